This is an optimization exercise on Yosys and OpenROAD, whose aim is small area and a short achievable clock period, not a production implementation. Where RTL was checked, it was by simulation tests only, not by an equivalence proof against the original. Order is by start time. A run may have started before the one above it ended, and the first run may already hold edits. Some runs may be left out. An edit can pass the tests and still lose a function that they never use. The RTL of runs 5 to 7, 11 and 14 to 16 was laid out without a check of its function. Power and IR drop assume default switching activity.

==> design.v <==
`timescale 1ns / 1ps
module Fetch(
    input wire clk,
    input wire reset,
    input wire freeze,
    input wire update_pc,
    input wire [15:0] instruction,
    input wire [31:0] pc_new,
    output reg [15:0] data,
    output reg [31:0] pc
    );
always @(*)
begin
    data = instruction;
end
always @(posedge clk)
begin
    if (reset == 1) begin
        pc <= 0;
    end
    else begin
        if (freeze == 1) begin
            pc <= pc;
        end
        else begin
            if (update_pc == 1) begin
                pc <= pc_new;
            end
            else begin
                pc <= pc + 1;
            end
        end
    end
end
endmodule
`timescale 1ns / 1ps
module PipelineReg#(parameter bits_in = 0, parameter dep_out = 0)(
    input wire clk,
    input wire reset,
    input wire freeze,
    input wire update_pc,
    input wire [bits_in:0] data_in,
    input wire [63:0] operands_in,
    input wire [33:0] MuxData,
    output reg [63:0] operands_out,
    output reg [bits_in:0] data_out,
    output reg [dep_out:0] dependency_out,
    output reg [31:0] new_operand
    );
always @(posedge clk)
begin
    operands_out <= 0;
    if (reset == 1) begin
        case (bits_in)
            15 :
                begin
                    data_out <= {2'b00, 5'b00001, 9'b0};
                    dependency_out <= {2'b00, 5'b00001, 9'b0};
                end
            18 :
                begin
                    data_out <= {5'b00001, 14'b0};
                    dependency_out <= {5'b00001, 3'b0};
                end
            41 :
                begin
                    data_out <= 0;
                    dependency_out <= 0;
                    new_operand <= 0;
                end
        endcase
    end
    else
    case (bits_in)
        15 : 
            begin
                if (update_pc == 1) begin
                    data_out <= {2'b00, 5'b00001, 9'b0};
                    dependency_out <= {2'b00, 5'b00001, 9'b0};
                end
                else begin
                    if (freeze == 1) begin
                        dependency_out <= dependency_out;
                        data_out <= data_out;
                    end
                    else begin
                        dependency_out <= data_in;
                        data_out <= data_in;
                    end
                end
            end
        18 : 
            begin
                if (update_pc == 1) begin
                    data_out <= {5'b00001, 14'b0};
                    dependency_out <= {5'b00001, 3'b0};
                end
                else begin
                    if (freeze == 1) begin
                        data_out <= {5'b00001, 14'b0};
                        dependency_out <= {5'b00001, 3'b0};
                    end
                    else begin
                        if (MuxData[33:32] == 2'b01) begin
                            operands_out[63:32] <= MuxData[31:0];
                            operands_out[31:0] <= operands_in[31:0];
                        end
                        else if (MuxData[33:32] == 2'b10) begin
                            operands_out[31:0] <= MuxData[31:0];
                            operands_out[63:32] <= operands_in[63:32];
                        end
                        else begin
                            operands_out <= operands_in; 
                        end
                        data_out <= data_in;
                        dependency_out <= data_in[18:11];
                    end
                end
            end 
        41 :
            begin
                data_out <= data_in;
                dependency_out <= data_in[41:34];
                new_operand <= data_in[33:2];
            end
    endcase
end
endmodule
`timescale 1ns / 1ps
module Read(
    input wire [15:0] instruction,
    output reg [7:0] src,
    output reg [18:0] data
    );
reg [1:0] prefix;
reg [4:0] opcode;
reg [2:0] addr;
reg [7:0] val;
reg [2:0] cond;
always @(*)
begin
    prefix = 0;
    opcode = 0;
    addr = 0;
    cond = 0;
    val = 0;
    src = 0;
    prefix = instruction[15:14];
    case (prefix)
        2'b01:
            begin
                opcode = instruction[13:9];
                addr = instruction[8:6];
                case (opcode)
                    5'b01101, 5'b01110, 5'b01111 :
                        begin
                            src[7:6] = 2'b01;
                            src[5:3] = instruction[8:6];
                            val = {2'b0, instruction[5:0]};
                        end
                    default:
                        begin
                            src[7:6] = 2'b10;
                            src[5:3] = instruction[5:3];
                            src[2:0] = instruction[2:0];
                        end
                endcase
            end
        2'b10:
            begin
                addr = instruction[10:8];
                case (instruction[13:11])
                    3'b000:
                        begin
                            opcode = 5'b10000;
                        end
                    3'b001:
                        begin
                            src[7:6] = 2'b01;
                            src[5:3] = instruction[10:8];
                            opcode = 5'b10001;
                            val = instruction[7:0];
                        end
                    3'b010:
                        begin
                            src[7:6] = 2'b10;
                            src[5:3] = instruction[10:8];
                            src[2:0] = instruction[2:0];
                            opcode = 5'b10010;
                        end
                endcase
            end
        2'b11:
            begin
                case (instruction[13:12])
                    2'b00:
                        begin
                            src[7:6] = 2'b01;
                            src[5:3] = instruction[2:0];
                            opcode = 5'b10011;
                            val = {2'b0, instruction[5:0]};
                        end
                    2'b01 : opcode = 5'b10100;
                    2'b10:
                        begin
                            src[7:6] = 2'b10;
                            src[5:3] = instruction[8:6];
                            src[2:0] = instruction[2:0];
                            opcode = 5'b10101;
                            cond = instruction[11:9];
                        end
                    2'b11:
                        begin
                            src[7:6] = 2'b01;
                            src[5:3] = instruction[8:6];
                            opcode = 5'b10110;
                            cond = instruction[11:9];
                            val = {2'b0, instruction[5:0]};
                        end
                endcase
            end
        2'b00: 
            begin
                case(instruction[13:9])
                    5'b00001 : opcode = 5'b00001;
                    5'b00010 : opcode = 5'b00010;
                endcase
            end
    endcase
    data = {opcode, addr, cond, val};
end
endmodule
`timescale 1ns / 1ps
module Regs(
    input wire clk,
    input wire reset,
    input wire we,
    input wire [7:0] src,
    input wire [2:0] dest,
    input wire [31:0] result,
    output reg [63:0] operands
    );
reg [31:0] R[7:0];    
integer i;
always @(*)begin
    operands = 0;
    case (src[7:6])
        2'b01:
            begin
                operands[63:32] = R[src[5:3]];
                operands[31:0] = 0;
            end
        2'b10:
            begin
                operands[63:32] = R[src[5:3]];
                operands[31:0] = R[src[2:0]];
            end
    endcase
end
always @(posedge clk)
begin
    if (reset == 1) begin
        for (i = 0; i <= 7; i = i + 1) begin
            R[i] <= 0;
        end
    end
    else begin
        if (we == 1) begin
            R[dest] <= result;
        end    
    end
end
endmodule
`timescale 1ns / 1ps
module Execute(
    input wire [18:0] instruction,
    input wire [63:0] operands_in,
    output reg [9:0] addr,
    output reg update_pc,
    output reg [31:0] pc_new,
    output reg [31:0] data_out,
    output reg [41:0] exec_out,
    output reg [31:0] exec_operand_fast
    );
reg [31:0] result;
reg [7:0] val;
reg [2:0] cond;
reg [2:0] dest;
reg read_memory;
reg write_enable;
reg [4:0] opcode;
reg [31:0] operand1;
reg [31:0] operand2;
always @(*)
begin
    read_memory = 0;
    addr = 0;
    data_out = 0;
    write_enable = 0;
    update_pc = 0;
    val = instruction[7:0];
    cond = 0;
    opcode = instruction[18:14];
    result = 0;
    dest = 0;
    operand1 = operands_in[63:32];
    operand2 = operands_in[31:0];
    pc_new = 0;
    case(opcode)
        5'b00011 : 
            begin 
                result = operand1 + operand2;
                dest = instruction[13:11];
                write_enable = 1;
            end
        5'b00100 : 
            begin 
                result = operand1 + operand2;
                dest = instruction[13:11];
                write_enable = 1;
            end
        5'b00101 : 
            begin
                result = operand1 - operand2;
                dest = instruction[13:11];
                write_enable = 1;
            end
        5'b00110 : 
            begin
                result = operand1 - operand2;
                dest = instruction[13:11];
                write_enable = 1;
            end
        5'b00111 : 
            begin
                result = operand1 & operand2;
                dest = instruction[13:11];
                write_enable = 1;
            end
        5'b01000 : 
            begin
                result = operand1 | operand2;
                dest = instruction[13:11];
                write_enable = 1;
            end
        5'b01001 : 
            begin
                result = operand1 ^ operand2;
                dest = instruction[13:11];
                write_enable = 1;
            end
        5'b01010 : 
            begin
                result = ~(operand1 & operand2);
                dest = instruction[13:11];
                write_enable = 1;
            end
        5'b01011 : 
            begin
                result = ~(operand1 | operand2);
                dest = instruction[13:11];
                write_enable = 1;
            end
        5'b01100 : 
            begin
                result = ~(operand1 ^ operand2);
                dest = instruction[13:11];
                write_enable = 1;
            end
        5'b01101 : 
            begin
                result = operand1 >> val;
                dest = instruction[13:11];
                write_enable = 1;
            end
        5'b01110 : 
            begin
                result = $signed(operand1) >>> val;
                dest = instruction[13:11];
                write_enable = 1;
            end
        5'b01111 : 
            begin
                result = operand1 << val;
                dest = instruction[13:11];
                write_enable = 1;
            end
        5'b10000 : 
            begin
                dest = instruction[13:11];
                read_memory = 1;
                write_enable = 1;
            end
        5'b10001 : 
            begin
                result = {operand1[31:8],val};
                dest = instruction[13:11];
                write_enable = 1;
            end
        5'b10010 : 
            begin
                addr = operand1;
                data_out = operand2;
            end
        5'b10011 : 
            begin
                update_pc = 1;
                pc_new = operand1;
            end
        5'b10100 :
            begin
                update_pc = 1;
                pc_new = operand1 + val;
            end
        5'b10101 : 
            begin
                cond = instruction[10:8];
                case (cond)
                    3'b000 : if ($signed(operand1) < 0) begin
                                update_pc = 1;
                                pc_new = operand2;   
                             end
                    3'b001 : if ($signed(operand1) >= 0) begin
                                update_pc = 1;
                                pc_new = operand2;   
                             end
                    3'b010 : if (operand1 == 0) begin
                                update_pc = 1;
                                pc_new = operand2;   
                             end
                    3'b011 : if (operand1 != 0) begin
                                update_pc = 1;
                                pc_new = operand2;   
                             end
                endcase
            end
        5'b10110 :
            begin
                cond = instruction[10:8];
                val = instruction[5:0];
                case (cond)
                    3'b000 : if ($signed(operand1) < 0) begin
                                update_pc = 1;
                                pc_new = pc_new + val;   
                             end
                    3'b001 : if ($signed(operand1) >= 0) begin
                                update_pc = 1;
                                pc_new = pc_new + val;   
                             end
                    3'b010 : if (operand1 == 0) begin
                                update_pc = 1;
                                pc_new = pc_new + val;   
                             end
                    3'b011 : if (operand1 != 0) begin
                                update_pc = 1;
                                pc_new = pc_new + val;   
                             end
                endcase
            end
        5'b00001 : ;
        5'b00010 : ; 
    endcase
    exec_out = {opcode, dest, result, read_memory, write_enable};
    exec_operand_fast = result;
end    
endmodule
`timescale 1ns / 1ps
module WriteBack(
    input wire [31:0] data_in,
    input wire [41:0] exec_out,
    output reg we,
    output reg [2:0] dest,
    output reg [31:0] result
    );
reg read_memory;
always @(*)
begin
    read_memory = exec_out[1:1]; 
    we = exec_out[0:0];
    dest = exec_out[36:34]; 
    if (read_memory == 1) begin
        result = data_in;
    end
    else begin
        result = exec_out[34:2];
    end
end    
endmodule
`timescale 1ns / 1ps
module MUX_DataDependency(
    input wire [3:0] MuxCtrl,
    input wire [31:0] exec_operand,
    input wire [31:0] load_data,
    input wire [31:0] exec_operand_fast,
    output reg [33:0] MuxData
    );
always @(*)
begin
    case (MuxCtrl)
        4'b0101, 4'b0111 : MuxData = {2'b01,load_data};
        4'b0110, 4'b1000 : MuxData = {2'b10,load_data};
        4'b0011 : MuxData = {2'b01,exec_operand};
        4'b0100 : MuxData = {2'b10,exec_operand};
        4'b0001 : MuxData = {2'b01,exec_operand_fast};
        4'b0010 : MuxData = {2'b10,exec_operand_fast};
        default : MuxData = 0;
    endcase
end    
endmodule
`timescale 1ns / 1ps
module DataDependencyDetection(
    input wire [15:0] dataR1,
    input wire [7:0] dataR2,
    input wire [7:0] dataR3,
    input wire update_pc,
    output reg freeze,
    output reg [3:0] MuxCtrl
    );
reg marker;    
always @(*)
begin
    marker = 0;
    freeze = 0;
    MuxCtrl = 0;
    if (((dataR2[7:3] == 5'b10011) | (dataR2[7:3] == 5'b10100) | (dataR2[7:3] == 5'b10101) | (dataR2[7:3] == 5'b10110)) & (update_pc == 1)) begin
    end
    else begin
        case (dataR1[15:14])
            2'b01 :
                begin
                    case (dataR1[13:9])
                        5'b01101, 5'b01110, 5'b01111 :
                            begin 
                                if (dataR1[8:6] == dataR2[2:0]) begin
                                    if (dataR2[7:3] == 5'b10000) begin
                                        freeze = 1;
                                        MuxCtrl = 4'b0101;  
                                    end
                                    else if (dataR2[7:3] != 5'b00001) begin
                                        MuxCtrl = 4'b0001;  
                                    end
                                end
                                else if (dataR1[8:6] == dataR3[2:0]) begin
                                    if (dataR3[7:3] == 5'b10000) begin
                                        MuxCtrl = 4'b0111;  
                                    end
                                    else if (dataR2[7:3] != 5'b00001) begin
                                        MuxCtrl = 4'b0011;  
                                    end
                                end
                            end
                        default :
                            begin
                                if (dataR1[5:3] == dataR2[2:0]) begin
                                    if (dataR2[7:3] == 5'b10000) begin
                                        freeze = 1;
                                        MuxCtrl = 4'b0101;  
                                    end
                                    else if (dataR2[7:3] != 5'b00001) begin
                                        MuxCtrl = 4'b0001;  
                                    end
                                end
                                else if (dataR1[2:0] == dataR2[2:0]) begin
                                    if (dataR2[7:3] == 5'b10000) begin
                                        freeze = 1;
                                        MuxCtrl = 4'b0110;  
                                    end
                                    else if (dataR2[7:3] != 5'b00001) begin
                                        MuxCtrl = 4'b0010;  
                                    end
                                end
                                else if (dataR1[5:3] == dataR3[2:0]) begin
                                    if (dataR3[7:3] == 5'b10000) begin
                                        MuxCtrl = 4'b0111;  
                                    end
                                    else if (dataR3[7:3] != 5'b00001) begin
                                        MuxCtrl = 4'b0011;  
                                    end
                                end
                                else if (dataR1[2:0] == dataR3[2:0]) begin
                                    if (dataR3[7:3] == 5'b10000) begin
                                        MuxCtrl = 4'b1000;  
                                    end
                                    else if (dataR2[7:3] != 5'b00001) begin
                                        MuxCtrl = 4'b0100;  
                                    end
                                end
                            end
                    endcase
                end
            2'b10 :
                begin
                    case (dataR1[13:11])
                        3'b001 : 
                            begin
                                if (dataR1[10:8] == dataR2[2:0]) begin
                                    if (dataR2[7:3] == 5'b10000) begin
                                        freeze = 1;
                                        MuxCtrl = 4'b0101;  
                                    end
                                    else begin
                                        MuxCtrl = 4'b0001;  
                                    end
                                end
                                else if (dataR1[10:8] == dataR3[2:0]) begin
                                    if (dataR3[7:3] == 5'b10000) begin
                                        MuxCtrl = 4'b0111;  
                                    end
                                    else begin
                                        MuxCtrl = 4'b0011;  
                                    end
                                end
                            end
                        3'b010 : 
                            begin
                                if (dataR1[10:8] == dataR2[2:0]) begin
                                    if (dataR2[7:3] == 5'b10000) begin
                                        freeze = 1;
                                        MuxCtrl = 4'b0101;  
                                    end
                                    else begin
                                        MuxCtrl = 4'b0001;  
                                    end
                                end
                                else if (dataR1[10:8] == dataR3[2:0]) begin
                                    if (dataR3[7:3] == 5'b10000) begin
                                        MuxCtrl = 4'b0111;  
                                    end
                                    else begin
                                        MuxCtrl = 4'b0011;  
                                    end
                                end
                                else if (dataR1[2:0] == dataR2[2:0]) begin
                                    if (dataR2[7:3] == 5'b10000) begin
                                        freeze = 1;
                                        MuxCtrl = 4'b0110;  
                                    end
                                    else begin
                                        MuxCtrl = 4'b0010;  
                                    end
                                end
                                else if (dataR1[2:0] == dataR3[2:0]) begin
                                    if (dataR3[7:3] == 5'b10000) begin
                                        MuxCtrl = 4'b1000;  
                                    end
                                    else begin
                                        MuxCtrl = 4'b0100;  
                                    end
                                end
                            end
                    endcase
                end
            2'b11 :
                begin
                    case (dataR1[13:12])
                        2'b00 :
                            begin
                                if (dataR1[2:0] == dataR2[2:0]) begin
                                    if (dataR2[7:3] == 5'b10000) begin
                                        freeze = 1;
                                        MuxCtrl = 4'b0101;  
                                    end
                                    else begin
                                        MuxCtrl = 4'b0001;  
                                    end
                                end
                                else if (dataR1[2:0] == dataR3[2:0]) begin
                                    if (dataR3[7:3] == 5'b10000) begin
                                        MuxCtrl = 4'b0111;  
                                    end
                                    else begin
                                        MuxCtrl = 4'b0011;  
                                    end
                                end
                            end
                        2'b10 : 
                            begin
                                if (dataR1[8:6] == dataR2[2:0]) begin
                                    if (dataR2[7:3] == 5'b10000) begin
                                        freeze = 1;
                                        MuxCtrl = 4'b0101;  
                                    end
                                    else begin
                                        MuxCtrl = 4'b0001;  
                                    end
                                end
                                else if (dataR1[8:6] == dataR3[2:0]) begin
                                    if (dataR3[7:3] == 5'b10000) begin
                                        MuxCtrl = 4'b0111;  
                                    end
                                    else begin
                                        MuxCtrl = 4'b0011;  
                                    end
                                end
                                else if (dataR1[2:0] == dataR2[2:0]) begin
                                    if (dataR2[7:3] == 5'b10000) begin
                                        freeze = 1;
                                        MuxCtrl = 4'b0110;  
                                    end
                                    else begin
                                        MuxCtrl = 4'b0010;  
                                    end
                                end
                                else if (dataR1[2:0] == dataR3[2:0]) begin
                                    if (dataR3[7:3] == 5'b10000) begin
                                        MuxCtrl = 4'b1000;  
                                    end
                                    else begin
                                        MuxCtrl = 4'b0100;  
                                    end
                                end
                            end
                        2'b11 :
                            begin
                                if (dataR1[8:6] == dataR2[2:0]) begin
                                    if (dataR2[7:3] == 5'b10000) begin
                                        MuxCtrl = 4'b0101;  
                                        freeze = 1;
                                    end
                                    else begin
                                        MuxCtrl = 4'b0001;  
                                    end
                                end
                                else if (dataR1[8:6] == dataR3[2:0]) begin
                                    if (dataR3[7:3] == 5'b10000) begin
                                        MuxCtrl = 4'b0111;  
                                    end
                                    else begin
                                        MuxCtrl = 4'b0011;  
                                    end
                                end
                            end
                    endcase
                end
        endcase
    end
end
endmodule
`timescale 1ns / 1ps
module Processor(
    input wire clk,
    input wire reset,
    input wire [15:0] instruction,
    input wire [31:0] data_in,
    output wire [31:0] pc,
    output wire [9:0] addr,
    output wire [31:0] data_out
    );
wire freeze;
wire update_pc;
wire [31:0] pc_new;
wire [15:0] data;    
Fetch F(
    .clk(clk),
    .reset(reset),
    .freeze(freeze),
    .update_pc(update_pc),
    .instruction(instruction),
    .pc_new(pc_new),
    .data(data),
    .pc(pc)
);
wire [15:0] R1_out;
wire [15:0] R1_dep;
PipelineReg #(.bits_in(15), .dep_out(15)) R1(
    .clk(clk),
    .reset(reset),
    .freeze(freeze),
    .update_pc(update_pc),
    .data_in(data),
    .data_out(R1_out),
    .dependency_out(R1_dep)
);
wire [7:0] src;
wire [18:0] Read_out;
Read R(
    .instruction(R1_out),
    .src(src),
    .data(Read_out)
);
wire [18:0] R2_out;
wire [7:0] R2_dep;
wire [63:0] operands_in;
wire [63:0] operands_out;
wire [63:0] operands;
wire [33:0] MuxData;
wire [63:0] new_operand;
PipelineReg #(.bits_in(18), .dep_out(7)) R2(
    .clk(clk),
    .reset(reset),
    .freeze(freeze),
    .update_pc(update_pc),
    .data_in(Read_out),
    .operands_in(operands),
    .MuxData(MuxData),
    .operands_out(operands_out),
    .data_out(R2_out),
    .dependency_out(R2_dep)
);
wire [31:0] memory_data;
wire [41:0] Exec_out;
wire [31:0] exec_operand_fast;
assign data_out = memory_data;
Execute E(
    .instruction(R2_out),
    .operands_in(operands_out),
    .addr(addr),
    .update_pc(update_pc),
    .pc_new(pc_new),
    .data_out(memory_data),
    .exec_out(Exec_out),
    .exec_operand_fast(exec_operand_fast)
);
wire [7:0] R3_dep;
wire [41:0] R3_out;
PipelineReg #(.bits_in(41), .dep_out(7)) R3(
    .clk(clk),
    .reset(reset),
    .data_in(Exec_out),
    .data_out(R3_out),
    .dependency_out(R3_dep),
    .new_operand(new_operand)
);
wire we;
wire [2:0] dest;
wire [31:0] result;
WriteBack WB(
    .data_in(data_in),
    .exec_out(R3_out),
    .we(we),
    .dest(dest),
    .result(result)
);
Regs Regs(
    .clk(clk),
    .reset(reset),
    .we(we),
    .src(src),
    .dest(dest),
    .result(result),
    .operands(operands)
);
wire [3:0] MuxCtrl;
DataDependencyDetection DDD(
    .dataR1(R1_dep),
    .dataR2(R2_dep),
    .dataR3(R3_dep),
    .update_pc(update_pc),
    .freeze(freeze),
    .MuxCtrl(MuxCtrl)
);
MUX_DataDependency MUX(
    .MuxCtrl(MuxCtrl),
    .exec_operand(new_operand),
    .load_data(data_in),
    .exec_operand_fast(exec_operand_fast),
    .MuxData(MuxData)
);
endmodule
==> run.sh <==
#!/bin/bash
# synth_recipe.tcl (not shown) runs the flow's synth.tcl, then flattens the netlist and writes it again
# the make line also repeats each setting of config.mk as NAME=value (left out here)
make -C /OpenROAD-flow-scripts/flow DESIGN_CONFIG=/design/flow/config.mk WORK_HOME=/design/flow/orfs CLKGATE_MAP_FILE= SYNTH_SCRIPT=/design/flow/synth_recipe.tcl finish
==> config.mk <==
export PLATFORM = sky130hd
export DESIGN_NAME = Processor
export DESIGN_NICKNAME = Processor
export VERILOG_FILES = /design/flow/design.v
export SDC_FILE = /design/flow/constraint.sdc
export NUM_CORES = 4
export LEC_CHECK = 0
export CAP_MARGIN = 20
export CORE_MARGIN = 2
export CORE_UTILIZATION = 40
export PLACE_DENSITY = 0.6
export SLEW_MARGIN = 20
==> constraint.sdc <==
create_clock -name core_clock -period 6.5 [get_ports {clk}]
set_input_delay 1.3000 -clock core_clock [delete_from_list [all_inputs] [get_ports {clk}]]
set_output_delay 1.3000 -clock core_clock [all_outputs]
set_load 0.01 [all_outputs]
==> results of run 1 <==
[layout make-up]
cell class              instances  area (um2)
repair buffers                242        2150
clock inverters                27         305
multi-input cells            3097       19800
diodes                          2        5.00
inverters                     118         443
clock buffers                  66        1390
well taps                    1060        1330
flip-flops and latches        429       11200
fillers                      8011       44100
[report_power, final]
| part | leakage [uW] | internal (uW) | switching (uW) |
|---|---|---|---|
| Sequential | 0.00405 | 2970 | 111 |
| Clock | 0.000827 | 1750 | 1240 |
| Combinational | 0.00783 | 616 | 1190 |
[layer usage]
| metal | vias to the layer above | wire length [um] | part of all wire |
|---|---|---|---|
| met5 | - | 37 | 0.00024 |
| li1 | 14600 | - | - |
| met4 | 6 | 9710 | 0.063 |
| met3 | 445 | 16700 | 0.11 |
| met1 | 16200 | 61200 | 0.40 |
| met2 | 2306 | 66700 | 0.43 |
[worst paths after layout]
kind	endpoint	from	slack [ns]	cells after the start
min	R2.operands_out[34]$_SDFF_PP0_	R3.new_operand[2]$_SDFF_PP0_	0.51	1
max reg2reg	R2.operands_out[27]$_SDFF_PP0_	R2.operands_out[8]$_SDFF_PP0_	1.11	18
max	R2.operands_out[27]$_SDFF_PP0_	R2.operands_out[8]$_SDFF_PP0_	1.11	18
min reg2reg	R2.operands_out[34]$_SDFF_PP0_	R3.new_operand[2]$_SDFF_PP0_	0.51	1
[sequential cells by signal, summed over array words and instances (netlist names)]
signal and count:
F.pc 32, R1.data_out 16, R2.data_out 12, R2.dependency_out 7
R2.operands_out 64, R3.data_out 3, R3.dependency_out 8, R3.new_operand 31
Regs.R 256
[critical path, stage by stage (launching register included)]
cell      delay [ns]
dfxtp_1         0.36
or4_1           0.60
nor3_2          0.27
nand2b_1        0.15
or2_1           0.29
or4_1           0.55
o21ai_0         0.25
xnor2_1         0.16
ha_1            0.38
a21o_1          0.24
a21o_1          0.17
a21oi_1         0.22
nor3_1          0.10
nor4_1          0.19
o311ai_0        0.17
a221o_1         0.36
a211oi_1        0.40
o221a_2         0.28
o22ai_1         0.07
[kinds of logic after synthesis]
kind of cell | synth area share
xor+xnor | 0.0278
simple gates | 0.226
flops | 0.341
buf+inv | 0.0576
fa+ha+maj | 0.0437
compound gates | 0.220
mux | 0.0836
[cell usage after synthesis (65+ instances only)]
master | n | share of area
ha_1 | 111 | 0.042
nand3_1 | 108 | 0.017
nand2_1 | 548 | 0.063
inv_1 | 115 | 0.013
a21oi_1 | 287 | 0.044
edfxtp_1 | 256 | 0.24
o21ai_0 | 210 | 0.032
nor2_1 | 520 | 0.060
mux2i_1 | 82 | 0.025
mux4_2 | 67 | 0.046
and3_1 | 82 | 0.016
clkbuf_1 | 237 | 0.027
nor3_1 | 65 | 0.0099
dfxtp_1 | 173 | 0.11
xnor2_1 | 74 | 0.020
[placed cells by master (no fill, tap or decap), types with 55 or more instances in the layout]
master / instances
nand2_1: 546
nor2_1: 519
a21oi_1: 287
edfxtp_1: 256
o21ai_0: 210
dfxtp_1: 166
clkdlybuf4s50_1: 122
inv_1: 115
buf_4: 114
ha_1: 111
nand3_1: 106
and3_1: 82
mux2i_1: 81
xnor2_1: 74
mux4_2: 67
nor3_1: 59
a311oi_1: 59
o22ai_1: 57
and2_1: 56
a221oi_1: 55
[per-stage QoR]
stage | setup WS (ns) | hold WS [ns] | instance area (um2) | util
floorplan | 1.97 | 0.477 | 32700 | -
global placement | 1.35 | 0.497 | 34900 | 0.432
detailed placement | 1.26 | 0.497 | 34900 | 0.432
CTS | 1.22 | 0.512 | 36600 | 0.453
global route | 0.787 | 0.545 | 36600 | 0.453
finish | 1.11 | 0.512 | 36600 | 0.454
==> impl_metrics.yaml, run 1 <==
status:
  status: "no timing/DRC/antenna violations"
clock_network:
  clock_sinks: 429
  cts_setup_buffers: 0
  clk_pin_slew_ns: 0.06
  cts_made_buffers: 50
  cts_max_level: 2
  clockRootBuffer: "clkbuf_16"
  clk_latency_ns: 0.64
  ctsLongestPathBuffers: 3
  cts.repair.resized: 0
  cts_tree: "built"
  ctsHoldBuffers: 0
route:
  routed_wl_um: 154000
  drtAntennaViolNets: 0
  first_pass_iters: 9
  viasPerCell: 6.65
  drt_iter0_drc: 5332
  avgRoutedWirePerCell_um: 30.6
  vias: 33500
  route.detailed.drc: 0
sta:
  max_freq_mhz: 186
  setup_violations: 0
  finalClockSkew_ns: 0.0548
  relSlewSlack: 0.121
  period_minus_slack_ns: 5.39
  finalSetupTns_ns: 0
  rsz0062_at_grt: "false"
  maxSlewViolCount: 0
  fin_crit_sh: 0.829
  finalHoldViolations: 0
  worst_slew_pin_slew_ns: 1.32
power_and_ir_drop:
  finalPower_uw: 7870
  leakage_uw: 0.0127
  cellPowerDensity_nw_per_um2: 215
  vdd_drop_max_uv: 218
job:
  maxCapViolCount: 0
worst_setup_path:
  cp-end-kind: "register"
  required_ns: 6.94
  crit_arrival_ns: 5.82
  startpoint_type: "register"
  critical_path_class: "register to register"
  cp_max_fo: 8
floorplan:
  rows: 104
  die_h_um: 290
  die_w_um: 290
  start_util: 0.405
  io_pins: 124
  core-area_um2: 80700
  die_area_um2: 84100
grt:
  use_met1: 0.473
  gr-usage-met3: 0.0651
  use_met2: 0.534
  overflow: 0
  grt-busiest-layer: "met2"
  grt_max_degree: 127
  grt_pass1_vias: 30700
  track_usage: 0.352
  antenna_found_initial: 4
  grt_pass1_wl_um: 220000
yosys:
  ys_types: 110
  synth_flop_cell: "edfxtp_1"
  ys_ff_latch: 429
  ys_warn_count: 12
  syn_area_per_cell_um2: 8.23
  synth-edff-count: 256
  synthArstFlopShare: 0
  seq_area_frac_synth: 0.341
  synth_nets: 4137
  netlist_area_um2: 32700
  syn_inst: 3974
placement:
  dp_hpwl_um: 106000
  place_congestion: 1.10
  port_buffers: 123
  dp_cells: 4944
worst_hold_path:
  hold_path.class: "register to register"
finish:
  drive_gt1_frac: 0.0955
  area_growth_pct: 11.9
  stdcell_count: 5041
  final_nets: 4101
==> run 2: changes to the inputs <==
==> design.v (replaced) <==
`timescale 1ns / 1ps
module Processor(
    input wire clk,
    input wire reset,
    input wire [15:0] instruction,
    input wire [31:0] data_in,
    output reg [31:0] pc,
    output wire [9:0] addr,
    output wire [31:0] data_out
    );
function [31:0] rev32(input [31:0] x);
    integer n;
    begin
        for (n = 0; n < 32; n = n + 1) rev32[n] = x[31-n];
    end
endfunction
reg [15:0] i1;
reg [4:0]  op2;
reg [2:0]  a2;
reg [1:0]  c2;
reg [7:0]  v2;
reg        sub2;
reg [31:0] opA, opB;
reg [31:0] res3;
reg [2:0]  d3;
reg        we3, l3, n3;
reg [31:0] R [0:7];
wire isN   = (op2 == 5'd1);
wire isL   = (op2 == 5'd16);
wire isADD = (op2 == 5'd3);
wire isAND = (op2 == 5'd7);
wire isOR  = (op2 == 5'd8);
wire isXOR = (op2 == 5'd9);
wire isNAND= (op2 == 5'd10);
wire isNOR = (op2 == 5'd11);
wire isXNOR= (op2 == 5'd12);
wire isSHR = (op2 == 5'd13);
wire isSRA = (op2 == 5'd14);
wire isSHL = (op2 == 5'd15);
wire isLDC = (op2 == 5'd17);
wire isST  = (op2 == 5'd18);
wire isJA  = (op2 == 5'd19);
wire isJ0  = (op2 == 5'd20);
wire isJC1 = (op2 == 5'd21);
wire isJC2 = (op2 == 5'd22);
wire we    = (op2 >= 5'd3) && (op2 <= 5'd17);
wire [32:0] sum33 = {opA, 1'b1} + {opB ^ {32{sub2}}, sub2};
wire [31:0] sum = sum33[32:1];
wire [31:0] lg = opA & opB;
wire [31:0] lo = opA | opB;
wire [31:0] lx = opA ^ opB;
wire fill = isSRA & opA[31];
wire [31:0] s0 = v2[0] ? {fill, opA[31:1]} : opA;
wire [31:0] s1 = v2[1] ? {{2{fill}}, s0[31:2]} : s0;
wire [31:0] s2 = v2[2] ? {{4{fill}}, s1[31:4]} : s1;
wire [31:0] s3 = v2[3] ? {{8{fill}}, s2[31:8]} : s2;
wire [31:0] s4 = v2[4] ? {{16{fill}}, s3[31:16]} : s3;
wire [31:0] sh = v2[5] ? {32{fill}} : s4;
wire nr = ~reset;
wire [31:0] ex_res =
      ({32{(isADD | sub2) & nr}} & sum)
    | ({32{isAND & nr}}  & lg)
    | ({32{isOR & nr}}   & lo)
    | ({32{isXOR & nr}}  & lx)
    | ({32{isNAND & nr}} & ~lg)
    | ({32{isNOR & nr}}  & ~lo)
    | ({32{isXNOR & nr}} & ~lx)
    | ({32{(isSHR | isSRA) & nr}} & sh)
    | ({32{isSHL & nr}}  & rev32(sh))
    | ({32{isLDC & nr}}  & {opA[31:8], v2});
reg cond_ok;
always @(*) begin
    case (c2)
        2'd0: cond_ok = opA[31];
        2'd1: cond_ok = ~opA[31];
        2'd2: cond_ok = (opA == 32'd0);
        default: cond_ok = (opA != 32'd0);
    endcase
end
wire update_pc = isJA | isJ0 | ((isJC1 | isJC2) & cond_ok);
wire [31:0] pc_new = ({32{isJA}} & opA) | ({32{isJC1}} & opB)
                   | ({32{isJC2}} & {26'd0, v2[5:0]});
assign addr     = {10{isST}} & opA[9:0];
assign data_out = {32{isST}} & opB;
wire [31:0] wb_val = l3 ? data_in : res3;
wire [1:0] cls = i1[15:14];
wire [4:0] f   = i1[13:9];
wire c_alu = (cls == 2'b01);
wire c_ls  = (cls == 2'b10);
wire c_j   = (cls == 2'b11);
wire c_np  = (cls == 2'b00);
wire shft  = (f == 5'd13) | (f == 5'd14) | (f == 5'd15);
wire [2:0] lk = i1[13:11];
wire [1:0] jk = i1[13:12];
wire T_sh   = c_alu & shft;
wire T_alu2 = c_alu & ~shft;
wire r_ldc  = c_ls & (lk == 3'd1);
wire r_st   = c_ls & (lk == 3'd2);
wire r_j0   = c_j & (jk == 2'd0);
wire r_jc1  = c_j & (jk == 2'd2);
wire r_jc2  = c_j & (jk == 2'd3);
wire T_1    = r_ldc | r_j0 | r_jc2;
wire T_2    = r_st | r_jc1;
reg [4:0] rop;
always @(*) begin
    rop = 5'd0;
    case (cls)
        2'b01:
            case (f)
                5'd3, 5'd4: rop = 5'd3;
                5'd5, 5'd6: rop = 5'd5;
                5'd1, 5'd7, 5'd8, 5'd9, 5'd10, 5'd11, 5'd12, 5'd13, 5'd14,
                5'd15, 5'd16, 5'd17, 5'd18, 5'd19, 5'd21, 5'd22: rop = f;
                5'd20: rop = 5'd19;
                default: rop = 5'd0;
            endcase
        2'b10:
            case (lk)
                3'd0: rop = 5'd16;
                3'd1: rop = 5'd17;
                3'd2: rop = 5'd18;
                default: rop = 5'd0;
            endcase
        2'b11:
            case (jk)
                2'd0: rop = 5'd19;
                2'd1: rop = 5'd20;
                2'd2: rop = i1[11] ? 5'd0 : 5'd21;
                default: rop = i1[11] ? 5'd0 : 5'd22;
            endcase
        default: rop = (f == 5'd1) ? 5'd1 : 5'd0;
    endcase
end
wire [2:0] raddr = c_alu ? i1[8:6] : c_ls ? i1[10:8] : 3'd0;
wire [1:0] rcond = c_j ? i1[10:9] : 2'd0;
wire [7:0] rval  = {c_ls ? i1[7:6] : 2'b00, T_alu2 ? 6'd0 : i1[5:0]};
wire [2:0] sA = T_alu2 ? i1[5:3] : (c_ls ? i1[10:8] : (r_j0 ? i1[2:0] : i1[8:6]));
wire [2:0] sB = i1[2:0];
wire mAe = (sA == a2);
wire mAw = (sA == d3);
wire mBe = (sB == a2);
wire mBw = (sB == d3);
wire freeze = isL & (((T_sh | T_1) & mAe) | (T_alu2 & (mAe | mBe))
                   | (T_2 & (mAe | (~mAw & mBe))));
wire fAe = ((T_sh | T_alu2) & mAe & ~isN) | ((T_1 | T_2) & mAe);
wire fBe = (T_alu2 & ~mAe & mBe & ~isN) | (T_2 & ~mAe & ~mAw & mBe);
wire fAw = (T_sh & ~mAe & mAw & (l3 | ~isN))
         | (T_alu2 & ~mAe & ~mBe & mAw & (l3 | ~n3))
         | ((T_1 | T_2) & ~mAe & mAw);
wire fBw = (T_alu2 & ~mAe & ~mBe & ~mAw & mBw & (l3 | ~isN))
         | (T_2 & ~mAe & ~mAw & ~mBe & mBw);
wire [31:0] a_src = fAe ? ex_res : (fAw ? wb_val : R[sA]);
wire [31:0] b_src = fBe ? ex_res : (fBw ? wb_val : R[sB]);
wire rshl = (rop == 5'd15);
wire kill = reset | update_pc;
always @(posedge clk) begin
    if (reset)
        pc <= 32'd0;
    else if (update_pc)
        pc <= pc_new;
    else if (!freeze)
        pc <= pc + 32'd1;
    if (kill)
        i1[15:9] <= 7'b0000001;
    else if (!freeze)
        i1[15:9] <= instruction[15:9];
    if (!freeze)
        i1[8:0] <= instruction[8:0];
    if (kill | freeze) begin
        op2  <= 5'd1;
        a2   <= 3'd0;
        sub2 <= 1'b0;
    end else begin
        op2  <= rop;
        a2   <= raddr;
        sub2 <= (rop == 5'd5);
    end
    c2  <= rcond;
    v2  <= rval;
    opA <= rshl ? rev32(a_src) : a_src;
    opB <= b_src;
    res3 <= ex_res;
    d3   <= (we & nr) ? a2 : 3'd0;
    we3  <= we & nr;
    l3   <= isL & nr;
    n3   <= isN & nr;
end
integer k;
always @(posedge clk) begin
    if (reset) begin
        for (k = 0; k < 8; k = k + 1) R[k] <= 32'd0;
    end else if (we3) begin
        R[d3] <= wb_val;
    end
end
endmodule
==> impl_metrics.yaml, run 2 <==
worst_setup_path:
  r2r_end: "opB[22]$_DFF_P_"
  critical_path_class: "register to register"
  cp_slowest_cell: "dfxtp_1"
  r2r_cells: 10
  reg2reg_slack_ns: 1.90
  cp-end-kind: "register"
  max_stage_delay_ns: 0.79
  cp_max_fo: 35
  required_ns: 7.02
  startpoint_type: "register"
  cp_cell_sequence: "nor2b_1 -> o211ai_2 -> o31ai_4 -> buf_4 -> xnor2_1 -> and2_1 -> a221oi_2 -> nand2_2 -> mux2_1 -> mux2i_1"
  rr_startpoint: "i1[14]$_SDFFE_PP0N_"
  crit_arrival_ns: 5.12
sta:
  setup_violations: 0
  max_freq_mhz: 218
  worst_slew_pin_slew_ns: 1.11
  finalClockSkew_ns: 0.0385
  fin_crit_sh: 0.707
  relSlewSlack: 0.240
  period_minus_slack_ns: 4.60
  finalHoldViolations: 0
  maxSlewViolCount: 0
  finalSetupTns_ns: 0
  rsz0062_at_grt: "false"
clock_network:
  ctsLongestPathBuffers: 3
  cts_max_level: 2
  clk_latency_ns: 0.61
  clockRootBuffer: "clkbuf_16"
  clock_sinks: 428
  clk_pin_slew_ns: 0.07
  ctsHoldBuffers: 0
  cts_setup_buffers: 0
  cts_made_buffers: 47
  cts_tree: "built"
  cts.repair.resized: 0
yosys:
  synthTopCellsByArea: "edfxtp_1 27%, dfxtp_1 11%, mux4_2 9.1%"
  ys_ff_latch: 428
  synth_flop_cell: "edfxtp_1"
  ys_types: 93
  syn_inst: 3043
  seq_area_frac_synth: 0.386
  netlist.top_cell.by_area: "edfxtp_1"
  synth-edff-count: 265
  netlist_area_um2: 29100
  synthMostInstantiatedCell: "nor2_1"
  synthArstFlopShare: 0
  synth_top_area_share: 0.274
  synth_nets: 3194
  ys_top_cells_by_count: "439 x nor2_1, 298 x nand2_1, 265 x edfxtp_1"
  ys_warn_count: 1
  syn_area_per_cell_um2: 9.55
finish:
  largest_register_ffs: 256
  fillerInstances: 6755
  area_growth_pct: 12.7
  final_common_cell: "nor2_1"
  diodes: 0
  post-route-util: 0.457
  final_nets: 3203
  final-seq-area_um2: 11200
  multi_input_area_um2: 16600
  drive_gt1_frac: 0.125
  stdcell_count: 4040
  layout_common_cells: "435 x nor2_1, 295 x nand2_1, 265 x edfxtp_1, 194 x mux2i_1, 156 x dfxtp_1"
  regMostFlops: "R"
worst_hold_path:
  hold_path.class: "register to register"
  whs_endpoint: "d3[0]$_SDFF_PN0_"
  hold_depth: 1
  holdCritStartpoint: "a2[0]$_SDFF_PP0_"
placement:
  dp_hpwl_um: 81700
  place_congestion: 1.06
  port_buffers: 123
  dp_cells: 3951
floorplan:
  start_util: 0.405
  rows: 98
  die_w_um: 274
  io_pins: 124
  core-area_um2: 71700
  die_h_um: 274
  die_area_um2: 74800
route:
  drtAntennaViolNets: 0
  avgRoutedWirePerCell_um: 28.7
  routed_wl_um: 116000
  route.detailed.drc: 0
  drt_iter0_drc: 3120
  viasPerCell: 6.38
  first_pass_iters: 6
  vias: 25800
power_and_ir_drop:
  vdd_drop_max_uv: 183
  cellPowerDensity_nw_per_um2: 270
  leakage_uw: 0.0125
grt:
  grt_pass1_vias: 25000
  overflow: 0
  grt_pass1_wl_um: 168000
  grt_max_degree: 65
  track_usage: 0.302
  antenna_found_initial: 1
status:
  status: "no timing/DRC/antenna violations"
job:
  maxCapViolCount: 0
-- run 2: changes by cell type in the layout (fill, tap and decap cells not counted), moves of 47 or more --
cell / previous run / this run
a21oi_1: 287 / 155
a311oi_1: 59 / 8
and3_1: 82 / 18
buf_4: 114 / 67
mux2i_1: 81 / 194
mux4_2: 67 / 117
nand2_1: 546 / 295
nor2_1: 519 / 435
o21ai_0: 210 / 117
xnor2_1: 74 / 22
-- run 2: logic make-up after synthesis --
family | count (synthesis) | synth area share
adder cells (fa/ha/maj) | 102 | 0.0438
AO/OA/AOI/OAI | 621 | 0.146
multiplexers | 373 | 0.184
buffers and inverters | 339 | 0.0482
AND/OR/NAND/NOR | 1115 | 0.172
XOR/XNOR | 65 | 0.0198
flip-flops | 428 | 0.386
-- run 2: final cells by class --
class                           count  area share
Clock buffer                       56      0.0385
Clock inverter                     31      0.0106
Inverter                          106      0.0121
Multi-Input combinational cell   2276       0.505
Sequential cell                   428       0.343
Tap cell                          950      0.0363
Timing Repair Buffer              193      0.0542
-- run 2: stage by stage --
| step | hold slack, ns | power [uW] | worst slack [ns] | instance area, um2 |
|---|---|---|---|---|
| floorplan | 0.450 | 5000 | 2.85 | 29100 |
| global placement | 0.519 | 5980 | 1.73 | 31100 |
| detailed placement | 0.523 | 5990 | 1.99 | 31100 |
| CTS | 0.541 | 8770 | 1.97 | 32700 |
| global route | 0.559 | 9150 | 1.60 | 32800 |
| finish | 0.536 | 8830 | 1.90 | 32800 |
-- run 2: layer usage --
| layer | GRT usage | vias up | wire (um) |
|---|---|---|---|
| met5 | 0 | - | 0 |
| met4 | 0.138 | 0 | 5990 |
| met3 | 0.0531 | 302 | 10400 |
| met2 | 0.485 | 1412 | 53300 |
| met1 | 0.396 | 12700 | 46200 |
| li1 | - | 11300 | - |
-- run 2: worst max-delay path by stage --
| stage | from | cells past startpoint | slack, ns | to |
|---|---|---|---|---|
| floorplan | reset | 7 | 2.85 | R[7][0]$_SDFFCE_PN0P_ |
| global placement | i1[14]$_SDFFE_PP0N_ | 10 | 1.73 | opA[31]$_DFF_P_ |
| detailed placement | i1[14]$_SDFFE_PP0N_ | 10 | 1.99 | opB[22]$_DFF_P_ |
| CTS | i1[14]$_SDFFE_PP0N_ | 10 | 1.97 | opB[22]$_DFF_P_ |
| global route | i1[14]$_SDFFE_PP0N_ | 10 | 1.60 | opB[22]$_DFF_P_ |
| finish | i1[14]$_SDFFE_PP0N_ | 10 | 1.90 | opB[22]$_DFF_P_ |
-- run 2: worst max-delay path: cells and delay by family, from the launching register on --
kind | cells | cell delay [ns]
multiplexers | 2 | 0.79
buffers and inverters | 1 | 0.42
flip-flops | 1 | 0.79
AND/OR/NAND/NOR | 3 | 1.53
AO/OA/AOI/OAI | 3 | 0.79
XOR/XNOR | 1 | 0.17
-- run 2: power breakdown --
group          switching (uW)  internal [uW]
Combinational            1630            919
Sequential                416           3090
Clock                    1180           1600
Total                    3220           5610
==> run 3: changes to the inputs <==
--- a/config.mk
+++ b/config.mk
@@ -9,4 +9,5 @@
 export CORE_MARGIN = 2
 export CORE_UTILIZATION = 40
 export PLACE_DENSITY = 0.6
+export SETUP_SLACK_MARGIN = 2.5
 export SLEW_MARGIN = 20
==> impl_metrics.yaml, run 3 <==
floorplan:
  core-area_um2: 71700
  die_w_um: 274
  die_h_um: 274
  die_area_um2: 74800
  start_util: 0.405
  rows: 98
  io_pins: 124
worst_setup_path:
  required_ns: 6.99
  cp_max_fo: 10
  crit_arrival_ns: 4.51
  startpoint_type: "register"
  critical_path_class: "register to register"
  cp-end-kind: "register"
yosys:
  syn_inst: 3043
  ys_types: 93
  synth-edff-count: 265
  netlist.top_cell.by_area: "edfxtp_1"
  ys_ff_latch: 428
  synth_xor_area_frac: 0.0198
  ys_top_cells_by_count: "439 x nor2_1, 298 x nand2_1, 265 x edfxtp_1"
  synthTopCellsByArea: "edfxtp_1 27%, dfxtp_1 11%, mux4_2 9.1%"
  synth_top_family_by_area: "multiplexers"
  synthArstFlopShare: 0
  syn_area_per_cell_um2: 9.55
  synth_flop_cell: "edfxtp_1"
  synthMuxAreaShare: 0.184
  seq_area_frac_synth: 0.386
  synthMostInstantiatedCell: "nor2_1"
  synthAdderAreaFrac: 0.0438
  ys_warn_count: 1
  synth_nets: 3194
  yosys.area_share.simple: 0.172
  synth_compound_area_frac: 0.146
  netlist_area_um2: 29100
  synth_top_area_share: 0.274
grt:
  overflow: 0
  grt_max_degree: 65
  grt_pass1_wl_um: 169000
  antenna_found_initial: 1
  grt_pass1_vias: 25000
  track_usage: 0.303
route:
  drt_iter0_drc: 3313
  wl_met3_um: 10200
  routed_wl_um: 117000
  route.detailed.drc: 0
  vias: 25900
  wl_met1_um: 46800
  avgRoutedWirePerCell_um: 28.9
  wl_met2_um: 53800
  viasPerCell: 6.40
  highest-signal-layer: "met4"
  drtAntennaViolNets: 0
  first_pass_iters: 7
finish:
  regMostFlops: "R"
  drive_gt1_frac: 0.133
  fillerInstances: 6744
  multi_input_area_um2: 16700
  final_nets: 3206
  layout_common_cells: "434 x nor2_1, 292 x nand2_1, 265 x edfxtp_1, 194 x mux2i_1, 153 x a21oi_1"
  diodes: 0
  final_common_cell: "nor2_1"
  area_growth_pct: 13.2
  final-seq-area_um2: 11200
  largest_register_ffs: 256
worst_hold_path:
  hold_path.class: "register to register"
power_and_ir_drop:
  seq_power_share: 0.396
  swShare: 0.366
  power_frac_comb: 0.290
  p_int_uw: 5620
  vdd_drop_max_uv: 184
  cellPowerDensity_nw_per_um2: 269
  leakage_uw: 0.0126
  p_clk_frac: 0.314
  switchingPower_uw: 3240
sta:
  rsz0062_at_grt: "true"
  max_freq_mhz: 249
  maxSlewViolCount: 0
  finalSetupTns_ns: 0
  finalClockSkew_ns: 0.0428
  timing.hold.ws_ns: 0.539
  setup_violations: 0
  fin_crit_sh: 0.618
  worst_slew_pin_slew_ns: 1.14
  finalHoldViolations: 0
  period_minus_slack_ns: 4.02
  relSlewSlack: 0.218
placement:
  dp_hpwl_um: 81700
  port_buffers: 123
  place_congestion: 1.06
clock_network:
  clk_pin_slew_ns: 0.07
  cts_tree: "built"
  cts_made_buffers: 47
  clock_sinks: 428
  cts_max_level: 2
  clk_latency_ns: 0.61
  ctsLongestPathBuffers: 3
  clockRootBuffer: "clkbuf_16"
job:
  maxCapViolCount: 0
status:
  status: "no timing/DRC/antenna violations"
## run 3: layout make-up
class,count,area share
clock inverter,31,0.0105
multi-input combinational,2278,0.507
timing repair buffer,194,0.0543
clock buffer,56,0.0384
inverter,106,0.0121
sequential,428,0.342
tap,950,0.0361
## run 3: cells by family after synthesis
logic type / after synthesis
fa+ha+maj: 102
simple gates: 1115
buf+inv: 339
flops: 428
compound gates: 621
xor+xnor: 65
mux: 373
## run 3: path summary, 6_finish.rpt
| check | slack (ns) | from | depth (start not counted) | endpoint |
|---|---|---|---|---|
| hold reg to reg | 0.54 | pc[6]$_SDFFE_PP0P_ | 2 | pc[6]$_SDFFE_PP0P_ |
| setup reg to reg | 2.48 | opA[31]$_DFF_P_ | 9 | pc[14]$_SDFFE_PP0P_ |
| hold / removal | 0.54 | pc[6]$_SDFFE_PP0P_ | 2 | pc[6]$_SDFFE_PP0P_ |
| setup / recovery | 2.48 | opA[31]$_DFF_P_ | 9 | pc[14]$_SDFFE_PP0P_ |
## run 3: metal layers
metal  vias up  GRT usage
met4         0      0.143
li1      11300          -
met2      1422      0.486
met3       299     0.0527
met1     12800      0.398
met5         -          0
## run 3: timing repair
action	in CTS	in global routing
hold buffers	0	0
resized for setup	17	24
gates cloned	1	1
buffers inserted	0	0
pin swaps	0	1
hold endpoints to repair	0	0
endpoints found under the setup margin	163	133
## run 3: stage by stage
stage / utilization / cell area [um2] / instances / setup WS, ns / power, uW
floorplan: - / 29100 / 3043 / 2.85 / 5000
global placement: 0.434 / 31100 / 3951 / 1.73 / 5980
detailed placement: 0.434 / 31100 / 3951 / 1.99 / 5990
CTS: 0.457 / 32800 / 4039 / 2.46 / 8780
global route: 0.459 / 32900 / 4043 / 2.45 / 9170
finish: 0.459 / 32900 / 4043 / 2.48 / 8860
## run 3: power groups by stage
stage | registers (uW) | clock network, uW | logic (uW)
after floorplan | 3290 | 0 | 1720
after global placement | 3530 | 0 | 2450
after detailed placement | 3530 | 0 | 2460
after CTS | 3470 | 2820 | 2480
after global routing | 3500 | 2930 | 2740
final | 3510 | 2790 | 2570
## run 3: critical path, stage by stage, from the launching register on
cell and delay, ns:
dfxtp_1 0.73, inv_1 0.24, or3_1 0.42, maj3_1 0.35, o21ai_1 0.14, a31oi_1 0.08, or3b_2 0.64, a221oi_1 0.88
a41oi_1 0.10, o221a_2 0.32
==> run 4: changes to the inputs <==
--- a/config.mk
+++ b/config.mk
@@ -5,9 +5,9 @@
 export SDC_FILE = /design/flow/constraint.sdc
 export NUM_CORES = 4
 export LEC_CHECK = 0
+export ABC_CLOCK_PERIOD_IN_PS = 3000
 export CAP_MARGIN = 20
 export CORE_MARGIN = 2
 export CORE_UTILIZATION = 40
 export PLACE_DENSITY = 0.6
-export SETUP_SLACK_MARGIN = 2.5
 export SLEW_MARGIN = 20
==> impl_metrics.yaml, run 4 <==
sta:
  maxSlewViolCount: 0
  fin_crit_sh: 0.707
  period_minus_slack_ns: 4.60
  timing.hold.ws_ns: 0.536
  finalHoldViolations: 0
  finalSetupTns_ns: 0
  setup_violations: 0
  worst_slew_pin_slew_ns: 1.11
  relSlewSlack: 0.240
  finalClockSkew_ns: 0.0385
  max_freq_mhz: 218
  rsz0062_at_grt: "false"
  setup_slack_ns: 1.90
power_and_ir_drop:
  leakage_uw: 0.0125
  cellPowerDensity_nw_per_um2: 270
  switchingPower_uw: 3220
  swShare: 0.365
  p_int_uw: 5610
  seq_power_share: 0.397
  vdd_drop_max_uv: 183
  finalPower_uw: 8830
  p_clk_frac: 0.315
  power_frac_comb: 0.288
yosys:
  synth_flop_cell: "edfxtp_1"
  synth_top_area_share: 0.274
  synth-edff-count: 265
  ys_types: 93
  seq_area_frac_synth: 0.386
  ys_top_cells_by_count: "439 x nor2_1, 298 x nand2_1, 265 x edfxtp_1"
  synth_nets: 3194
  syn_inst: 3043
  synthMostInstantiatedCell: "nor2_1"
  synthTopCellsByArea: "edfxtp_1 27%, dfxtp_1 11%, mux4_2 9.1%"
  ys_ff_latch: 428
  syn_area_per_cell_um2: 9.55
  synthArstFlopShare: 0
  ys_warn_count: 1
  netlist_area_um2: 29100
  netlist.top_cell.by_area: "edfxtp_1"
clock_network:
  clockRootBuffer: "clkbuf_16"
  cts_made_buffers: 47
  cts_max_level: 2
  clk_pin_slew_ns: 0.07
  cts_tree: "built"
  ctsLongestPathBuffers: 3
  ctsHoldBuffers: 0
  clk_latency_ns: 0.61
  cts.repair.resized: 0
  clock_sinks: 428
  cts_setup_buffers: 0
floorplan:
  start_util: 0.405
  rows: 98
  io_pins: 124
  die_h_um: 274
  die_area_um2: 74800
  die_w_um: 274
  core-area_um2: 71700
worst_setup_path:
  cp-end-kind: "register"
  required_ns: 7.02
  crit_arrival_ns: 5.12
  critical_path_class: "register to register"
  cp_max_fo: 35
  startpoint_type: "register"
status:
  status: "no timing/DRC/antenna violations"
grt:
  grt_pass1_wl_um: 168000
  grt-busiest-layer: "met2"
  grt_pass1_vias: 25000
  track_usage: 0.302
  use_met1: 0.396
  use_met2: 0.485
  antenna_found_initial: 1
  overflow: 0
  grt_max_degree: 65
  gr-usage-met3: 0.0531
finish:
  regMostFlops: "R"
  largest_register_ffs: 256
  drive_gt1_frac: 0.125
  final_nets: 3203
  area_growth_pct: 12.7
  final_common_cell: "nor2_1"
  fin_area_um2: 32800
  diodes: 0
  layout_common_cells: "435 x nor2_1, 295 x nand2_1, 265 x edfxtp_1, 194 x mux2i_1, 156 x dfxtp_1"
route:
  route.detailed.drc: 0
  vias: 25800
  drtAntennaViolNets: 0
  routed_wl_um: 116000
  first_pass_iters: 6
  avgRoutedWirePerCell_um: 28.7
  viasPerCell: 6.38
  drt_iter0_drc: 3120
worst_hold_path:
  hold_path.class: "register to register"
placement:
  place_area_um2: 31100
  dp_hpwl_um: 81700
  pre_cts_slack_ns: 1.99
  port_buffers: 123
  place_congestion: 1.06
job:
  maxCapViolCount: 0
==> run 4: cell types whose count changed in the layout (fill, tap and decap cells not counted), moves of 3 or more <==
| cell | before | now |
|---|---|---|
| dfxtp_1 | 148 | 156 |
| dfxtp_2 | 11 | 6 |
| dfxtp_4 | 4 | 1 |
| nand2_1 | 292 | 295 |
| or3b_4 | 3 | 0 |
==> run 4: cells by family after synthesis <==
group                    share of synthesized area
AO/OA/AOI/OAI                                0.146
XOR/XNOR                                    0.0198
adder cells (fa/ha/maj)                     0.0438
buffers and inverters                       0.0482
flip-flops                                   0.386
multiplexers                                 0.184
AND/OR/NAND/NOR                              0.172
==> run 4: worst max-delay path: stages, from the launching register on <==
cell      delay [ns]
dfxtp_1         0.79
nor2b_1         0.69
o211ai_2        0.35
o31ai_4         0.12
buf_4           0.42
xnor2_1         0.17
and2_1          0.22
a221oi_2        0.32
nand2_2         0.62
mux2_1          0.63
mux2i_1         0.16
==> run 4: final timing paths <==
check | from | to | slack [ns] | cells past startpoint
hold / removal | a2[0]$_SDFF_PP0_ | d3[0]$_SDFF_PN0_ | 0.54 | 1
setup reg to reg | i1[14]$_SDFFE_PP0N_ | opB[22]$_DFF_P_ | 1.90 | 10
hold reg to reg | a2[0]$_SDFF_PP0_ | d3[0]$_SDFF_PN0_ | 0.54 | 1
setup / recovery | i1[14]$_SDFFE_PP0N_ | opB[22]$_DFF_P_ | 1.90 | 10
==> run 4: through the flow <==
step / cells / util
6_report: 4040 / 0.457
2_1_floorplan: 3043 / -
3_5_place_dp: 3951 / 0.434
3_3_place_gp: 3951 / 0.434
5_1_grt: 4040 / 0.457
4_1_cts: 4038 / 0.456
==> run 4: power by group through the flow <==
stage	Sequential (uW)	Clock, uW	Combinational, uW
floorplan	3290	0	1720
global route	3500	2930	2720
global placement	3530	0	2450
detailed placement	3530	0	2460
finish	3500	2780	2550
CTS	3470	2820	2480
==> run 4: final cells by class <==
| type | instances | area (um2) |
|---|---|---|
| clock buffer | 56 | 1260 |
| sequential | 428 | 11200 |
| timing repair buffer | 193 | 1770 |
| tap | 950 | 1190 |
| inverter | 106 | 398 |
| clock inverter | 31 | 347 |
| fill | 6755 | 39000 |
| multi-input combinational | 2276 | 16600 |
==> run 4: layer usage <==
metal | vias to the layer above | part of all wire
met5 | - | 0
met4 | 0 | 0.052
met1 | 12700 | 0.40
met3 | 302 | 0.090
met2 | 1412 | 0.46
li1 | 11300 | -
==> run 5: changes to the inputs <==
--- a/design.v
+++ b/design.v
@@ -19,7 +19,7 @@
 reg [2:0]  a2;
 reg [1:0]  c2;
 reg [7:0]  v2;
-reg        sub2;
+reg        sub2, st2;
 reg [31:0] opA, opB;
 reg [31:0] res3;
 reg [2:0]  d3;
@@ -80,27 +80,18 @@
 wire update_pc = isJA | isJ0 | ((isJC1 | isJC2) & cond_ok);
 wire [31:0] pc_new = ({32{isJA}} & opA) | ({32{isJC1}} & opB)
                    | ({32{isJC2}} & {26'd0, v2[5:0]});
-assign addr     = {10{isST}} & opA[9:0];
-assign data_out = {32{isST}} & opB;
+assign addr     = {10{st2}} & opA[9:0];
+assign data_out = {32{st2}} & opB;
 wire [31:0] wb_val = l3 ? data_in : res3;
 wire [1:0] cls = i1[15:14];
 wire [4:0] f   = i1[13:9];
 wire c_alu = (cls == 2'b01);
 wire c_ls  = (cls == 2'b10);
 wire c_j   = (cls == 2'b11);
-wire c_np  = (cls == 2'b00);
 wire shft  = (f == 5'd13) | (f == 5'd14) | (f == 5'd15);
 wire [2:0] lk = i1[13:11];
 wire [1:0] jk = i1[13:12];
-wire T_sh   = c_alu & shft;
 wire T_alu2 = c_alu & ~shft;
-wire r_ldc  = c_ls & (lk == 3'd1);
-wire r_st   = c_ls & (lk == 3'd2);
-wire r_j0   = c_j & (jk == 2'd0);
-wire r_jc1  = c_j & (jk == 2'd2);
-wire r_jc2  = c_j & (jk == 2'd3);
-wire T_1    = r_ldc | r_j0 | r_jc2;
-wire T_2    = r_st | r_jc1;
 reg [4:0] rop;
 always @(*) begin
     rop = 5'd0;
@@ -134,23 +125,72 @@
 wire [2:0] raddr = c_alu ? i1[8:6] : c_ls ? i1[10:8] : 3'd0;
 wire [1:0] rcond = c_j ? i1[10:9] : 2'd0;
 wire [7:0] rval  = {c_ls ? i1[7:6] : 2'b00, T_alu2 ? 6'd0 : i1[5:0]};
-wire [2:0] sA = T_alu2 ? i1[5:3] : (c_ls ? i1[10:8] : (r_j0 ? i1[2:0] : i1[8:6]));
-wire [2:0] sB = i1[2:0];
-wire mAe = (sA == a2);
-wire mAw = (sA == d3);
-wire mBe = (sB == a2);
-wire mBw = (sB == d3);
-wire freeze = isL & (((T_sh | T_1) & mAe) | (T_alu2 & (mAe | mBe))
-                   | (T_2 & (mAe | (~mAw & mBe))));
-wire fAe = ((T_sh | T_alu2) & mAe & ~isN) | ((T_1 | T_2) & mAe);
-wire fBe = (T_alu2 & ~mAe & mBe & ~isN) | (T_2 & ~mAe & ~mAw & mBe);
-wire fAw = (T_sh & ~mAe & mAw & (l3 | ~isN))
-         | (T_alu2 & ~mAe & ~mBe & mAw & (l3 | ~n3))
-         | ((T_1 | T_2) & ~mAe & mAw);
-wire fBw = (T_alu2 & ~mAe & ~mBe & ~mAw & mBw & (l3 | ~isN))
-         | (T_2 & ~mAe & ~mAw & ~mBe & mBw);
-wire [31:0] a_src = fAe ? ex_res : (fAw ? wb_val : R[sA]);
-wire [31:0] b_src = fBe ? ex_res : (fBw ? wb_val : R[sB]);
+function [2:0] srcA(input [15:0] w);
+    begin
+        if (w[15:14] == 2'b01)
+            srcA = ((w[13:9] == 5'd13) | (w[13:9] == 5'd14) | (w[13:9] == 5'd15))
+                   ? w[8:6] : w[5:3];
+        else if (w[15:14] == 2'b10)
+            srcA = w[10:8];
+        else if (w[13:12] == 2'd0)
+            srcA = w[2:0];
+        else
+            srcA = w[8:6];
+    end
+endfunction
+function [4:0] hazard(input [15:0] w, input [2:0] a, input n2, input l2,
+                      input [2:0] d, input n3, input l3);
+    reg alu, sh, t_sh, t_alu2, t_1, t_2, ls, jp;
+    reg ae86, ae53, ae108, ae20, aw86, aw53, aw108, aw20;
+    reg mAe, mAw, mBe, mBw;
+    begin
+        alu = (w[15:14] == 2'b01);
+        ls  = (w[15:14] == 2'b10);
+        jp  = (w[15:14] == 2'b11);
+        sh  = (w[13:9] == 5'd13) | (w[13:9] == 5'd14) | (w[13:9] == 5'd15);
+        t_sh   = alu & sh;
+        t_alu2 = alu & ~sh;
+        t_1 = (ls & (w[13:11] == 3'd1)) | (jp & (w[13:12] == 2'd0))
+            | (jp & (w[13:12] == 2'd3));
+        t_2 = (ls & (w[13:11] == 3'd2)) | (jp & (w[13:12] == 2'd2));
+        ae86 = (w[8:6] == a);  aw86 = (w[8:6] == d);
+        ae53 = (w[5:3] == a);  aw53 = (w[5:3] == d);
+        ae108 = (w[10:8] == a); aw108 = (w[10:8] == d);
+        ae20 = (w[2:0] == a);  aw20 = (w[2:0] == d);
+        if (alu) begin
+            mAe = sh ? ae86 : ae53;
+            mAw = sh ? aw86 : aw53;
+        end else if (ls) begin
+            mAe = ae108;
+            mAw = aw108;
+        end else if (w[13:12] == 2'd0) begin
+            mAe = ae20;
+            mAw = aw20;
+        end else begin
+            mAe = ae86;
+            mAw = aw86;
+        end
+        mBe = ae20;
+        mBw = aw20;
+        hazard[4] = l2 & (((t_sh | t_1) & mAe) | (t_alu2 & (mAe | mBe))
+                        | (t_2 & (mAe | (~mAw & mBe))));
+        hazard[3] = ((t_sh | t_alu2) & mAe & ~n2) | ((t_1 | t_2) & mAe);
+        hazard[2] = (t_alu2 & ~mAe & mBe & ~n2) | (t_2 & ~mAe & ~mAw & mBe);
+        hazard[1] = (t_sh & ~mAe & mAw & (l3 | ~n2))
+                  | (t_alu2 & ~mAe & ~mBe & mAw & (l3 | ~n3))
+                  | ((t_1 | t_2) & ~mAe & mAw);
+        hazard[0] = (t_alu2 & ~mAe & ~mBe & ~mAw & mBw & (l3 | ~n2))
+                  | (t_2 & ~mAe & ~mAw & ~mBe & mBw);
+    end
+endfunction
+reg [2:0] sA1;
+reg freeze, fAe, fBe, fAw, fBw;
+wire [2:0] d3n = we ? a2 : 3'd0;
+wire [4:0] hz_load = hazard(instruction, raddr, rop == 5'd1, rop == 5'd16,
+                            d3n, isN, isL);
+wire [4:0] hz_hold = hazard(i1, 3'd0, 1'b1, 1'b0, a2, 1'b0, 1'b1);
+wire [31:0] a_src = fAe ? ex_res : (fAw ? wb_val : R[sA1]);
+wire [31:0] b_src = fBe ? ex_res : (fBw ? wb_val : R[i1[2:0]]);
 wire rshl = (rop == 5'd15);
 wire kill = reset | update_pc;
 always @(posedge clk) begin
@@ -164,16 +204,26 @@
         i1[15:9] <= 7'b0000001;
     else if (!freeze)
         i1[15:9] <= instruction[15:9];
-    if (!freeze)
+    if (!freeze) begin
         i1[8:0] <= instruction[8:0];
+        sA1 <= srcA(instruction);
+    end
+    if (kill)
+        {freeze, fAe, fBe, fAw, fBw} <= 5'd0;
+    else if (freeze)
+        {freeze, fAe, fBe, fAw, fBw} <= hz_hold;
+    else
+        {freeze, fAe, fBe, fAw, fBw} <= hz_load;
     if (kill | freeze) begin
         op2  <= 5'd1;
         a2   <= 3'd0;
         sub2 <= 1'b0;
+        st2  <= 1'b0;
     end else begin
         op2  <= rop;
         a2   <= raddr;
         sub2 <= (rop == 5'd5);
+        st2  <= (rop == 5'd18);
     end
     c2  <= rcond;
     v2  <= rval;
--- a/config.mk
+++ b/config.mk
@@ -5,9 +5,9 @@
 export SDC_FILE = /design/flow/constraint.sdc
 export NUM_CORES = 4
 export LEC_CHECK = 0
-export ABC_CLOCK_PERIOD_IN_PS = 3000
 export CAP_MARGIN = 20
 export CORE_MARGIN = 2
 export CORE_UTILIZATION = 40
 export PLACE_DENSITY = 0.6
+export SETUP_SLACK_MARGIN = 3.0
 export SLEW_MARGIN = 20
==> impl_metrics.yaml, run 5 <==
finish:
  largest_register_ffs: 256
  fillerInstances: 6819
  layout_common_cells: "433 x nor2_1, 268 x edfxtp_1, 204 x nand2_1, 157 x mux4_2, 141 x dfxtp_1"
  drive_gt1_frac: 0.167
  final_common_cell: "nor2_1"
  fin_area_um2: 34000
  area_growth_pct: 14.7
  stdcell_count: 4011
  regMostFlops: "R"
  final_nets: 3163
  post-route-util: 0.465
  diodes: 0
worst_setup_path:
  required_ns: 7.02
  r2r_cells: 12
  cp_max_fo: 5
  critical_path_class: "register to register"
  reg2reg_slack_ns: 3.06
  r2r_end: "opA[10]$_DFF_P_"
  crit_arrival_ns: 3.96
  startpoint_type: "register"
  rr_startpoint: "sub2$_SDFF_PP0_"
  cp-end-kind: "register"
route:
  drt_iter0_drc: 2991
  viasPerCell: 6.42
  first_pass_iters: 6
  route.detailed.drc: 0
  vias: 25700
  routed_wl_um: 114000
  drtAntennaViolNets: 0
  avgRoutedWirePerCell_um: 28.5
job:
  maxCapViolCount: 0
placement:
  port_buffers: 123
  dp_cells: 3899
  dp_hpwl_um: 79800
  place_congestion: 0.988
  place_area_um2: 31800
yosys:
  synth_flop_cell: "edfxtp_1"
  synth-edff-count: 268
  netlist.top_cell.by_area: "edfxtp_1"
  synth_nets: 3123
  ys_types: 91
  seq_area_frac_synth: 0.387
  synthMostInstantiatedCell: "nor2_1"
  synth_top_area_share: 0.271
  synthTopCellsByArea: "edfxtp_1 27%, mux4_2 12%, dfxtp_1 12%"
  syn_area_per_cell_um2: 9.98
  ys_warn_count: 1
  ys_top_cells_by_count: "437 x nor2_1, 268 x edfxtp_1, 211 x nand2_1"
  ys_ff_latch: 439
  syn_inst: 2972
  synthArstFlopShare: 0
  netlist_area_um2: 29700
worst_hold_path:
  holdCritStartpoint: "sA1[2]$_DFFE_PN_"
  hold_path.class: "register to register"
  hold_depth: 1
grt:
  track_usage: 0.291
  grt_max_degree: 65
  grt_pass1_wl_um: 168000
  grt_pass1_vias: 24900
  antenna_found_initial: 2
  overflow: 0
clock_network:
  cts_made_buffers: 48
  clk_pin_slew_ns: 0.06
  ctsLongestPathBuffers: 3
  cts_tree: "built"
  cts_max_level: 2
  clockRootBuffer: "clkbuf_16"
  clk_latency_ns: 0.60
  ctsHoldBuffers: 0
  clock_sinks: 439
floorplan:
  die_area_um2: 76400
  io_pins: 124
  die_w_um: 276
  start_util: 0.405
  rows: 99
  die_h_um: 276
  core-area_um2: 73200
sta:
  finalClockSkew_ns: 0.0393
  setup_violations: 0
  max_freq_mhz: 291
  worst_slew_pin_slew_ns: 1.13
  period_minus_slack_ns: 3.44
  rsz0062_at_grt: "true"
  finalHoldViolations: 0
  finalSetupTns_ns: 0
  relSlewSlack: 0.241
  fin_crit_sh: 0.529
  maxSlewViolCount: 0
power_and_ir_drop:
  cellPowerDensity_nw_per_um2: 247
  vdd_drop_max_uv: 209
  leakage_uw: 0.0122
status:
  status: "no timing/DRC/antenna violations"
-- run 5: changes by cell type in the layout (fill, tap and decap cells not counted), moves of 31 or more --
cell,change
a211oi_1,+78
a21oi_1,-43
and2_1,+38
mux2i_1,-106
mux4_2,+40
nand2_1,-91
nor2b_1,+47
nor3_1,-64
xor2_1,+31
-- run 5: worst max-delay path by stage --
stage	startpoint	to	depth (start not counted)
finish	sub2$_SDFF_PP0_	opA[10]$_DFF_P_	12
global placement	reset	opB[27]$_DFF_P_	8
detailed placement	reset	opB[27]$_DFF_P_	9
floorplan	reset	opA[6]$_DFF_P_	13
CTS	opA[31]$_DFF_P_	pc[17]$_SDFFE_PP0P_	8
global route	opA[25]$_DFF_P_	st2$_SDFF_PP0_	9
-- run 5: area by class of cell --
class	instances	area (um2)	area share
tap	959	1200	0.0353
multi-input combinational	2206	17400	0.510
clock buffer	70	1390	0.0407
sequential	439	11500	0.338
inverter	101	383	0.0112
timing repair buffer	216	2000	0.0588
clock inverter	20	194	0.00570
-- run 5: cell families after synthesis --
family	after synthesis	share of synthesized area
adder cells (fa/ha/maj)	102	0.0429
multiplexers	297	0.169
AND/OR/NAND/NOR	1010	0.159
buffers and inverters	327	0.0443
XOR/XNOR	113	0.0334
flip-flops	439	0.387
AO/OA/AOI/OAI	684	0.164
-- run 5: through the flow --
| stage | hold slack (ns) | total power (uW) | setup slack, ns |
|---|---|---|---|
| after floorplan | 0.449 | 4730 | 3.03 |
| after global placement | 0.460 | 5510 | 1.74 |
| after detailed placement | 0.469 | 5540 | 1.79 |
| after CTS | 0.477 | 8310 | 2.92 |
| after global routing | 0.490 | 8690 | 2.90 |
| final | 0.470 | 8400 | 3.06 |
-- run 5: layer usage --
layer	up-vias	GRT usage	wire [um]
li1	11300	-	-
met1	12900	0.392	46300
met2	1362	0.460	51500
met3	251	0.0442	10300
met4	4	0.144	6320
met5	-	0	18
-- run 5: worst max-delay path, cell delays in order, from the launching register on --
cell	delay, ns
dfxtp_4	0.41
buf_6	0.16
xor2_1	0.14
ha_1	0.40
nand4_1	0.20
o211ai_1	0.33
o2111ai_2	0.22
o41ai_4	0.40
buf_4	0.19
nor2_2	0.06
xnor2_1	0.17
o211ai_1	0.39
o221a_2	0.27
-- run 5: repair_timing --
action	CTS	global route
endpoints found under the setup margin	270	71
buffers inserted	10	11
resized for setup	62	66
pin swaps	3	15
gates cloned	0	1
-- run 5: where the power goes --
| part | internal [uW] | total (uW) | switching [uW] |
|---|---|---|---|
| clock | 1570 | 2740 | 1170 |
| combinational | 889 | 2180 | 1290 |
| sequential | 3110 | 3480 | 374 |
| total | 5570 | 8400 | 2840 |
==> run 6: changes to the inputs <==
--- a/config.mk
+++ b/config.mk
@@ -9,5 +9,5 @@
 export CORE_MARGIN = 2
 export CORE_UTILIZATION = 40
 export PLACE_DENSITY = 0.6
-export SETUP_SLACK_MARGIN = 3.0
+export SETUP_SLACK_MARGIN = 4.0
 export SLEW_MARGIN = 20
==> impl_metrics.yaml, run 6 <==
status:
  status: "no timing/DRC/antenna violations"
worst_setup_path:
  crit_path_start: "sub2$_SDFF_PP0_"
  cp-end-kind: "register"
  r2r_cells: 12
  required_ns: 7.00
  cp_max_fo: 6
  r2r_end: "opA[0]$_DFF_P_"
  critical_path_class: "register to register"
  startpoint_type: "register"
  rr_startpoint: "sub2$_SDFF_PP0_"
  crit_arrival_ns: 3.79
  reg2reg_slack_ns: 3.21
yosys:
  synth-edff-count: 268
  syn_area_per_cell_um2: 9.98
  synthTopCellsByArea: "edfxtp_1 27%, mux4_2 12%, dfxtp_1 12%"
  ys_warn_count: 1
  ys_types: 91
  netlist.top_cell.by_area: "edfxtp_1"
  seq_area_frac_synth: 0.387
  synth_nets: 3123
  synth_top_area_share: 0.271
  ys_top_cells_by_count: "437 x nor2_1, 268 x edfxtp_1, 211 x nand2_1"
  netlist_area_um2: 29700
  synthArstFlopShare: 0
  synth_flop_cell: "edfxtp_1"
  syn_inst: 2972
  synthMostInstantiatedCell: "nor2_1"
  ys_ff_latch: 439
power_and_ir_drop:
  vdd_drop_max_uv: 185
  cellPowerDensity_nw_per_um2: 231
  finalPower_uw: 9000
  leakage_uw: 0.0144
sta:
  finalSetupTns_ns: 0
  period_minus_slack_ns: 3.29
  setup_violations: 0
  fin_crit_sh: 0.507
  worst_slew_pin_slew_ns: 1.07
  finalClockSkew_ns: 0.0358
  rsz0062_at_grt: "true"
  timing.hold.ws_ns: 0.477
  setup_slack_ns: 3.21
  relSlewSlack: 0.269
  finalHoldViolations: 0
  max_freq_mhz: 304
  maxSlewViolCount: 0
clock_network:
  ctsHoldBuffers: 0
  cts_max_level: 2
  clk_pin_slew_ns: 0.07
  cts_made_buffers: 49
  clockRootBuffer: "clkbuf_16"
  clk_latency_ns: 0.62
  clock_sinks: 439
  cts_tree: "built"
  ctsLongestPathBuffers: 3
finish:
  regMostFlops: "R"
  layout_common_cells: "405 x nor2_1, 268 x edfxtp_1, 187 x nand2_1, 176 x buf_4, 157 x mux4_2"
  final_nets: 3375
  stdcell_count: 4224
  largest_register_ffs: 256
  final_common_cell: "nor2_1"
  area_growth_pct: 31.5
  drive_gt1_frac: 0.358
floorplan:
  io_pins: 124
  die_area_um2: 76400
  die_w_um: 276
  start_util: 0.405
  core-area_um2: 73200
  rows: 99
  die_h_um: 276
job:
  maxCapViolCount: 0
grt:
  grt_pass1_wl_um: 184000
  grt_pass1_vias: 26400
  grt_max_degree: 65
  track_usage: 0.323
  overflow: 0
  antenna_found_initial: 3
placement:
  port_buffers: 123
  place_congestion: 1.00
  dp_cells: 3892
  dp_hpwl_um: 80500
  pre_cts_slack_ns: 1.84
route:
  viasPerCell: 6.52
  drtAntennaViolNets: 0
  routed_wl_um: 129000
  first_pass_iters: 8
  vias: 27600
  drt_iter0_drc: 3233
  route.detailed.drc: 0
  avgRoutedWirePerCell_um: 30.4
worst_hold_path:
  holdCritStartpoint: "sA1[1]$_DFFE_PN_"
  hold_path.class: "register to register"
  hold_depth: 1
[run 6: layout make-up]
| type | count | area [um2] |
|---|---|---|
| clock inverter | 30 | 240 |
| multi-input combinational | 2209 | 19600 |
| antenna | 2 | 5.00 |
| tap | 959 | 1200 |
| timing repair buffer | 424 | 4610 |
| inverter | 101 | 385 |
| fill | 6295 | 34200 |
| clock buffer | 60 | 1290 |
| sequential | 439 | 11700 |
[run 6: how the worst max path moves through the flow]
stage | endpoint | slack [ns] | cells past startpoint
6_report | opA[0]$_DFF_P_ | 3.21 | 12
5_1_grt | opA[0]$_DFF_P_ | 3.12 | 12
4_1_cts | opA[22]$_DFF_P_ | 3.29 | 12
3_5_place_dp | opA[24]$_DFF_P_ | 1.84 | 11
3_3_place_gp | opA[5]$_DFF_P_ | 1.77 | 10
2_1_floorplan | opA[10]$_DFF_P_ | 3.16 | 11
[run 6: critical path, stage by stage, from the launching register on]
cell,delay [ns]
dfxtp_4,0.39
buf_6,0.15
xor2_1,0.14
ha_1,0.39
nand4_1,0.27
o211ai_1,0.36
o2111ai_4,0.20
o41ai_4,0.27
buf_6,0.18
nor2_4,0.06
a41oi_2,0.24
nand3_2,0.15
a221o_1,0.37
[run 6: metrics by stage]
| stage | util | cell area, um2 |
|---|---|---|
| floorplan | - | 30100 |
| global placement | 0.437 | 32000 |
| detailed placement | 0.437 | 32000 |
| CTS | 0.512 | 37500 |
| global route | 0.533 | 39000 |
| finish | 0.533 | 39000 |
[run 6: kinds of logic after synthesis]
group / count (synthesis) / share of synthesized area
AND/OR/NAND/NOR: 1010 / 0.159
multiplexers: 297 / 0.169
buffers and inverters: 327 / 0.0443
XOR/XNOR: 113 / 0.0334
adder cells (fa/ha/maj): 102 / 0.0429
flip-flops: 439 / 0.387
AO/OA/AOI/OAI: 684 / 0.164
[run 6: timing repair]
| item | 4_1_cts | 5_1_grt |
|---|---|---|
| endpoints found under the setup margin | 564 | 309 |
| cloned | 22 | 2 |
| resized for setup | 861 | 268 |
| pin swaps | 131 | 89 |
| setup buffers | 161 | 55 |
[run 6: power by group]
group          total, uW  internal (uW)  switching, uW
Sequential          3500           3120            382
Combinational       2800           1220           1580
Clock               2690           1470           1220
[run 6: routing by layer]
layer,up-vias,track usage,part of all wire
met3,397,0.0616,0.099
li1,11700,-,-
met5,-,0,0.00019
met4,4,0.176,0.066
met1,13800,0.425,0.39
met2,1657,0.504,0.45
==> run 7: changes to the inputs <==
--- a/design.v
+++ b/design.v
@@ -38,7 +38,6 @@
 wire isSRA = (op2 == 5'd14);
 wire isSHL = (op2 == 5'd15);
 wire isLDC = (op2 == 5'd17);
-wire isST  = (op2 == 5'd18);
 wire isJA  = (op2 == 5'd19);
 wire isJ0  = (op2 == 5'd20);
 wire isJC1 = (op2 == 5'd21);
@@ -183,14 +182,23 @@
                   | (t_2 & ~mAe & ~mAw & ~mBe & mBw);
     end
 endfunction
-reg [2:0] sA1;
+reg [7:0] selA, selB;   
 reg freeze, fAe, fBe, fAw, fBw;
 wire [2:0] d3n = we ? a2 : 3'd0;
 wire [4:0] hz_load = hazard(instruction, raddr, rop == 5'd1, rop == 5'd16,
                             d3n, isN, isL);
 wire [4:0] hz_hold = hazard(i1, 3'd0, 1'b1, 1'b0, a2, 1'b0, 1'b1);
-wire [31:0] a_src = fAe ? ex_res : (fAw ? wb_val : R[sA1]);
-wire [31:0] b_src = fBe ? ex_res : (fBw ? wb_val : R[i1[2:0]]);
+reg [31:0] rfA, rfB;
+integer q;
+always @(*) begin
+    rfA = 32'd0; rfB = 32'd0;
+    for (q = 0; q < 8; q = q + 1) begin
+        rfA = rfA | ({32{selA[q]}} & R[q]);
+        rfB = rfB | ({32{selB[q]}} & R[q]);
+    end
+end
+wire [31:0] a_src = fAe ? ex_res : (fAw ? wb_val : rfA);
+wire [31:0] b_src = fBe ? ex_res : (fBw ? wb_val : rfB);
 wire rshl = (rop == 5'd15);
 wire kill = reset | update_pc;
 always @(posedge clk) begin
@@ -206,7 +214,8 @@
         i1[15:9] <= instruction[15:9];
     if (!freeze) begin
         i1[8:0] <= instruction[8:0];
-        sA1 <= srcA(instruction);
+        selA <= 8'd1 << srcA(instruction);
+        selB <= 8'd1 << instruction[2:0];
     end
     if (kill)
         {freeze, fAe, fBe, fAw, fBw} <= 5'd0;
--- a/config.mk
+++ b/config.mk
@@ -8,6 +8,7 @@
 export CAP_MARGIN = 20
 export CORE_MARGIN = 2
 export CORE_UTILIZATION = 40
+export CTS_BUF_LIST = sky130_fd_sc_hd__clkbuf_8
 export PLACE_DENSITY = 0.6
-export SETUP_SLACK_MARGIN = 4.0
+export SETUP_SLACK_MARGIN = 3.0
 export SLEW_MARGIN = 20
==> impl_metrics.yaml, run 7 <==
status:
  status: "no timing/DRC/antenna violations"
yosys:
  syn_inst: 3186
  yosys.area_share.simple: 0.181
  synthTopCellsByArea: "edfxtp_1 29%, dfxtp_1 11%, nor2_1 6.4%"
  synth_top_area_share: 0.289
  syn_area_per_cell_um2: 9.18
  synth_nets: 3337
  netlist_area_um2: 29200
  synthArstFlopShare: 0
  synthMuxAreaShare: 0.0565
  synth_flop_cell: "edfxtp_1"
  seq_area_frac_synth: 0.402
  synthMostInstantiatedCell: "nor2_1"
  synth_xor_area_frac: 0.0318
  synth_compound_area_frac: 0.232
  ys_ff_latch: 446
  ys_types: 115
  synthAdderAreaFrac: 0.0436
  netlist.top_cell.by_area: "edfxtp_1"
  synth_top_family_by_area: "compound AO/OA/AOI/OAI gates"
  ys_warn_count: 1
  synth-edff-count: 281
  ys_top_cells_by_count: "497 x nor2_1, 281 x edfxtp_1, 203 x a21oi_1, 203 x a22oi_1, 172 x clkbuf_1"
job:
  maxCapViolCount: 0
clock_network:
  clockRootBuffer: "clkbuf_8"
  cts_max_level: 3
  cts_tree: "built"
  clk_latency_ns: 0.68
  clk_pin_slew_ns: 0.06
  ctsHoldBuffers: 0
  clock_sinks: 446
  ctsLongestPathBuffers: 3
  cts_made_buffers: 74
worst_setup_path:
  rr_startpoint: "op2[4]$_SDFF_PP0_"
  required_ns: 7.04
  crit_path_start: "op2[4]$_SDFF_PP0_"
  cp_max_fo: 17
  cp-end-kind: "register"
  critical_path_class: "register to register"
  endpoint: "opA[5]$_DFF_P_"
  reg2reg_slack_ns: 2.99
  cp_cell_sequence: "nand2b_1 -> nor2_2 -> buf_4 -> o22ai_1 -> mux2i_2 -> a221o_1 -> a211oi_2 -> a21oi_1 -> a21o_1"
  cp_slowest_cell: "dfxtp_2"
  r2r_end: "opA[5]$_DFF_P_"
  crit_arrival_ns: 4.05
  max_stage_delay_ns: 0.69
  startpoint_type: "register"
  r2r_cells: 9
sta:
  finalSetupTns_ns: 0
  finalHoldViolations: 0
  maxSlewViolCount: 0
  worst_slew_pin_slew_ns: 1.12
  setup_violations: 0
  period_minus_slack_ns: 3.51
  fin_crit_sh: 0.541
  setup_slack_ns: 2.99
  relSlewSlack: 0.235
  rsz0062_at_grt: "true"
  finalClockSkew_ns: 0.0694
  max_freq_mhz: 285
finish:
  layout_common_cells: "490 x nor2_1, 281 x edfxtp_1, 203 x a22oi_1, 198 x a21oi_1, 163 x nand2_1"
  area_growth_pct: 14.2
  final_nets: 3386
  final_common_cell: "nor2_1"
  largest_register_ffs: 256
  regMostFlops: "R"
  drive_gt1_frac: 0.126
  fin_area_um2: 33400
floorplan:
  die_h_um: 274
  io_pins: 124
  start_util: 0.402
  die_w_um: 274
  die_area_um2: 75300
  core-area_um2: 72700
  rows: 99
grt:
  overflow: 0
  grt_pass1_wl_um: 188000
  grt_max_degree: 65
  grt_pass1_vias: 27600
  track_usage: 0.341
  antenna_found_initial: 4
placement:
  place_congestion: 1.03
  place_area_um2: 31200
  dp_hpwl_um: 88000
  port_buffers: 123
  pre_cts_slack_ns: 1.91
route:
  drt_iter0_drc: 3960
  first_pass_iters: 8
  vias: 28500
  avgRoutedWirePerCell_um: 31.0
  routed_wl_um: 132000
  drtAntennaViolNets: 0
  viasPerCell: 6.70
  route.detailed.drc: 0
power_and_ir_drop:
  cellPowerDensity_nw_per_um2: 256
  vdd_drop_max_uv: 129
  leakage_uw: 0.0121
worst_hold_path:
  hold_path.class: "register to register"
run 7: changes by cell type after synthesis, sizes merged, moves of 38 or more:
cell,delta
nand4,+53
nor2,+62
nand2,-42
a222oi,+38
nor2b,-38
a22oi,+188
a21oi,+87
mux4,-127
run 7: critical path: cells and delay by family, from the launching register on:
kind	cells	cell delay, ns
flip-flops	1	0.69
AO/OA/AOI/OAI	5	1.73
AND/OR/NAND/NOR	2	0.46
multiplexers	1	0.24
buffers and inverters	1	0.24
run 7: cell type report:
cell class / count / area (um2)
well taps: 959 / 1200
repair inverters: 1 / 5.00
fillers: 6995 / 39300
inverters: 118 / 448
flip-flops and latches: 446 / 11800
clock inverters: 49 / 364
repair buffers: 217 / 2020
diodes: 2 / 5.00
clock buffers: 81 / 1110
multi-input cells: 2377 / 16400
run 7: how the worst min path moves through the flow:
stage                   startpoint                   to  slack (ns)  depth (start not counted)
2_1_floorplan      i1[5]$_DFFE_PN_     v2[5]$_SDFF_PP0_        0.50                          1
3_3_place_gp   pc[30]$_SDFFE_PP0P_  pc[30]$_SDFFE_PP0P_        0.54                          2
3_5_place_dp       i1[3]$_DFFE_PN_     v2[3]$_SDFF_PP0_        0.55                          1
4_1_cts            i1[4]$_DFFE_PN_     v2[4]$_SDFF_PP0_        0.55                          1
5_1_grt            i1[3]$_DFFE_PN_     v2[3]$_SDFF_PP0_        0.58                          1
6_report           i1[3]$_DFFE_PN_     v2[3]$_SDFF_PP0_        0.56                          1
run 7: timing repair:
| item | 4_1_cts | 5_1_grt |
|---|---|---|
| cloned | 0 | 2 |
| gates resized for setup | 75 | 67 |
| setup endpoints to repair | 132 | 76 |
| pin swaps | 4 | 14 |
| buffers inserted | 6 | 10 |
| endpoints found under the hold margin | 0 | 0 |
run 7: metrics by stage:
stage,instances,hold slack [ns],utilization,total power (uW)
after floorplan,3186,0.495,-,4820
after global placement,4099,0.542,0.429,5790
after detailed placement,4099,0.546,0.429,5810
after CTS,4235,0.554,0.454,8370
after global routing,4249,0.584,0.459,8820
final,4250,0.556,0.459,8560
run 7: cell families after synthesis:
logic type / count (synthesis)
AO/OA/AOI/OAI: 936
XOR/XNOR: 106
adder cells (fa/ha/maj): 102
buffers and inverters: 364
flip-flops: 446
multiplexers: 121
AND/OR/NAND/NOR: 1111
run 7: power by group:
part	switching (uW)	internal (uW)	total, uW
sequential	445	3180	3630
combinational	1540	855	2390
clock	1210	1330	2530
total	3190	5360	8560
run 7: per-layer routing:
layer / GRT usage / vias to the layer above / share of wire
li1: - / 12200 / -
met1: 0.437 / 13800 / 0.38
met2: 0.533 / 1988 / 0.45
met3: 0.0666 / 527 / 0.10
met4: 0.209 / 4 / 0.068
met5: 0 / - / 0.00020
==> run 8: changes to the inputs <==
--- a/design.v
+++ b/design.v
@@ -43,8 +43,29 @@
 wire isJC1 = (op2 == 5'd21);
 wire isJC2 = (op2 == 5'd22);
 wire we    = (op2 >= 5'd3) && (op2 <= 5'd17);
-wire [32:0] sum33 = {opA, 1'b1} + {opB ^ {32{sub2}}, sub2};
-wire [31:0] sum = sum33[32:1];
+wire [31:0] bb = opB ^ {32{sub2}};
+wire [31:0] ap = opA ^ bb;
+wire [31:0] ag = opA & bb;
+reg [31:0] G [0:5];
+reg [31:0] P [0:5];
+integer l, i, j;
+always @(*) begin
+    G[0] = ag;
+    P[0] = ap;
+    G[0][0] = ag[0] | (ap[0] & sub2);
+    for (l = 0; l < 5; l = l + 1) begin
+        G[l+1] = G[l];
+        P[l+1] = P[l];
+        for (i = 0; i < 32; i = i + 1) begin
+            if (i[l]) begin
+                j = ((i >> l) << l) - 1;
+                G[l+1][i] = G[l][i] | (P[l][i] & G[l][j]);
+                P[l+1][i] = P[l][i] & P[l][j];
+            end
+        end
+    end
+end
+wire [31:0] sum = ap ^ {G[5][30:0], sub2};
 wire [31:0] lg = opA & opB;
 wire [31:0] lo = opA | opB;
 wire [31:0] lx = opA ^ opB;
--- a/config.mk
+++ b/config.mk
@@ -8,7 +8,6 @@
 export CAP_MARGIN = 20
 export CORE_MARGIN = 2
 export CORE_UTILIZATION = 40
-export CTS_BUF_LIST = sky130_fd_sc_hd__clkbuf_8
 export PLACE_DENSITY = 0.6
 export SETUP_SLACK_MARGIN = 3.0
 export SLEW_MARGIN = 20
==> impl_metrics.yaml, run 8 <==
finish:
  final_nets: 3276
  post-route-util: 0.467
  layout_common_cells: "487 x nor2_1, 281 x edfxtp_1, 241 x a22oi_1, 190 x nand2_1, 161 x a21oi_1"
  drive_gt1_frac: 0.107
  largest_register_ffs: 256
  regMostFlops: "R"
  final_common_cell: "nor2_1"
  area_growth_pct: 15.7
clock_network:
  ctsLongestPathBuffers: 3
  cts_max_level: 2
  ctsHoldBuffers: 0
  clk_latency_ns: 0.65
  clockRootBuffer: "clkbuf_16"
  cts_made_buffers: 50
  cts_tree: "built"
  clk_pin_slew_ns: 0.06
  clock_sinks: 446
yosys:
  synth_nets: 3227
  netlist_area_um2: 28200
  synthArstFlopShare: 0
  syn_inst: 3078
  synth_top_area_share: 0.299
  ys_ff_latch: 446
  synth-edff-count: 281
  synthTopCellsByArea: "edfxtp_1 30%, dfxtp_1 12%, nor2_1 6.6%"
  ys_top_cells_by_count: "495 x nor2_1, 281 x edfxtp_1, 241 x a22oi_1"
  ys_types: 95
  netlist.top_cell.by_area: "edfxtp_1"
  ys_warn_count: 3
  synthMostInstantiatedCell: "nor2_1"
  syn_area_per_cell_um2: 9.17
  synth_flop_cell: "edfxtp_1"
  seq_area_frac_synth: 0.416
grt:
  overflow: 0
  grt_max_degree: 67
  grt_pass1_wl_um: 173000
  antenna_found_initial: 6
  grt_pass1_vias: 25900
  track_usage: 0.315
placement:
  dp_hpwl_um: 78800
  port_buffers: 123
  place_congestion: 0.995
power_and_ir_drop:
  leakage_uw: 0.0116
  cellPowerDensity_nw_per_um2: 266
  vdd_drop_max_uv: 207
worst_setup_path:
  path_buf_inv: 2
  cp-end-kind: "register"
  critical_path_class: "register to register"
  crit_arrival_ns: 4.08
  rr_startpoint: "opA[4]$_DFF_P_"
  startpoint_type: "register"
  critPathTopFamily: "simple AND/OR/NAND/NOR gates"
  r2r_cells: 10
  cpMostUsedCell: "nor4_1"
  cp_slowest_cell: "or4_4"
  r2r_end: "freeze$_SDFF_PP0_"
  cp_cell_sequence: "buf_4 -> nor4_1 -> nand4_1 -> nor3_2 -> a2111oi_0 -> o31a_2 -> buf_6 -> or2_4 -> or4_4 -> nor4_1"
  max_stage_delay_ns: 0.58
  required_ns: 7.03
  cp_max_fo: 66
  reg2reg_slack_ns: 2.95
sta:
  max_freq_mhz: 282
  finalHoldViolations: 0
  maxSlewViolCount: 0
  relSlewSlack: 0.233
  finalClockSkew_ns: 0.0631
  fin_crit_sh: 0.546
  period_minus_slack_ns: 3.55
  setup_violations: 0
  timing.hold.ws_ns: 0.550
  rsz0062_at_grt: "true"
  finalSetupTns_ns: 0
  worst_slew_pin_slew_ns: 1.12
worst_hold_path:
  hold_path.class: "register to register"
  whs_endpoint: "v2[5]$_SDFF_PP0_"
  hold_depth: 1
  holdCritStartpoint: "i1[5]$_DFFE_PN_"
route:
  drt_iter0_drc: 3792
  first_pass_iters: 6
  drtAntennaViolNets: 0
  vias: 27000
  viasPerCell: 6.58
  avgRoutedWirePerCell_um: 29.2
  routed_wl_um: 120000
  route.detailed.drc: 0
status:
  status: "no timing/DRC/antenna violations"
floorplan:
  die_h_um: 270
  die_w_um: 270
  io_pins: 124
  die_area_um2: 72700
  start_util: 0.404
  core-area_um2: 69900
  rows: 97
job:
  maxCapViolCount: 0
run 8: worst max path at each step:
| stage | startpoint | endpoint | slack, ns | depth (start not counted) |
|---|---|---|---|---|
| floorplan | sub2$_SDFF_PP0_ | opA[9]$_DFF_P_ | 3.00 | 14 |
| global placement | reset | opA[9]$_DFF_P_ | 2.08 | 10 |
| detailed placement | reset | opA[9]$_DFF_P_ | 2.07 | 10 |
| CTS | opB[1]$_DFF_P_ | opA[27]$_DFF_P_ | 2.98 | 11 |
| global route | opA[4]$_DFF_P_ | freeze$_SDFF_PP0_ | 2.93 | 10 |
| finish | opA[4]$_DFF_P_ | freeze$_SDFF_PP0_ | 2.95 | 10 |
run 8: final cells by class:
cell class                      instances  area, um2
Fill cell                            6682      37300
Multi-Input combinational cell       2297      15500
Sequential cell                       446      11800
Timing Repair Buffer                  226       2050
Clock buffer                           62       1340
Tap cell                              940       1180
Inverter                              105        398
Clock inverter                         28        367
Timing Repair inverter                  1       5.00
Antenna cell                            2       5.00
run 8: kinds of logic (layout without fill, tap and decap cells):
| family | count (synthesis) | in the layout | synth area share |
|---|---|---|---|
| AO/OA/AOI/OAI | 883 | 883 | 0.220 |
| XOR/XNOR | 111 | 111 | 0.0344 |
| adder cells (fa/ha/maj) | 100 | 100 | 0.0456 |
| buffers and inverters | 335 | 422 | 0.0463 |
| flip-flops | 446 | 446 | 0.416 |
| multiplexers | 119 | 119 | 0.0573 |
| other | 0 | 2 | 0 |
| AND/OR/NAND/NOR | 1084 | 1084 | 0.180 |
run 8: metrics by stage:
step           setup WS [ns]  cells  total power (uW)  instance area [um2]
2_1_floorplan           3.00   3078              4730                28200
6_report                2.95   4107              8700                32700
3_3_place_gp            2.08   3993              5580                30400
3_5_place_dp            2.07   3993              5630                30400
5_1_grt                 2.93   4106              8960                32700
4_1_cts                 2.98   4091              8570                32400
run 8: power by group:
group	internal, uW	switching, uW	leakage, uW
Combinational	791	1370	0.00651
Clock	1710	1240	0.000820
Sequential	3190	409	0.00430
run 8: what timing repair did:
action,in CTS,in global routing
resized for setup,56,53
hold endpoints to repair,0,0
setup buffers,8,13
setup endpoints to repair,125,80
gates cloned,0,1
pin swaps,5,25
run 8: layer usage:
metal	share of wire	GRT usage
met2	0.45	0.502
met5	0.00031	0
met4	0.060	0.172
met1	0.38	0.404
met3	0.10	0.0580
==> run 9: changes to the inputs <==
--- a/config.mk
+++ b/config.mk
@@ -7,7 +7,7 @@
 export LEC_CHECK = 0
 export CAP_MARGIN = 20
 export CORE_MARGIN = 2
-export CORE_UTILIZATION = 40
-export PLACE_DENSITY = 0.6
+export CORE_UTILIZATION = 55
+export PLACE_DENSITY = 0.75
 export SETUP_SLACK_MARGIN = 3.0
 export SLEW_MARGIN = 20
==> impl_metrics.yaml, run 9 <==
yosys:
  synthMuxAreaShare: 0.0573
  synth_top_area_share: 0.299
  yosys.area_share.simple: 0.180
  netlist.top_cell.by_area: "edfxtp_1"
  synth_compound_area_frac: 0.220
  synth_flop_cell: "edfxtp_1"
  ys_ff_latch: 446
  syn_inst: 3078
  seq_area_frac_synth: 0.416
  ys_types: 95
  netlist_area_um2: 28200
  synthAdderAreaFrac: 0.0456
  ys_top_cells_by_count: "495 x nor2_1, 281 x edfxtp_1, 241 x a22oi_1"
  synth_top_family_by_area: "compound AO/OA/AOI/OAI gates"
  ys_warn_count: 3
  synth_nets: 3227
  synth-edff-count: 281
  synthMostInstantiatedCell: "nor2_1"
  synthArstFlopShare: 0
  synth_xor_area_frac: 0.0344
  syn_area_per_cell_um2: 9.17
  synthTopCellsByArea: "edfxtp_1 30%, dfxtp_1 12%, nor2_1 6.6%"
sta:
  relSlewSlack: 0.207
  finalHoldViolations: 0
  finalSetupTns_ns: 0
  worst_slew_pin_slew_ns: 1.16
  maxSlewViolCount: 0
  setup_violations: 0
  rsz0062_at_grt: "true"
  finalClockSkew_ns: 0.0439
  fin_crit_sh: 0.543
  timing.hold.ws_ns: 0.555
  max_freq_mhz: 283
  period_minus_slack_ns: 3.53
status:
  status: "no timing/DRC/antenna violations"
route:
  vias: 27200
  route.detailed.drc: 0
  viasPerCell: 7.11
  routed_wl_um: 113000
  avgRoutedWirePerCell_um: 29.5
  drt_iter0_drc: 4281
  drtAntennaViolNets: 0
  first_pass_iters: 10
power_and_ir_drop:
  vdd_drop_max_uv: 285
  leakage_uw: 0.0115
  cellPowerDensity_nw_per_um2: 263
clock_network:
  clk_latency_ns: 0.60
  clockRootBuffer: "clkbuf_16"
  cts_made_buffers: 47
  cts_tree: "built"
  ctsLongestPathBuffers: 3
  clock_sinks: 446
  clk_pin_slew_ns: 0.06
  cts_max_level: 2
floorplan:
  die_w_um: 231
  io_pins: 124
  core-area_um2: 51000
  start_util: 0.553
  die_h_um: 231
  rows: 83
  die_area_um2: 53100
worst_setup_path:
  required_ns: 6.92
  path_buf_inv: 3
  startpoint_type: "register"
  critical_path_class: "register to register"
  max_stage_delay_ns: 0.38
  crit_arrival_ns: 3.95
  cp_cell_sequence: "buf_12 -> buf_4 -> xor2_1 -> ha_1 -> nand2_1 -> a211oi_2 -> a21oi_2 -> nor2_1 -> nor2_1 -> fa_2 -> xnor2_2 -> a2111oi_2 -> o21ai_1 -> a21oi_2 -> buf_6 -> o221ai_1"
  cp-end-kind: "register"
  cp_slowest_cell: "dfxtp_4"
  critPathTopFamily: "compound AO/OA/AOI/OAI gates"
  cp_max_fo: 8
finish:
  final_nets: 3266
  post-route-util: 0.630
  largest_register_ffs: 256
  area_growth_pct: 13.9
  stdcell_count: 3833
  fillerInstances: 4235
  layout_common_cells: "491 x nor2_1, 281 x edfxtp_1, 241 x a22oi_1, 191 x nand2_1, 161 x a21oi_1"
  diodes: 0
  final_common_cell: "nor2_1"
  drive_gt1_frac: 0.0993
  regMostFlops: "R"
placement:
  place_congestion: 1.06
  port_buffers: 123
  dp_cells: 3722
  dp_hpwl_um: 74000
job:
  maxCapViolCount: 0
grt:
  track_usage: 0.414
  grt-busiest-layer: "met2"
  use_met2: 0.636
  grt_pass1_vias: 26000
  gr-usage-met3: 0.0925
  grt_pass1_wl_um: 166000
  antenna_found_initial: 2
  use_met1: 0.529
  overflow: 0
  grt_max_degree: 66
worst_hold_path:
  hold_path.class: "register to register"
run 9: cell counts after synthesis:
Identical to the previous run, type by type.
run 9: through the flow:
stage                     cell area [um2]  power, uW  worst slack, ns
after global placement              30000       5500             2.00
after floorplan                     28200       4730             3.00
final                               32100       8470             2.97
after detailed placement            30000       5550             2.02
after global routing                32100       8680             2.83
after CTS                           31800       8270             2.95
run 9: final timing paths:
path | from | to | slack, ns | depth (start not counted)
hold / removal | i1[5]$_DFFE_PN_ | v2[5]$_SDFF_PP0_ | 0.56 | 1
hold reg to reg | i1[5]$_DFFE_PN_ | v2[5]$_SDFF_PP0_ | 0.56 | 1
setup / recovery | sub2$_SDFF_PP0_ | opA[17]$_DFF_P_ | 2.97 | 16
setup reg to reg | sub2$_SDFF_PP0_ | opA[17]$_DFF_P_ | 2.97 | 16
run 9: worst reg2reg max path, stage by stage, from the launching register on:
cell	delay [ns]
dfxtp_4	0.38
buf_12	0.16
buf_4	0.15
xor2_1	0.14
ha_1	0.37
nand2_1	0.11
a211oi_2	0.31
a21oi_2	0.13
nor2_1	0.12
nor2_1	0.07
fa_2	0.37
xnor2_2	0.16
a2111oi_2	0.38
o21ai_1	0.13
a21oi_2	0.13
buf_6	0.14
o221ai_1	0.12
run 9: cell type report:
cell class / instances / area, um2 / share of cell area
clock inverters: 20 / 260 / 0.00810
multi-input cells: 2297 / 15500 / 0.483
clock buffers: 65 / 1290 / 0.0403
flip-flops and latches: 446 / 11800 / 0.367
inverters: 105 / 395 / 0.0123
repair buffers: 220 / 2040 / 0.0634
well taps: 680 / 851 / 0.0265
run 9: per-layer routing:
layer	up-vias	part of all wire
met5	-	0.00012
met4	2	0.074
met3	556	0.13
met2	2205	0.44
met1	12800	0.36
li1	11700	-
run 9: cells by family after synthesis:
family	after synthesis
AO/OA/AOI/OAI	883
XOR/XNOR	111
adder cells (fa/ha/maj)	100
buffers and inverters	335
flip-flops	446
multiplexers	119
AND/OR/NAND/NOR	1084
run 9: what timing repair did:
item | 4_1_cts | 5_1_grt
cloned | 1 | 1
hold buffers | 0 | 0
pin swaps | 6 | 13
buffers inserted | 9 | 15
setup endpoints to repair | 82 | 57
resized for setup | 52 | 45
run 9: report_power, final:
group	internal (uW)	leakage, uW	switching (uW)
logic	792	0.00649	1300
registers	3190	0.00430	429
clock network	1600	0.000752	1160
total	5570	0.0115	2890
==> run 10: changes to the inputs <==
--- a/design.v
+++ b/design.v
@@ -66,9 +66,10 @@
     end
 end
 wire [31:0] sum = ap ^ {G[5][30:0], sub2};
-wire [31:0] lg = opA & opB;
-wire [31:0] lo = opA | opB;
-wire [31:0] lx = opA ^ opB;
+wire lu_g   = isAND | isOR | isNAND | isNOR;
+wire lu_p   = isOR | isXOR | isNOR | isXNOR;
+wire lu_inv = isNAND | isNOR | isXNOR;
+wire [31:0] lu = (({32{lu_g}} & ag) | ({32{lu_p}} & ap)) ^ {32{lu_inv & nr}};
 wire fill = isSRA & opA[31];
 wire [31:0] s0 = v2[0] ? {fill, opA[31:1]} : opA;
 wire [31:0] s1 = v2[1] ? {{2{fill}}, s0[31:2]} : s0;
@@ -79,12 +80,7 @@
 wire nr = ~reset;
 wire [31:0] ex_res =
       ({32{(isADD | sub2) & nr}} & sum)
-    | ({32{isAND & nr}}  & lg)
-    | ({32{isOR & nr}}   & lo)
-    | ({32{isXOR & nr}}  & lx)
-    | ({32{isNAND & nr}} & ~lg)
-    | ({32{isNOR & nr}}  & ~lo)
-    | ({32{isXNOR & nr}} & ~lx)
+    | ({32{nr}} & lu)
     | ({32{(isSHR | isSRA) & nr}} & sh)
     | ({32{isSHL & nr}}  & rev32(sh))
     | ({32{isLDC & nr}}  & {opA[31:8], v2});
--- a/config.mk
+++ b/config.mk
@@ -7,7 +7,7 @@
 export LEC_CHECK = 0
 export CAP_MARGIN = 20
 export CORE_MARGIN = 2
-export CORE_UTILIZATION = 55
-export PLACE_DENSITY = 0.75
+export CORE_UTILIZATION = 40
+export PLACE_DENSITY = 0.6
 export SETUP_SLACK_MARGIN = 3.0
 export SLEW_MARGIN = 20
==> impl_metrics.yaml, run 10 <==
sta:
  maxSlewViolCount: 0
  worst_slew_pin_slew_ns: 1.12
  fin_crit_sh: 0.555
  period_minus_slack_ns: 3.61
  relSlewSlack: 0.235
  max_freq_mhz: 277
  finalClockSkew_ns: 0.0258
  setup_slack_ns: 2.89
  setup_violations: 0
  finalSetupTns_ns: 0
  rsz0062_at_grt: "true"
  finalHoldViolations: 0
finish:
  stdcell_count: 3768
  layout_common_cells: "406 x nor2_1, 281 x edfxtp_1, 226 x a22oi_1, 169 x nand2_1, 148 x dfxtp_1"
  final_nets: 2953
  final_common_cell: "nor2_1"
  regMostFlops: "R"
  largest_register_ffs: 256
  area_growth_pct: 17.1
  drive_gt1_frac: 0.125
  final-seq-area_um2: 11800
  fillerInstances: 6230
  multi_input_area_um2: 14400
clock_network:
  cts_tree: "built"
  clk_latency_ns: 0.59
  clockRootBuffer: "clkbuf_16"
  cts_max_level: 2
  ctsLongestPathBuffers: 3
  clk_pin_slew_ns: 0.07
  cts_made_buffers: 47
  clock_sinks: 446
  ctsHoldBuffers: 0
floorplan:
  die_h_um: 262
  rows: 94
  die_w_um: 262
  die_area_um2: 68800
  io_pins: 124
  core-area_um2: 65900
  start_util: 0.405
placement:
  dp_cells: 3635
  dp_hpwl_um: 74200
  pre_cts_slack_ns: 1.86
  place_congestion: 1.03
  port_buffers: 123
yosys:
  netlist.top_cell.by_area: "edfxtp_1"
  ys_ff_latch: 446
  synth_top_area_share: 0.316
  netlist_area_um2: 26700
  synthTopCellsByArea: "edfxtp_1 32%, dfxtp_1 12%, a22oi_1 6.4%"
  synthArstFlopShare: 0
  ys_types: 91
  synthMostInstantiatedCell: "nor2_1"
  syn_area_per_cell_um2: 9.53
  ys_warn_count: 3
  synth_nets: 2888
  ys_top_cells_by_count: "411 x nor2_1, 281 x edfxtp_1, 226 x a22oi_1"
  syn_inst: 2800
  synth-edff-count: 281
  seq_area_frac_synth: 0.440
  synth_flop_cell: "edfxtp_1"
power_and_ir_drop:
  vdd_drop_max_uv: 206
  cellPowerDensity_nw_per_um2: 266
  leakage_uw: 0.0110
  finalPower_uw: 8310
route:
  routed_wl_um: 114000
  route.detailed.drc: 0
  viasPerCell: 6.71
  wl_met3_um: 12600
  vias: 25300
  first_pass_iters: 9
  avgRoutedWirePerCell_um: 30.4
  wl_met1_um: 44700
  drt_iter0_drc: 3863
  highest-signal-layer: "met5"
  drtAntennaViolNets: 0
  wl_met2_um: 51100
grt:
  grt_pass1_vias: 24500
  antenna_found_initial: 3
  grt_max_degree: 69
  overflow: 0
  track_usage: 0.319
  grt_pass1_wl_um: 166000
worst_setup_path:
  cp-end-kind: "register"
  startpoint_type: "register"
  crit_arrival_ns: 4.09
  required_ns: 6.98
  cp_cell_sequence: "buf_8 -> mux2_4 -> fa_2 -> a211oi_4 -> o211ai_1 -> buf_4 -> buf_6 -> and3b_2 -> a2111oi_4 -> o21bai_1 -> xor2_1 -> a211o_1 -> buf_4 -> a21o_1"
  cpMostUsedCell: "buf_4"
  critical_path_class: "register to register"
  max_stage_delay_ns: 0.40
  cp_slowest_cell: "dfxtp_4"
  cp_max_fo: 6
worst_hold_path:
  hold_path.class: "register to register"
status:
  status: "no timing/DRC/antenna violations"
job:
  maxCapViolCount: 0
-- run 10: worst paths after layout --
path                        start               end  slack (ns)  cells past startpoint
setup reg to reg  sub2$_SDFF_PP0_   opB[13]$_DFF_P_        2.89                     14
hold / removal    i1[2]$_DFFE_PN_  v2[2]$_SDFF_PP0_        0.54                      1
setup / recovery  sub2$_SDFF_PP0_   opB[13]$_DFF_P_        2.89                     14
hold reg to reg   i1[2]$_DFFE_PN_  v2[2]$_SDFF_PP0_        0.54                      1
-- run 10: final cells by class --
| cell class | instances | area share |
|---|---|---|
| Multi-Input combinational cell | 2082 | 0.459 |
| Sequential cell | 446 | 0.377 |
| Timing Repair Buffer | 243 | 0.0705 |
| Clock buffer | 61 | 0.0422 |
| Tap cell | 864 | 0.0346 |
| Clock inverter | 26 | 0.0109 |
| Inverter | 45 | 0.00541 |
| Antenna cell | 1 | 0.0000801 |
-- run 10: kinds of logic after synthesis --
family	Yosys count	synth area share
multiplexers	147	0.0682
adder cells (fa/ha/maj)	38	0.0192
flip-flops	446	0.440
XOR/XNOR	129	0.0424
AO/OA/AOI/OAI	813	0.220
AND/OR/NAND/NOR	955	0.170
buffers and inverters	272	0.0401
-- run 10: worst max-delay path, delay by kind of cell, from the launching register on --
| kind | cells | cell delay, ns |
|---|---|---|
| compound gates | 6 | 1.39 |
| flops | 1 | 0.40 |
| simple gates | 1 | 0.21 |
| buf+inv | 4 | 0.63 |
| fa+ha+maj | 1 | 0.39 |
| mux | 1 | 0.28 |
| xor+xnor | 1 | 0.18 |
-- run 10: timing repair --
action | in CTS | in global routing
pin swaps | 11 | 35
buffers inserted | 9 | 36
endpoints found under the hold margin | 0 | 0
endpoints found under the setup margin | 96 | 58
gates resized for setup | 44 | 76
cloned | 0 | 0
-- run 10: metrics by stage --
step                area [um2]  hold slack (ns)  utilization
floorplan                26700            0.495            -
global placement         28700            0.520        0.436
detailed placement       28700            0.525        0.436
CTS                      30600            0.539        0.465
global route             31200            0.564        0.474
finish                   31200            0.536        0.474
-- run 10: where the power goes --
group	internal (uW)	switching, uW
logic	695	1180
clock network	1750	1170
registers	3170	347
-- run 10: routing by layer --
layer | vias up | track usage
met4 | 2 | 0.158
li1 | 10800 | -
met1 | 12400 | 0.422
met5 | - | 0
met2 | 1711 | 0.496
met3 | 369 | 0.0660
==> run 11: changes to the inputs <==
--- a/design.v
+++ b/design.v
@@ -23,7 +23,7 @@
 reg [31:0] opA, opB;
 reg [31:0] res3;
 reg [2:0]  d3;
-reg        we3, l3, n3;
+reg        we3, l3;
 reg [31:0] R [0:7];
 wire isN   = (op2 == 5'd1);
 wire isL   = (op2 == 5'd16);
@@ -69,7 +69,7 @@
 wire lu_g   = isAND | isOR | isNAND | isNOR;
 wire lu_p   = isOR | isXOR | isNOR | isXNOR;
 wire lu_inv = isNAND | isNOR | isXNOR;
-wire [31:0] lu = (({32{lu_g}} & ag) | ({32{lu_p}} & ap)) ^ {32{lu_inv & nr}};
+wire [31:0] lu = (({32{lu_g}} & ag) | ({32{lu_p}} & ap)) ^ {32{lu_inv}};
 wire fill = isSRA & opA[31];
 wire [31:0] s0 = v2[0] ? {fill, opA[31:1]} : opA;
 wire [31:0] s1 = v2[1] ? {{2{fill}}, s0[31:2]} : s0;
@@ -79,11 +79,11 @@
 wire [31:0] sh = v2[5] ? {32{fill}} : s4;
 wire nr = ~reset;
 wire [31:0] ex_res =
-      ({32{(isADD | sub2) & nr}} & sum)
-    | ({32{nr}} & lu)
-    | ({32{(isSHR | isSRA) & nr}} & sh)
-    | ({32{isSHL & nr}}  & rev32(sh))
-    | ({32{isLDC & nr}}  & {opA[31:8], v2});
+      ({32{(isADD | sub2)}} & sum)
+    | lu
+    | ({32{(isSHR | isSRA)}} & sh)
+    | ({32{isSHL}}  & rev32(sh))
+    | ({32{isLDC}}  & {opA[31:8], v2});
 reg cond_ok;
 always @(*) begin
     case (c2)
@@ -256,10 +256,9 @@
     opA <= rshl ? rev32(a_src) : a_src;
     opB <= b_src;
     res3 <= ex_res;
-    d3   <= (we & nr) ? a2 : 3'd0;
-    we3  <= we & nr;
-    l3   <= isL & nr;
-    n3   <= isN & nr;
+    d3   <= a2;
+    we3  <= we & ~reset;
+    l3   <= isL;
 end
 integer k;
 always @(posedge clk) begin
--- a/config.mk
+++ b/config.mk
@@ -7,7 +7,8 @@
 export LEC_CHECK = 0
 export CAP_MARGIN = 20
 export CORE_MARGIN = 2
-export CORE_UTILIZATION = 40
-export PLACE_DENSITY = 0.6
+export CORE_UTILIZATION = 50
+export CTS_BUF_LIST = sky130_fd_sc_hd__clkbuf_8
+export PLACE_DENSITY = 0.7
 export SETUP_SLACK_MARGIN = 3.0
 export SLEW_MARGIN = 20
==> impl_metrics.yaml, run 11 <==
yosys:
  ys_top_cells_by_count: "424 x nor2_1, 281 x edfxtp_1, 225 x a22oi_1"
  synth_top_area_share: 0.317
  ys_warn_count: 3
  syn_inst: 2781
  synth-edff-count: 281
  netlist.top_cell.by_area: "edfxtp_1"
  synthArstFlopShare: 0
  syn_area_per_cell_um2: 9.57
  ys_ff_latch: 446
  ys_types: 90
  netlist_area_um2: 26600
  seq_area_frac_synth: 0.441
  synth_flop_cell: "edfxtp_1"
  synthMostInstantiatedCell: "nor2_1"
  synth_nets: 2869
  synthTopCellsByArea: "edfxtp_1 32%, dfxtp_1 12%, a22oi_1 6.3%"
placement:
  pre_cts_slack_ns: 2.14
  place_congestion: 1.01
  dp_hpwl_um: 70100
  port_buffers: 123
sta:
  worst_slew_pin_slew_ns: 1.08
  period_minus_slack_ns: 3.49
  relSlewSlack: 0.259
  finalHoldViolations: 0
  finalClockSkew_ns: 0.0578
  finalSetupTns_ns: 0
  timing.hold.ws_ns: 0.506
  rsz0062_at_grt: "true"
  fin_crit_sh: 0.537
  max_freq_mhz: 286
  setup_slack_ns: 3.01
  maxSlewViolCount: 0
  setup_violations: 0
finish:
  final_common_cell: "nor2_1"
  largest_register_ffs: 256
  drive_gt1_frac: 0.124
  layout_common_cells: "420 x nor2_1, 281 x edfxtp_1, 225 x a22oi_1, 159 x nand2_1, 149 x dfxtp_1"
  area_growth_pct: 14.9
  regMostFlops: "R"
  final_nets: 2949
  post-route-util: 0.582
floorplan:
  die_area_um2: 55100
  die_h_um: 235
  rows: 84
  start_util: 0.506
  io_pins: 124
  core-area_um2: 52600
  die_w_um: 235
clock_network:
  cts_max_level: 3
  ctsHoldBuffers: 0
  clk_latency_ns: 0.70
  clock_sinks: 446
  clk_pin_slew_ns: 0.06
  cts_tree: "built"
  cts_made_buffers: 78
  clockRootBuffer: "clkbuf_8"
  ctsLongestPathBuffers: 3
route:
  viasPerCell: 7.04
  vias: 25500
  drt_iter0_drc: 4006
  avgRoutedWirePerCell_um: 29.5
  first_pass_iters: 9
  routed_wl_um: 107000
  drtAntennaViolNets: 0
  route.detailed.drc: 0
worst_setup_path:
  critical_path_class: "register to register"
  crit_arrival_ns: 3.97
  cp-end-kind: "register"
  cp_cell_sequence: "nor4b_1 -> nand4_1 -> o31ai_1 -> xor2_1 -> a21oi_4 -> buf_6 -> a221oi_1 -> a211oi_1"
  required_ns: 6.98
  reg2reg_slack_ns: 3.01
  r2r_end: "pc[13]$_SDFFE_PP0P_"
  r2r_cells: 8
  cp_max_fo: 66
  cp_slowest_cell: "a221oi_1"
  startpoint_type: "register"
  max_stage_delay_ns: 0.87
  rr_startpoint: "opA[16]$_DFF_P_"
worst_hold_path:
  hold_depth: 0
  whs_endpoint: "d3[2]$_DFF_P_"
  hold_path.class: "register to register"
  holdCritStartpoint: "a2[2]$_SDFF_PP0_"
status:
  status: "no timing/DRC/antenna violations"
grt:
  overflow: 0
  antenna_found_initial: 5
  grt_max_degree: 67
  grt_pass1_wl_um: 157000
  grt_pass1_vias: 24600
  track_usage: 0.375
power_and_ir_drop:
  cellPowerDensity_nw_per_um2: 263
  leakage_uw: 0.0110
  vdd_drop_max_uv: 154
job:
  maxCapViolCount: 0
run 11: cell count changes in the layout (fill, tap and decap cells not counted), sizes merged, moves of 13 or more:
cell | before | now
o21ai | 98 | 85
clkbuf | 62 | 94
buf | 120 | 96
a21oi | 149 | 128
inv | 48 | 113
nor2 | 411 | 424
mux2i | 107 | 75
xnor2 | 35 | 60
o32ai | 7 | 21
run 11: stage by stage:
stage	power (uW)	area, um2	cells
3_5_place_dp	5350	28400	3439
4_1_cts	7890	30100	3594
2_1_floorplan	4610	26600	2781
5_1_grt	8280	30600	3615
6_report	8050	30600	3619
3_3_place_gp	5320	28400	3439
run 11: cell families (layout without fill, tap and decap cells):
| logic type | count (synthesis) | after routing | share of synthesized area |
|---|---|---|---|
| other | 0 | 6 | 0 |
| muxes | 131 | 131 | 0.0660 |
| DFF | 446 | 446 | 0.441 |
| xor gates and xnor gates | 143 | 143 | 0.0471 |
| adders and majority gates | 38 | 38 | 0.0193 |
| buffers and inverters | 297 | 441 | 0.0446 |
| AOI/OAI and AO/OA | 785 | 785 | 0.216 |
| and+or+nand+nor | 941 | 941 | 0.166 |
run 11: worst max path at each step:
stage	from	to	depth (start not counted)
finish	opA[16]$_DFF_P_	pc[13]$_SDFFE_PP0P_	8
global route	sub2$_SDFF_PP0_	opA[9]$_DFF_P_	16
CTS	reset	R[3][30]$_SDFFCE_PN0P_	7
detailed placement	reset	R[7][6]$_SDFFCE_PN0P_	7
global placement	reset	R[0][26]$_SDFFCE_PN0P_	6
floorplan	sub2$_SDFF_PP0_	opA[9]$_DFF_P_	16
run 11: cell type report:
| type | count | area (um2) |
|---|---|---|
| antenna | 6 | 15.0 |
| clock buffer | 92 | 1270 |
| clock inverter | 52 | 258 |
| fill | 4594 | 22000 |
| inverter | 76 | 290 |
| multi-input combinational | 2038 | 14000 |
| sequential | 446 | 11800 |
| tap | 688 | 861 |
| timing repair buffer | 221 | 2080 |
run 11: worst max-delay path: cells and delay by family, from the launching register on:
kind	cells	cell delay, ns
compound gates	4	1.51
simple gates	2	0.71
flops	1	0.50
xor+xnor	1	0.29
buf+inv	1	0.28
run 11: timing repair:
item,in CTS,in global routing
buffers inserted,11,17
endpoints found under the setup margin,238,248
gates cloned,0,2
resized for setup,32,53
pin swaps,6,20
hold endpoints to repair,0,0
run 11: report_power, final:
| group | switching, uW | internal, uW | total, uW |
|---|---|---|---|
| combinational | 1200 | 715 | 1920 |
| clock | 1260 | 1300 | 2560 |
| sequential | 388 | 3190 | 3580 |
run 11: layer usage:
metal / vias to the layer above / wire [um] / GRT usage
li1: 10700 / - / -
met1: 12200 / 40000 / 0.501
met2: 2105 / 45700 / 0.547
met3: 425 / 15300 / 0.110
met4: 2 / 5800 / 0.201
met5: - / 13 / 0
==> run 12: changes to the inputs <==
--- a/design.v
+++ b/design.v
@@ -71,7 +71,8 @@
 wire lu_inv = isNAND | isNOR | isXNOR;
 wire [31:0] lu = (({32{lu_g}} & ag) | ({32{lu_p}} & ap)) ^ {32{lu_inv}};
 wire fill = isSRA & opA[31];
-wire [31:0] s0 = v2[0] ? {fill, opA[31:1]} : opA;
+wire [31:0] shin = isSHL ? rev32(opA) : opA;
+wire [31:0] s0 = v2[0] ? {fill, shin[31:1]} : shin;
 wire [31:0] s1 = v2[1] ? {{2{fill}}, s0[31:2]} : s0;
 wire [31:0] s2 = v2[2] ? {{4{fill}}, s1[31:4]} : s1;
 wire [31:0] s3 = v2[3] ? {{8{fill}}, s2[31:8]} : s2;
@@ -216,7 +217,6 @@
 end
 wire [31:0] a_src = fAe ? ex_res : (fAw ? wb_val : rfA);
 wire [31:0] b_src = fBe ? ex_res : (fBw ? wb_val : rfB);
-wire rshl = (rop == 5'd15);
 wire kill = reset | update_pc;
 always @(posedge clk) begin
     if (reset)
@@ -253,7 +253,7 @@
     end
     c2  <= rcond;
     v2  <= rval;
-    opA <= rshl ? rev32(a_src) : a_src;
+    opA <= a_src;
     opB <= b_src;
     res3 <= ex_res;
     d3   <= a2;
--- a/config.mk
+++ b/config.mk
@@ -7,8 +7,7 @@
 export LEC_CHECK = 0
 export CAP_MARGIN = 20
 export CORE_MARGIN = 2
-export CORE_UTILIZATION = 50
-export CTS_BUF_LIST = sky130_fd_sc_hd__clkbuf_8
-export PLACE_DENSITY = 0.7
+export CORE_UTILIZATION = 40
+export PLACE_DENSITY = 0.6
 export SETUP_SLACK_MARGIN = 3.0
 export SLEW_MARGIN = 20
==> impl_metrics.yaml, run 12 <==
power_and_ir_drop:
  power_frac_comb: 0.234
  leakage_uw: 0.0108
  p_int_uw: 5610
  p_clk_frac: 0.342
  finalPower_uw: 8470
  cellPowerDensity_nw_per_um2: 270
  swShare: 0.337
  switchingPower_uw: 2860
  seq_power_share: 0.425
  vdd_drop_max_uv: 171
clock_network:
  clockRootBuffer: "clkbuf_16"
  ctsHoldBuffers: 0
  cts_made_buffers: 48
  ctsLongestPathBuffers: 3
  cts_max_level: 2
  cts_tree: "built"
  clk_pin_slew_ns: 0.07
  clk_latency_ns: 0.61
  clock_sinks: 446
grt:
  grt_pass1_vias: 25000
  track_usage: 0.334
  grt_max_degree: 66
  antenna_found_initial: 9
  grt_pass1_wl_um: 172000
  overflow: 0
route:
  drt_iter0_drc: 3751
  vias: 25800
  avgRoutedWirePerCell_um: 31.7
  first_pass_iters: 6
  route.detailed.drc: 0
  routed_wl_um: 120000
  drtAntennaViolNets: 0
  viasPerCell: 6.82
floorplan:
  rows: 94
  core-area_um2: 66000
  die_w_um: 262
  die_area_um2: 68900
  io_pins: 124
  start_util: 0.405
  die_h_um: 262
yosys:
  netlist_area_um2: 26700
  syn_inst: 2824
  ys_ff_latch: 446
  ys_warn_count: 3
  synthMostInstantiatedCell: "nor2_1"
  syn_area_per_cell_um2: 9.46
  synth_flop_cell: "edfxtp_1"
  synth_top_area_share: 0.316
  synthArstFlopShare: 0
  ys_top_cells_by_count: "373 x nor2_1, 299 x a22oi_1, 281 x edfxtp_1"
  ys_types: 90
  netlist.top_cell.by_area: "edfxtp_1"
  synth-edff-count: 281
  synthTopCellsByArea: "edfxtp_1 32%, dfxtp_1 12%, a22oi_1 8.4%"
  seq_area_frac_synth: 0.439
  synth_nets: 2912
finish:
  final_common_cell: "nor2_1"
  area_growth_pct: 17.4
  layout_common_cells: "369 x nor2_1, 299 x a22oi_1, 281 x edfxtp_1, 167 x nand2_1, 137 x dfxtp_1"
  regMostFlops: "R"
  final_nets: 2967
  drive_gt1_frac: 0.127
  largest_register_ffs: 256
sta:
  finalClockSkew_ns: 0.0258
  worst_slew_pin_slew_ns: 1.17
  rsz0062_at_grt: "true"
  setup_slack_ns: 2.89
  period_minus_slack_ns: 3.61
  maxSlewViolCount: 0
  relSlewSlack: 0.218
  setup_violations: 0
  max_freq_mhz: 277
  finalSetupTns_ns: 0
  finalHoldViolations: 0
  fin_crit_sh: 0.555
worst_setup_path:
  crit_arrival_ns: 4.06
  max_stage_delay_ns: 0.47
  cp_max_fo: 2
  cp-end-kind: "register"
  path_buf_inv: 2
  cp_cell_sequence: "mux2_4 -> fa_2 -> a211oi_4 -> o21ai_2 -> nor3_2 -> buf_4 -> nor2_2 -> fa_2 -> xor2_2 -> a221o_1 -> a311oi_4 -> buf_4 -> o21ai_4"
  critPathTopFamily: "compound AO/OA/AOI/OAI gates"
  cp_slowest_cell: "a311oi_4"
  startpoint_type: "register"
  required_ns: 6.95
  critical_path_class: "register to register"
job:
  maxCapViolCount: 0
placement:
  place_congestion: 1.05
  port_buffers: 123
  pre_cts_slack_ns: 1.40
  dp_hpwl_um: 80400
status:
  status: "no timing/DRC/antenna violations"
worst_hold_path:
  hold_path.class: "register to register"
-- run 12: cell count changes in the layout (fill, tap and decap cells not counted), moves of 17 or more --
cell       change
clkbuf_8      -86
a22oi_1       +74
o211ai_1      +58
nor2_1        -51
a21oi_1       -50
clkbuf_16     +48
inv_1         -40
a222oi_1      -26
and3_1        -19
mux2i_1       -19
nand3_1       +19
mux2_2        -17
-- run 12: cell type report --
class	instances	area, um2
sequential	446	11800
multi-input combinational	2076	14400
fill	6154	34600
antenna	2	5.00
inverter	74	278
clock buffer	67	1350
tap	864	1080
clock inverter	23	299
timing repair buffer	233	2140
-- run 12: cells by family after synthesis --
kind of cell / Yosys count / share of synthesized area
AO/OA/AOI/OAI: 857 / 0.233
XOR/XNOR: 144 / 0.0472
adder cells (fa/ha/maj): 38 / 0.0192
buffers and inverters: 303 / 0.0450
flip-flops: 446 / 0.439
multiplexers: 93 / 0.0488
AND/OR/NAND/NOR: 943 / 0.168
-- run 12: final timing paths --
kind                            cells after the start  slack (ns)               end            start
worst max-delay path                               13        2.89    opB[9]$_DFF_P_   opB[0]$_DFF_P_
worst min-delay path                                1        0.56  v2[1]$_SDFF_PP0_  i1[1]$_DFFE_PN_
worst max register to register                     13        2.89    opB[9]$_DFF_P_   opB[0]$_DFF_P_
worst min register to register                      1        0.56  v2[1]$_SDFF_PP0_  i1[1]$_DFFE_PN_
-- run 12: power groups by stage --
stage | clock network, uW | logic [uW] | registers (uW)
after floorplan | 0 | 1160 | 3360
after global placement | 0 | 1730 | 3630
final | 2900 | 1980 | 3600
after detailed placement | 0 | 1730 | 3620
after CTS | 2920 | 1820 | 3560
after global routing | 3020 | 2070 | 3590
-- run 12: repair_timing --
| action | 4_1_cts | 5_1_grt |
|---|---|---|
| setup endpoints to repair | 273 | 68 |
| pin swaps | 22 | 31 |
| setup buffers | 16 | 15 |
| resized for setup | 87 | 77 |
| cloned | 0 | 2 |
-- run 12: worst register-to-register path: cells and delay by family (launching register included) --
family	cells	cell delay, ns
AO/OA/AOI/OAI	5	1.35
XOR/XNOR	1	0.17
adder cells (fa/ha/maj)	2	0.74
buffers and inverters	2	0.37
flip-flops	1	0.36
multiplexers	1	0.30
AND/OR/NAND/NOR	2	0.15
-- run 12: metal layers --
layer,vias to the layer above,global-route usage,share of wire
met5,-,0,0.00084
met4,12,0.183,0.060
met3,415,0.0720,0.11
met2,1865,0.518,0.44
met1,12700,0.434,0.38
li1,10900,-,-
-- run 12: stage by stage --
stage               utilization  cell area, um2  hold WS, ns  cells
detailed placement        0.436           28800        0.552   3660
CTS                       0.468           30900        0.556   3766
finish                    0.475           31400        0.557   3785
global placement          0.436           28800        0.541   3659
global route              0.475           31400        0.596   3783
floorplan                     -           26700        0.329   2824
==> run 13: changes to the inputs <==
--- a/config.mk
+++ b/config.mk
@@ -7,7 +7,9 @@
 export LEC_CHECK = 0
 export CAP_MARGIN = 20
 export CORE_MARGIN = 2
-export CORE_UTILIZATION = 40
-export PLACE_DENSITY = 0.6
-export SETUP_SLACK_MARGIN = 3.0
+export CORE_UTILIZATION = 50
+export CTS_BUF_LIST = sky130_fd_sc_hd__clkbuf_8
+export PLACE_DENSITY = 0.7
+export SETUP_SLACK_MARGIN = 3.3
 export SLEW_MARGIN = 20
+export TNS_END_PERCENT = 10
==> impl_metrics.yaml, run 13 <==
job:
  maxCapViolCount: 0
yosys:
  netlist_area_um2: 26700
  synth_flop_cell: "edfxtp_1"
  ys_types: 90
  seq_area_frac_synth: 0.439
  synth_nets: 2912
  ys_warn_count: 3
  ys_ff_latch: 446
  synthTopCellsByArea: "edfxtp_1 32%, dfxtp_1 12%, a22oi_1 8.4%"
  synthArstFlopShare: 0
  syn_inst: 2824
  netlist.top_cell.by_area: "edfxtp_1"
  ys_top_cells_by_count: "373 x nor2_1, 299 x a22oi_1, 281 x edfxtp_1"
  synth-edff-count: 281
  synth_top_area_share: 0.316
  synthMostInstantiatedCell: "nor2_1"
  syn_area_per_cell_um2: 9.46
floorplan:
  die_h_um: 235
  die_w_um: 235
  rows: 84
  core-area_um2: 52700
  start_util: 0.508
  die_area_um2: 55300
  io_pins: 124
route:
  drt_iter0_drc: 3643
  route.detailed.drc: 0
  viasPerCell: 7.14
  vias: 26100
  drtAntennaViolNets: 0
  first_pass_iters: 8
  avgRoutedWirePerCell_um: 32.0
  routed_wl_um: 117000
placement:
  port_buffers: 123
  dp_hpwl_um: 79100
  place_congestion: 1.06
grt:
  grt_pass1_wl_um: 170000
  track_usage: 0.411
  grt_max_degree: 65
  overflow: 0
  grt_pass1_vias: 25300
  antenna_found_initial: 3
sta:
  finalClockSkew_ns: 0.0535
  max_freq_mhz: 280
  fin_crit_sh: 0.549
  timing.hold.ws_ns: 0.566
  period_minus_slack_ns: 3.57
  maxSlewViolCount: 0
  worst_slew_pin_slew_ns: 1.19
  relSlewSlack: 0.207
  finalSetupTns_ns: 0
  finalHoldViolations: 0
  rsz0062_at_grt: "true"
  setup_violations: 0
worst_setup_path:
  cp-end-kind: "register"
  cp_max_fo: 26
  startpoint_type: "register"
  cpMostUsedCell: "buf_4"
  max_stage_delay_ns: 0.73
  cp_cell_sequence: "buf_4 -> inv_1 -> buf_4 -> nor2_1 -> a22o_1 -> o41ai_1 -> a211oi_1 -> a21oi_1 -> o21ai_0"
  crit_arrival_ns: 4.16
  critical_path_class: "register to register"
  required_ns: 7.09
  cp_slowest_cell: "a211oi_1"
power_and_ir_drop:
  vdd_drop_max_uv: 266
  cellPowerDensity_nw_per_um2: 260
  leakage_uw: 0.0108
status:
  status: "no timing/DRC/antenna violations"
clock_network:
  cts_max_level: 3
  clock_sinks: 446
  ctsHoldBuffers: 0
  cts_made_buffers: 75
  clockRootBuffer: "clkbuf_8"
  clk_pin_slew_ns: 0.06
  cts_tree: "built"
  clk_latency_ns: 0.70
  ctsLongestPathBuffers: 3
finish:
  drive_gt1_frac: 0.121
  area_growth_pct: 15.1
  largest_register_ffs: 256
  regMostFlops: "R"
  layout_common_cells: "371 x nor2_1, 299 x a22oi_1, 281 x edfxtp_1, 168 x nand2_1, 139 x dfxtp_1"
  final_nets: 2988
  final_common_cell: "nor2_1"
worst_hold_path:
  hold_path.class: "register to register"
[run 13: final cells by class]
type	count	area (um2)
fillers	4586	21900
multi-input cells	2076	14200
flip-flops and latches	446	11800
repair buffers	227	2110
clock buffers	77	1060
well taps	688	861
clock inverters	62	434
inverters	74	280
diodes	2	5.00
[run 13: worst max-delay path, delay by kind of cell, from the launching register on]
kind	cells	cell delay [ns]
AOI/OAI and AO/OA	5	1.62
buffers and inverters	3	1.00
DFF	1	0.33
and+or+nand+nor	1	0.53
[run 13: layer usage]
metal,up-vias,track usage,share of wire
met5,-,0,0.00011
met3,564,0.101,0.12
met4,2,0.243,0.067
li1,10900,-,-
met1,12600,0.544,0.38
met2,1981,0.611,0.43
[run 13: where the power goes]
group          switching [uW]  total, uW  leakage [uW]  internal [uW]
combinational            1180       1870       0.00563            684
clock                    1240       2560      0.000887           1330
sequential                394       3580       0.00430           3180
[run 13: repair_timing]
item	4_1_cts	5_1_grt
gates cloned	2	1
setup buffers	31	1
setup endpoints to repair	317	339
gates resized for setup	98	18
pin swaps	13	4
[run 13: cell families (layout without fill, tap and decap cells)]
logic type | after synthesis | after routing | share of synthesized area
AOI/OAI and AO/OA | 857 | 857 | 0.233
and+or+nand+nor | 943 | 944 | 0.168
muxes | 93 | 93 | 0.0488
DFF | 446 | 446 | 0.439
xor gates and xnor gates | 144 | 144 | 0.0472
adders and majority gates | 38 | 38 | 0.0192
buffers and inverters | 303 | 440 | 0.0450
other | 0 | 2 | 0
[run 13: path summary, 6_finish.rpt]
path / startpoint / endpoint / slack [ns] / cells past startpoint
setup / recovery: v2[1]$_SDFF_PP0_ / opA[8]$_DFF_P_ / 2.93 / 9
hold / removal: i1[2]$_DFFE_PN_ / v2[2]$_SDFF_PP0_ / 0.57 / 1
setup reg to reg: v2[1]$_SDFF_PP0_ / opA[8]$_DFF_P_ / 2.93 / 9
hold reg to reg: i1[2]$_DFFE_PN_ / v2[2]$_SDFF_PP0_ / 0.57 / 1
[run 13: through the flow]
step / instance area [um2] / utilization / total power [uW] / setup slack [ns] / cells
floorplan: 26800 / - / 4530 / 3.31 / 2824
global placement: 28500 / 0.541 / 5300 / 2.02 / 3476
detailed placement: 28500 / 0.541 / 5300 / 1.94 / 3476
CTS: 30700 / 0.582 / 7910 / 2.91 / 3648
global route: 30700 / 0.584 / 8240 / 2.88 / 3650
finish: 30800 / 0.584 / 8010 / 2.93 / 3652
==> run 14: changes to the inputs <==
--- a/design.v
+++ b/design.v
@@ -43,7 +43,7 @@
 wire isJC1 = (op2 == 5'd21);
 wire isJC2 = (op2 == 5'd22);
 wire we    = (op2 >= 5'd3) && (op2 <= 5'd17);
-wire [31:0] bb = opB ^ {32{sub2}};
+wire [31:0] bb = opB;    
 wire [31:0] ap = opA ^ bb;
 wire [31:0] ag = opA & bb;
 reg [31:0] G [0:5];
@@ -254,7 +254,7 @@
     c2  <= rcond;
     v2  <= rval;
     opA <= a_src;
-    opB <= b_src;
+    opB <= b_src ^ {32{rop == 5'd5}};
     res3 <= ex_res;
     d3   <= a2;
     we3  <= we & ~reset;
--- a/config.mk
+++ b/config.mk
@@ -10,6 +10,5 @@
 export CORE_UTILIZATION = 50
 export CTS_BUF_LIST = sky130_fd_sc_hd__clkbuf_8
 export PLACE_DENSITY = 0.7
-export SETUP_SLACK_MARGIN = 3.3
+export SETUP_SLACK_MARGIN = 3.0
 export SLEW_MARGIN = 20
-export TNS_END_PERCENT = 10
==> impl_metrics.yaml, run 14 <==
sta:
  rsz0062_at_grt: "true"
  worst_slew_pin_slew_ns: 1.24
  relSlewSlack: 0.172
  finalHoldViolations: 0
  timing.hold.ws_ns: 0.572
  finalClockSkew_ns: 0.0274
  period_minus_slack_ns: 3.51
  max_freq_mhz: 285
  fin_crit_sh: 0.541
  setup_violations: 0
  maxSlewViolCount: 0
  finalSetupTns_ns: 0
yosys:
  netlist.top_cell.by_area: "edfxtp_1"
  ys_types: 89
  synth_nets: 2857
  synthMostInstantiatedCell: "nor2_1"
  ys_top_cells_by_count: "467 x nor2_1, 299 x a22oi_1, 281 x edfxtp_1"
  synth_flop_cell: "edfxtp_1"
  ys_ff_latch: 446
  synth_top_area_share: 0.319
  syn_inst: 2768
  synth-edff-count: 281
  syn_area_per_cell_um2: 9.54
  synthTopCellsByArea: "edfxtp_1 32%, dfxtp_1 13%, a22oi_1 8.5%"
  seq_area_frac_synth: 0.445
  synthArstFlopShare: 0
  ys_warn_count: 3
  netlist_area_um2: 26400
route:
  viasPerCell: 6.94
  routed_wl_um: 117000
  first_pass_iters: 6
  drt_iter0_drc: 3648
  route.detailed.drc: 0
  avgRoutedWirePerCell_um: 32.3
  drtAntennaViolNets: 0
  vias: 25100
finish:
  layout_common_cells: "467 x nor2_1, 298 x a22oi_1, 281 x edfxtp_1, 163 x a21oi_1, 131 x nand2_1"
  final-seq-area_um2: 11800
  drive_gt1_frac: 0.145
  largest_register_ffs: 256
  area_growth_pct: 15.8
  regMostFlops: "R"
  fillerInstances: 4514
  stdcell_count: 3619
  final_nets: 2961
  final_common_cell: "nor2_1"
  multi_input_area_um2: 14100
  post-route-util: 0.584
worst_setup_path:
  critical_path_class: "register to register"
  cp_max_fo: 8
  startpoint_type: "register"
  max_stage_delay_ns: 0.76
  cp_cell_sequence: "ha_1 -> inv_1 -> nor4b_2 -> o311ai_1 -> buf_4 -> a31oi_4 -> a211oi_1 -> o211ai_1 -> a21oi_2 -> buf_4 -> a21oi_1 -> xor2_1"
  cpMostUsedCell: "buf_4"
  cp-end-kind: "register"
  required_ns: 7.10
  cp_slowest_cell: "dfxtp_1"
  crit_arrival_ns: 4.11
grt:
  grt_pass1_wl_um: 165000
  grt_pass1_vias: 23800
  track_usage: 0.420
  antenna_found_initial: 3
  overflow: 0
  grt_max_degree: 67
power_and_ir_drop:
  leakage_uw: 0.0107
  vdd_drop_max_uv: 227
  cellPowerDensity_nw_per_um2: 275
  finalPower_uw: 8420
clock_network:
  clk_latency_ns: 0.70
  clockRootBuffer: "clkbuf_8"
  cts_max_level: 3
  clock_sinks: 446
  clk_pin_slew_ns: 0.06
  cts_made_buffers: 79
  ctsLongestPathBuffers: 3
  cts_tree: "built"
  ctsHoldBuffers: 0
floorplan:
  rows: 84
  die_w_um: 234
  start_util: 0.505
  io_pins: 124
  die_area_um2: 54700
  core-area_um2: 52300
  die_h_um: 234
job:
  maxCapViolCount: 0
placement:
  dp_cells: 3434
  dp_hpwl_um: 75400
  port_buffers: 123
  place_congestion: 1.06
status:
  status: "no timing/DRC/antenna violations"
worst_hold_path:
  hold_path.class: "register to register"
## run 14: cell types whose count changed after synthesis, sizes merged, moves of 14 or more
cell    before  now
nor2       374  468
a21oi       78  169
o211ai      73    7
o21ai      107   65
nand2      169  133
a221oi      38   14
mux4        29   52
nor3        58   40
a211oi      81   67
nand2b      41   27
nor2b       14   28
o31ai       20    6
## run 14: what timing repair did
action                     4_1_cts  5_1_grt
pin swaps                       15       22
setup buffers                   25       18
gates cloned                     1        0
resized for setup               87       42
setup endpoints to repair      101       44
## run 14: area by class of cell
| class | instances | share of cell area |
|---|---|---|
| diodes | 1 | 0.0000818 |
| clock buffers | 89 | 0.0401 |
| clock inverters | 50 | 0.00913 |
| inverters | 62 | 0.00782 |
| multi-input cells | 2047 | 0.460 |
| flip-flops and latches | 446 | 0.386 |
| well taps | 688 | 0.0282 |
| repair buffers | 236 | 0.0686 |
## run 14: cells by family after synthesis
kind of cell / count (synthesis) / share of synthesized area
AND/OR/NAND/NOR: 958 / 0.169
AO/OA/AOI/OAI: 781 / 0.206
flip-flops: 446 / 0.445
buffers and inverters: 276 / 0.0405
XOR/XNOR: 146 / 0.0484
multiplexers: 122 / 0.0716
adder cells (fa/ha/maj): 39 / 0.0202
## run 14: worst paths after layout
| path | depth (start not counted) | slack [ns] | from | to |
|---|---|---|---|---|
| setup reg to reg | 12 | 2.99 | opA[20]$_DFF_P_ | opB[28]$_DFF_P_ |
| hold reg to reg | 1 | 0.57 | i1[2]$_DFFE_PN_ | v2[2]$_SDFF_PP0_ |
| setup / recovery | 12 | 2.99 | opA[20]$_DFF_P_ | opB[28]$_DFF_P_ |
| hold / removal | 1 | 0.57 | i1[2]$_DFFE_PN_ | v2[2]$_SDFF_PP0_ |
## run 14: stage by stage
stage	area, um2	setup WS (ns)
2_1_floorplan	26400	3.20
3_3_place_gp	28200	1.90
3_5_place_dp	28200	1.81
4_1_cts	30200	2.98
5_1_grt	30600	2.93
6_report	30600	2.99
## run 14: where the power goes
group,leakage [uW],internal [uW],switching [uW]
registers,0.00430,3210,398
clock network,0.000838,1310,1250
logic,0.00556,817,1440
total,0.0107,5330,3090
## run 14: layer usage
| metal | vias to the layer above | routed length (um) | GRT usage | part of all wire |
|---|---|---|---|---|
| li1 | 10700 | - | - | - |
| met1 | 12100 | 43900 | 0.556 | 0.38 |
| met2 | 1888 | 50600 | 0.628 | 0.43 |
| met3 | 457 | 14700 | 0.110 | 0.13 |
| met4 | 4 | 7450 | 0.232 | 0.064 |
| met5 | - | 26 | 0 | 0.00022 |
## run 14: critical path, delay by kind of cell (launching register included)
family	cells	cell delay, ns
buffers and inverters	3	0.48
and+or+nand+nor	1	0.37
DFF	1	0.76
AOI/OAI and AO/OA	6	1.29
adders and majority gates	1	0.35
xor gates and xnor gates	1	0.16
==> run 15: changes to the inputs <==
--- a/config.mk
+++ b/config.mk
@@ -10,5 +10,5 @@
 export CORE_UTILIZATION = 50
 export CTS_BUF_LIST = sky130_fd_sc_hd__clkbuf_8
 export PLACE_DENSITY = 0.7
-export SETUP_SLACK_MARGIN = 3.0
+export SETUP_SLACK_MARGIN = 2.8
 export SLEW_MARGIN = 20
==> impl_metrics.yaml, run 15 <==
clock_network:
  ctsHoldBuffers: 0
  clk_pin_slew_ns: 0.06
  cts_tree: "built"
  cts_made_buffers: 79
  clock_sinks: 446
  cts_max_level: 3
  clk_latency_ns: 0.70
  ctsLongestPathBuffers: 3
  clockRootBuffer: "clkbuf_8"
worst_setup_path:
  endpoint: "opB[28]$_DFF_P_"
  reg2reg_slack_ns: 2.77
  cp_max_fo: 8
  cp_cell_sequence: "ha_1 -> a21oi_1 -> o21ai_0 -> a311o_1 -> a2bb2oi_1 -> nand3_1 -> o211ai_1 -> a21oi_2 -> a21oi_1 -> xor2_1"
  r2r_end: "opB[28]$_DFF_P_"
  crit_arrival_ns: 4.33
  required_ns: 7.10
  cpMostUsedCell: "a21oi_1"
  crit_path_start: "opA[23]$_DFF_P_"
  r2r_cells: 10
  path_buf_inv: 0
  rr_startpoint: "opA[23]$_DFF_P_"
  cp_slowest_cell: "dfxtp_1"
  critical_path_class: "register to register"
  critPathTopFamily: "compound AO/OA/AOI/OAI gates"
  startpoint_type: "register"
  cp-end-kind: "register"
  max_stage_delay_ns: 0.72
  cp_num_cells: 10
finish:
  drive_gt1_frac: 0.128
  fillerInstances: 4548
  fin_area_um2: 30300
  layout_common_cells: "467 x nor2_1, 298 x a22oi_1, 281 x edfxtp_1, 164 x a21oi_1"
  area_growth_pct: 14.6
  largest_register_ffs: 256
  regMostFlops: "R"
  final_nets: 2936
  final_common_cell: "nor2_1"
sta:
  finalHoldViolations: 0
  period_minus_slack_ns: 3.73
  max_freq_mhz: 268
  rsz0062_at_grt: "true"
  fin_crit_sh: 0.573
  finalSetupTns_ns: 0
  maxSlewViolCount: 0
  finalClockSkew_ns: 0.0290
  setup_violations: 0
  worst_slew_pin_slew_ns: 1.19
  relSlewSlack: 0.204
power_and_ir_drop:
  cellPowerDensity_nw_per_um2: 276
  switchingPower_uw: 3060
  seq_power_share: 0.432
  vdd_drop_max_uv: 230
  p_clk_frac: 0.306
  power_frac_comb: 0.262
  leakage_uw: 0.0106
  p_int_uw: 5290
  swShare: 0.367
status:
  status: "no timing/DRC/antenna violations"
route:
  highest-signal-layer: "met5"
  route.detailed.drc: 0
  routed_wl_um: 116000
  drtAntennaViolNets: 0
  drt_iter0_drc: 3615
  wl_met1_um: 44100
  viasPerCell: 6.92
  vias: 24900
  wl_met2_um: 50200
  wl_met3_um: 14600
  avgRoutedWirePerCell_um: 32.3
  first_pass_iters: 9
grt:
  antenna_found_initial: 2
  grt_max_degree: 67
  track_usage: 0.420
  grt_pass1_wl_um: 165000
  overflow: 0
  grt_pass1_vias: 23600
floorplan:
  core-area_um2: 52300
  start_util: 0.505
  die_h_um: 234
  rows: 84
  io_pins: 124
  die_area_um2: 54700
  die_w_um: 234
placement:
  place_congestion: 1.06
  dp_hpwl_um: 75400
  place_area_um2: 28200
  port_buffers: 123
yosys:
  netlist.top_cell.by_area: "edfxtp_1"
  synthTopCellsByArea: "edfxtp_1 32%, dfxtp_1 13%, a22oi_1 8.5%"
  syn_area_per_cell_um2: 9.54
  synthMostInstantiatedCell: "nor2_1"
  synth-edff-count: 281
  ys_top_cells_by_count: "467 x nor2_1, 299 x a22oi_1, 281 x edfxtp_1"
  ys_warn_count: 3
  synthArstFlopShare: 0
  netlist_area_um2: 26400
  seq_area_frac_synth: 0.445
  synth_nets: 2857
  ys_types: 89
  synth_flop_cell: "edfxtp_1"
  ys_ff_latch: 446
  syn_inst: 2768
  synth_top_area_share: 0.319
worst_hold_path:
  hold_path.class: "register to register"
job:
  maxCapViolCount: 0
==> run 15: changes by cell type in the layout (fill, tap and decap cells not counted), sizes merged <==
cell      delta
buf         -25
clkinv       +1
clkinvlp     -1
diode        +2
==> run 15: cell families after synthesis <==
| kind of cell | Yosys count | share of synthesized area |
|---|---|---|
| simple gates | 958 | 0.169 |
| compound gates | 781 | 0.206 |
| flops | 446 | 0.445 |
| buf+inv | 276 | 0.0405 |
| xor+xnor | 146 | 0.0484 |
| mux | 122 | 0.0716 |
| fa+ha+maj | 39 | 0.0202 |
==> run 15: worst min path at each step <==
stage / from / to / slack [ns] / cells after the start
3_5_place_dp: i1[2]$_DFFE_PN_ / v2[2]$_SDFF_PP0_ / 0.57 / 1
2_1_floorplan: a2[0]$_SDFF_PP0_ / d3[0]$_DFF_P_ / 0.33 / 0
5_1_grt: a2[0]$_SDFF_PP0_ / d3[0]$_DFF_P_ / 0.58 / 0
3_3_place_gp: a2[1]$_SDFF_PP0_ / d3[1]$_DFF_P_ / 0.55 / 0
6_report: a2[0]$_SDFF_PP0_ / d3[0]$_DFF_P_ / 0.57 / 0
4_1_cts: a2[0]$_SDFF_PP0_ / d3[0]$_DFF_P_ / 0.56 / 0
==> run 15: final cells by class <==
class                      count  area, um2  share of cell area
antenna                        3       7.51            0.000248
clock buffer                  89       1220              0.0405
clock inverter                50        279             0.00922
inverter                      62        234             0.00773
multi-input combinational   2047      14000               0.461
sequential                   446      11800               0.390
tap                          688        861              0.0284
timing repair buffer         211       1900              0.0629
==> run 15: worst register-to-register path, stage by stage (launching register included) <==
cell	delay [ns]
dfxtp_1	0.72
ha_1	0.45
a21oi_1	0.16
o21ai_0	0.27
a311o_1	0.50
a2bb2oi_1	0.38
nand3_1	0.12
o211ai_1	0.45
a21oi_2	0.17
a21oi_1	0.24
xor2_1	0.16
==> run 15: through the flow <==
step / utilization / total power, uW / setup WS (ns) / hold slack (ns) / cells
after detailed placement: 0.540 / 5620 / 1.81 / 0.567 / 3434
after global placement: 0.539 / 5610 / 1.90 / 0.552 / 3433
final: 0.578 / 8350 / 2.77 / 0.575 / 3596
after global routing: 0.578 / 8560 / 2.72 / 0.576 / 3593
after CTS: 0.574 / 8200 / 2.75 / 0.559 / 3584
after floorplan: - / 4700 / 3.20 / 0.329 / 2768
==> run 15: timing repair <==
action / CTS / global route
setup endpoints to repair: 95 / 37
buffers inserted: 10 / 8
pin swaps: 6 / 9
resized for setup: 50 / 39
gates cloned: 1 / 0
==> run 15: power groups by stage <==
stage               combinational [uW]  sequential, uW  clock (uW)
CTS                               2060            3570        2570
floorplan                         1300            3400           0
global placement                  1990            3620           0
finish                            2190            3610        2560
global route                      2280            3600        2680
detailed placement                2000            3620           0
==> run 15: layer usage <==
metal	GRT usage	up-vias
met1	0.556	12000
met2	0.623	1899
met3	0.114	429
li1	-	10600
met4	0.234	4
met5	0	-
==> run 16: changes to the inputs <==
--- a/config.mk
+++ b/config.mk
@@ -10,5 +10,5 @@
 export CORE_UTILIZATION = 50
 export CTS_BUF_LIST = sky130_fd_sc_hd__clkbuf_8
 export PLACE_DENSITY = 0.7
-export SETUP_SLACK_MARGIN = 2.8
+export SETUP_SLACK_MARGIN = 3.2
 export SLEW_MARGIN = 20
==> impl_metrics.yaml, run 16 <==
status:
  status: "no timing/DRC/antenna violations"
finish:
  area_growth_pct: 18.9
  largest_register_ffs: 256
  fin_area_um2: 31400
  post-route-util: 0.600
  drive_gt1_frac: 0.170
  final_common_cell: "nor2_1"
  final_nets: 3008
  regMostFlops: "R"
  stdcell_count: 3665
  layout_common_cells: "466 x nor2_1, 297 x a22oi_1, 281 x edfxtp_1, 152 x a21oi_1, 143 x buf_4"
power_and_ir_drop:
  vdd_drop_max_uv: 187
  leakage_uw: 0.0113
  cellPowerDensity_nw_per_um2: 272
clock_network:
  cts_tree: "built"
  ctsHoldBuffers: 0
  clockRootBuffer: "clkbuf_8"
  cts_max_level: 3
  cts_made_buffers: 76
  clk_pin_slew_ns: 0.07
  clk_latency_ns: 0.71
  clock_sinks: 446
  ctsLongestPathBuffers: 3
floorplan:
  io_pins: 124
  die_h_um: 234
  start_util: 0.505
  rows: 84
  die_w_um: 234
  core-area_um2: 52300
  die_area_um2: 54700
placement:
  place_congestion: 1.05
  port_buffers: 123
  pre_cts_slack_ns: 2.08
  place_area_um2: 28300
  dp_cells: 3434
  dp_hpwl_um: 76200
route:
  highest-signal-layer: "met5"
  first_pass_iters: 8
  routed_wl_um: 117000
  wl_met3_um: 14800
  route.detailed.drc: 0
  drtAntennaViolNets: 0
  drt_iter0_drc: 3538
  vias: 25600
  avgRoutedWirePerCell_um: 31.9
  wl_met2_um: 50600
  wl_met1_um: 43500
  viasPerCell: 6.98
worst_setup_path:
  rr_startpoint: "op2[4]$_SDFF_PP0_"
  cp-end-kind: "register"
  cp_max_fo: 7
  r2r_end: "opB[21]$_DFF_P_"
  r2r_cells: 11
  reg2reg_slack_ns: 3.07
  critical_path_class: "register to register"
  crit_arrival_ns: 3.97
  startpoint_type: "register"
  required_ns: 7.04
yosys:
  ys_top_cells_by_count: "467 x nor2_1, 299 x a22oi_1, 281 x edfxtp_1"
  netlist.top_cell.by_area: "edfxtp_1"
  synthAdderAreaFrac: 0.0202
  ys_ff_latch: 446
  seq_area_frac_synth: 0.445
  ys_types: 89
  synth_nets: 2857
  netlist_area_um2: 26400
  synth_compound_area_frac: 0.206
  synth_xor_area_frac: 0.0484
  syn_inst: 2768
  yosys.area_share.simple: 0.169
  synthArstFlopShare: 0
  synth_top_family_by_area: "compound AO/OA/AOI/OAI gates"
  ys_warn_count: 3
  synth_top_area_share: 0.319
  synthMostInstantiatedCell: "nor2_1"
  synthTopCellsByArea: "edfxtp_1 32%, dfxtp_1 13%, a22oi_1 8.5%"
  synthMuxAreaShare: 0.0716
  synth-edff-count: 281
  synth_flop_cell: "edfxtp_1"
  syn_area_per_cell_um2: 9.54
sta:
  worst_slew_pin_slew_ns: 1.19
  rsz0062_at_grt: "true"
  finalClockSkew_ns: 0.0542
  relSlewSlack: 0.208
  period_minus_slack_ns: 3.43
  finalSetupTns_ns: 0
  fin_crit_sh: 0.528
  maxSlewViolCount: 0
  finalHoldViolations: 0
  setup_violations: 0
  setup_slack_ns: 3.07
  max_freq_mhz: 291
worst_hold_path:
  hold_path.class: "register to register"
  whs_endpoint: "v2[1]$_SDFF_PP0_"
  holdCritStartpoint: "i1[1]$_DFFE_PN_"
  hold_depth: 1
job:
  maxCapViolCount: 0
grt:
  overflow: 0
  antenna_found_initial: 6
  grt_max_degree: 66
  grt_pass1_wl_um: 166000
  grt_pass1_vias: 24200
  track_usage: 0.419
run 16: cells by family after synthesis:
group,after synthesis
AO/OA/AOI/OAI,781
XOR/XNOR,146
adder cells (fa/ha/maj),39
buffers and inverters,276
flip-flops,446
multiplexers,122
AND/OR/NAND/NOR,958
run 16: cell type report:
| type | count | area [um2] |
|---|---|---|
| clock buffers | 85 | 1170 |
| diodes | 2 | 5.00 |
| repair buffers | 287 | 2680 |
| well taps | 688 | 861 |
| flip-flops and latches | 446 | 11800 |
| multi-input cells | 2046 | 14300 |
| inverters | 62 | 241 |
| clock inverters | 49 | 317 |
| fillers | 4488 | 20900 |
run 16: what timing repair did:
item	in CTS	in global routing
setup buffers	32	57
gates cloned	2	2
gates resized for setup	151	78
pin swaps	20	48
hold endpoints to repair	0	0
setup endpoints to repair	149	66
run 16: critical path: stages, from the launching register on:
cell	delay, ns
dfxtp_4	0.37
and4b_4	0.39
nand2_8	0.09
buf_12	0.14
mux4_2	0.48
mux4_2	0.57
o21ai_2	0.21
buf_4	0.13
a211oi_2	0.05
or4_4	0.59
a21oi_2	0.16
xnor2_1	0.08
run 16: report_power, final:
group,total [uW],switching (uW),internal (uW)
Clock,2570,1240,1320
Sequential,3590,381,3210
Combinational,2390,1490,895
Total,8540,3110,5430
run 16: stage by stage:
step / total power (uW) / hold slack, ns
detailed placement: 5600 / 0.532
CTS: 8250 / 0.530
global placement: 5600 / 0.541
global route: 8760 / 0.560
finish: 8540 / 0.527
floorplan: 4700 / 0.329
run 16: worst max path at each step:
| stage | start | end | slack [ns] | cells past startpoint |
|---|---|---|---|---|
| floorplan | opA[0]$_DFF_P_ | opB[17]$_DFF_P_ | 3.23 | 13 |
| global placement | opA[0]$_DFF_P_ | opB[28]$_DFF_P_ | 2.08 | 12 |
| detailed placement | op2[1]$_SDFF_PP0_ | opB[10]$_DFF_P_ | 2.08 | 9 |
| CTS | sub2$_SDFF_PP0_ | opB[17]$_DFF_P_ | 3.07 | 14 |
| global route | sub2$_SDFF_PP0_ | opB[17]$_DFF_P_ | 2.98 | 14 |
| finish | op2[4]$_SDFF_PP0_ | opB[21]$_DFF_P_ | 3.07 | 11 |
run 16: metal layers:
layer,GRT usage,vias up
li1,-,10700
met1,0.553,12300
met2,0.631,2092
met3,0.0958,466
met4,0.248,6
met5,0,-
==> run 17: changes to the inputs <==
--- a/design.v
+++ b/design.v
@@ -203,9 +203,14 @@
 reg [7:0] selA, selB;   
 reg freeze, fAe, fBe, fAw, fBw;
 wire [2:0] d3n = we ? a2 : 3'd0;
-wire [4:0] hz_load = hazard(instruction, raddr, rop == 5'd1, rop == 5'd16,
-                            d3n, isN, isL);
-wire [4:0] hz_hold = hazard(i1, 3'd0, 1'b1, 1'b0, a2, 1'b0, 1'b1);
+wire [15:0] hz_w  = freeze ? i1 : instruction;
+wire [2:0]  hz_a  = freeze ? 3'd0 : raddr;
+wire        hz_n2 = freeze | (rop == 5'd1);
+wire        hz_l2 = ~freeze & (rop == 5'd16);
+wire [2:0]  hz_d  = freeze ? a2 : d3n;
+wire        hz_n3 = ~freeze & isN;
+wire        hz_l3 = freeze | isL;
+wire [4:0]  hz_one = hazard(hz_w, hz_a, hz_n2, hz_l2, hz_d, hz_n3, hz_l3);
 reg [31:0] rfA, rfB;
 integer q;
 always @(*) begin
@@ -236,10 +241,8 @@
     end
     if (kill)
         {freeze, fAe, fBe, fAw, fBw} <= 5'd0;
-    else if (freeze)
-        {freeze, fAe, fBe, fAw, fBw} <= hz_hold;
     else
-        {freeze, fAe, fBe, fAw, fBw} <= hz_load;
+        {freeze, fAe, fBe, fAw, fBw} <= hz_one;
     if (kill | freeze) begin
         op2  <= 5'd1;
         a2   <= 3'd0;
--- a/config.mk
+++ b/config.mk
@@ -10,5 +10,5 @@
 export CORE_UTILIZATION = 50
 export CTS_BUF_LIST = sky130_fd_sc_hd__clkbuf_8
 export PLACE_DENSITY = 0.7
-export SETUP_SLACK_MARGIN = 3.2
+export SETUP_SLACK_MARGIN = 3.0
 export SLEW_MARGIN = 20
==> impl_metrics.yaml, run 17 <==
yosys:
  synth_top_area_share: 0.316
  ys_types: 89
  synthArstFlopShare: 0
  synthTopCellsByArea: "edfxtp_1 32%, dfxtp_1 12%, a22oi_1 9.3%"
  synthMostInstantiatedCell: "nor2_1"
  ys_top_cells_by_count: "457 x nor2_1, 331 x a22oi_1, 281 x edfxtp_1"
  netlist_area_um2: 26700
  syn_inst: 2845
  netlist.top_cell.by_area: "edfxtp_1"
  seq_area_frac_synth: 0.440
  synth-edff-count: 281
  synth_flop_cell: "edfxtp_1"
  synth_nets: 2934
  ys_warn_count: 3
  syn_area_per_cell_um2: 9.38
  ys_ff_latch: 446
worst_setup_path:
  crit_path_start: "instruction[8]"
  startpoint_type: "primary input"
  required_ns: 7.08
  max_stage_delay_ns: 0.56
  cp_num_cells: 10
  path_buf_inv: 1
  crit_arrival_ns: 4.06
  r2r_end: "opB[31]$_DFF_P_"
  cp-end-kind: "register"
  critical_path_class: "primary input to register"
  cp_slowest_cell: "or4_1"
  cp_cell_sequence: "clkdlybuf4s50_1 -> mux2i_2 -> nor2_1 -> a22o_1 -> a32oi_1 -> a211oi_1 -> or4_1 -> nor4_1 -> a21oi_1 -> nor3_1"
  endpoint: "fBe$_SDFF_PP0_"
  reg2reg_slack_ns: 3.06
  cp_max_fo: 7
  critPathTopFamily: "simple AND/OR/NAND/NOR gates"
  rr_startpoint: "opB[17]$_DFF_P_"
  r2r_cells: 9
sta:
  finalHoldViolations: 0
  relSlewSlack: 0.213
  maxSlewViolCount: 0
  max_freq_mhz: 288
  setup_violations: 0
  finalClockSkew_ns: 0.0503
  setup_slack_ns: 3.02
  worst_slew_pin_slew_ns: 1.15
  fin_crit_sh: 0.535
  period_minus_slack_ns: 3.48
  finalSetupTns_ns: 0
  rsz0062_at_grt: "true"
  timing.hold.ws_ns: 0.430
finish:
  area_growth_pct: 15.0
  regMostFlops: "R"
  final_common_cell: "nor2_1"
  fin_area_um2: 30700
  final_nets: 3014
  largest_register_ffs: 256
  layout_common_cells: "453 x nor2_1, 330 x a22oi_1, 281 x edfxtp_1, 162 x nand2_1, 136 x dfxtp_1"
  post-route-util: 0.583
  drive_gt1_frac: 0.125
  fillerInstances: 4525
clock_network:
  clk_pin_slew_ns: 0.06
  clockRootBuffer: "clkbuf_8"
  cts_max_level: 3
  clock_sinks: 446
  clk_latency_ns: 0.69
  cts_made_buffers: 76
  cts_tree: "built"
  ctsLongestPathBuffers: 3
  ctsHoldBuffers: 0
placement:
  port_buffers: 123
  pre_cts_slack_ns: 2.10
  place_congestion: 1.06
  dp_hpwl_um: 74800
  place_area_um2: 28500
power_and_ir_drop:
  cellPowerDensity_nw_per_um2: 274
  vdd_drop_max_uv: 182
  leakage_uw: 0.0106
floorplan:
  rows: 84
  core-area_um2: 52700
  die_w_um: 235
  start_util: 0.507
  die_area_um2: 55200
  die_h_um: 235
  io_pins: 124
grt:
  grt_pass1_wl_um: 163000
  antenna_found_initial: 2
  grt_pass1_vias: 24300
  track_usage: 0.393
  grt_max_degree: 68
  overflow: 0
route:
  viasPerCell: 6.96
  drtAntennaViolNets: 0
  avgRoutedWirePerCell_um: 30.6
  routed_wl_um: 112000
  route.detailed.drc: 0
  vias: 25600
  first_pass_iters: 6
  drt_iter0_drc: 3660
worst_hold_path:
  hold_path.class: "register to register"
job:
  maxCapViolCount: 0
status:
  status: "no timing/DRC/antenna violations"
-- run 17: cell count changes after synthesis, moves of 12 or more --
cell / delta
nand4_1: +12
nand2b_1: +12
o211ai_1: +21
a22oi_1: +32
clkbuf_1: -13
mux4_2: -17
nand2_1: +34
xor2_1: -34
buf_2: +16
o21ai_0: +28
mux2i_1: +16
a21oi_1: -33
-- run 17: metrics by stage --
step	power, uW	std cells
after global routing	8600	3678
after global placement	5510	3514
final	8400	3678
after floorplan	4630	2845
after detailed placement	5520	3514
after CTS	8210	3661
-- run 17: power breakdown --
part	switching, uW	internal [uW]	total, uW
clock network	1270	1430	2700
logic	1420	742	2160
registers	343	3200	3540
-- run 17: how the worst min path moves through the flow --
stage	cells past startpoint	end	slack, ns	from
global placement	0	d3[1]$_DFF_P_	0.43	a2[1]$_SDFF_PP0_
CTS	0	d3[1]$_DFF_P_	0.44	a2[1]$_SDFF_PP0_
global route	0	d3[1]$_DFF_P_	0.46	a2[1]$_SDFF_PP0_
detailed placement	0	d3[1]$_DFF_P_	0.43	a2[1]$_SDFF_PP0_
floorplan	0	d3[2]$_DFF_P_	0.33	a2[2]$_SDFF_PP0_
finish	0	d3[1]$_DFF_P_	0.43	a2[1]$_SDFF_PP0_
-- run 17: repair_timing --
item / 4_1_cts / 5_1_grt
gates resized for setup: 49 / 58
buffers inserted: 4 / 13
cloned: 2 / 1
setup endpoints to repair: 137 / 122
pin swaps: 6 / 16
-- run 17: routing by layer --
metal | routed length (um) | up-vias | global-route usage
met5 | 0 | - | 0
met2 | 48500 | 2040 | 0.591
li1 | - | 10900 | -
met3 | 14200 | 488 | 0.0893
met4 | 8380 | 0 | 0.235
met1 | 41400 | 12100 | 0.517
-- run 17: kinds of logic (layout without fill, tap and decap cells) --
logic type / Yosys count / after routing / synth area share
simple gates: 1012 / 1015 / 0.179
mux: 123 / 123 / 0.0617
fa+ha+maj: 40 / 40 / 0.0204
xor+xnor: 121 / 121 / 0.0397
other cells: 0 / 2 / 0
buf+inv: 272 / 412 / 0.0409
flops: 446 / 446 / 0.440
compound gates: 831 / 831 / 0.218
-- run 17: worst register-to-register path: cells and delay by family, from the launching register on --
kind / cells / cell delay (ns)
flops: 1 / 0.65
compound gates: 6 / 1.74
fa+ha+maj: 1 / 0.42
simple gates: 2 / 0.55
-- run 17: final cells by class --
cell class                 count  area [um2]  share of cell area
multi-input combinational   2130       14300               0.465
sequential                   446       11800               0.385
timing repair buffer         211        1910              0.0621
clock buffer                  84        1160              0.0377
tap                          688         861              0.0281
clock inverter                57         455              0.0148
inverter                      60         229             0.00746
antenna                        2        5.00            0.000163
==> run 18: changes to the inputs <==
--- a/config.mk
+++ b/config.mk
@@ -9,6 +9,8 @@
 export CORE_MARGIN = 2
 export CORE_UTILIZATION = 50
 export CTS_BUF_LIST = sky130_fd_sc_hd__clkbuf_8
+export CTS_CLUSTER_DIAMETER = 60
+export CTS_CLUSTER_SIZE = 13
 export PLACE_DENSITY = 0.7
-export SETUP_SLACK_MARGIN = 3.0
+export SETUP_SLACK_MARGIN = 3.1
 export SLEW_MARGIN = 20
==> impl_metrics.yaml, run 18 <==
clock_network:
  ctsLongestPathBuffers: 3
  clk_pin_slew_ns: 0.09
  cts_made_buffers: 43
  cts_max_level: 2
  cts_tree: "built"
  clockRootBuffer: "clkbuf_8"
  ctsHoldBuffers: 0
  clk_latency_ns: 0.65
  clock_sinks: 446
finish:
  regMostFlops: "R"
  layout_common_cells: "453 x nor2_1, 330 x a22oi_1, 281 x edfxtp_1, 162 x nand2_1, 135 x dfxtp_1"
  largest_register_ffs: 256
  area_growth_pct: 12.5
  final_common_cell: "nor2_1"
  final_nets: 2988
  drive_gt1_frac: 0.114
  fillerInstances: 4599
yosys:
  synth_top_area_share: 0.316
  ys_types: 89
  synth-edff-count: 281
  synthArstFlopShare: 0
  ys_ff_latch: 446
  syn_area_per_cell_um2: 9.38
  synth_nets: 2934
  netlist_area_um2: 26700
  synthMostInstantiatedCell: "nor2_1"
  synth_flop_cell: "edfxtp_1"
  syn_inst: 2845
  ys_warn_count: 3
  synthTopCellsByArea: "edfxtp_1 32%, dfxtp_1 12%, a22oi_1 9.3%"
  netlist.top_cell.by_area: "edfxtp_1"
  ys_top_cells_by_count: "457 x nor2_1, 331 x a22oi_1, 281 x edfxtp_1"
  seq_area_frac_synth: 0.440
grt:
  overflow: 0
  grt_pass1_vias: 24000
  antenna_found_initial: 3
  grt_max_degree: 68
  track_usage: 0.390
  grt_pass1_wl_um: 162000
sta:
  fin_crit_sh: 0.533
  rsz0062_at_grt: "true"
  maxSlewViolCount: 0
  period_minus_slack_ns: 3.46
  finalSetupTns_ns: 0
  finalClockSkew_ns: 0.0298
  relSlewSlack: 0.230
  finalHoldViolations: 0
  worst_slew_pin_slew_ns: 1.12
  max_freq_mhz: 289
  setup_violations: 0
  setup_slack_ns: 3.04
job:
  maxCapViolCount: 0
worst_hold_path:
  hold_depth: 0
  hold_path.class: "register to register"
  holdCritStartpoint: "a2[1]$_SDFF_PP0_"
placement:
  place_congestion: 1.06
  pre_cts_slack_ns: 2.10
  dp_hpwl_um: 74800
  port_buffers: 123
worst_setup_path:
  crit_arrival_ns: 3.98
  rr_startpoint: "opA[27]$_DFF_P_"
  startpoint_type: "register"
  max_stage_delay_ns: 0.81
  endpoint: "opB[28]$_DFF_P_"
  critical_path_class: "register to register"
  cp-end-kind: "register"
  r2r_cells: 7
  required_ns: 7.02
  r2r_end: "opB[28]$_DFF_P_"
  cp_slowest_cell: "dfxtp_1"
  cp_max_fo: 9
  reg2reg_slack_ns: 3.04
  cp_cell_sequence: "inv_1 -> mux4_2 -> a222oi_1 -> buf_4 -> o2111ai_1 -> a41oi_1 -> xnor2_1"
  crit_path_start: "opA[27]$_DFF_P_"
route:
  first_pass_iters: 8
  drtAntennaViolNets: 0
  vias: 25600
  routed_wl_um: 112000
  drt_iter0_drc: 3602
  avgRoutedWirePerCell_um: 31.0
  viasPerCell: 7.06
  route.detailed.drc: 0
floorplan:
  die_h_um: 235
  start_util: 0.507
  core-area_um2: 52700
  rows: 84
  die_area_um2: 55200
  die_w_um: 235
  io_pins: 124
power_and_ir_drop:
  seq_power_share: 0.478
  leakage_uw: 0.0102
  cellPowerDensity_nw_per_um2: 246
  vdd_drop_max_uv: 202
  swShare: 0.378
  p_clk_frac: 0.227
  switchingPower_uw: 2800
  p_int_uw: 4600
  power_frac_comb: 0.295
status:
  status: "no timing/DRC/antenna violations"
## run 18: cell types whose count changed in the layout (fill, tap and decap cells not counted), sizes merged, moves of 5 or more
cell    previous run  this run
clkbuf            85        45
clkinv            33         6
buf               87        95
inv               75        82
bufinv             5         0
## run 18: cell type report
class | count | area [um2] | share of cell area
flip-flops and latches | 446 | 11800 | 0.394
inverters | 60 | 229 | 0.00763
clock buffers | 45 | 619 | 0.0206
well taps | 688 | 861 | 0.0287
clock inverters | 31 | 158 | 0.00525
diodes | 3 | 7.51 | 0.000250
multi-input cells | 2130 | 14300 | 0.478
repair buffers | 218 | 1980 | 0.0659
## run 18: worst min path at each step
stage | slack, ns | end
2_1_floorplan | 0.33 | d3[2]$_DFF_P_
3_3_place_gp | 0.43 | d3[1]$_DFF_P_
3_5_place_dp | 0.43 | d3[1]$_DFF_P_
4_1_cts | 0.44 | d3[1]$_DFF_P_
5_1_grt | 0.47 | d3[1]$_DFF_P_
6_report | 0.44 | d3[1]$_DFF_P_
## run 18: cells by family (layout without fill, tap and decap cells)
group,Yosys count,count (layout),share of synthesized area
buf+inv,272,354,0.0409
xor+xnor,121,121,0.0397
compound gates,831,831,0.218
flops,446,446,0.440
other cells,0,3,0
mux,123,123,0.0617
simple gates,1012,1015,0.179
fa+ha+maj,40,40,0.0204
## run 18: timing repair
| item | CTS | global route |
|---|---|---|
| buffers inserted | 11 | 14 |
| resized for setup | 65 | 73 |
| cloned | 2 | 1 |
| pin swaps | 8 | 18 |
| endpoints found under the setup margin | 139 | 235 |
## run 18: power groups by stage
stage,Combinational (uW),Sequential [uW],Clock (uW)
floorplan,1240,3390,0
global placement,1950,3560,0
detailed placement,1960,3560,0
CTS,2010,3500,1680
global route,2270,3530,1770
finish,2180,3540,1680
## run 18: metal layers
metal / GRT usage / vias to the layer above / wire length, um
li1: - / 10800 / -
met1: 0.518 / 12200 / 41500
met2: 0.587 / 2054 / 48300
met3: 0.0869 / 476 / 14200
met4: 0.228 / 0 / 8130
met5: 0 / - / 0
## run 18: critical path: cells and delay by family (launching register included)
kind	cells	cell delay (ns)
AO/OA/AOI/OAI	3	1.53
XOR/XNOR	1	0.08
buffers and inverters	2	0.38
flip-flops	1	0.81
multiplexers	1	0.54
## run 18: through the flow
| step | util | instance area, um2 | hold slack (ns) | total power [uW] | std cells |
|---|---|---|---|---|---|
| 2_1_floorplan | - | 26700 | 0.329 | 4630 | 2845 |
| 3_3_place_gp | 0.541 | 28500 | 0.430 | 5510 | 3514 |
| 3_5_place_dp | 0.541 | 28500 | 0.428 | 5520 | 3514 |
| 4_1_cts | 0.562 | 29600 | 0.439 | 7190 | 3603 |
| 5_1_grt | 0.570 | 30000 | 0.469 | 7570 | 3620 |
| 6_report | 0.570 | 30000 | 0.437 | 7400 | 3621 |
==> run 19: changes to the inputs <==
--- a/config.mk
+++ b/config.mk
@@ -8,9 +8,9 @@
 export CAP_MARGIN = 20
 export CORE_MARGIN = 2
 export CORE_UTILIZATION = 50
-export CTS_BUF_LIST = sky130_fd_sc_hd__clkbuf_8
-export CTS_CLUSTER_DIAMETER = 60
-export CTS_CLUSTER_SIZE = 13
+export CTS_BUF_LIST = sky130_fd_sc_hd__clkbuf_16
+export CTS_CLUSTER_DIAMETER = 80
+export CTS_CLUSTER_SIZE = 24
 export PLACE_DENSITY = 0.7
 export SETUP_SLACK_MARGIN = 3.1
 export SLEW_MARGIN = 20
==> impl_metrics.yaml, run 19 <==
sta:
  timing.hold.ws_ns: 0.399
  finalSetupTns_ns: 0
  rsz0062_at_grt: "true"
  period_minus_slack_ns: 3.43
  setup_violations: 0
  fin_crit_sh: 0.528
  worst_slew_pin_slew_ns: 1.12
  max_freq_mhz: 291
  relSlewSlack: 0.231
  finalClockSkew_ns: 0.0593
  finalHoldViolations: 0
  maxSlewViolCount: 0
worst_setup_path:
  reg2reg_slack_ns: 3.07
  cp_max_fo: 3
  required_ns: 6.96
  startpoint_type: "register"
  critical_path_class: "register to register"
  cp-end-kind: "register"
  r2r_cells: 14
  crit_arrival_ns: 3.89
grt:
  antenna_found_initial: 2
  gr-usage-met3: 0.0754
  grt_max_degree: 68
  grt_pass1_wl_um: 161000
  grt-busiest-layer: "met2"
  track_usage: 0.388
  use_met2: 0.588
  grt_pass1_vias: 23800
  overflow: 0
  use_met1: 0.521
finish:
  multi_input_area_um2: 14400
  final_nets: 2973
  area_growth_pct: 13.2
  stdcell_count: 3595
  regMostFlops: "R"
  fin_area_um2: 30200
  final_common_cell: "nor2_1"
  layout_common_cells: "453 x nor2_1, 330 x a22oi_1, 281 x edfxtp_1, 162 x nand2_1, 134 x dfxtp_1"
  post-route-util: 0.574
  fillerInstances: 4551
  final-seq-area_um2: 11800
  drive_gt1_frac: 0.111
  largest_register_ffs: 256
yosys:
  netlist_area_um2: 26700
  synthArstFlopShare: 0
  syn_inst: 2845
  synthTopCellsByArea: "edfxtp_1 32%, dfxtp_1 12%, a22oi_1 9.3%"
  synth_nets: 2934
  ys_warn_count: 3
  synth-edff-count: 281
  ys_top_cells_by_count: "457 x nor2_1, 331 x a22oi_1, 281 x edfxtp_1"
  synth_top_area_share: 0.316
  ys_types: 89
  ys_ff_latch: 446
  seq_area_frac_synth: 0.440
  syn_area_per_cell_um2: 9.38
  netlist.top_cell.by_area: "edfxtp_1"
  synthMostInstantiatedCell: "nor2_1"
  synth_flop_cell: "edfxtp_1"
clock_network:
  ctsHoldBuffers: 0
  cts_max_level: 1
  cts_tree: "built"
  clock_sinks: 446
  clk_latency_ns: 0.63
  ctsLongestPathBuffers: 3
  clockRootBuffer: "clkbuf_16"
  clk_pin_slew_ns: 0.10
  cts_made_buffers: 26
job:
  maxCapViolCount: 0
floorplan:
  start_util: 0.507
  core-area_um2: 52700
  die_w_um: 235
  io_pins: 124
  die_area_um2: 55200
  die_h_um: 235
  rows: 84
status:
  status: "no timing/DRC/antenna violations"
route:
  route.detailed.drc: 0
  drtAntennaViolNets: 0
  viasPerCell: 7.04
  drt_iter0_drc: 3760
  avgRoutedWirePerCell_um: 31.0
  first_pass_iters: 9
  routed_wl_um: 111000
  vias: 25300
placement:
  port_buffers: 123
  dp_hpwl_um: 74800
  place_congestion: 1.06
  place_area_um2: 28500
  dp_cells: 3514
power_and_ir_drop:
  cellPowerDensity_nw_per_um2: 254
  vdd_drop_max_uv: 299
  leakage_uw: 0.0103
worst_hold_path:
  hold_path.class: "register to register"
  hold_depth: 0
[run 19: cell types whose count changed in the layout (fill, tap and decap cells not counted), sizes merged, moves of 2 or more]
| cell | delta |
|---|---|
| bufinv | +3 |
| inv | -11 |
| clkbuf | -17 |
| clkinvlp | -2 |
[run 19: cell type report]
| class | instances | area share |
|---|---|---|
| timing repair buffer | 221 | 0.0666 |
| clock inverter | 22 | 0.00911 |
| clock buffer | 26 | 0.0215 |
| antenna | 3 | 0.000249 |
| sequential | 446 | 0.391 |
| multi-input combinational | 2129 | 0.475 |
| tap | 688 | 0.0285 |
| inverter | 60 | 0.00758 |
[run 19: routing by layer]
layer	part of all wire	wire, um	vias to the layer above
li1	-	-	10800
met1	0.37	41400	12100
met2	0.44	49000	1910
met3	0.12	13200	458
met4	0.070	7760	0
met5	0	0	-
[run 19: path summary, 6_finish.rpt]
path,from,to
max,sub2$_SDFF_PP0_,opB[16]$_DFF_P_
min,a2[1]$_SDFF_PP0_,d3[1]$_DFF_P_
max reg2reg,sub2$_SDFF_PP0_,opB[16]$_DFF_P_
min reg2reg,a2[1]$_SDFF_PP0_,d3[1]$_DFF_P_
[run 19: metrics by stage]
step           power, uW  setup slack [ns]
5_1_grt             7840              2.92
3_3_place_gp        5510              2.09
3_5_place_dp        5520              2.10
4_1_cts             7460              2.99
6_report            7660              3.07
2_1_floorplan       4630              3.28
[run 19: repair_timing]
item | CTS | global route
pin swaps | 11 | 21
endpoints found under the setup margin | 196 | 216
buffers inserted | 12 | 15
endpoints found under the hold margin | 0 | 0
cloned | 2 | 0
gates resized for setup | 71 | 73
[run 19: where the power goes]
part	internal [uW]	total, uW	leakage [uW]	switching, uW
sequential	3190	3530	0.00430	340
combinational	756	2190	0.00551	1430
clock	894	1940	0.000480	1050
total	4840	7660	0.0103	2820
[run 19: critical path: stages, from the launching register on]
cell	delay (ns)
dfxtp_4	0.36
fa_2	0.38
inv_2	0.08
fa_2	0.22
nand2b_4	0.17
a21oi_2	0.08
o211ai_1	0.22
nand2_1	0.12
a41o_1	0.22
fa_1	0.45
a22oi_2	0.21
nand2_2	0.10
nor4_4	0.41
o21ai_2	0.13
xnor2_1	0.15
[run 19: cell families after synthesis]
logic type                 count (synthesis)  synth area share
buffers and inverters                    272            0.0409
DFF                                      446             0.440
xor gates and xnor gates                 121            0.0397
muxes                                    123            0.0617
adders and majority gates                 40            0.0204
AOI/OAI and AO/OA                        831             0.218
and+or+nand+nor                         1012             0.179
==> run 20: changes to the inputs <==
--- a/config.mk
+++ b/config.mk
@@ -7,10 +7,10 @@
 export LEC_CHECK = 0
 export CAP_MARGIN = 20
 export CORE_MARGIN = 2
-export CORE_UTILIZATION = 50
+export CORE_UTILIZATION = 60
 export CTS_BUF_LIST = sky130_fd_sc_hd__clkbuf_16
 export CTS_CLUSTER_DIAMETER = 80
 export CTS_CLUSTER_SIZE = 24
-export PLACE_DENSITY = 0.7
+export PLACE_DENSITY = 0.8
 export SETUP_SLACK_MARGIN = 3.1
 export SLEW_MARGIN = 20
==> impl_metrics.yaml, run 20 <==
yosys:
  synth_top_family_by_area: "compound AO/OA/AOI/OAI gates"
  syn_area_per_cell_um2: 9.38
  synthTopCellsByArea: "edfxtp_1 32%, dfxtp_1 12%, a22oi_1 9.3%"
  synth_top_area_share: 0.316
  synth_compound_area_frac: 0.218
  ys_warn_count: 3
  synth_nets: 2934
  netlist.top_cell.by_area: "edfxtp_1"
  netlist_area_um2: 26700
  synthMuxAreaShare: 0.0617
  synthArstFlopShare: 0
  ys_ff_latch: 446
  ys_types: 89
  syn_inst: 2845
  synth_flop_cell: "edfxtp_1"
  synth_xor_area_frac: 0.0397
  synthAdderAreaFrac: 0.0204
  seq_area_frac_synth: 0.440
  synth-edff-count: 281
  ys_top_cells_by_count: "457 x nor2_1, 331 x a22oi_1, 281 x edfxtp_1"
  synthMostInstantiatedCell: "nor2_1"
  yosys.area_share.simple: 0.179
power_and_ir_drop:
  power_frac_comb: 0.276
  seq_power_share: 0.486
  leakage_uw: 0.0102
  cellPowerDensity_nw_per_um2: 249
  vdd_drop_max_uv: 278
  swShare: 0.366
  switchingPower_uw: 2720
  p_int_uw: 4710
  p_clk_frac: 0.238
sta:
  finalSetupTns_ns: 0
  worst_slew_pin_slew_ns: 1.16
  finalClockSkew_ns: 0.0302
  rsz0062_at_grt: "true"
  max_freq_mhz: 291
  period_minus_slack_ns: 3.44
  fin_crit_sh: 0.529
  finalHoldViolations: 0
  relSlewSlack: 0.207
  setup_violations: 0
  maxSlewViolCount: 0
finish:
  area_growth_pct: 11.8
  final_common_cell: "nor2_1"
  fin_area_um2: 29800
  multi_input_area_um2: 14300
  regMostFlops: "R"
  largest_register_ffs: 256
  layout_common_cells: "452 x nor2_1, 330 x a22oi_1, 281 x edfxtp_1, 164 x nand2_1, 128 x dfxtp_1"
  final-seq-area_um2: 11800
  final_nets: 2964
  drive_gt1_frac: 0.109
  diodes: 0
  fillerInstances: 3417
clock_network:
  ctsHoldBuffers: 0
  ctsLongestPathBuffers: 3
  cts_max_level: 1
  cts_made_buffers: 25
  clk_latency_ns: 0.60
  clk_pin_slew_ns: 0.10
  clock_sinks: 446
  cts_tree: "built"
  clockRootBuffer: "clkbuf_16"
route:
  routed_wl_um: 107000
  drtAntennaViolNets: 0
  first_pass_iters: 8
  vias: 25700
  drt_iter0_drc: 4527
  route.detailed.drc: 0
  viasPerCell: 7.37
  avgRoutedWirePerCell_um: 30.6
worst_setup_path:
  cp_max_fo: 9
  cp-end-kind: "register"
  cp_cell_sequence: "ha_1 -> nand2b_4 -> a21oi_4 -> o211ai_1 -> nand2_1 -> a41o_1 -> fa_2 -> xor2_1 -> a221oi_1 -> nand3_1 -> a21oi_2 -> xnor2_1"
  critical_path_class: "register to register"
  required_ns: 6.95
  cp_slowest_cell: "dfxtp_1"
  max_stage_delay_ns: 0.75
  startpoint_type: "register"
  crit_arrival_ns: 3.89
floorplan:
  rows: 77
  die_h_um: 215
  core-area_um2: 44000
  start_util: 0.606
  die_w_um: 215
  die_area_um2: 46200
  io_pins: 124
grt:
  antenna_found_initial: 2
  grt_pass1_wl_um: 156000
  grt_pass1_vias: 24100
  overflow: 0
  track_usage: 0.448
  grt_max_degree: 68
job:
  maxCapViolCount: 0
placement:
  port_buffers: 123
  place_congestion: 1.05
  place_area_um2: 28300
  dp_hpwl_um: 71400
status:
  status: "no timing/DRC/antenna violations"
worst_hold_path:
  hold_path.class: "register to register"
-- run 20: cell count changes in the layout (fill, tap and decap cells not counted), sizes merged --
cell and change:
nor2 -1, dlymetal6s2s -1, clkdlybuf4s50 +1, buf -6, bufinv -2, and3b +1
clkbuf -3, diode -3, clkinv -2, clkinvlp +3
-- run 20: worst paths after layout --
check / startpoint / to / slack, ns / cells after the start
worst max-delay path: opA[2]$_DFF_P_ / opB[17]$_DFF_P_ / 3.06 / 12
worst min-delay path: a2[1]$_SDFF_PP0_ / d3[1]$_DFF_P_ / 0.45 / 0
worst max register to register: opA[2]$_DFF_P_ / opB[17]$_DFF_P_ / 3.06 / 12
worst min register to register: a2[1]$_SDFF_PP0_ / d3[1]$_DFF_P_ / 0.45 / 0
-- run 20: cell families (layout without fill, tap and decap cells) --
family          after synthesis  after routing
mux                         123            123
flops                       446            446
xor+xnor                    121            121
fa+ha+maj                    40             40
buf+inv                     272            319
compound gates              831            831
simple gates               1012           1014
-- run 20: timing repair --
| item | in CTS | in global routing |
|---|---|---|
| pin swaps | 12 | 18 |
| resized for setup | 70 | 79 |
| setup buffers | 18 | 15 |
| cloned | 1 | 1 |
| endpoints found under the setup margin | 331 | 289 |
-- run 20: area by class of cell --
class	count	area share
timing repair buffer	213	0.0641
inverter	60	0.00789
sequential	446	0.396
clock buffer	25	0.0210
tap	592	0.0248
multi-input combinational	2129	0.480
clock inverter	21	0.00583
-- run 20: layer usage --
layer  vias to the layer above  part of all wire  wire length, um  GRT usage
li1                      10800                 -                -          -
met1                     12100              0.34            36600      0.579
met2                      2275              0.43            46100      0.689
met3                       534              0.15            15700      0.109
met4                         4             0.078             8300      0.262
met5                         -           0.00024               26          0
-- run 20: metrics by stage --
step / power (uW) / std cells / setup WS (ns) / util / hold slack (ns)
3_3_place_gp: 5430 / 3405 / 2.25 / 0.642 / 0.412
4_1_cts: 7200 / 3470 / 2.94 / 0.668 / 0.436
3_5_place_dp: 5460 / 3405 / 2.25 / 0.642 / 0.420
5_1_grt: 7580 / 3486 / 3.04 / 0.677 / 0.450
2_1_floorplan: 4630 / 2845 / 3.28 / - / 0.329
6_report: 7420 / 3486 / 3.06 / 0.677 / 0.448
-- run 20: critical path, delay by kind of cell, from the launching register on --
family / cells / cell delay [ns]
DFF: 1 / 0.75
and+or+nand+nor: 3 / 0.50
adders and majority gates: 2 / 0.73
xor gates and xnor gates: 2 / 0.25
AOI/OAI and AO/OA: 5 / 1.06
-- run 20: power groups by stage --
stage | clock, uW | sequential, uW | combinational, uW
6_report | 1770 | 3610 | 2050
5_1_grt | 1840 | 3590 | 2150
4_1_cts | 1750 | 3560 | 1890
3_5_place_dp | 0 | 3620 | 1840
3_3_place_gp | 0 | 3620 | 1810
2_1_floorplan | 0 | 3390 | 1240

what the ideal ports hide:
No port has a modelled driver above. Below, the same layouts with a new extraction and two added sets of constraints. Step 1: set_driving_cell puts a clkbuf_16 on clk and a buf_2 on each other input, an assumption about the parent block. Step 2, shift: input delay + t, output delay - t, t = (earliest + latest rising clock arrival at the registers) / 2. This alone moves slack from input paths to output paths. a / b / c = ideal / step 1 / step 2; a / b = the first two.
run | shift t [ns] | slack for setup (ns) | clock arrival spread, ns | cell pins on the clock port's net
run 1 | 0.679 | 1.114 / 1.114 / 1.114 | 0.055 / 0.055 | 1
run 2 | 0.653 | 1.902 / 1.902 / 1.902 | 0.040 / 0.040 | 1
run 3 | 0.653 | 2.481 / 2.481 / 1.934 | 0.043 / 0.044 | 1
run 4 | 0.653 | 1.902 / 1.902 / 1.902 | 0.040 / 0.040 | 1
run 5 | 0.648 | 3.060 / 3.035 / 2.468 | 0.040 / 0.040 | 1
run 6 | 0.669 | 3.206 / 3.206 / 2.818 | 0.037 / 0.037 | 1
run 7 | 0.708 | 2.986 / 2.986 / 2.348 | 0.070 / 0.070 | 1
run 8 | 0.681 | 2.952 / 2.952 / 2.387 | 0.064 / 0.064 | 1
run 9 | 0.643 | 2.970 / 2.970 / 2.439 | 0.045 / 0.045 | 1
run 10 | 0.643 | 2.892 / 2.892 / 2.433 | 0.025 / 0.026 | 1
run 11 | 0.727 | 3.009 / 2.953 / 2.509 | 0.061 / 0.060 | 1
run 12 | 0.663 | 2.893 / 2.893 / 2.543 | 0.025 / 0.025 | 1
run 13 | 0.736 | 2.930 / 2.930 / 2.283 | 0.054 / 0.054 | 1
run 14 | 0.749 | 2.986 / 2.961 / 2.501 | 0.030 / 0.030 | 1
run 15 | 0.746 | 2.775 / 2.775 / 2.295 | 0.029 / 0.029 | 1
run 16 | 0.745 | 3.069 / 3.069 / 2.583 | 0.054 / 0.054 | 1
run 17 | 0.726 | 3.023 / 3.037 / 2.326 | 0.050 / 0.051 | 1
run 18 | 0.696 | 3.035 / 3.035 / 2.374 | 0.034 / 0.034 | 1
run 19 | 0.657 | 3.068 / 3.068 / 2.526 | 0.062 / 0.062 | 1
run 20 | 0.647 | 3.061 / 3.039 / 2.551 | 0.030 / 0.031 | 1
After both steps every run listed still meets setup and hold. The setup slack of run 17, which loses most, moves by +0.014 ns with the drivers and by -0.697 ns with both steps.
